From an optimization exercise on the open Yosys and OpenROAD flow, aimed at small area and a short achievable clock period; shortcuts taken in it are not production practice.
In this exercise RTL edits were held to simulation tests only and were not proved equivalent to the original.
Order is by start time. A run may have started before the one above it ended, and the first run may already hold edits.
The series may have gaps, and a smaller design here may also do less where the tests do not look.
No activity file was given, so power comes from the tool's default toggle rates.

`flow/design.v`:
```
`timescale 1ns / 1ps
module MUX(input [31:0] a,
           input [31:0] b, 
           input sel, 
           output [31:0] y);
	assign y = sel ? a : b;
endmodule
`timescale 1ns / 1ps
module INCR(input [31:0] pcin, 
            output [31:0] pcout);
	assign pcout = pcin + 1;
endmodule
`timescale 1ns / 1ps
module PC(input clk,
          input rst, 
          input enable,
          input halt,
          input stall,
          input PCSrc,
          input [31:0] target,
          input [31:0] npc, 
          output reg [31:0] PC);
	reg        br_pend;
	reg [31:0] br_tgt;
	wire       take  = PCSrc | br_pend;
	wire [31:0] dest = PCSrc ? target : br_tgt;
	always @ (posedge clk)
	if(rst)
	begin
	   PC <= {32{1'b0}};
	   br_pend <= 1'b0;
	   br_tgt <= {32{1'b0}};
    end
    else
	begin
	if (enable)
	   begin
	       if (stall)
	       begin
	           if (PCSrc)
	           begin
	               br_pend <= 1'b1;
	               br_tgt <= target;
	           end
	       end
	       else
	       begin
	           br_pend <= 1'b0;
	           if (take)
	               PC <= dest;
	           else if (!halt)
	               PC <= npc;
	       end
	   end
	end
endmodule
`timescale 1ns / 1ps
module IF_ID(input clk,
             input rst,
             input enable,
             input stall,
             input [31:0] npc,
             input [31:0] instr,
             output reg [31:0] rs,
             output reg [31:0] rt,
             output reg [31:0] instrout,
             output reg [31:0] npcout);
	always @ (posedge clk)
        if(rst)
            begin
                npcout <= 0;
                instrout <= 0;
                rs <= 0;
                rt <= 0;
			end
        else if (enable && !stall)
        begin
            npcout <= npc;
			instrout <= instr;
			rs <= instr[25:21];
			rt <= instr[20:16];
		end
endmodule
`timescale 1ns / 1ps
module I_FETCH(
    input clk,
    input enable,
    input PCSrc,
    input rst,
    input stall,
    input wire [31:0] EX_MEM_NPC, 
    input wire [31:0] imem_data,
    output wire [31:0] imem_addr,
    output wire [31:0] IF_ID_IR, 
    output wire [31:0] IF_ID_NPC,
    output wire [31:0] IF_ID_rs,
    output wire [31:0] IF_ID_rt
    );
	wire [31:0] npc_wire;
    wire [31:0] pc_wire;
	wire halt_wire;
	assign halt_wire = (imem_data[31:26] == 6'b111111);
	PC pc(
	   .clk(clk),
	   .halt(halt_wire),
	   .rst(rst),
	   .enable(enable),
	   .stall(stall),
	   .PCSrc(PCSrc),
	   .target(EX_MEM_NPC),
	   .npc(npc_wire),
	   .PC(pc_wire));
	assign imem_addr = pc_wire;
	INCR incr(
	   .pcin(pc_wire), 
	   .pcout(npc_wire));
	IF_ID if_id(
	   .clk(clk),
	   .rst(rst),
	   .stall(stall),
	   .enable(enable),
	   .npc(npc_wire),
	   .instr(imem_data),
	   .instrout(IF_ID_IR),
	   .npcout(IF_ID_NPC),
	   .rs(IF_ID_rs),
	   .rt(IF_ID_rt));
endmodule
`timescale 1ns / 1ps
    module CONTROL(input [5:0] opcode,
                   output reg [1:0] WB,
                   output reg [2:0] M,
                   output reg [3:0] EX);
	always @ *
	begin
		case (opcode)
			6'b000000:   
				begin
					WB = 2'b10;
					M  = 3'b000;
					EX = 4'b1100;
				end					
			6'b100011:   
				begin
					WB = 2'b11;
					M  = 3'b010;
					EX = 4'b0001;
				end					
			6'b101011:  
				begin
					WB = 2'b00;
					M  = 3'b001;
					EX = 4'b0001;
				end					
			6'b000100:   
				begin
					WB = 2'b00;
					M  = 3'b100;
					EX = 4'b0010;
				end			
            6'b100000:	 
				begin
					WB = 2'b00;
					M  = 3'b000;
					EX = 4'b0000;
				end
            6'b111111:	 
				begin
					WB = 2'b00;
					M  = 3'b000;
					EX = 4'b0000;
				end
			default:
			 begin
			    WB = 2'b00;
				M  = 3'b000;
				EX = 4'b0000;
			 end
		endcase
	end
endmodule
`timescale 1ns / 1ps
module REG(input clk,
           input regwrite,
           input enable,
           input [4:0] rs,
           input [4:0] rt,
           input [4:0] rd,
           input [31:0] writedata,
	       output reg [31:0] A, B);
	reg [31:0] GP_REG [31:1];
	always @ *
	begin
		if (rs == 5'd0)
			A = 32'h00000000;
		else if (regwrite && (rd == rs))
			A = writedata;
		else
			A = GP_REG[rs];
		if (rt == 5'd0)
			B = 32'h00000000;
		else if (regwrite && (rd == rt))
			B = writedata;
		else
			B = GP_REG[rt];
	end
	always @ (posedge clk)
	begin
	   if (enable && regwrite && (rd != 5'd0))
	   begin
		  GP_REG[rd] <= writedata;
       end
	end
endmodule
`timescale 1ns / 1ps
module S_EXTEND
#(
    parameter   IN_SIZE = 16,
    parameter   OUT_SIZE = 32
)
(   input   [(IN_SIZE - 1):0]   din,
    output  [(OUT_SIZE - 1):0]  dout);
	assign dout[(OUT_SIZE - 1):0] = { { IN_SIZE{din[(IN_SIZE - 1)]} }, din[(IN_SIZE - 1):0] };
endmodule
`timescale 1ns / 1ps
module ID_EX(input clk,
        	 input rst,
	         input enable,
	         input stall,
	         input [1:0]  ctlwb_out, 
	         input [2:0]  ctlm_out, 
	         input [3:0]  ctlex_out,
	         input [31:0] npc, 
	         input [31:0] readdat1, 
	         input [31:0] readdat2, 
	         input [31:0] signext_out, 
	         input [4:0]  instr_2016, 
	         input [4:0]  instr_1511, 
	         output reg [1:0]  wb_ctlout,
	         output reg [2:0]  m_ctlout,
	         output reg [3:0]  ex_ctlout,
	         output reg [31:0] npcout,
	         output reg [31:0] rdata1out, 
	         output reg [31:0] rdata2out,
	         output reg [31:0] s_extendout,
	         output reg [4:0]  instrout_2016, 
	         output reg [4:0]  instrout_1511,
             input      [4:0]  instr_2521,
             output reg [4:0]  instrout_2521
            );
	always @ (posedge clk)
        if(rst)
            begin
            wb_ctlout     <= 2'b00;
			m_ctlout      <= 3'b000;
			ex_ctlout     <= 4'b0000;
			npcout        <= {32{1'b0}};
			rdata1out     <= {32{1'b0}};
			rdata2out     <= {32{1'b0}};
			s_extendout   <= {32{1'b0}};
			instrout_2016 <= 5'b00000;
			instrout_1511 <= 5'b00000;
			instrout_2521 <= 5'b00000;
			end
        else if (enable)
            begin
            wb_ctlout     <= stall ? 2'b00 : ctlwb_out;
			m_ctlout      <= stall ? 3'b000 : ctlm_out;
			ex_ctlout     <= ctlex_out;
			npcout        <= npc;
			rdata1out     <= readdat1;
			rdata2out     <= readdat2;
			s_extendout   <= signext_out;
			instrout_2016 <= instr_2016;
			instrout_1511 <= instr_1511;
			instrout_2521 <= instr_2521;
			end
endmodule
`timescale 1ns / 1ps
module I_DECODE(
	input  clk, 
	input  rst, 
	input  enable, 
	input  stall,
	input  RegWrite,
	input  [31:0] IF_ID_Instr, 
	input  [31:0] IF_ID_NPC, 
	input  [4:0]  MEM_WB_Writereg,
    input  [31:0] MEM_WB_Writedata,
	output [1:0]  WB,
	output [2:0]  M,
	output [3:0]  EX,
	output [31:0] NPC,
	output [31:0] rdata1out,
	output [31:0] rdata2out,
	output [31:0] IR,
	output [4:0]  instrout_2016,
	output [4:0]  instrout_1511,
	output [4:0]  instrout_2521
	);
	wire [1:0]  CTL_WB_wire;
	wire [2:0]  CTL_M_wire;
	wire [3:0]  CTL_EX_wire;
	wire [31:0] REG_A_wire;
	wire [31:0] REG_B_wire; 
	wire [31:0] EXT_OUT_wire;
	CONTROL ctl(.opcode(IF_ID_Instr[31:26]),
	            .WB(CTL_WB_wire), 
	            .M(CTL_M_wire),
	            .EX(CTL_EX_wire));
	REG gp_reg(.clk(clk), 
	           .enable(enable),
	           .regwrite(RegWrite), 
	           .rs(IF_ID_Instr[25:21]), 
		       .rt(IF_ID_Instr[20:16]), 
		       .rd(MEM_WB_Writereg),
		       .writedata(MEM_WB_Writedata), 
		       .A(REG_A_wire),
		       .B(REG_B_wire));
	S_EXTEND #(.OUT_SIZE(32), 
	           .IN_SIZE(16)) s_ex(.din(IF_ID_Instr[15:0]), 
		       .dout(EXT_OUT_wire));
	ID_EX id_ex(.clk(clk), 
	            .rst(rst), 
	            .enable(enable),
	            .stall(stall),
	            .ctlwb_out(CTL_WB_wire), 
	            .ctlm_out(CTL_M_wire), 
		        .ctlex_out(CTL_EX_wire), 
		        .npc(IF_ID_NPC), 
		        .readdat1(REG_A_wire), 
		        .readdat2(REG_B_wire), 
		        .signext_out(EXT_OUT_wire), 
		        .instr_2016(IF_ID_Instr[20:16]), 
		        .instr_1511(IF_ID_Instr[15:11]), 
		        .instr_2521(IF_ID_Instr[25:21]),
		        .wb_ctlout(WB), 
		        .m_ctlout(M),
		        .ex_ctlout(EX), 
		        .npcout(NPC), 
		        .rdata1out(rdata1out), 
		        .rdata2out(rdata2out), 
		        .s_extendout(IR), 
		        .instrout_2016(instrout_2016),
		        .instrout_1511(instrout_1511), 
		        .instrout_2521(instrout_2521));
endmodule
`timescale 1ns / 1ps
module ADDER(
    input [31:0] add_in1, 
    input [31:0] add_in2, 
    output [31:0] add_out);
	assign add_out = add_in1 + add_in2;
endmodule
`timescale 1ns / 1ps
module ALU_MUX(
    input [31:0] a,
    input [31:0] b,
    input sel,
    output [31:0] y);
	assign y = sel ? a : b;
endmodule
`timescale 1ns / 1ps
module ALU(
    input [31:0] A, 
    input [31:0] B, 
    input [2:0] control, 
    output reg zero, 
	output reg [31:0] result);
	always @ *
	begin
		case (control)
			3'b000:
				result = A & B;
			3'b001:
				result = A | B;
			3'b010:
				result = A + B;
			3'b110:
				result = A - B;
			3'b111:
				result = (A < B) ? 1 : 0;
			default:
				result = 32'h00000000;
		endcase
		zero = (result == 32'h00000000);
	end
endmodule
`timescale 1ns / 1ps
module ALU_CONTROL(
    input [5:0] funct, 
    input [1:0] alu_op, 
    output reg [2:0] select);
    always @ * 
    begin
        case (alu_op) 
			2'b00: 
				begin
					select = 3'b010;             
				end
			2'b01: 
				begin
					select = 3'b110;             
				end
			2'b10: 
				begin
					case (funct) 
						6'b100000: 
							begin
								select = 3'b010;    
							end
                        6'b100001:
							begin
								select = 3'b010;    
							end
						6'b100010: 
							begin
								select = 3'b110;    
							end
                        6'b100011: 
							begin
								select = 3'b110;    
							end
						6'b100100: 
							begin
								select = 3'b000;    
							end
						6'b100101: 
							begin
								select = 3'b001;    
							end
						6'b101010: 
							begin
								select = 3'b111;    
							end
						default:
						    begin
                                select = 3'b011;    
						    end
					endcase
				end
			2'b11:
				begin
					select = 3'b011;             
				end
		endcase
	end
endmodule
`timescale 1ns / 1ps
module BOTTOM_MUX(
    input [4:0] a,
    input [4:0] b,
    input sel,
    output [4:0] y);
	assign y = sel ? a : b;
endmodule
`timescale 1ns / 1ps
module THREE_ONE_MUX(
    input [31:0] a,
    input [31:0] b,
    input [31:0] c,
    input [1:0] sel,
    output reg [31:0] y);
	always @ *
		case (sel)
			2'b00: y = c;
			2'b01: y = b;
			2'b10: y = a;
			default: y = 0;
		endcase
endmodule
`timescale 1ns / 1ps
module EX_MEM(
    input clk, 
    input rst, 
    input enable,
    input [1:0]  ctlwb_out,
    input [2:0]  ctlm_out,
    input [31:0] adder_out,
    input        aluzero,
    input [31:0] aluout,
    input [31:0] readdat2,
    input [4:0]  muxout,
    output reg [1:0]  wb_ctlout,
    output reg [2:0]  m_ctlout,
    output reg [31:0] add_result,
    output reg        zero,
    output reg [31:0] alu_result,
    output reg [31:0] rdata2out,
    output reg [4:0]  five_bit_muxout);
	always @ (posedge clk)
        if(rst)
        begin
            wb_ctlout <= 0;
            m_ctlout <= 0;
            add_result <= 0;
            zero <= 0;
            alu_result <= 0;
            rdata2out <= 0;
            five_bit_muxout  <= 0;	
        end
        else if (enable)
		begin
			wb_ctlout <= ctlwb_out;
			m_ctlout <= ctlm_out;
			add_result <= adder_out;
			zero <= aluzero;
			alu_result <= aluout;
			rdata2out <= readdat2;
			five_bit_muxout  <= muxout;
		end
endmodule
`timescale 1ns / 1ps
module I_EXECUTE(
	input  clk, 
	input  rst, 
	input  enable,
    input  [1:0]  WB,
	input  [2:0]  M,
	input  [3:0]  EX,
	input  [31:0] NPC,
	input  [31:0] rdata1in,
	input  [31:0] rdata2in,
	input  [31:0] IR,
	input  [4:0]  instrout_2016,
	input  [4:0]  instrout_1511,	
	input  [1:0]  forward_a_sel,
	input  [1:0]  forward_b_sel,
	input  [31:0] wb_data,
	input  [31:0] mem_alu_result,
	output [1:0]  wb_ctlout,
	output [2:0]  m_ctlout,
	output [31:0] add_result,
	output        zero,
	output [31:0] alu_result,
	output [31:0] rdata2out,
	output [4:0]  five_bit_muxout
	);
	wire [31:0] add_out_wire;
	wire [31:0] alu_mux_out_wire;
	wire [2:0]  alu_control_out_wire;
	wire        alu_zero_wire;
	wire [31:0] alu_result_wire;
	wire [4:0]  bottom_mux_out_wire;
	wire [31:0] forward_mux_b_out_wire;
	wire [31:0] forward_mux_a_out_wire;
	ADDER adder(
		.add_in1(NPC), 
		.add_in2(IR), 
		.add_out(add_out_wire));	
	ALU_MUX alu_mux(
		.a(IR), 
		.b(forward_mux_b_out_wire), 
		.sel(EX[0]), 
		.y(alu_mux_out_wire));
	ALU alu(
		.A(forward_mux_a_out_wire), 
		.B(alu_mux_out_wire), 
		.control(alu_control_out_wire), 
		.zero(alu_zero_wire), 
		.result(alu_result_wire));	
	ALU_CONTROL alu_control(
		.funct(IR[5:0]), 
		.alu_op(EX[2:1]), 
		.select(alu_control_out_wire));	
	BOTTOM_MUX bottom_mux(
		.a(instrout_1511), 
		.b(instrout_2016), 
		.sel(EX[3]), 
		.y(bottom_mux_out_wire));			
	EX_MEM ex_mem(
		.clk(clk), 
		.rst(rst),
		.enable(enable),
		.ctlwb_out(WB), 
		.ctlm_out(M), 
		.adder_out(add_out_wire), 
		.aluzero(alu_zero_wire), 
		.aluout(alu_result_wire), 
		.readdat2(forward_mux_b_out_wire), 
		.muxout(bottom_mux_out_wire), 
		.wb_ctlout(wb_ctlout), 
		.m_ctlout(m_ctlout), 
		.add_result(add_result), 
		.zero(zero), 
		.alu_result(alu_result), 
		.rdata2out(rdata2out), 
		.five_bit_muxout(five_bit_muxout));
	THREE_ONE_MUX FORWARD_MUX_A(
		.a(mem_alu_result), 
		.b(wb_data), 
		.c(rdata1in), 
		.sel(forward_a_sel), 
		.y(forward_mux_a_out_wire));
	THREE_ONE_MUX FORWARD_MUX_B(
		.a(mem_alu_result), 
		.b(wb_data), 
		.c(rdata2in), 
		.sel(forward_b_sel), 
		.y(forward_mux_b_out_wire));
endmodule
`timescale 1ns / 1ps
module MEM_WB(
	input  clk, 
	input  rst,
	input  enable,
	input  [1:0]  control_wb_in,
	input  [31:0] Read_data_in,
	input  [31:0] ALU_result_in,
	input  [4:0]  Write_reg_in,
	output reg [1:0]  mem_control_wb,
	output reg [31:0] Read_data,
	output reg [31:0] mem_ALU_result,
	output reg [4:0]  mem_Write_reg);
	always @ (posedge clk)
        if(rst)
        begin
            mem_control_wb <= 0;
            Read_data      <= 0;
            mem_ALU_result <= 0;
            mem_Write_reg  <= 0;
        end
        else if (enable)
		begin
			mem_control_wb <= control_wb_in;
			Read_data      <= Read_data_in;
			mem_ALU_result <= ALU_result_in;
			mem_Write_reg  <= Write_reg_in;
		end
endmodule
`timescale 1ns / 1ps
module AND_Gate(
    input m_ctlout,
    input zero,
    output PCSrc);
	assign PCSrc = zero && m_ctlout;
endmodule
`timescale 1ns / 1ps
module MEM(
	input         clk, 
	input         rst, 
	input         enable,
	input         m_ctlout,
	input         zero,
	input  [31:0] dmem_rdata,
	input  [1:0]  control_wb_in,
	input  [31:0] ALU_result_in,
	input  [4:0]  Write_reg_in,
	output        PCSrc,
	output [1:0]  mem_control_wb,
	output [31:0] Read_data,
	output [31:0] mem_ALU_result,
	output [4:0]  mem_Write_reg);
	MEM_WB mem_wb(.clk(clk),
	              .rst(rst),
	              .enable(enable),
	              .control_wb_in(control_wb_in), 
	              .Read_data_in(dmem_rdata), 
		          .ALU_result_in(ALU_result_in), 
		          .Write_reg_in(Write_reg_in),
		          .mem_control_wb(mem_control_wb), 
		          .Read_data(Read_data),
		          .mem_ALU_result(mem_ALU_result), 
		          .mem_Write_reg(mem_Write_reg));
	AND_Gate and_gate(.m_ctlout(m_ctlout), 
	                  .zero(zero), 
	                  .PCSrc(PCSrc));
endmodule
`timescale 1ns / 1ps
module WB(
    input  MemtoReg, 
    input  [31:0] ReadData, 
    input  [31:0] ALUResult, 
	output [31:0] WriteData);
	MUX mux(.a(ReadData),
	        .b(ALUResult),
	        .sel(MemtoReg),
	        .y(WriteData));
endmodule
`timescale 1ns / 1ps
module FORWARDING_UNIT(
	input  [4:0] IdExRegisterRs,
	input  [4:0] IdExRegisterRt, 
	input  [4:0] ExMemRegisterRd, 
	input  [1:0] ExMemRegWrite, 
	input  [4:0] MemWbRegRd,
	input  [1:0] MemWbRegWrite, 
	output reg [1:0] forward_a_sel,
	output reg [1:0] forward_b_sel);
	always @ *
	begin
		forward_a_sel = 2'b00;
		forward_b_sel = 2'b00;
		if (ExMemRegWrite[1] && 
		    (ExMemRegisterRd != 0) && (ExMemRegisterRd == IdExRegisterRs)) 
			begin
				forward_a_sel = 2'b10;
			end
		if (ExMemRegWrite[1] && 
		    (ExMemRegisterRd != 0) && (ExMemRegisterRd == IdExRegisterRt)) 
			begin
				forward_b_sel = 2'b10;
			end
		if (MemWbRegWrite[1] && (MemWbRegRd != 0) && 
		    !(ExMemRegWrite[1] && (ExMemRegisterRd != 0) && (ExMemRegisterRd == IdExRegisterRs)) && 
			 (MemWbRegRd == IdExRegisterRs)) 
			begin
				forward_a_sel = 2'b01;
			end
		if (MemWbRegWrite[1] && (MemWbRegRd != 0) && 
		    !(ExMemRegWrite[1] && (ExMemRegisterRd != 0) && 
		    (ExMemRegisterRd == IdExRegisterRt)) && 
			 (MemWbRegRd == IdExRegisterRt)) 
			begin
				forward_b_sel = 2'b01;
			end
	end						  
endmodule
`timescale 1ns / 1ps
module HAZARD_DETECTION_UNIT(
    input IdExMemRead,
    input [4:0] IdExRegisterRt,
    input [4:0] IfIdRegisterRs,
    input [4:0] IfIdRegisterRt,
    output reg stall);
    always @ *
	begin
        if(IdExMemRead &&
        ((IdExRegisterRt == IfIdRegisterRs) ||
        (IdExRegisterRt == IfIdRegisterRt)))
        begin
            stall = 1'b1;
        end
        else
        begin
            stall = 1'b0;
        end
	end					
endmodule
`timescale 1ns / 1ps
module DEBUG_UNIT(
    input clk,
    input rst,
    input on,
    input btn,
    output enable);
assign enable = !rst && (!on || btn);
endmodule
`timescale 1ns / 1ps
module PIPELINE(input clk,
                input rst,
                input btn,
                input on,
                output [31:0] imem_addr,
                input  [31:0] imem_data,
                output [31:0] dmem_addr,
                output [31:0] dmem_wdata,
                output        dmem_we,
                output        dmem_re,
                input  [31:0] dmem_rdata,
                output        wb_we,
                output [4:0]  wb_reg,
                output [31:0] wb_data);
	wire [31:0] IF_ID_IR_wire;
	wire [31:0] IF_ID_NPC_wire;
	wire [31:0] IF_ID_rs_wire;
	wire [31:0] IF_ID_rt_wire;
	wire [1:0]  ID_EX_WB_wire;
	wire [2:0]  ID_EX_M_wire;
	wire [3:0]  ID_EX_EX_wire;
	wire [31:0] ID_EX_NPC_wire;
	wire [31:0] ID_EX_rdata1out_wire;
	wire [31:0] ID_EX_rdata2out_wire;
	wire [31:0] ID_EX_IR_wire;
	wire [4:0]  ID_EX_instrout_2016_wire;
	wire [4:0]  ID_EX_instrout_1511_wire;
	wire [4:0]  ID_EX_instrout_2521_wire;
	wire [1:0]  EX_MEM_wb_ctlout_wire;
	wire [2:0]  EX_MEM_m_ctlout_wire;
	wire [31:0] EX_MEM_add_result_wire;
	wire        EX_MEM_zero_wire;
	wire [31:0] EX_MEM_alu_result_wire;
	wire [31:0] EX_MEM_rdata2out_wire;
	wire [4:0]  EX_MEM_five_bit_muxout_wire;
	wire        PCSrc_wire;
	wire [4:0]  mem_Write_reg_wire;
	wire [1:0]  mem_control_wb_wire;
	wire [31:0] Read_data_wire;
	wire [31:0] mem_ALU_result_wire;
	wire [31:0] wb_data_wire;
	wire [1:0]  forward_a_sel_wire;
	wire [1:0]  forward_b_sel_wire;
	wire enable_wire;
	wire stall_wire;
	I_FETCH FETCH(
	   .clk(clk),
	   .rst(rst),
	   .stall(stall_wire),
	   .enable(enable_wire),
	   .PCSrc(PCSrc_wire), 
	   .EX_MEM_NPC(EX_MEM_add_result_wire),
	   .imem_data(imem_data),
	   .imem_addr(imem_addr),
	   .IF_ID_IR(IF_ID_IR_wire),
	   .IF_ID_NPC(IF_ID_NPC_wire),
	   .IF_ID_rs(IF_ID_rs_wire),
	   .IF_ID_rt(IF_ID_rt_wire));
	I_DECODE DECODE(
		.clk(clk),
        .rst(rst), 
        .enable(enable_wire),
        .stall(stall_wire),
		.RegWrite(mem_control_wb_wire[1]), 
		.IF_ID_Instr(IF_ID_IR_wire), 
		.IF_ID_NPC(IF_ID_NPC_wire), 
		.MEM_WB_Writereg(mem_Write_reg_wire), 
		.MEM_WB_Writedata(wb_data_wire), 
		.WB(ID_EX_WB_wire), 
		.M(ID_EX_M_wire), 
		.EX(ID_EX_EX_wire), 
		.NPC(ID_EX_NPC_wire), 
		.rdata1out(ID_EX_rdata1out_wire), 
		.rdata2out(ID_EX_rdata2out_wire), 
		.IR(ID_EX_IR_wire), 
		.instrout_2016(ID_EX_instrout_2016_wire), 
		.instrout_1511(ID_EX_instrout_1511_wire),
		.instrout_2521(ID_EX_instrout_2521_wire));
	I_EXECUTE EXECUTE(
		.clk(clk), 
		.rst(rst),
		.enable(enable_wire),
		.WB(ID_EX_WB_wire), 
		.M(ID_EX_M_wire), 
		.EX(ID_EX_EX_wire), 
		.NPC(ID_EX_NPC_wire), 
		.rdata1in(ID_EX_rdata1out_wire), 
		.rdata2in(ID_EX_rdata2out_wire), 
		.IR(ID_EX_IR_wire), 
		.instrout_2016(ID_EX_instrout_2016_wire), 
		.instrout_1511(ID_EX_instrout_1511_wire), 
		.wb_ctlout(EX_MEM_wb_ctlout_wire), 
		.m_ctlout(EX_MEM_m_ctlout_wire), 
		.add_result(EX_MEM_add_result_wire), 
		.zero(EX_MEM_zero_wire), 
		.alu_result(EX_MEM_alu_result_wire), 
		.rdata2out(EX_MEM_rdata2out_wire),
		.five_bit_muxout(EX_MEM_five_bit_muxout_wire),
		.forward_a_sel(forward_a_sel_wire), 
		.forward_b_sel(forward_b_sel_wire), 
		.wb_data(wb_data_wire), 
		.mem_alu_result(EX_MEM_alu_result_wire)
		);
	MEM MEMORY(
		.clk(clk),
		.rst(rst),
		.enable(enable_wire),
		.m_ctlout(EX_MEM_m_ctlout_wire[2]), 
		.zero(EX_MEM_zero_wire), 
		.dmem_rdata(dmem_rdata),
		.control_wb_in(EX_MEM_wb_ctlout_wire), 
		.ALU_result_in(EX_MEM_alu_result_wire), 
		.Write_reg_in(EX_MEM_five_bit_muxout_wire),
		.PCSrc(PCSrc_wire),
		.mem_control_wb(mem_control_wb_wire), 
		.Read_data(Read_data_wire),
		.mem_ALU_result(mem_ALU_result_wire), 
		.mem_Write_reg(mem_Write_reg_wire));
	assign dmem_addr  = EX_MEM_alu_result_wire;
	assign dmem_wdata = EX_MEM_rdata2out_wire;
	assign dmem_we    = EX_MEM_m_ctlout_wire[0] & enable_wire;
	assign dmem_re    = EX_MEM_m_ctlout_wire[1] & enable_wire;
	WB WRITEBACK(
		.MemtoReg(mem_control_wb_wire[0]), 
		.ReadData(Read_data_wire), 
		.ALUResult(mem_ALU_result_wire), 
		.WriteData(wb_data_wire));
	FORWARDING_UNIT FU(
		.IdExRegisterRs(ID_EX_instrout_2521_wire), 
		.IdExRegisterRt(ID_EX_instrout_2016_wire), 
		.ExMemRegisterRd(EX_MEM_five_bit_muxout_wire), 
		.ExMemRegWrite(EX_MEM_wb_ctlout_wire), 
		.MemWbRegRd(mem_Write_reg_wire), 
		.MemWbRegWrite(mem_control_wb_wire), 
		.forward_a_sel(forward_a_sel_wire), 
		.forward_b_sel(forward_b_sel_wire));
	HAZARD_DETECTION_UNIT HDU(
        .IdExMemRead(ID_EX_M_wire[1]),
        .IdExRegisterRt(ID_EX_instrout_2016_wire),
        .IfIdRegisterRs(IF_ID_rs_wire[4:0]),
        .IfIdRegisterRt(IF_ID_rt_wire[4:0]),
        .stall(stall_wire));
	DEBUG_UNIT DU(
	   .clk(clk),
	   .rst(rst),
	   .btn(btn),
	   .on(on),
	   .enable(enable_wire));
	assign wb_we   = mem_control_wb_wire[1] & enable_wire;
	assign wb_reg  = mem_Write_reg_wire;
	assign wb_data = wb_data_wire;
endmodule
```
`flow/constraint.sdc`:
```
create_clock -name core_clock -period 6.5 [get_ports {clk}]
set_input_delay 1.3000 -clock core_clock [delete_from_list [all_inputs] [get_ports {clk}]]
set_output_delay 1.3000 -clock core_clock [all_outputs]
set_load 0.01 [all_outputs]
```
`flow/config.mk`:
```
export PLATFORM = sky130hd
export DESIGN_NAME = PIPELINE
export DESIGN_NICKNAME = PIPELINE
export VERILOG_FILES = /design/flow/design.v
export SDC_FILE = /design/flow/constraint.sdc
export NUM_CORES = 4
export LEC_CHECK = 0
export CAP_MARGIN = 20
export CORE_MARGIN = 2
export CORE_UTILIZATION = 40
export SLEW_MARGIN = 20
```
`flow/run.sh`:
```
#!/bin/bash
# synth_recipe.tcl (not shown) runs the flow's synth.tcl, then flattens the netlist and writes it again
# the make line also repeats each setting of config.mk as NAME=value (left out here)
make -C /OpenROAD-flow-scripts/flow DESIGN_CONFIG=/design/flow/config.mk WORK_HOME=/design/flow/orfs CLKGATE_MAP_FILE= SYNTH_SCRIPT=/design/flow/synth_recipe.tcl finish
```
==> results.txt, run 1 <==
* Status: timing/DRC/antenna clean
* Layer with the highest usage: met2
* Reg2reg path depth at 23
* Compound-cell area share of the yosys netlist at 11.1%
* TritonCTS Buffers at 158
* PwrDens at 277 nW/µm²
* Distinct cells, synth at 85
* Hold Path End: DECODE.id_ex.npcout[11]$_SDFFE_PP0P_
* Total Wirelength at 228,000 µm
* RR Endpoint: EXECUTE.ex_mem.zero$_SDFFE_PP0P_
* # rows at 154
* First-pass GRT wire length at 331,000 µm
* Yosys top cell area share at 41.9%
* Yosys reg bits at 1,439
* Placeable Area at 176,000 µm²
* Critical path class: reg2reg
* Mapped Avg Cell Area at 12.8 µm²
* Area contributors post-synth: edfxtp_1 42%, mux4_2 16%, dfxtp_1 13%
* Initial DRC Count at 5,838
* Slew Limit Fails at 0
* Final hold violation count at 0
* Worst hold-check path type: reg2reg
* Setup ws final at 0.378 ns
* Most frequent cell on the critical path: o21ai_0
* Placed cell area at 76,600 µm²
* Tot GR Track Use at 24.7%
* DRT Pass-1 Iters at 6
* Overflow after GRT at 0
* Min cycle time layout at 6.12 ns
* Met2 usage at 38.4%
* Final setup fails at 0
* HP Start: FETCH.if_id.npcout[11]$_SDFFE_PP0P_
* Post-Syn Area at 71,100 µm²
* Most flop-heavy register: DECODE.gp_reg.GP_REG
* Detail Route Antenna Nets at 0
* Die H at 426 µm
* Setup repair after global routing missed its margin: no
* Via count at 49,400
* Post-Syn Nets at 5,766
* Max Fanout on Critical Path at 21
* Initial antenna violation count at 4
* CTS tree: yes
* Drt wl/cell at 27.9 µm
* Vias in the first global route at 47,900
* Full die area at 181,000 µm²
* R2R setup slack at 0.38 ns
* Worst stage delay on the critical path at 0.51 ns
* Slowest cell on crit path: or4_1
* Primary FF master, synth: edfxtp_1
* Max Cap Viol at 0
* Number of remaining DRC errors at 0
* Initial core utilization at 40.3%
* Setup TNS at 0 ns
* Chip width at 426 µm
* Crit-path cells: or3_1 > o31ai_1 > nor4_2 > buf_12 > nand2_1 > o21ai_0 > o21ai_0 > buf_4 > nor2_1 > a21o_1 > ha_1 > and2b_1 > o21ai_0 > a31oi_2 > a31oi_2 > o31ai_4 > a2111o_1 > o211ai_1 > o31ai_1 > xnor2_1 > a2111o_1 > or4_1 > o31ai_2
* Area grow syn2layout at 14.9%
* Met3 Use GR at 4.61%
* Register area share after synthesis at 54.5%
* Post-synth top area cell: edfxtp_1
* Relative slew margins at 27.3%
* EDFF count, synth at 992
* Adder-cell share of the synthesized area at 2.34%
* Area of all placed cells without fillers at 81,700 µm²
* Vias per cell at 6.05
* CTS max path bufs at 3
* Critical path startpoint category: register
* Final weighted congestion in routability-driven placement at 0.923
* Ports at 204
* Max reg flops at 992
* Clock Skew at 0.0726 ns
* H-tree depth at 4
* Hold depth at 2
* Final period utilization at 94.2%
* Port bufs at 203
* WP data required at 7.18 ns
* Post-detail-place hpwl at 142,000 µm
* Simple-Gate Fraction of Synth Area at 8.32%
* VDD IR max at 0.243 mV
* Leak pwr at 27.3 nW
* Worst setup EP type: register
* Slew @ Worst Pin at 1.09 ns
* Nets at 5,891
* Largest family of logic cells by synthesized area: multiplexers
* Critical path arrival at 6.80 ns
* Share of layout cells above drive strength 1 at 17.7%
* Clk slew on worst S/H paths at 0.06 ns
* Ys async rst share at 0%
* Synth warnings at 12
* Achievable Freq at 0.163 GHz
* Layout fillers at 15,700
* Clock Latency Late Sink at 0.82 ns
* XOR/XNOR share of the synthesized area at 1.33%
* FF-to-FF Start: MEMORY.mem_wb.mem_Write_reg[4]$_SDFFE_PP0P_
* Dpl ws at 0.333 ns
* Clock sinks at 1,439
* Gate Count Post-Synth at 5,567
* Post-synthesis mux area share at 19.4%
* GR Util met1 at 34.6%
* Largest net degree at the start of global routing at 138
* CTS Root Cell: clkbuf_16
-- cell usage in the layout (no fill, tap or decap), drive strengths merged, types with 192 or more instances in the layout --
cell             n
buf            192
edfxtp         992
a21oi          271
clkdlybuf4s50  202
dfxtp          447
clkbuf         213
a211oi         265
mux4           512
nand2          747
o21ai          270
mux2i          204
nor2           350
-- cell families (layout without fill, tap and decap cells) --
logic type,Yosys count,after routing
adders and majority gates,131,131
DFF,1439,1439
AOI/OAI and AO/OA,1179,1179
other,0,1
muxes,732,732
buffers and inverters,586,836
and+or+nand+nor,1392,1392
xor gates and xnor gates,108,108
-- critical path: cells and delay by family, from the launching register on --
kind | cells | cell delay (ns)
compound gates | 13 | 3.33
simple gates | 6 | 1.32
fa+ha+maj | 1 | 0.44
flops | 1 | 0.36
buf+inv | 2 | 0.34
xor+xnor | 1 | 0.19
-- layer usage --
metal | up-vias | routed length, µm
li1 | 21600 | -
met1 | 25100 | 94700
met2 | 2211 | 105000
met3 | 399 | 19900
met4 | 4 | 8270
met5 | - | 34
-- what timing repair did --
action / in CTS / in global routing
hold buffers: 0 / 0
setup buffers: 0 / 0
setup endpoints to repair: 0 / 1
resized for setup: 0 / 6
-- where the power goes --
group	total (mW)	internal, mW	switching [mW]
sequential	10.3	10.0	0.289
clock	8.84	5.02	3.82
combinational	3.50	1.43	2.07
-- worst max path at each step --
stage	slack (ns)	from	to	depth (start not counted)
2_1_floorplan	0.50	MEMORY.mem_wb.mem_Write_reg[2]$_SDFFE_PP0P_	EXECUTE.ex_mem.zero$_SDFFE_PP0P_	23
3_3_place_gp	0.32	EXECUTE.ex_mem.five_bit_muxout[4]$_SDFFE_PP0P_	EXECUTE.ex_mem.zero$_SDFFE_PP0P_	21
3_5_place_dp	0.33	MEMORY.mem_wb.mem_Write_reg[4]$_SDFFE_PP0P_	EXECUTE.ex_mem.zero$_SDFFE_PP0P_	21
4_1_cts	0.23	MEMORY.mem_wb.mem_Write_reg[4]$_SDFFE_PP0P_	EXECUTE.ex_mem.zero$_SDFFE_PP0P_	21
5_1_grt	0.01	DECODE.id_ex.instrout_2016[3]$_SDFFE_PP0P_	EXECUTE.ex_mem.zero$_SDFFE_PP0P_	22
6_report	0.38	MEMORY.mem_wb.mem_Write_reg[4]$_SDFFE_PP0P_	EXECUTE.ex_mem.zero$_SDFFE_PP0P_	23
-- synth_stat cells, types with 17 or more instances --
master and number:
buf_1 81, nor3_1 74, nand3_1 56, mux4_2 512, a21o_1 27, clkbuf_1 345
and3_1 27, xor2_1 50, edfxtp_1 992, a32o_1 64, nor2_1 350, a31oi_1 24
nor4_1 17, nand2b_1 29, o21ai_0 266, xnor2_1 58, dfxtp_1 447, a211o_1 67
a22oi_1 18, mux2i_1 204, nand2_1 747, ha_1 128, inv_1 156, a21oi_1 271
o21a_1 54, a211oi_1 265
-- area by class of cell --
class	count	area [µm²]	area share (%)
clock inverters	72	763	0.934
inverters	157	589	0.721
diodes	1	2.50	0.00306
multi-input cells	3542	30500	37.4
flip-flops and latches	1439	38800	47.5
repair buffers	394	3800	4.65
clock buffers	213	4290	5.26
well taps	2340	2930	3.58
-- stage by stage --
step,power [mW],std cells,hold slack [ns],utilization (%)
finish,22.7,8158,0.442,46.3
global route,23.4,8157,0.466,46.3
CTS,22.7,8155,0.445,46.3
detailed placement,13.9,7870,0.444,43.4
global placement,13.9,7870,0.438,43.4
floorplan,12.6,5567,0.426,-
==> inputs of run 2 (changes only) <==
==> flow/design.v (replaced) <==
`timescale 1ns / 1ps
module PIPELINE(input clk,
                input rst,
                input btn,
                input on,
                output [31:0] imem_addr,
                input  [31:0] imem_data,
                output [31:0] dmem_addr,
                output [31:0] dmem_wdata,
                output        dmem_we,
                output        dmem_re,
                input  [31:0] dmem_rdata,
                output        wb_we,
                output [4:0]  wb_reg,
                output [31:0] wb_data);
	wire enable = !rst && (!on || btn);
	reg [31:0] pc;
	reg        br_pend;
	reg [31:0] d_ir;
	reg [31:0] d_npc;
	reg        e_rw, e_ld, e_st, e_br;    
	reg        e_fa, e_fb;                
	reg [31:0] e_a, e_b;                  
	reg [31:0] e_x;                       
	reg [4:0]  e_rt;
	reg        m_rw, m_ld, m_st, m_tk;
	reg [31:0] m_res;                     
	reg [31:0] m_wd;
	reg [4:0]  m_rd;
	reg        w_rw;
	reg [31:0] w_data;
	reg [4:0]  w_rd;
	reg [31:0] rf [1:31];
	wire [5:0] d_op = d_ir[31:26];
	wire [4:0] d_rs = d_ir[25:21];
	wire [4:0] d_rt = d_ir[20:16];
	wire d_isR  = (d_op == 6'b000000);
	wire d_isLW = (d_op == 6'b100011);
	wire d_isSW = (d_op == 6'b101011);
	wire d_isBR = (d_op == 6'b000100);
	wire stall = e_ld && ((e_rt == d_rs) || (e_rt == d_rt));
	wire [4:0] e_rd = e_ld ? e_rt : e_x[15:11];
	reg [31:0] rf_a, rf_b;
	integer i;
	always @* begin
		rf_a = 32'h00000000;
		rf_b = 32'h00000000;
		for (i = 1; i < 32; i = i + 1) begin
			rf_a = rf_a | (rf[i] & {32{d_rs == i}});
			rf_b = rf_b | (rf[i] & {32{d_rt == i}});
		end
	end
	wire wbyp_a = w_rw && (w_rd == d_rs) && (d_rs != 5'd0);
	wire wbyp_b = w_rw && (w_rd == d_rt) && (d_rt != 5'd0);
	wire [31:0] m_val = m_ld ? dmem_rdata : m_res;
	wire mhit_a = m_rw && (m_rd != 5'd0) && (m_rd == d_rs);
	wire mhit_b = m_rw && (m_rd != 5'd0) && (m_rd == d_rt);
	wire [31:0] d_a = mhit_a ? m_val : wbyp_a ? w_data : rf_a;
	wire [31:0] d_b = mhit_b ? m_val : wbyp_b ? w_data : rf_b;
	wire ehit_a = e_rw && (e_rd != 5'd0) && (e_rd == d_rs);
	wire ehit_b = e_rw && (e_rd != 5'd0) && (e_rd == d_rt);
	wire [31:0] d_sext = {{16{d_ir[15]}}, d_ir[15:0]};
	wire [31:0] d_tgt  = d_npc + d_sext;
	wire [31:0] x_a  = e_fa ? m_res : e_a;
	wire [31:0] x_bf = e_fb ? m_res : e_b;
	wire        e_isR  = e_rw && !e_ld;
	wire        e_mem  = e_ld || e_st;
	wire [5:0]  e_fn   = e_x[5:0];
	wire        f_add  = e_isR && (e_fn[5:1] == 5'b10000);
	wire        f_sub  = e_isR && (e_fn[5:1] == 5'b10001);
	wire        f_and  = e_isR && (e_fn == 6'b100100);
	wire        f_or   = e_isR && (e_fn == 6'b100101);
	wire        f_slt  = e_isR && (e_fn == 6'b101010);
	wire        sub    = !e_mem && e_fn[1];
	wire [31:0] x_b    = e_mem ? e_x : x_bf;
	wire [32:0] sum    = {1'b0, x_a} + {1'b0, x_b ^ {32{sub}}} + {32'd0, sub};
	wire        ltu    = !sum[32];
	wire [31:0] x_res  = ({32{f_add | f_sub | e_mem}} & sum[31:0])
	                   | ({32{f_and}} & (x_a & x_b))
	                   | ({32{f_or}}  & (x_a | x_b))
	                   | {31'd0, f_slt & ltu}
	                   | ({32{e_br}}  & e_x);
	wire        x_eq   = (x_a == x_bf);
	wire PCSrc = m_tk;
	assign dmem_addr  = m_res;
	assign dmem_wdata = m_wd;
	assign dmem_we    = m_st & enable;
	assign dmem_re    = m_ld & enable;
	assign wb_we   = w_rw & enable;
	assign wb_reg  = w_rd;
	assign wb_data = w_data;
	wire halt = (imem_data[31:26] == 6'b111111);
	wire [31:0] pc_inc = pc + 32'd1;
	assign imem_addr = pc;
	always @(posedge clk)
		if (rst) begin
			pc      <= 32'd0;
			br_pend <= 1'b0;
		end else if (enable) begin
			if (stall)
				br_pend <= PCSrc;
			else begin
				br_pend <= 1'b0;
				if (PCSrc)
					pc <= m_res;
				else if (br_pend)
					pc <= e_x;
				else if (!halt)
					pc <= pc_inc;
			end
		end
	always @(posedge clk)
		if (rst) begin
			d_ir[31:26] <= 6'd0;
			d_ir[15:11] <= 5'd0;
			d_ir[5:0]   <= 6'd0;
		end else if (enable && !stall) begin
			d_ir[31:26] <= imem_data[31:26];
			d_ir[15:11] <= imem_data[15:11];
			d_ir[5:0]   <= imem_data[5:0];
		end
	always @(posedge clk)
		if (enable && !stall) begin
			d_ir[25:16] <= imem_data[25:16];
			d_ir[10:6]  <= imem_data[10:6];
			d_npc       <= pc_inc;
		end
	always @(posedge clk)
		if (rst) begin
			e_rw <= 1'b0;
			e_ld <= 1'b0;
			e_st <= 1'b0;
			e_br <= 1'b0;
		end else if (enable) begin
			e_rw <= !stall && (d_isR || d_isLW);
			e_ld <= !stall && d_isLW;
			e_st <= !stall && d_isSW;
			e_br <= !stall && d_isBR;
		end
	always @(posedge clk)
		if (enable) begin
			e_fa <= ehit_a;
			e_fb <= ehit_b;
			e_a  <= d_a;
			e_b  <= d_b;
			e_x  <= stall ? m_res : (d_isBR ? d_tgt : d_sext);
			e_rt <= d_rt;
		end
	always @(posedge clk)
		if (rst) begin
			m_rw <= 1'b0;
			m_ld <= 1'b0;
			m_st <= 1'b0;
			m_tk <= 1'b0;
		end else if (enable) begin
			m_rw <= e_rw;
			m_ld <= e_ld;
			m_st <= e_st;
			m_tk <= e_br && x_eq;
		end
	always @(posedge clk)
		if (enable) begin
			m_res <= x_res;
			m_wd  <= x_bf;
			m_rd  <= e_rd;
		end
	always @(posedge clk)
		if (rst)
			w_rw <= 1'b0;
		else if (enable)
			w_rw <= m_rw;
	always @(posedge clk)
		if (enable) begin
			w_data <= m_val;
			w_rd   <= m_rd;
		end
	always @(posedge clk)
		if (enable && w_rw && (w_rd != 5'd0))
			rf[w_rd] <= w_data;
endmodule
==> run 2 against run 1 <==
  * Maximum frequency grew 22%
  * Global-route usage grew 10 points
  * Synthesized area shrank 15%
  * Die area shrank 15%
  * Register-to-register slack gained 1.1 ns
  * Critical path depth shrank 10
  * Flip-flop and latch count shrank 132
  * Clock power shrank 9.2%
  * Synthesized cell count shrank 18%
  * Highest routed layer unchanged
==> results.txt, run 2 <==
* Final cell count without fillers at 6,920 (was 8,158)
* Initial core utilization at 40.3% (about the same)
* Sw Share at 26.2% (was 27.3%)
* Detail Route Antenna Nets at 0 (unchanged)
* Most common library cells after synthesis: 1,248 x edfxtp_1, 417 x a22oi_1, 256 x a221oi_1 (was 992 x edfxtp_1, 747 x nand2_1, 512 x mux4_2)
* Clock sinks at 1,307 (was 1,439)
* Chip width at 393 µm (was 426 µm)
* Full die area at 154,000 µm² (was 181,000 µm²)
* Setup repair after global routing missed its margin: no (unchanged)
* Vias in the first global route at 46,900 (was 47,900)
* Max Cap Viol at 0 (unchanged)
* First-pass GRT wire length at 375,000 µm (was 331,000 µm)
* Count leader, synth: edfxtp_1 (unchanged)
* Port bufs at 203 (unchanged)
* Initial antenna violation count at 8 (was 4)
* Clock Latency Late Sink at 0.82 ns (about the same)
* DRT Pass-1 Iters at 13 (was 6)
* Commonest non-fill, non-tap cells in the layout: 1,248 x edfxtp_1, 417 x a22oi_1, 256 x a221oi_1 (was 992 x edfxtp_1, 746 x nand2_1, 512 x mux4_2)
* Synth warnings at 1 (was 12)
* Die H at 393 µm (was 426 µm)
* Largest net degree at the start of global routing at 90 (was 138)
* RR Endpoint: m_res[30]$_DFFE_PP_ (was EXECUTE.ex_mem.zero$_SDFFE_PP0P_)
* Switch Pwr at 5.17 mW (was 6.18 mW)
* CTS Root Cell: clkbuf_16 (unchanged)
* FF-to-FF Start: e_ld$_SDFFE_PP0P_ (was MEMORY.mem_wb.mem_Write_reg[4]$_SDFFE_PP0P_)
* Slew Limit Fails at 0 (unchanged)
* Area of all placed cells without fillers at 70,900 µm² (was 81,700 µm²)
* Achievable Freq at 0.200 GHz (was 0.163 GHz)
* Slew @ Worst Pin at 1.33 ns (was 1.09 ns)
* Clock Skew at 0.0592 ns (was 0.0726 ns)
* Max reg flops at 992 (unchanged)
* Register area share after synthesis at 64.0% (was 54.5%)
* Final setup fails at 0 (unchanged)
* Resized Gates After CTS at 0 (unchanged)
* Tot GR Track Use at 34.9% (was 24.7%)
* H-tree depth at 4 (unchanged)
* # rows at 142 (was 154)
* Most flop-heavy register: rf (was DECODE.gp_reg.GP_REG)
* Via count at 49,700 (was 49,400)
* Critical path class: reg2reg (unchanged)
* Final period utilization at 77.1% (was 94.2%)
* Relative slew margins at 11.1% (was 27.3%)
* Number of remaining DRC errors at 0 (unchanged)
* Initial DRC Count at 11,100 (was 5,838)
* EDFF count, synth at 1,248 (was 992)
* Critical path startpoint category: register (unchanged)
* Post-detail-place hpwl at 170,000 µm (was 142,000 µm)
* Clock share of power at 40.6% (was 39.0%)
* Hold Buf Count CTS at 0 (unchanged)
* Worst setup EP type: register (unchanged)
* Nets at 4,920 (was 5,891)
* Drt wl/cell at 39.9 µm (was 27.9 µm)
* Mapped Avg Cell Area at 13.2 µm² (was 12.8 µm²)
* Area contributors post-synth: edfxtp_1 62%, a22oi_1 5.2%, a221oi_1 3.7% (was edfxtp_1 42%, mux4_2 16%, dfxtp_1 13%)
* Hold depth at 2 (unchanged)
* Placeable Area at 150,000 µm² (was 176,000 µm²)
* Placed insts at 6,660 (was 7,870)
* Ports at 204 (unchanged)
* Sequential Power Share at 48.5% (was 45.5%)
* Final weighted congestion in routability-driven placement at 0.989 (was 0.923)
* TritonCTS Buffers at 138 (was 158)
* Internal power at 14.6 mW (was 16.5 mW)
* Clk slew on worst S/H paths at 0.06 ns (about the same)
* R2R setup slack at 1.49 ns (was 0.38 ns)
* Leak pwr at 23.0 nW (was 27.3 nW)
* Post-synth top area cell: edfxtp_1 (unchanged)
* Yosys top cell area share at 62.0% (was 41.9%)
* Max Fanout on Critical Path at 62 (was 21)
* Gate Count Post-Synth at 4,575 (was 5,567)
* Overflow after GRT at 0 (unchanged)
* HP Start: m_st$_SDFFE_PP0P_ (was FETCH.if_id.npcout[11]$_SDFFE_PP0P_)
* Total Wirelength at 276,000 µm (was 228,000 µm)
* CTS tree: yes (unchanged)
* Yosys reg bits at 1,307 (was 1,439)
* Reg2reg path depth at 13 (was 23)
* Post-Syn Area at 60,400 µm² (was 71,100 µm²)
* WP data required at 7.01 ns (was 7.18 ns)
* Critical path arrival at 5.52 ns (was 6.80 ns)
* Status: timing/DRC/antenna clean (unchanged)
* Final hold violation count at 0 (unchanged)
* Layout fillers at 13,200 (was 15,700)
* Placed cell area at 66,200 µm² (was 76,600 µm²)
* Ys async rst share at 0% (unchanged)
* Min cycle time layout at 5.01 ns (was 6.12 ns)
* Setup TNS at 0 ns (unchanged)
* Hold Path End: m_st$_SDFFE_PP0P_ (was DECODE.id_ex.npcout[11]$_SDFFE_PP0P_)
* PwrDens at 279 nW/µm² (was 277 nW/µm²)
* Share of layout cells above drive strength 1 at 11.9% (was 17.7%)
* Commonest non-fill, non-tap cell in the layout: edfxtp_1 (unchanged)
* Post-CTS Repair Setup Buffers at 0 (unchanged)
* Worst hold-check path type: reg2reg (unchanged)
* Distinct cells, synth at 86 (was 85)
* Post-Syn Nets at 4,708 (was 5,766)
* Area grow syn2layout at 17.3% (was 14.9%)
* Primary FF master, synth: edfxtp_1 (unchanged)
* VDD IR max at 0.236 mV (was 0.243 mV)
* Vias per cell at 7.18 (was 6.05)
* CTS max path bufs at 3 (unchanged)
* Power share of the combinational group at 10.8% (was 15.5%)
==> run 2: cell families after synthesis <==
family | share of synthesized area (%)
AO/OA/AOI/OAI | 19.2
XOR/XNOR | 2.48
adder cells (fa/ha/maj) | 1.87
buffers and inverters | 2.77
flip-flops | 64.0
multiplexers | 2.45
AND/OR/NAND/NOR | 7.23
==> run 2: power groups by stage <==
stage | logic, mW | registers, mW | clock network, mW
floorplan | 1.18 | 9.75 | 0
global placement | 2.02 | 9.78 | 0
detailed placement | 2.03 | 9.78 | 0
CTS | 2.04 | 9.60 | 8.03
global route | 2.27 | 9.61 | 8.37
finish | 2.14 | 9.60 | 8.03
==> run 2: per-layer routing <==
metal | part of all wire (%) | wire length, µm | track usage [%] | up-vias
li1 | - | - | - | 19200
met1 | 35 | 95700 | 42.9 | 24000
met2 | 42 | 116000 | 51.2 | 5108
met3 | 16 | 44600 | 14.7 | 1416
met4 | 7.2 | 19900 | 20.2 | 14
met5 | 0.048 | 133 | 0.766 | -
==> run 2: worst max-delay path by stage <==
stage,start,to,slack [ns],depth (start not counted)
3_5_place_dp,btn,rf[9][21]$_DFFE_PP_,1.63,7
3_3_place_gp,btn,rf[9][21]$_DFFE_PP_,1.60,7
6_report,e_ld$_SDFFE_PP0P_,m_res[30]$_DFFE_PP_,1.49,13
4_1_cts,e_ld$_SDFFE_PP0P_,m_res[30]$_DFFE_PP_,1.57,13
2_1_floorplan,on,d_ir[10]$_DFFE_PP_,0.006,6
5_1_grt,e_ld$_SDFFE_PP0P_,m_res[30]$_DFFE_PP_,1.13,13
==> run 2: critical path, cell delays in order (launching register included) <==
cell	delay, ns
dfxtp_1	0.72
or2_2	0.59
buf_4	0.57
o21ai_0	0.21
ha_1	0.48
a21o_1	0.23
a21oi_1	0.13
o21ai_0	0.11
o41ai_1	0.47
nor3b_1	0.30
a21oi_1	0.20
a31oi_1	0.36
mux2i_1	0.24
nand3_1	0.09
==> run 2: layout make-up <==
cell class / count / area [µm²] / share of cell area (%)
Sequential cell: 1307 / 38700 / 54.6
Multi-Input combinational cell: 2859 / 21000 / 29.6
Timing Repair Buffer: 393 / 3870 / 5.46
Clock buffer: 161 / 3560 / 5.02
Tap cell: 2016 / 2520 / 3.56
Clock inverter: 87 / 937 / 1.32
Inverter: 88 / 330 / 0.466
Antenna cell: 9 / 22.5 / 0.0318
==> run 2: per-stage QoR <==
stage / hold slack, ns / power [mW] / utilization [%] / setup WS (ns)
floorplan: 0.421 / 10.9 / - / 0.00644
finish: 0.487 / 19.8 / 47.3 / 1.49
CTS: 0.483 / 19.7 / 47.1 / 1.57
detailed placement: 0.479 / 11.8 / 44.1 / 1.63
global placement: 0.477 / 11.8 / 44.1 / 1.60
global route: 0.523 / 20.2 / 47.2 / 1.13
==> inputs of run 3 (changes only) <==
--- a/flow/design.v
+++ b/flow/design.v
@@ -1,3 +1,20 @@
+`timescale 1ns / 1ps
+module ADDER(input [31:0] a, input [31:0] b, input cin, output [32:0] s);
+	wire [32:0] g0 = {a & b, cin};
+	wire [32:0] p0 = {a ^ b, 1'b0};
+	wire [32:0] g1 = g0 | (p0 & {g0[31:0], 1'b0});
+	wire [32:0] p1 = p0 & {p0[31:0], 1'b0};
+	wire [32:0] g2 = g1 | (p1 & {g1[30:0], 2'b0});
+	wire [32:0] p2 = p1 & {p1[30:0], 2'b0};
+	wire [32:0] g3 = g2 | (p2 & {g2[28:0], 4'b0});
+	wire [32:0] p3 = p2 & {p2[28:0], 4'b0};
+	wire [32:0] g4 = g3 | (p3 & {g3[24:0], 8'b0});
+	wire [32:0] p4 = p3 & {p3[24:0], 8'b0};
+	wire [32:0] g5 = g4 | (p4 & {g4[16:0], 16'b0});
+	wire [32:0] p5 = p4 & {p4[16:0], 16'b0};
+	wire [32:0] g6 = g5 | (p5 & {g5[0:0], 32'b0});
+	assign s = {g6[32], p0[32:1] ^ g6[31:0]};
+endmodule
 `timescale 1ns / 1ps
 module PIPELINE(input clk,
                 input rst,
@@ -23,6 +40,9 @@
 	reg [31:0] e_a, e_b;                  
 	reg [31:0] e_x;                       
 	reg [4:0]  e_rt;
+	reg        e_bm, e_bmn, e_bb, e_bbn, e_bx;  
+	reg        e_sub;                     
+	reg        e_rsum, e_rand, e_ror, e_rslt;  
 	reg        m_rw, m_ld, m_st, m_tk;
 	reg [31:0] m_res;                     
 	reg [31:0] m_wd;
@@ -50,37 +70,37 @@
 			rf_b = rf_b | (rf[i] & {32{d_rt == i}});
 		end
 	end
-	wire wbyp_a = w_rw && (w_rd == d_rs) && (d_rs != 5'd0);
-	wire wbyp_b = w_rw && (w_rd == d_rt) && (d_rt != 5'd0);
 	wire [31:0] m_val = m_ld ? dmem_rdata : m_res;
 	wire mhit_a = m_rw && (m_rd != 5'd0) && (m_rd == d_rs);
 	wire mhit_b = m_rw && (m_rd != 5'd0) && (m_rd == d_rt);
+	wire wbyp_a = w_rw && (w_rd == d_rs) && (d_rs != 5'd0);
+	wire wbyp_b = w_rw && (w_rd == d_rt) && (d_rt != 5'd0);
 	wire [31:0] d_a = mhit_a ? m_val : wbyp_a ? w_data : rf_a;
 	wire [31:0] d_b = mhit_b ? m_val : wbyp_b ? w_data : rf_b;
 	wire ehit_a = e_rw && (e_rd != 5'd0) && (e_rd == d_rs);
 	wire ehit_b = e_rw && (e_rd != 5'd0) && (e_rd == d_rt);
+	wire [5:0] d_fn  = d_ir[5:0];
+	wire d_mem  = d_isLW || d_isSW;
+	wire d_add  = d_isR && (d_fn[5:1] == 5'b10000);
+	wire d_sub  = d_isR && (d_fn[5:1] == 5'b10001);
+	wire d_and  = d_isR && (d_fn == 6'b100100);
+	wire d_or   = d_isR && (d_fn == 6'b100101);
+	wire d_slt  = d_isR && (d_fn == 6'b101010);
 	wire [31:0] d_sext = {{16{d_ir[15]}}, d_ir[15:0]};
 	wire [31:0] d_tgt  = d_npc + d_sext;
 	wire [31:0] x_a  = e_fa ? m_res : e_a;
 	wire [31:0] x_bf = e_fb ? m_res : e_b;
-	wire        e_isR  = e_rw && !e_ld;
-	wire        e_mem  = e_ld || e_st;
-	wire [5:0]  e_fn   = e_x[5:0];
-	wire        f_add  = e_isR && (e_fn[5:1] == 5'b10000);
-	wire        f_sub  = e_isR && (e_fn[5:1] == 5'b10001);
-	wire        f_and  = e_isR && (e_fn == 6'b100100);
-	wire        f_or   = e_isR && (e_fn == 6'b100101);
-	wire        f_slt  = e_isR && (e_fn == 6'b101010);
-	wire        sub    = !e_mem && e_fn[1];
-	wire [31:0] x_b    = e_mem ? e_x : x_bf;
-	wire [32:0] sum    = {1'b0, x_a} + {1'b0, x_b ^ {32{sub}}} + {32'd0, sub};
+	wire [31:0] x_b    = ({32{e_bm}} & m_res) | ({32{e_bmn}} & ~m_res) | ({32{e_bb}} & e_b) | ({32{e_bbn}} & ~e_b)
+	                   | ({32{e_bx}} & e_x);
+	wire [32:0] sum;
+	ADDER alu_add(.a(x_a), .b(x_b), .cin(e_sub), .s(sum));
 	wire        ltu    = !sum[32];
-	wire [31:0] x_res  = ({32{f_add | f_sub | e_mem}} & sum[31:0])
-	                   | ({32{f_and}} & (x_a & x_b))
-	                   | ({32{f_or}}  & (x_a | x_b))
-	                   | {31'd0, f_slt & ltu}
-	                   | ({32{e_br}}  & e_x);
-	wire        x_eq   = (x_a == x_bf);
+	wire [31:0] x_res  = ({32{e_rsum}} & sum[31:0])
+	                   | ({32{e_rand}} & (x_a & x_b))
+	                   | ({32{e_ror}}  & (x_a | x_b))
+	                   | {31'd0, e_rslt & ltu}
+	                   | ({32{e_br}}   & e_x);
+	wire        x_eq   = ~|(x_a ^ x_b);
 	wire PCSrc = m_tk;
 	assign dmem_addr  = m_res;
 	assign dmem_wdata = m_wd;
@@ -145,6 +165,16 @@
 			e_b  <= d_b;
 			e_x  <= stall ? m_res : (d_isBR ? d_tgt : d_sext);
 			e_rt <= d_rt;
+			e_bx   <= d_mem;
+			e_bm   <= !d_mem && ehit_b && !(d_sub || d_slt);
+			e_bmn  <= !d_mem && ehit_b && (d_sub || d_slt);
+			e_bb   <= !d_mem && !ehit_b && !(d_sub || d_slt);
+			e_bbn  <= !d_mem && !ehit_b && (d_sub || d_slt);
+			e_sub  <= d_sub || d_slt;
+			e_rsum <= d_add || d_sub || d_mem;
+			e_rand <= d_and;
+			e_ror  <= d_or;
+			e_rslt <= d_slt;
 		end
 	always @(posedge clk)
 		if (rst) begin
==> flow/flow/run.sh (new file) <==
#!/bin/bash
# The standard layout (standard.sh, unchanged synthesis and steps), with
# the port buffers that buffer_ports inserts made of buf_2 cells instead of
# the delay buffers it picks by default. make's full output goes to
# flow_make.log here; ORFS keeps each step's log under orfs/logs/.
set -euo pipefail
export BUFFER_PORTS_ARGS="-buffer_cell sky130_fd_sc_hd__buf_2"
bash standard.sh finish > flow_make.log 2>&1
==> flow/standard.sh (new file) <==
#!/bin/bash
# synth_recipe.tcl (not shown) runs the flow's synth.tcl, then flattens the netlist and writes it again
# the make line also repeats each setting of config.mk as NAME=value (left out here)
make -C /OpenROAD-flow-scripts/flow DESIGN_CONFIG=/design/flow/config.mk WORK_HOME=/design/flow/orfs CLKGATE_MAP_FILE= SYNTH_SCRIPT=/design/flow/synth_recipe.tcl "${@:-finish}"
--- a/flow/config.mk
+++ b/flow/config.mk
@@ -6,6 +6,15 @@
 export NUM_CORES = 4
 export LEC_CHECK = 0
 export CAP_MARGIN = 20
+export CELL_PAD_IN_SITES_DETAIL_PLACEMENT = 1
+export CELL_PAD_IN_SITES_GLOBAL_PLACEMENT = 1
 export CORE_MARGIN = 2
 export CORE_UTILIZATION = 40
+export CTS_BUF_LIST = sky130_fd_sc_hd__clkbuf_8
+export CTS_CLUSTER_DIAMETER = 70
+export CTS_CLUSTER_SIZE = 14
+export PLACE_DENSITY = 0.55
+export SETUP_SLACK_MARGIN = 2.8
 export SLEW_MARGIN = 20
+export SYNTH_HIERARCHICAL = 1
+export TNS_END_PERCENT = 5
removed: flow/run.sh
==> run 3 against run 2 <==
  * Critical path type unchanged
  * Non-clock buffer count grew 120
  * Register-to-register slack gained 1.2 ns
  * Design area shrank 0.55%
  * Largest power group unchanged
  * Maximum frequency grew 32%
  * Highest routed layer unchanged
==> results.txt, run 3 <==
* Status: timing/DRC/antenna clean (unchanged)
* Setup repair after global routing missed its margin: yes (was no)
* Area contributors post-synth: edfxtp_1 61%, a22oi_1 4.7%, a221oi_1 3.6% (was edfxtp_1 62%, a22oi_1 5.2%, a221oi_1 3.7%)
* Relative slew margins at 21.2% (was 11.1%)
* Clk slew on worst S/H paths at 0.10 ns (was 0.06 ns)
* CTS max path bufs at 3 (unchanged)
* Total power at 18.1 mW (was 19.8 mW)
* Gate Count Post-Synth at 4,727 (was 4,575)
* Via count at 51,000 (was 49,700)
* Final period utilization at 58.6% (was 77.1%)
* Synth warnings at 7 (was 1)
* Total Wirelength at 312,000 µm (was 276,000 µm)
* Largest net degree at the start of global routing at 73 (was 90)
* Yosys top cell area share at 61.2% (was 62.0%)
* Critical path class: reg2reg (unchanged)
* Switch Pwr at 5.49 mW (was 5.17 mW)
* Clock share of power at 28.4% (was 40.6%)
* RR Endpoint: e_a[18]$_DFFE_PP_ (was m_res[30]$_DFFE_PP_)
* TritonCTS Buffers at 120 (was 138)
* Critical path startpoint category: register (unchanged)
* Critical path arrival at 4.46 ns (was 5.52 ns)
* Full die area at 158,000 µm² (was 154,000 µm²)
* Post-synth top area cell: edfxtp_1 (unchanged)
* Slowest cell on crit path: nor2_4 (was dfxtp_1)
* Placed insts at 6,879 (was 6,660)
* Slew Limit Fails at 0 (unchanged)
* Initial core utilization at 40.2% (was 40.3%)
* Port bufs at 203 (unchanged)
* Min cycle time layout at 3.81 ns (was 5.01 ns)
* Max Fanout on Critical Path at 21 (was 62)
* Leak pwr at 23.6 nW (was 23.0 nW)
* Final hold violation count at 0 (unchanged)
* Max reg flops at 992 (unchanged)
* Crit. path cell count at 10 (was 13)
* Commonest non-fill, non-tap cells in the layout: 1,258 x edfxtp_1, 387 x a22oi_1, 285 x nand2_1 (was 1,248 x edfxtp_1, 417 x a22oi_1, 256 x a221oi_1)
* Clock Latency Late Sink at 0.92 ns (was 0.82 ns)
* Final weighted congestion in routability-driven placement at 0.941 (was 0.989)
* CTS Root Cell: clkbuf_8 (was clkbuf_16)
* HP Start: e_st$_SDFFE_PP0P_ (was m_st$_SDFFE_PP0P_)
* Worst setup EP type: register (unchanged)
* Reg2reg path depth at 10 (was 13)
* Layout fillers at 15,600 (was 13,200)
* Mapped Avg Cell Area at 13.1 µm² (was 13.2 µm²)
* CTS tree: yes (unchanged)
* Detail Route Antenna Nets at 0 (unchanged)
* Initial DRC Count at 8,539 (was 11,100)
* EDFF count, synth at 1,258 (was 1,248)
* Max Cap Viol at 0 (unchanged)
* Share of layout cells above drive strength 1 at 18.5% (was 11.9%)
* Fin util at 45.9% (was 47.3%)
* FF+latch area at 39,000 µm² (was 38,700 µm²)
* CP top delay family: simple AND/OR/NAND/NOR gates (was compound AO/OA/AOI/OAI gates)
* VDD IR max at 0.191 mV (was 0.236 mV)
* Commonest non-fill, non-tap cell in the layout: edfxtp_1 (unchanged)
* Yosys reg bits at 1,317 (was 1,307)
* PwrDens at 257 nW/µm² (was 279 nW/µm²)
* Tot GR Track Use at 38.6% (was 34.9%)
* Hold depth at 2 (unchanged)
* Area of the multi-input gates at 22,400 µm² (was 21,000 µm²)
* Worst stage delay on the critical path at 0.67 ns (was 0.72 ns)
* Primary FF master, synth: edfxtp_1 (unchanged)
* Most common library cells after synthesis: 1,258 x edfxtp_1, 387 x a22oi_1, 290 x nand2_1 (was 1,248 x edfxtp_1, 417 x a22oi_1, 256 x a221oi_1)
* Ys async rst share at 0% (unchanged)
* Chip width at 397 µm (was 393 µm)
* # rows at 144 (was 142)
* H-tree depth at 3 (was 4)
* Clock sinks at 1,317 (was 1,307)
* Placeable Area at 154,000 µm² (was 150,000 µm²)
* Clock Skew at 0.0688 ns (was 0.0592 ns)
* R2R setup slack at 2.69 ns (was 1.49 ns)
* Die H at 397 µm (was 393 µm)
* Internal power at 12.6 mW (was 14.6 mW)
* Nets at 5,234 (was 4,920)
* Post-Syn Nets at 4,925 (was 4,708)
* Vias in the first global route at 49,600 (was 46,900)
* DRT Pass-1 Iters at 11 (was 13)
* Initial antenna violation count at 8 (unchanged)
* Most flop-heavy register: rf (unchanged)
* Final cell count without fillers at 7,147 (was 6,920)
* Crit-path cells: or3b_2 > nor2_4 > buf_4 > a22o_1 > a221oi_1 > nand4_1 > nor3_1 > nand2_1 > o211ai_1 > o21ai_0 (was or2_2 > buf_4 > o21ai_0 > ha_1 > a21o_1 > a21oi_1 > o21ai_0 > o41ai_1 > nor3b_1 > a21oi_1 > a31oi_1 > mux2i_1 > nand3_1)
* FF-to-FF Start: d_ir[24]$_DFFE_PP_ (was e_ld$_SDFFE_PP0P_)
* Slew @ Worst Pin at 1.18 ns (was 1.33 ns)
* Drt wl/cell at 43.7 µm (was 39.9 µm)
* Count leader, synth: edfxtp_1 (unchanged)
* Crit path buf inv count at 1 (unchanged)
* Distinct cells, synth at 92 (was 86)
* Overflow after GRT at 0 (unchanged)
* First-pass GRT wire length at 420,000 µm (was 375,000 µm)
* Post-detail-place hpwl at 200,000 µm (was 170,000 µm)
* Post-Syn Area at 61,800 µm² (was 60,400 µm²)
* Ports at 204 (unchanged)
* Area grow syn2layout at 14.1% (was 17.3%)
* Number of remaining DRC errors at 0 (unchanged)
* Vias per cell at 7.13 (was 7.18)
* Worst hold-check path type: reg2reg (unchanged)
* Register area share after synthesis at 63.1% (was 64.0%)
* Power share of the combinational group at 17.2% (was 10.8%)
* Sw Share at 30.3% (was 26.2%)
* Hold Path End: m_st$_SDFFE_PP0P_ (unchanged)
* Final setup fails at 0 (unchanged)
* Achievable Freq at 0.263 GHz (was 0.200 GHz)
* WP data required at 7.16 ns (was 7.01 ns)
* Sequential Power Share at 54.4% (was 48.5%)
==> run 3: cell count changes in the layout (fill, tap and decap cells not counted), moves of 52 or more <==
cell	previous run	this run
clkbuf_16	138	1
clkbuf_8	2	125
inv_1	86	139
buf_2	0	203
nand2_1	226	285
clkdlybuf4s50_1	203	0
buf_4	156	273
ha_1	63	115
==> run 3: through the flow <==
step                      instance area, µm²  setup TNS (ns)  hold slack (ns)  setup slack, ns
after floorplan                        61900         -323.90            0.421           -0.582
after global placement                 66700               0            0.441             1.75
after detailed placement               66800               0            0.446             1.85
after CTS                              69400               0            0.457             2.54
after global routing                   70500               0            0.490             2.63
final                                  70500               0            0.449             2.69
==> run 3: worst max-delay path by stage <==
| stage | startpoint | to | slack [ns] |
|---|---|---|---|
| 3_3_place_gp | on | rf[21][11]$_DFFE_PP_ | 1.75 |
| 3_5_place_dp | on | pc[28]$_SDFFE_PP0P_ | 1.85 |
| 2_1_floorplan | on | rf[5][0]$_DFFE_PP_ | -0.58 |
| 5_1_grt | e_bb$_DFFE_PP_ | m_res[0]$_DFFE_PP_ | 2.63 |
| 6_report | d_ir[24]$_DFFE_PP_ | e_a[18]$_DFFE_PP_ | 2.69 |
| 4_1_cts | on | wb_we | 2.54 |
==> run 3: tightest hold or removal path, delay by kind of cell, from the launching register on <==
kind             cells  cell delay, ns
AND/OR/NAND/NOR      1            0.05
AO/OA/AOI/OAI        1            0.05
flip-flops           1            0.32
==> run 3: Yosys stat by module, one instance, submodules excluded <==
| module | times used | cells inside | flops+latches | area [µm²] |
|---|---|---|---|---|
| PIPELINE | 1 | 4470 | 1317 | 59900 |
| ADDER | 1 | 257 | 0 | 1890 |
==> run 3: final cells by class <==
type | instances | area share [%]
diodes | 7 | 0.0249
clock buffers | 125 | 2.44
clock inverters | 57 | 0.708
inverters | 130 | 0.692
multi-input cells | 2954 | 31.8
flip-flops and latches | 1317 | 55.3
well taps | 2044 | 3.63
repair buffers | 513 | 5.41
==> run 3: cells by family (layout without fill, tap and decap cells) <==
family	count (synthesis)	after routing	share of synthesized area (%)
buffers and inverters	456	825	2.90
AOI/OAI and AO/OA	1514	1514	18.9
muxes	157	157	2.61
xor gates and xnor gates	117	117	1.66
other	0	7	0
and+or+nand+nor	1036	1036	8.23
DFF	1317	1317	63.1
adders and majority gates	130	130	2.66
==> run 3: repair_timing <==
action                     4_1_cts  5_1_grt
setup buffers                   17       51
setup endpoints to repair       89      221
cloned                           1        2
hold buffers                     0        0
pin swaps                        5       21
gates resized for setup         37       79
==> run 3: metal layers <==
layer	vias up	part of all wire, %	wire length, µm	global-route usage [%]
met1	25800	36	113000	48.2
met2	4130	45	140000	60.2
met4	8	7.1	22000	22.0
li1	19800	-	-	-
met3	1172	12	36800	10.7
met5	-	0.015	47	0
==> run 3: power groups by stage <==
stage               clock (mW)  combinational [mW]  sequential [mW]
global route              5.45                3.29             9.89
CTS                       5.19                2.83             9.90
floorplan                    0                1.55             10.0
detailed placement           0                2.76             10.1
finish                    5.15                3.11             9.87
global placement             0                2.75             10.1
==> inputs of run 4 (changes only) <==
==> flow/run.sh (new file) <==
#!/bin/bash
# synth_recipe.tcl (not shown) runs the flow's synth.tcl, then flattens the netlist and writes it again
# the make line also repeats each setting of config.mk as NAME=value (left out here)
make -C /OpenROAD-flow-scripts/flow DESIGN_CONFIG=/design/flow/config.mk WORK_HOME=/design/flow/orfs CLKGATE_MAP_FILE= SYNTH_SCRIPT=/design/flow/synth_recipe.tcl finish
removed: flow/flow/run.sh
removed: flow/standard.sh
==> run 4 against run 3 <==
  * Clock skew down 0.0070 ns
  * Via count fell by 1.0%
  * Routed wire length is essentially flat
  * Critical path depth is 1 higher
  * Clock power fell by 2%
  * Synthesized area unchanged
  * Die area unchanged
  * Maximum frequency is 4.1% lower
  * Synthesized cell count did not move
  * Global-route usage grew 0.10 points
  * Hold slack improved by 0.0092 ns
  * Power decreased by 0.27%
  * Highest routed layer unchanged
==> results.txt, run 4 <==
* Max Cap Viol at 0 (unchanged)
* Placeable Area at 154,000 µm² (unchanged)
* Post-Syn Nets at 4,925 (unchanged)
* Post-Syn Area at 61,800 µm² (unchanged)
* Sequential Power Share at 54.5% (was 54.4%)
* Worst setup EP type: register (unchanged)
* Slew Limit Fails at 0 (unchanged)
* Power share of the combinational group at 17.5% (was 17.2%)
* Min cycle time layout at 3.97 ns (was 3.81 ns)
* Yosys top cell area share at 61.2% (unchanged)
* Die H at 397 µm (unchanged)
* Critical path startpoint category: register (unchanged)
* Worst stage delay on the critical path at 0.72 ns (was 0.67 ns)
* Internal power at 12.7 mW (was 12.6 mW)
* Commonest non-fill, non-tap cell in the layout: edfxtp_1 (unchanged)
* Switch Pwr at 5.43 mW (was 5.49 mW)
* Layout fillers at 15,500 (was 15,600)
* CP Launch Point: d_ir[23]$_DFFE_PP_ (was d_ir[24]$_DFFE_PP_)
* Clk slew on worst S/H paths at 0.09 ns (was 0.10 ns)
* Mapped Avg Cell Area at 13.1 µm² (unchanged)
* Vias in the first global route at 49,900 (was 49,600)
* Area of all placed cells without fillers at 70,900 µm² (was 70,500 µm²)
* Relative slew margins at 22.6% (was 21.2%)
* Crit-path cells: nand3b_1 > nor2_4 > buf_4 > buf_4 > a22o_1 > a221oi_1 > nand4_1 > nor3_1 > nand2_1 > o211ai_1 > o21ai_0 (was or3b_2 > nor2_4 > buf_4 > a22o_1 > a221oi_1 > nand4_1 > nor3_1 > nand2_1 > o211ai_1 > o21ai_0)
* RR Endpoint: e_a[29]$_DFFE_PP_ (was e_a[18]$_DFFE_PP_)
* Post-synth top area cell: edfxtp_1 (unchanged)
* Critical path class: reg2reg (unchanged)
* Hold Buf Count CTS at 0 (unchanged)
* Max Fanout on Critical Path at 19 (was 21)
* Register area share after synthesis at 63.1% (unchanged)
* Commonest non-fill, non-tap cells in the layout: 1,258 x edfxtp_1, 387 x a22oi_1, 286 x nand2_1 (was 1,258 x edfxtp_1, 387 x a22oi_1, 285 x nand2_1)
* Setup repair after global routing missed its margin: yes (unchanged)
* Vias per cell at 7.10 (was 7.13)
* Slowest cell on crit path: edfxtp_1 (was nor2_4)
* Status: timing/DRC/antenna clean (unchanged)
* Clock share of power at 28.0% (was 28.4%)
* Clock sinks at 1,317 (unchanged)
* Reg2reg path depth at 11 (was 10)
* Nets at 5,201 (was 5,234)
* Number of remaining DRC errors at 0 (unchanged)
* CTS max path bufs at 3 (unchanged)
* Largest net degree at the start of global routing at 65 (was 73)
* Primary FF master, synth: edfxtp_1 (unchanged)
* CP top delay family: simple AND/OR/NAND/NOR gates (unchanged)
* Ys async rst share at 0% (unchanged)
* Worst hold-check path type: reg2reg (unchanged)
* CP Capture Point: e_a[29]$_DFFE_PP_ (was e_a[18]$_DFFE_PP_)
* Clock Latency Late Sink at 0.90 ns (was 0.92 ns)
* Leak pwr at 23.3 nW (was 23.6 nW)
* FF-to-FF Start: d_ir[23]$_DFFE_PP_ (was d_ir[24]$_DFFE_PP_)
* Critical path arrival at 4.56 ns (was 4.46 ns)
* VDD IR max at 0.184 mV (was 0.191 mV)
* Total Wirelength at 312,000 µm (about the same)
* Final period utilization at 61.1% (was 58.6%)
* Synth warnings at 7 (unchanged)
* Share of layout cells above drive strength 1 at 13.7% (was 18.5%)
* Area contributors post-synth: edfxtp_1 61%, a22oi_1 4.7%, a221oi_1 3.6% (unchanged)
* Achievable Freq at 0.252 GHz (was 0.263 GHz)
* Ports at 204 (unchanged)
* FF+latch area at 39,000 µm² (unchanged)
* Chip width at 397 µm (unchanged)
* EDFF count, synth at 1,258 (unchanged)
* Most common library cells after synthesis: 1,258 x edfxtp_1, 387 x a22oi_1, 290 x nand2_1 (unchanged)
* Slew @ Worst Pin at 1.16 ns (was 1.18 ns)
* Initial antenna violation count at 16 (was 8)
* Sw Share at 30.0% (was 30.3%)
* Drt wl/cell at 43.9 µm (was 43.7 µm)
* Initial DRC Count at 8,399 (was 8,539)
* Overflow after GRT at 0 (unchanged)
* Post-detail-place hpwl at 201,000 µm (was 200,000 µm)
* Yosys reg bits at 1,317 (unchanged)
* WP data required at 7.10 ns (was 7.16 ns)
* Most flop-heavy register: rf (unchanged)
* Area of the multi-input gates at 22,300 µm² (was 22,400 µm²)
* Clock Skew at 0.0618 ns (was 0.0688 ns)
* CTS tree: yes (unchanged)
* Final setup fails at 0 (unchanged)
* R2R setup slack at 2.53 ns (was 2.69 ns)
* Tot GR Track Use at 38.7% (was 38.6%)
* Via count at 50,400 (was 51,000)
* First-pass GRT wire length at 422,000 µm (was 420,000 µm)
* Most frequent cell on the critical path: buf_4
* Count leader, synth: edfxtp_1 (unchanged)
* Distinct cells, synth at 92 (unchanged)
* Port bufs at 203 (unchanged)
* Final weighted congestion in routability-driven placement at 0.952 (was 0.941)
* Final hold violation count at 0 (unchanged)
* Full die area at 158,000 µm² (unchanged)
* Initial core utilization at 40.2% (unchanged)
* PwrDens at 255 nW/µm² (was 257 nW/µm²)
* Setup TNS at 0 ns (unchanged)
* Area grow syn2layout at 14.7% (was 14.1%)
* H-tree depth at 3 (unchanged)
* Placed cell area at 67,800 µm² (was 66,800 µm²)
* DRT Pass-1 Iters at 9 (was 11)
* Max reg flops at 992 (unchanged)
* Fin util at 46.1% (was 45.9%)
* Gate Count Post-Synth at 4,727 (unchanged)
* Crit. path cell count at 11 (was 10)
* TritonCTS Buffers at 118 (was 120)
* Detail Route Antenna Nets at 0 (unchanged)
* CTS Root Cell: clkbuf_8 (unchanged)
* Crit path buf inv count at 2 (was 1)
* # rows at 144 (unchanged)
-- run 4: changes by cell type in the layout (fill, tap and decap cells not counted), moves of 4 or more --
cell | previous run | this run
buf_16 | 7 | 0
ha_4 | 11 | 6
buf_4 | 273 | 255
nor3_2 | 24 | 29
clkbuf_8 | 125 | 121
buf_2 | 203 | 3
inv_1 | 139 | 148
clkdlybuf4s50_1 | 0 | 197
clkinvlp_4 | 10 | 4
nor3_4 | 17 | 11
-- run 4: worst reg2reg max path: stages (launching register included) --
cell and delay (ns):
edfxtp_1 0.72, nand3b_1 0.44, nor2_4 0.07, buf_4 0.26
buf_4 0.46, a22o_1 0.27, a221oi_1 0.34, nand4_1 0.16
nor3_1 0.60, nand2_1 0.12, o211ai_1 0.16, o21ai_0 0.13
-- run 4: through the flow --
step,hold slack [ns],setup WS (ns),cells,power [mW]
2_1_floorplan,0.421,-0.582,4727,11.6
3_3_place_gp,0.444,1.57,6872,13.0
3_5_place_dp,0.448,1.53,6873,13.0
4_1_cts,0.466,2.56,7087,18.0
5_1_grt,0.505,2.47,7107,18.6
6_report,0.458,2.53,7110,18.1
-- run 4: final cells by class --
cell class                      count  area share [%]
Clock inverter                     58           0.705
Timing Repair Buffer              482            6.20
Antenna cell                        4          0.0141
Multi-Input combinational cell   2954            31.4
Tap cell                         2044            3.61
Sequential cell                  1317            55.0
Clock buffer                      121            2.35
Inverter                          130           0.692
-- run 4: what timing repair did --
item,4_1_cts,5_1_grt
pin swaps,11,2
gates resized for setup,91,22
hold endpoints to repair,0,0
cloned,1,0
setup buffers,34,19
endpoints found under the setup margin,374,163
-- run 4: logic make-up (layout without fill, tap and decap cells) --
logic type,after synthesis,in the layout,synth area share [%]
other,0,4,0
muxes,157,157,2.61
DFF,1317,1317,63.1
and+or+nand+nor,1036,1036,8.23
xor gates and xnor gates,117,117,1.66
buffers and inverters,456,791,2.90
adders and majority gates,130,130,2.66
AOI/OAI and AO/OA,1514,1514,18.9
-- run 4: worst min path at each step --
stage               depth (start not counted)                 to  slack (ns)                from
floorplan                                   0  e_rt[0]$_DFFE_PP_        0.42  d_ir[16]$_DFFE_PP_
global route                                2  m_st$_SDFFE_PP0P_        0.50   m_st$_SDFFE_PP0P_
global placement                            2  e_st$_SDFFE_PP0P_        0.44   e_st$_SDFFE_PP0P_
CTS                                         2  m_st$_SDFFE_PP0P_        0.47   m_st$_SDFFE_PP0P_
detailed placement                          2  m_st$_SDFFE_PP0P_        0.45   m_st$_SDFFE_PP0P_
finish                                      2  m_st$_SDFFE_PP0P_        0.46   m_st$_SDFFE_PP0P_
-- run 4: power groups by stage --
stage,combinational (mW),sequential [mW],clock (mW)
2_1_floorplan,1.55,10.0,0
4_1_cts,3.02,9.87,5.11
5_1_grt,3.33,9.88,5.38
3_5_place_dp,2.89,10.1,0
3_3_place_gp,2.87,10.1,0
6_report,3.16,9.86,5.07
-- run 4: per-module statistics from Yosys, one instance, submodules excluded --
module,cell area [µm²],flops+latches,cells,copies in the design
ADDER,1890,0,257,1
PIPELINE,59900,1317,4470,1
-- run 4: layer usage --
| layer | share of wire [%] | vias to the layer above | global-route usage, % |
|---|---|---|---|
| met2 | 45 | 3850 | 61.0 |
| met1 | 36 | 25700 | 47.7 |
| li1 | - | 19800 | - |
| met5 | 0.048 | - | 0 |
| met4 | 6.9 | 22 | 22.5 |
| met3 | 12 | 1145 | 10.7 |
==> inputs of run 5 (changes only) <==
--- a/flow/design.v
+++ b/flow/design.v
@@ -1,3 +1,7 @@
+`timescale 1ns / 1ps
+module AO222N(input a0, input s0, input a1, input s1, input a2, input s2, output y);
+	assign y = ~((a0 & s0) | (a1 & s1) | (a2 & s2));
+endmodule
 `timescale 1ns / 1ps
 module ADDER(input [31:0] a, input [31:0] b, input cin, output [32:0] s);
 	wire [32:0] g0 = {a & b, cin};
@@ -60,23 +64,43 @@
 	wire d_isBR = (d_op == 6'b000100);
 	wire stall = e_ld && ((e_rt == d_rs) || (e_rt == d_rt));
 	wire [4:0] e_rd = e_ld ? e_rt : e_x[15:11];
-	reg [31:0] rf_a, rf_b;
-	integer i;
-	always @* begin
-		rf_a = 32'h00000000;
-		rf_b = 32'h00000000;
-		for (i = 1; i < 32; i = i + 1) begin
-			rf_a = rf_a | (rf[i] & {32{d_rs == i}});
-			rf_b = rf_b | (rf[i] & {32{d_rt == i}});
-		end
-	end
 	wire [31:0] m_val = m_ld ? dmem_rdata : m_res;
 	wire mhit_a = m_rw && (m_rd != 5'd0) && (m_rd == d_rs);
 	wire mhit_b = m_rw && (m_rd != 5'd0) && (m_rd == d_rt);
-	wire wbyp_a = w_rw && (w_rd == d_rs) && (d_rs != 5'd0);
-	wire wbyp_b = w_rw && (w_rd == d_rt) && (d_rt != 5'd0);
-	wire [31:0] d_a = mhit_a ? m_val : wbyp_a ? w_data : rf_a;
-	wire [31:0] d_b = mhit_b ? m_val : wbyp_b ? w_data : rf_b;
+	wire wbyp_a = !mhit_a && w_rw && (w_rd == d_rs) && (d_rs != 5'd0);
+	wire wbyp_b = !mhit_b && w_rw && (w_rd == d_rt) && (d_rt != 5'd0);
+	wire [32:0] sel_a, sel_b;                  
+	genvar gi, gb;
+	generate
+		for (gi = 0; gi < 31; gi = gi + 1) begin : g_sel
+			assign sel_a[gi] = (d_rs == gi + 1) && !mhit_a && !wbyp_a;
+			assign sel_b[gi] = (d_rt == gi + 1) && !mhit_b && !wbyp_b;
+		end
+	endgenerate
+	assign sel_a[31] = wbyp_a;
+	assign sel_a[32] = mhit_a;
+	assign sel_b[31] = wbyp_b;
+	assign sel_b[32] = mhit_b;
+	wire [31:0] d_a, d_b;
+	generate
+		for (gb = 0; gb < 32; gb = gb + 1) begin : g_rd
+			wire [32:0] in;
+			wire [10:0] ta, tb;
+			for (gi = 0; gi < 31; gi = gi + 1) begin : g_in
+				assign in[gi] = rf[gi + 1][gb];
+			end
+			assign in[31] = w_data[gb];
+			assign in[32] = m_val[gb];
+			for (gi = 0; gi < 11; gi = gi + 1) begin : g_grp
+				AO222N ga(.a0(in[3*gi]), .s0(sel_a[3*gi]), .a1(in[3*gi+1]), .s1(sel_a[3*gi+1]),
+				          .a2(in[3*gi+2]), .s2(sel_a[3*gi+2]), .y(ta[gi]));
+				AO222N gb2(.a0(in[3*gi]), .s0(sel_b[3*gi]), .a1(in[3*gi+1]), .s1(sel_b[3*gi+1]),
+				           .a2(in[3*gi+2]), .s2(sel_b[3*gi+2]), .y(tb[gi]));
+			end
+			assign d_a[gb] = ~&ta;
+			assign d_b[gb] = ~&tb;
+		end
+	endgenerate
 	wire ehit_a = e_rw && (e_rd != 5'd0) && (e_rd == d_rs);
 	wire ehit_b = e_rw && (e_rd != 5'd0) && (e_rd == d_rt);
 	wire [5:0] d_fn  = d_ir[5:0];
==> flow/flow/run.sh (new file) <==
#!/bin/bash
# The standard layout (standard.sh, unchanged synthesis and steps), with
# the port buffers that buffer_ports inserts made of buf_2 cells instead of
# the delay buffers it picks by default. make's full output goes to
# flow_make.log here; ORFS keeps each step's log under orfs/logs/.
set -euo pipefail
export BUFFER_PORTS_ARGS="-buffer_cell sky130_fd_sc_hd__buf_2"
bash standard.sh finish > flow_make.log 2>&1
==> flow/standard.sh (new file) <==
#!/bin/bash
# synth_recipe.tcl (not shown) runs the flow's synth.tcl, then flattens the netlist and writes it again
# the make line also repeats each setting of config.mk as NAME=value (left out here)
make -C /OpenROAD-flow-scripts/flow DESIGN_CONFIG=/design/flow/config.mk WORK_HOME=/design/flow/orfs CLKGATE_MAP_FILE= SYNTH_SCRIPT=/design/flow/synth_recipe.tcl "${@:-finish}"
removed: flow/run.sh
==> run 5 against run 4 <==
  * Die area fell by 4.0%
  * Worst setup slack got worse by 0.060 ns
  * Synthesized area fell by 4.0%
  * Clock skew rose by 0.0054 ns
  * Largest cell class unchanged
  * Non-clock buffer count rose by 93
  * Highest routed layer unchanged
  * Still clean on timing, DRC and antenna
  * Synthesized cell count fell by 13%
  * Routed wire length fell by 8.1%
  * Design area fell by 3.2%
  * Via count fell by 5.7%
==> results.txt, run 5 <==
* Leak pwr at 22.9 nW (was 23.3 nW)
* Slew @ Worst Pin at 1.19 ns (was 1.16 ns)
* Register area share after synthesis at 65.7% (was 63.1%)
* Max reg flops at 992 (unchanged)
* CTS Root Cell: clkbuf_8 (unchanged)
* Most common library cells after synthesis: 1,258 x edfxtp_1, 705 x a222oi_1, 266 x nor2_1 (was 1,258 x edfxtp_1, 387 x a22oi_1, 290 x nand2_1)
* Final hold violation count at 0 (unchanged)
* Share of layout cells above drive strength 1 at 21.3% (was 13.7%)
* Placed cell area at 64,300 µm² (was 67,800 µm²)
* Setup repair after global routing missed its margin: yes (unchanged)
* Hold Buf Count CTS at 0 (unchanged)
* Commonest non-fill, non-tap cells in the layout: 1,258 x edfxtp_1, 705 x a222oi_1, 298 x buf_4 (was 1,258 x edfxtp_1, 387 x a22oi_1, 286 x nand2_1)
* Initial core utilization at 40.2% (about the same)
* Final setup fails at 0 (unchanged)
* Switch Pwr at 5.26 mW (was 5.43 mW)
* Mapped Avg Cell Area at 14.5 µm² (was 13.1 µm²)
* Status: timing/DRC/antenna clean (unchanged)
* Vias in the first global route at 45,800 (was 49,900)
* Primary FF master, synth: edfxtp_1 (unchanged)
* Clock Skew at 0.0672 ns (was 0.0618 ns)
* # rows at 141 (was 144)
* Layout fillers at 14,700 (was 15,500)
* Ys async rst share at 0% (unchanged)
* TritonCTS Buffers at 114 (was 118)
* CTS tree: yes (unchanged)
* Drt wl/cell at 43.3 µm (was 43.9 µm)
* Min cycle time layout at 4.03 ns (was 3.97 ns)
* Initial antenna violation count at 14 (was 16)
* Nets at 4,836 (was 5,201)
* Post-synth top area cell: edfxtp_1 (unchanged)
* Final cell count without fillers at 6,624 (was 7,110)
* VDD IR max at 0.169 mV (was 0.184 mV)
* Placed insts at 6,292 (was 6,873)
* Post-Syn Nets at 4,294 (was 4,925)
* Yosys top cell area share at 63.7% (was 61.2%)
* Critical path class: reg2reg (unchanged)
* Post-detail-place hpwl at 181,000 µm (was 201,000 µm)
* Largest net degree at the start of global routing at 109 (was 65)
* Final weighted congestion in routability-driven placement at 0.926 (was 0.952)
* Clock Latency Late Sink at 0.91 ns (was 0.90 ns)
* Critical path arrival at 4.62 ns (was 4.56 ns)
* FF+latch area at 39,000 µm² (about the same)
* Post-Syn Area at 59,300 µm² (was 61,800 µm²)
* Most flop-heavy register: rf (unchanged)
* Via count at 47,600 (was 50,400)
* Overflow after GRT at 0 (unchanged)
* Distinct cells, synth at 83 (was 92)
* Count leader, synth: edfxtp_1 (unchanged)
* Yosys reg bits at 1,317 (unchanged)
* Area grow syn2layout at 15.7% (was 14.7%)
* Number of remaining DRC errors at 0 (unchanged)
* Max Cap Viol at 0 (unchanged)
* Worst hold-check path type: reg2reg (unchanged)
* Detail Route Antenna Nets at 0 (unchanged)
* CTS max path bufs at 3 (unchanged)
* Achievable Freq at 0.248 GHz (was 0.252 GHz)
* Vias per cell at 7.18 (was 7.10)
* Die H at 389 µm (was 397 µm)
* DRT Pass-1 Iters at 15 (was 9)
* Synth warnings at 7 (unchanged)
* Clk slew on worst S/H paths at 0.09 ns (about the same)
* Ports at 204 (unchanged)
* Power share of the combinational group at 16.4% (was 17.5%)
* Full die area at 151,000 µm² (was 158,000 µm²)
* Clock sinks at 1,317 (unchanged)
* Setup TNS at 0 ns (unchanged)
* Area contributors post-synth: edfxtp_1 64%, a222oi_1 12%, ha_1 2.7% (was edfxtp_1 61%, a22oi_1 4.7%, a221oi_1 3.6%)
* Total Wirelength at 287,000 µm (was 312,000 µm)
* PwrDens at 258 nW/µm² (was 255 nW/µm²)
* Area of all placed cells without fillers at 68,600 µm² (was 70,900 µm²)
* Placeable Area at 147,000 µm² (was 154,000 µm²)
* Max Fanout on Critical Path at 33 (was 19)
* Tot GR Track Use at 36.2% (was 38.7%)
* WP data required at 7.09 ns (was 7.10 ns)
* EDFF count, synth at 1,258 (unchanged)
* Sw Share at 29.7% (was 30.0%)
* H-tree depth at 3 (unchanged)
* Worst setup EP type: register (unchanged)
* Relative slew margins at 20.6% (was 22.6%)
* Internal power at 12.5 mW (was 12.7 mW)
* Critical path startpoint category: register (unchanged)
* Clock share of power at 27.4% (was 28.0%)
* Initial DRC Count at 9,849 (was 8,399)
* Chip width at 389 µm (was 397 µm)
* Final period utilization at 62.0% (was 61.1%)
* Gate Count Post-Synth at 4,096 (was 4,727)
* Area of the multi-input gates at 20,300 µm² (was 22,300 µm²)
* Commonest non-fill, non-tap cell in the layout: edfxtp_1 (unchanged)
* Port bufs at 203 (unchanged)
* Slew Limit Fails at 0 (unchanged)
* First-pass GRT wire length at 381,000 µm (was 422,000 µm)
* Sequential Power Share at 56.2% (was 54.5%)
[run 5: cell count changes after synthesis, moves of 63 or more]
cell,before,now
a22o_1,255,0
a22oi_1,387,6
nor3_1,104,41
nand4_1,173,245
nor2_1,195,266
o21ai_0,174,108
clkbuf_1,255,81
a222oi_1,65,705
nand3_1,110,36
a221oi_1,257,0
[run 5: logic make-up (layout without fill, tap and decap cells)]
family | count (synthesis) | after routing | synth area share [%]
AND/OR/NAND/NOR | 1003 | 1005 | 8.40
multiplexers | 159 | 159 | 2.82
flip-flops | 1317 | 1317 | 65.7
XOR/XNOR | 119 | 119 | 1.76
AO/OA/AOI/OAI | 1127 | 1127 | 16.7
other | 0 | 12 | 0
buffers and inverters | 241 | 825 | 1.85
adder cells (fa/ha/maj) | 130 | 130 | 2.77
[run 5: per-layer routing]
metal / vias up / global-route usage [%] / wire length (µm)
met4: 2 / 18.2 / 18100
li1: 18900 / - / -
met3: 672 / 7.54 / 31100
met2: 3355 / 57.5 / 130000
met5: - / 0 / 12
met1: 24600 / 47.1 / 108000
[run 5: final timing paths]
| check | startpoint | to | slack (ns) | cells after the start |
|---|---|---|---|---|
| worst max-delay path | m_rd[1]$_DFFE_PP_ | e_a[30]$_DFFE_PP_ | 2.47 | 14 |
| worst min-delay path | m_st$_SDFFE_PP0P_ | m_st$_SDFFE_PP0P_ | 0.45 | 2 |
| worst max register to register | m_rd[1]$_DFFE_PP_ | e_a[30]$_DFFE_PP_ | 2.47 | 14 |
| worst min register to register | m_st$_SDFFE_PP0P_ | m_st$_SDFFE_PP0P_ | 0.45 | 2 |
[run 5: repair_timing]
item,in CTS,in global routing
pin swaps,41,35
cloned,4,6
endpoints found under the setup margin,89,99
buffers inserted,87,61
resized for setup,101,62
[run 5: critical path, stage by stage, from the launching register on]
cell      delay (ns)
edfxtp_1        0.41
or4_4           0.55
o21ai_4         0.20
buf_4           0.14
nor3_2          0.04
buf_8           0.20
nand2b_4        0.22
nand3b_1        0.17
buf_4           0.20
nor2_2          0.05
buf_6           0.27
a222oi_1        0.60
nand4_1         0.19
nor2_1          0.31
nand4_1         0.14
[run 5: stage by stage]
stage               util [%]  power [mW]  setup slack [ns]  hold slack (ns)
CTS                     45.8        17.6              2.69            0.454
global route            46.5        18.2              2.50            0.475
detailed placement      43.6        12.7              1.78            0.441
floorplan                  -        11.4           0.00187            0.421
finish                  46.5        17.7              2.47            0.452
global placement        43.6        12.7              1.84            0.441
[run 5: per-module statistics from Yosys, one instance, submodules excluded]
module,cells inside,flip-flops and latches,area [µm²]
AO222N,1,0,10.0
ADDER,257,0,1890
PIPELINE,3135,1317,50300
[run 5: area by class of cell]
type | instances | area share [%]
diodes | 12 | 0.0438
clock buffers | 117 | 2.35
clock inverters | 43 | 0.573
inverters | 90 | 0.493
multi-input cells | 2540 | 29.6
flip-flops and latches | 1317 | 56.8
well taps | 1930 | 3.52
repair buffers | 575 | 6.64
[run 5: power by group through the flow]
| stage | clock [mW] | sequential (mW) | combinational, mW |
|---|---|---|---|
| 6_report | 4.86 | 9.96 | 2.90 |
| 5_1_grt | 5.16 | 9.96 | 3.06 |
| 4_1_cts | 4.91 | 9.95 | 2.74 |
| 3_5_place_dp | 0 | 10.2 | 2.52 |
| 3_3_place_gp | 0 | 10.2 | 2.50 |
| 2_1_floorplan | 0 | 10.0 | 1.44 |
==> inputs of run 6 (changes only) <==
--- a/flow/config.mk
+++ b/flow/config.mk
@@ -14,7 +14,7 @@
 export CTS_CLUSTER_DIAMETER = 70
 export CTS_CLUSTER_SIZE = 14
 export PLACE_DENSITY = 0.55
-export SETUP_SLACK_MARGIN = 2.8
+export SETUP_SLACK_MARGIN = 3.2
 export SLEW_MARGIN = 20
 export SYNTH_HIERARCHICAL = 1
 export TNS_END_PERCENT = 5
==> run 6 against run 5 <==
  * Critical path depth is the same
  * Worst setup slack gained 0.32 ns
  * Routed wire length grew 2.0%
  * Hold slack about the same
  * Critical endpoint is now e_b[21]$_DFFE_PP_
  * Highest routed layer unchanged
==> results.txt, run 6 <==
* TritonCTS Buffers at 114 (unchanged)
* Register area share after synthesis at 65.7% (unchanged)
* Final setup fails at 0 (unchanged)
* Drt wl/cell at 43.3 µm (about the same)
* Hold depth at 2 (unchanged)
* Gate Count Post-Synth at 4,096 (unchanged)
* CTS max path bufs at 3 (unchanged)
* Clk slew on worst S/H paths at 0.10 ns (was 0.09 ns)
* Detail Route Antenna Nets at 0 (unchanged)
* Leak pwr at 23.8 nW (was 22.9 nW)
* Chip width at 389 µm (unchanged)
* Largest net degree at the start of global routing at 109 (unchanged)
* CTS tree: yes (unchanged)
* FF-to-FF Start: m_rd[0]$_DFFE_PP_ (was m_rd[1]$_DFFE_PP_)
* Overflow after GRT at 0 (unchanged)
* Area of the multi-input gates at 20,700 µm² (was 20,300 µm²)
* Final cell count without fillers at 6,756 (was 6,624)
* Area of all placed cells without fillers at 70,600 µm² (was 68,600 µm²)
* Synth warnings at 7 (unchanged)
* Via count at 48,300 (was 47,600)
* Die H at 389 µm (unchanged)
* H-tree depth at 3 (unchanged)
* Critical path arrival at 4.34 ns (was 4.62 ns)
* Full die area at 151,000 µm² (unchanged)
* Relative slew margins at 23.1% (was 20.6%)
* PwrDens at 256 nW/µm² (was 258 nW/µm²)
* Min cycle time layout at 3.71 ns (was 4.03 ns)
* Ys async rst share at 0% (unchanged)
* Number of remaining DRC errors at 0 (unchanged)
* Achievable Freq at 0.269 GHz (was 0.248 GHz)
* Ports at 204 (unchanged)
* Clock Latency Late Sink at 0.91 ns (about the same)
* Initial DRC Count at 9,729 (was 9,849)
* Layout fillers at 14,600 (was 14,700)
* Most flop-heavy register: rf (unchanged)
* Max Fanout on Critical Path at 13 (was 33)
* Worst setup EP type: register (unchanged)
* Critical path startpoint category: register (unchanged)
* Power share of the combinational group at 18.0% (was 16.4%)
* Clock sinks at 1,317 (unchanged)
* Placeable Area at 147,000 µm² (unchanged)
* DRT Pass-1 Iters at 13 (was 15)
* Post-Syn Nets at 4,294 (unchanged)
* HP Start: m_st$_SDFFE_PP0P_ (unchanged)
* Initial antenna violation count at 16 (was 14)
* Mapped Avg Cell Area at 14.5 µm² (unchanged)
* Setup TNS at 0 ns (unchanged)
* Vias per cell at 7.15 (was 7.18)
* Count leader, synth: edfxtp_1 (unchanged)
* CTS Root Cell: clkbuf_8 (unchanged)
* Status: timing/DRC/antenna clean (unchanged)
* Final period utilization at 57.1% (was 62.0%)
* Clock share of power at 27.0% (was 27.4%)
* Hold Path End: m_st$_SDFFE_PP0P_ (unchanged)
* Total Wirelength at 293,000 µm (was 287,000 µm)
* Nets at 4,966 (was 4,836)
* Commonest non-fill, non-tap cells in the layout: 1,258 x edfxtp_1, 705 x a222oi_1, 384 x buf_4 (was 1,258 x edfxtp_1, 705 x a222oi_1, 298 x buf_4)
* Vias in the first global route at 46,900 (was 45,800)
* Max Cap Viol at 0 (unchanged)
* Distinct cells, synth at 83 (unchanged)
* Tot GR Track Use at 37.6% (was 36.2%)
* Area contributors post-synth: edfxtp_1 64%, a222oi_1 12%, ha_1 2.7% (unchanged)
* Switch Pwr at 5.39 mW (was 5.26 mW)
* VDD IR max at 0.175 mV (was 0.169 mV)
* Internal power at 12.6 mW (was 12.5 mW)
* Reg2reg path depth at 14 (unchanged)
* R2R setup slack at 2.79 ns (was 2.47 ns)
* Yosys reg bits at 1,317 (unchanged)
* Post-detail-place hpwl at 181,000 µm (unchanged)
* Final weighted congestion in routability-driven placement at 0.926 (unchanged)
* Slew @ Worst Pin at 1.15 ns (was 1.19 ns)
* Worst hold-check path type: reg2reg (unchanged)
* Port bufs at 203 (unchanged)
* Primary FF master, synth: edfxtp_1 (unchanged)
* Commonest non-fill, non-tap cell in the layout: edfxtp_1 (unchanged)
* EDFF count, synth at 1,258 (unchanged)
* Critical path class: reg2reg (unchanged)
* Hold Buf Count CTS at 0 (unchanged)
* Post-synth top area cell: edfxtp_1 (unchanged)
* WP data required at 7.13 ns (was 7.09 ns)
* Initial core utilization at 40.2% (unchanged)
* Setup repair after global routing missed its margin: yes (unchanged)
* Placed cell area at 64,300 µm² (unchanged)
* Sequential Power Share at 55.0% (was 56.2%)
* RR Endpoint: e_b[21]$_DFFE_PP_ (was e_a[30]$_DFFE_PP_)
* Sw Share at 29.9% (was 29.7%)
* Most common library cells after synthesis: 1,258 x edfxtp_1, 705 x a222oi_1, 266 x nor2_1 (unchanged)
* First-pass GRT wire length at 394,000 µm (was 381,000 µm)
* Final hold violation count at 0 (unchanged)
* # rows at 141 (unchanged)
* Placed insts at 6,292 (unchanged)
* Area grow syn2layout at 19.1% (was 15.7%)
* FF+latch area at 39,000 µm² (unchanged)
* Slew Limit Fails at 0 (unchanged)
* Share of layout cells above drive strength 1 at 24.6% (was 21.3%)
* Clock Skew at 0.0623 ns (was 0.0672 ns)
* Max reg flops at 992 (unchanged)
* Post-Syn Area at 59,300 µm² (unchanged)
* Yosys top cell area share at 63.7% (unchanged)
run 6: logic make-up after synthesis:
family | Yosys count | share of synthesized area, %
buffers and inverters | 241 | 1.85
flip-flops | 1317 | 65.7
adder cells (fa/ha/maj) | 130 | 2.77
XOR/XNOR | 119 | 1.76
AND/OR/NAND/NOR | 1003 | 8.40
multiplexers | 159 | 2.82
AO/OA/AOI/OAI | 1127 | 16.7
run 6: per-stage QoR:
| step | total power [mW] | utilization (%) | worst slack (ns) | hold slack [ns] |
|---|---|---|---|---|
| 2_1_floorplan | 11.4 | - | 0.00187 | 0.421 |
| 3_3_place_gp | 12.7 | 43.6 | 1.84 | 0.441 |
| 3_5_place_dp | 12.7 | 43.6 | 1.78 | 0.441 |
| 4_1_cts | 17.9 | 47.2 | 2.93 | 0.454 |
| 5_1_grt | 18.5 | 47.8 | 2.72 | 0.475 |
| 6_report | 18.0 | 47.8 | 2.79 | 0.452 |
run 6: Yosys stat by module, one instance, submodules excluded:
| module | cells inside | flip-flops and latches | times used | area, µm² |
|---|---|---|---|---|
| AO222N | 1 | 0 | 704 | 10.0 |
| ADDER | 257 | 0 | 1 | 1890 |
| PIPELINE | 3135 | 1317 | 1 | 50300 |
run 6: worst max-delay path by stage:
stage	startpoint	to	depth (start not counted)
after floorplan	on	rf[24][0]$_DFFE_PP_	6
after global placement	m_rd[0]$_DFFE_PP_	e_b[8]$_DFFE_PP_	12
after detailed placement	m_rd[0]$_DFFE_PP_	e_b[8]$_DFFE_PP_	12
after CTS	m_rd[1]$_DFFE_PP_	e_b[27]$_DFFE_PP_	14
after global routing	w_rd[4]$_DFFE_PP_	e_a[22]$_DFFE_PP_	14
final	m_rd[0]$_DFFE_PP_	e_b[21]$_DFFE_PP_	14
run 6: worst max-delay path, cell delays in order (launching register included):
cell and delay [ns]:
edfxtp_1 0.41, or4_4 0.55, o21ai_4 0.23, nor3_4 0.07
buf_12 0.13, nand2b_4 0.17, nand3b_1 0.14, buf_6 0.15
buf_4 0.12, nor2_4 0.08, buf_6 0.20, a222oi_1 0.47
nand4_1 0.32, nor2_2 0.28, nand4_1 0.12
run 6: routing by layer:
| metal | vias up | GRT usage [%] | share of wire, % |
|---|---|---|---|
| met5 | - | 0 | 0.014 |
| li1 | 19200 | - | - |
| met4 | 6 | 21.3 | 6.8 |
| met3 | 769 | 8.94 | 11 |
| met1 | 24900 | 47.6 | 37 |
| met2 | 3469 | 59.2 | 45 |
run 6: power by group through the flow:
stage	Sequential, mW	Combinational, mW	Clock, mW
after floorplan	10.0	1.44	0
after global placement	10.2	2.50	0
after detailed placement	10.2	2.52	0
after CTS	9.92	3.05	4.91
after global routing	9.93	3.39	5.17
final	9.92	3.24	4.87
run 6: layout make-up:
| type | count | share of cell area (%) |
|---|---|---|
| multi-input cells | 2540 | 29.3 |
| inverters | 90 | 0.479 |
| repair buffers | 705 | 8.68 |
| clock buffers | 117 | 2.28 |
| diodes | 14 | 0.0496 |
| well taps | 1930 | 3.42 |
| flip-flops and latches | 1317 | 55.2 |
| clock inverters | 43 | 0.557 |
run 6: what timing repair did:
item,in CTS,in global routing
gates resized for setup,215,60
buffers inserted,210,59
cloned,18,1
endpoints found under the setup margin,174,356
pin swaps,118,83
==> inputs of run 7 (changes only) <==
--- a/flow/design.v
+++ b/flow/design.v
@@ -2,8 +2,12 @@
 module AO222N(input a0, input s0, input a1, input s1, input a2, input s2, output y);
 	assign y = ~((a0 & s0) | (a1 & s1) | (a2 & s2));
 endmodule
+module NAND11(input [10:0] t, output y);
+	assign y = ~&t;
+endmodule
 `timescale 1ns / 1ps
-module ADDER(input [31:0] a, input [31:0] b, input cin, output [32:0] s);
+module ADDER(input [31:0] a, input [31:0] b, input cin, output [32:0] s,
+             output [31:0] and_ab, output [31:0] xor_ab);
 	wire [32:0] g0 = {a & b, cin};
 	wire [32:0] p0 = {a ^ b, 1'b0};
 	wire [32:0] g1 = g0 | (p0 & {g0[31:0], 1'b0});
@@ -18,6 +22,8 @@
 	wire [32:0] p5 = p4 & {p4[16:0], 16'b0};
 	wire [32:0] g6 = g5 | (p5 & {g5[0:0], 32'b0});
 	assign s = {g6[32], p0[32:1] ^ g6[31:0]};
+	assign and_ab = g0[32:1];
+	assign xor_ab = p0[32:1];
 endmodule
 `timescale 1ns / 1ps
 module PIPELINE(input clk,
@@ -69,36 +75,40 @@
 	wire mhit_b = m_rw && (m_rd != 5'd0) && (m_rd == d_rt);
 	wire wbyp_a = !mhit_a && w_rw && (w_rd == d_rs) && (d_rs != 5'd0);
 	wire wbyp_b = !mhit_b && w_rw && (w_rd == d_rt) && (d_rt != 5'd0);
+	wire rfsel_a = !mhit_a && !wbyp_a;
+	wire rfsel_b = !mhit_b && !wbyp_b;
 	wire [32:0] sel_a, sel_b;                  
 	genvar gi, gb;
 	generate
 		for (gi = 0; gi < 31; gi = gi + 1) begin : g_sel
-			assign sel_a[gi] = (d_rs == gi + 1) && !mhit_a && !wbyp_a;
-			assign sel_b[gi] = (d_rt == gi + 1) && !mhit_b && !wbyp_b;
+			assign sel_a[gi] = (d_rs == gi + 1);
+			assign sel_b[gi] = (d_rt == gi + 1);
 		end
 	endgenerate
-	assign sel_a[31] = wbyp_a;
-	assign sel_a[32] = mhit_a;
-	assign sel_b[31] = wbyp_b;
-	assign sel_b[32] = mhit_b;
+	assign sel_a[32:31] = 2'b00;
+	assign sel_b[32:31] = 2'b00;
 	wire [31:0] d_a, d_b;
 	generate
 		for (gb = 0; gb < 32; gb = gb + 1) begin : g_rd
 			wire [32:0] in;
 			wire [10:0] ta, tb;
+			wire ra, rb;
 			for (gi = 0; gi < 31; gi = gi + 1) begin : g_in
 				assign in[gi] = rf[gi + 1][gb];
 			end
-			assign in[31] = w_data[gb];
-			assign in[32] = m_val[gb];
-			for (gi = 0; gi < 11; gi = gi + 1) begin : g_grp
+			assign in[32:31] = 2'b00;
+			for (gi = 0; gi < 10; gi = gi + 1) begin : g_grp
 				AO222N ga(.a0(in[3*gi]), .s0(sel_a[3*gi]), .a1(in[3*gi+1]), .s1(sel_a[3*gi+1]),
 				          .a2(in[3*gi+2]), .s2(sel_a[3*gi+2]), .y(ta[gi]));
 				AO222N gb2(.a0(in[3*gi]), .s0(sel_b[3*gi]), .a1(in[3*gi+1]), .s1(sel_b[3*gi+1]),
 				           .a2(in[3*gi+2]), .s2(sel_b[3*gi+2]), .y(tb[gi]));
 			end
-			assign d_a[gb] = ~&ta;
-			assign d_b[gb] = ~&tb;
+			assign ta[10] = ~(in[30] & sel_a[30]);
+			assign tb[10] = ~(in[30] & sel_b[30]);
+			NAND11 na(.t(ta), .y(ra));
+			NAND11 nb(.t(tb), .y(rb));
+			assign d_a[gb] = (mhit_a & m_val[gb]) | (wbyp_a & w_data[gb]) | (rfsel_a & ra);
+			assign d_b[gb] = (mhit_b & m_val[gb]) | (wbyp_b & w_data[gb]) | (rfsel_b & rb);
 		end
 	endgenerate
 	wire ehit_a = e_rw && (e_rd != 5'd0) && (e_rd == d_rs);
@@ -117,14 +127,15 @@
 	wire [31:0] x_b    = ({32{e_bm}} & m_res) | ({32{e_bmn}} & ~m_res) | ({32{e_bb}} & e_b) | ({32{e_bbn}} & ~e_b)
 	                   | ({32{e_bx}} & e_x);
 	wire [32:0] sum;
-	ADDER alu_add(.a(x_a), .b(x_b), .cin(e_sub), .s(sum));
+	wire [31:0] x_and, x_xor;
+	ADDER alu_add(.a(x_a), .b(x_b), .cin(e_sub), .s(sum), .and_ab(x_and), .xor_ab(x_xor));
 	wire        ltu    = !sum[32];
 	wire [31:0] x_res  = ({32{e_rsum}} & sum[31:0])
-	                   | ({32{e_rand}} & (x_a & x_b))
-	                   | ({32{e_ror}}  & (x_a | x_b))
+	                   | ({32{e_rand}} & x_and)
+	                   | ({32{e_ror}}  & (x_and | x_xor))
 	                   | {31'd0, e_rslt & ltu}
 	                   | ({32{e_br}}   & e_x);
-	wire        x_eq   = ~|(x_a ^ x_b);
+	wire        x_eq   = ~|x_xor;
 	wire PCSrc = m_tk;
 	assign dmem_addr  = m_res;
 	assign dmem_wdata = m_wd;
--- a/flow/config.mk
+++ b/flow/config.mk
@@ -9,7 +9,7 @@
 export CELL_PAD_IN_SITES_DETAIL_PLACEMENT = 1
 export CELL_PAD_IN_SITES_GLOBAL_PLACEMENT = 1
 export CORE_MARGIN = 2
-export CORE_UTILIZATION = 40
+export CORE_UTILIZATION = 50
 export CTS_BUF_LIST = sky130_fd_sc_hd__clkbuf_8
 export CTS_CLUSTER_DIAMETER = 70
 export CTS_CLUSTER_SIZE = 14
==> run 7 against run 6 <==
  * Clock-buffer cell count fell by 4
  * Worst setup slack improved by 0.16 ns
  * Clock power decreased by 6.2%
  * Die area is 20% lower
  * Routed wire length is 21% lower
  * Synthesized area shrank 0.57%
  * Combinational power grew 2%
  * Non-clock buffer count shrank 214
  * Sequential share of layout area is 2.3 points higher
  * Synthesized cell count is 0.85% higher
  * Sequential power down 0.4%
  * Via count fell by 6.0%
  * Critical endpoint is now e_b[1]$_DFFE_PP_
  * Largest cell class unchanged
  * Largest power group unchanged
==> results.txt, run 7 <==
* Simple-Gate Fraction of Synth Area at 8.64% (was 8.40%)
* Compound-cell area share of the yosys netlist at 17.1% (was 16.7%)
* Worst hold-check path type: reg2reg (unchanged)
* Yosys top cell area share at 64.1% (was 63.7%)
* Largest family of logic cells by synthesized area: compound AO/OA/AOI/OAI gates (unchanged)
* Achievable Freq at 0.282 GHz (was 0.269 GHz)
* Setup repair after global routing missed its margin: yes (unchanged)
* Final hold violation count at 0 (unchanged)
* Power share of the combinational group at 18.7% (was 18.0%)
* Number of remaining DRC errors at 0 (unchanged)
* DRT Pass-1 Iters at 14 (was 13)
* Most common library cells after synthesis: 1,258 x edfxtp_1, 672 x a222oi_1, 258 x nand2_1 (was 1,258 x edfxtp_1, 705 x a222oi_1, 266 x nor2_1)
* Slew @ Worst Pin at 1.16 ns (was 1.15 ns)
* CTS max path bufs at 3 (unchanged)
* VDD IR max at 0.199 mV (was 0.175 mV)
* Relative slew margins at 21.6% (was 23.1%)
* Max Fanout on Critical Path at 16 (was 13)
* Critical path class: reg2reg (unchanged)
* Final setup fails at 0 (unchanged)
* Internal power at 12.6 mW (about the same)
* CP top delay family: simple AND/OR/NAND/NOR gates (unchanged)
* Critical path startpoint category: register (unchanged)
* Status: timing/DRC/antenna clean (unchanged)
* Port bufs at 203 (unchanged)
* XOR/XNOR share of the synthesized area at 1.88% (was 1.76%)
* Most flop-heavy register: rf (unchanged)
* Commonest non-fill, non-tap cell in the layout: edfxtp_1 (unchanged)
* Leak pwr at 22.4 nW (was 23.8 nW)
* Clock Skew at 0.0758 ns (was 0.0623 ns)
* Clock share of power at 25.7% (was 27.0%)
* Vias in the first global route at 44,500 (was 46,900)
* Register area share after synthesis at 66.1% (was 65.7%)
* Hold Buf Count CTS at 0 (unchanged)
* Area contributors post-synth: edfxtp_1 64%, a222oi_1 11%, mux2i_1 2.0% (was edfxtp_1 64%, a222oi_1 12%, ha_1 2.7%)
* Full die area at 121,000 µm² (was 151,000 µm²)
* Post-synth top area cell: edfxtp_1 (unchanged)
* First-pass GRT wire length at 322,000 µm (was 394,000 µm)
* Placeable Area at 117,000 µm² (was 147,000 µm²)
* Initial core utilization at 50.6% (was 40.2%)
* Sw Share at 29.1% (was 29.9%)
* Dpl ws at 1.98 ns (was 1.78 ns)
* Die H at 347 µm (was 389 µm)
* Crit-path cells: nand2_2 > buf_12 > buf_4 > nor2_4 > a222oi_1 > nand4_1 > or3_4 > nor2b_1 > a211oi_1 > a21oi_1 (was or4_4 > o21ai_4 > nor3_4 > buf_12 > nand2b_4 > nand3b_1 > buf_6 > buf_4 > nor2_4 > buf_6 > a222oi_1 > nand4_1 > nor2_2 > nand4_1)
* Commonest non-fill, non-tap cells in the layout: 1,258 x edfxtp_1, 672 x a222oi_1, 251 x nand2_1 (was 1,258 x edfxtp_1, 705 x a222oi_1, 384 x buf_4)
* Setup TNS at 0 ns (unchanged)
* H-tree depth at 3 (unchanged)
* Overflow after GRT at 0 (unchanged)
* Gate Count Post-Synth at 4,131 (was 4,096)
* Initial antenna violation count at 18 (was 16)
* Worst stage delay on the critical path at 0.70 ns (was 0.55 ns)
* Min cycle time layout at 3.55 ns (was 3.71 ns)
* Final weighted congestion in routability-driven placement at 0.901 (was 0.926)
* CTS tree: yes (unchanged)
* Sequential Power Share at 55.6% (was 55.0%)
* Primary FF master, synth: edfxtp_1 (unchanged)
* Critical path arrival at 4.11 ns (was 4.34 ns)
* TritonCTS Buffers at 110 (was 114)
* Chip width at 347 µm (was 389 µm)
* Distinct cells, synth at 84 (was 83)
* Final period utilization at 54.6% (was 57.1%)
* Max Cap Viol at 0 (unchanged)
* Clock Latency Late Sink at 0.87 ns (was 0.91 ns)
* Clock sinks at 1,317 (unchanged)
* CTS Root Cell: clkbuf_8 (unchanged)
* Detail Route Antenna Nets at 0 (unchanged)
* Adder-cell share of the synthesized area at 1.43% (was 2.77%)
* Synth warnings at 7 (unchanged)
* Ports at 204 (unchanged)
* Share of layout cells above drive strength 1 at 21.0% (was 24.6%)
* Slowest cell on crit path: a222oi_1 (was or4_4)
* Post-synthesis mux area share at 3.28% (was 2.82%)
* Vias per cell at 7.39 (was 7.15)
* Nets at 4,723 (was 4,966)
* Setup ws final at 2.95 ns (was 2.79 ns)
* # rows at 125 (was 141)
* Yosys reg bits at 1,317 (unchanged)
* Largest net degree at the start of global routing at 68 (was 109)
* WP data required at 7.06 ns (was 7.13 ns)
* Clk slew on worst S/H paths at 0.10 ns (about the same)
* Switch Pwr at 5.17 mW (was 5.39 mW)
* Post-Syn Area at 58,900 µm² (was 59,300 µm²)
* Slew Limit Fails at 0 (unchanged)
* Via count at 45,400 (was 48,300)
* PwrDens at 262 nW/µm² (was 256 nW/µm²)
* Total Wirelength at 230,000 µm (was 293,000 µm)
* Mapped Avg Cell Area at 14.3 µm² (was 14.5 µm²)
* EDFF count, synth at 1,258 (unchanged)
* Worst setup EP type: register (unchanged)
* Ys async rst share at 0% (unchanged)
* Count leader, synth: edfxtp_1 (unchanged)
* Max reg flops at 992 (unchanged)
* Post-Syn Nets at 4,265 (was 4,294)
* Crit path buf inv count at 2 (was 4)
* Area grow syn2layout at 15.1% (was 19.1%)
* Post-detail-place hpwl at 146,000 µm (was 181,000 µm)
* Tot GR Track Use at 36.6% (was 37.6%)
* Drt wl/cell at 37.5 µm (was 43.3 µm)
* Initial DRC Count at 9,094 (was 9,729)
## run 7: path summary, 6_finish.rpt
check                           slack [ns]  depth (start not counted)                   from                    end
worst min-delay path                  0.48                          2  d_ir[26]$_SDFFE_PP0P_  d_ir[26]$_SDFFE_PP0P_
worst max-delay path                  2.95                         10     d_ir[17]$_DFFE_PP_       e_b[1]$_DFFE_PP_
worst max register to register        2.95                         10     d_ir[17]$_DFFE_PP_       e_b[1]$_DFFE_PP_
worst min register to register        0.48                          2  d_ir[26]$_SDFFE_PP0P_  d_ir[26]$_SDFFE_PP0P_
## run 7: power groups by stage
stage / sequential, mW / clock (mW) / combinational [mW]
after floorplan: 10.1 / 0 / 1.52
after global placement: 10.1 / 0 / 2.65
after detailed placement: 10.1 / 0 / 2.68
after CTS: 9.88 / 4.61 / 3.04
after global routing: 9.89 / 4.87 / 3.49
final: 9.88 / 4.57 / 3.32
## run 7: area by class of cell
type	count	area [µm²]
clock inverter	33	294
multi-input combinational	2610	20800
tap	1524	1910
timing repair buffer	491	4040
sequential	1317	39000
inverter	59	221
antenna	3	7.51
fill	11100	48700
clock buffer	113	1560
## run 7: layer usage
layer / part of all wire [%] / global-route usage [%] / vias up / routed length (µm)
met5: 0.017 / 0 / - / 39
met4: 4.3 / 12.4 / 6 / 9900
met3: 11 / 7.41 / 476 / 24800
met2: 48 / 60.1 / 2889 / 110000
met1: 37 / 48.9 / 23300 / 85500
li1: - / - / 18800 / -
## run 7: worst min-delay path: stages (launching register included)
cell	delay, ns
dfxtp_1	0.33
nand2_1	0.05
o21ai_0	0.06
## run 7: kinds of logic (layout without fill, tap and decap cells)
family / count (synthesis) / after routing
compound gates: 1202 / 1202
xor+xnor: 125 / 125
fa+ha+maj: 66 / 66
buf+inv: 215 / 696
flops: 1317 / 1317
mux: 185 / 185
other cells: 0 / 3
simple gates: 1021 / 1032
## run 7: modules after synthesis (local to each module, per instance)
module    flip-flops and latches  cells inside  copies in the design
PIPELINE                    1317          2994                     1
ADDER                          0           241                     1
NAND11                         0             4                    64
AO222N                         0             1                   640
## run 7: per-stage QoR
step                total power [mW]  utilization (%)  instance area (µm²)  cells  hold slack (ns)
finish                          17.8             58.2                67800   6150            0.481
global route                    18.3             58.2                67800   6149            0.509
CTS                             17.5             57.3                66800   6089            0.485
detailed placement              12.8             54.0                63000   5833            0.464
global placement                12.7             53.9                62800   5827            0.450
floorplan                       11.6                -                59000   4131            0.428
## run 7: what timing repair did
action	4_1_cts	5_1_grt
gates resized for setup	207	109
buffers inserted	100	48
cloned	10	8
setup endpoints to repair	491	309
pin swaps	130	83
==> inputs of run 8 (changes only) <==
--- a/flow/config.mk
+++ b/flow/config.mk
@@ -9,12 +9,12 @@
 export CELL_PAD_IN_SITES_DETAIL_PLACEMENT = 1
 export CELL_PAD_IN_SITES_GLOBAL_PLACEMENT = 1
 export CORE_MARGIN = 2
-export CORE_UTILIZATION = 50
+export CORE_UTILIZATION = 40
 export CTS_BUF_LIST = sky130_fd_sc_hd__clkbuf_8
-export CTS_CLUSTER_DIAMETER = 70
-export CTS_CLUSTER_SIZE = 14
+export CTS_CLUSTER_DIAMETER = 80
+export CTS_CLUSTER_SIZE = 16
 export PLACE_DENSITY = 0.55
-export SETUP_SLACK_MARGIN = 3.2
+export SETUP_SLACK_MARGIN = 3.0
 export SLEW_MARGIN = 20
 export SYNTH_HIERARCHICAL = 1
 export TNS_END_PERCENT = 5
==> run 8 against run 7 <==
  * Flip-flop and latch count did not move
  * Highest routed layer unchanged
  * Maximum frequency shrank 1.9%
  * Largest power group unchanged
  * Synthesized cell count unchanged
  * Power down 0.89%
  * Non-clock buffer count decreased by 56
  * Sequential share of layout area grew 0.50 points
  * Clock-buffer cell count shrank 14
  * Via count decreased by 2.3%
==> results.txt, run 8 <==
* Status: timing/DRC/antenna clean (unchanged)
* Adder-cell share of the synthesized area at 1.43% (unchanged)
* Chip width at 388 µm (was 347 µm)
* Vias in the first global route at 43,900 (was 44,500)
* Number of remaining DRC errors at 0 (unchanged)
* Most common library cells after synthesis: 1,258 x edfxtp_1, 672 x a222oi_1, 258 x nand2_1 (unchanged)
* Distinct cells, synth at 84 (unchanged)
* Full die area at 150,000 µm² (was 121,000 µm²)
* Ys async rst share at 0% (unchanged)
* Critical path class: reg2reg (unchanged)
* Leak pwr at 22.0 nW (was 22.4 nW)
* Max Cap Viol at 0 (unchanged)
* Total Wirelength at 239,000 µm (was 230,000 µm)
* Mapped Avg Cell Area at 14.3 µm² (unchanged)
* Compound-cell area share of the yosys netlist at 17.1% (unchanged)
* Clk slew on worst S/H paths at 0.12 ns (was 0.10 ns)
* Port bufs at 203 (unchanged)
* Largest family of logic cells by synthesized area: compound AO/OA/AOI/OAI gates (unchanged)
* Slew @ Worst Pin at 1.22 ns (was 1.16 ns)
* Final period utilization at 55.7% (was 54.6%)
* Setup TNS at 0 ns (unchanged)
* Synth warnings at 7 (unchanged)
* Drt wl/cell at 36.7 µm (was 37.5 µm)
* Clock share of power at 25.9% (was 25.7%)
* Simple-Gate Fraction of Synth Area at 8.64% (unchanged)
* Vias per cell at 6.83 (was 7.39)
* Largest net degree at the start of global routing at 106 (was 68)
* EDFF count, synth at 1,258 (unchanged)
* Clock Skew at 0.0551 ns (was 0.0758 ns)
* Initial DRC Count at 7,432 (was 9,094)
* XOR/XNOR share of the synthesized area at 1.88% (unchanged)
* Internal power at 12.4 mW (was 12.6 mW)
* Final setup fails at 0 (unchanged)
* Sw Share at 29.8% (was 29.1%)
* Share of layout cells above drive strength 1 at 18.9% (was 21.0%)
* Max reg flops at 992 (unchanged)
* Nets at 4,657 (was 4,723)
* Final weighted congestion in routability-driven placement at 0.884 (was 0.901)
* Placed insts at 6,233 (was 5,833)
* DRT Pass-1 Iters at 13 (was 14)
* Relative slew margins at 18.4% (was 21.6%)
* Worst hold-check path type: reg2reg (unchanged)
* Tot GR Track Use at 30.4% (was 36.6%)
* # rows at 140 (was 125)
* Placeable Area at 146,000 µm² (was 117,000 µm²)
* Worst setup EP type: register (unchanged)
* First-pass GRT wire length at 332,000 µm (was 322,000 µm)
* Max Fanout on Critical Path at 32 (was 16)
* Power share of the combinational group at 18.0% (was 18.7%)
* Slew Limit Fails at 0 (unchanged)
* VDD IR max at 0.158 mV (was 0.199 mV)
* Overflow after GRT at 0 (unchanged)
* Sequential Power Share at 56.1% (was 55.6%)
* Detail Route Antenna Nets at 0 (unchanged)
* Achievable Freq at 0.276 GHz (was 0.282 GHz)
* TritonCTS Buffers at 99 (was 110)
* Hold Buf Count CTS at 0 (unchanged)
* Clock sinks at 1,317 (unchanged)
* WP data required at 7.09 ns (was 7.06 ns)
* Initial antenna violation count at 26 (was 18)
* Via count at 44,400 (was 45,400)
* CTS Root Cell: clkbuf_8 (unchanged)
* Min cycle time layout at 3.62 ns (was 3.55 ns)
* Clock Latency Late Sink at 0.88 ns (was 0.87 ns)
* Switch Pwr at 5.24 mW (was 5.17 mW)
* Count leader, synth: edfxtp_1 (unchanged)
* Most flop-heavy register: rf (unchanged)
* Commonest non-fill, non-tap cells in the layout: 1,258 x edfxtp_1, 672 x a222oi_1, 253 x nand2_1 (was 1,258 x edfxtp_1, 672 x a222oi_1, 251 x nand2_1)
* CTS tree: yes (unchanged)
* Initial core utilization at 40.4% (was 50.6%)
* Post-synthesis mux area share at 3.28% (unchanged)
* Register area share after synthesis at 66.1% (unchanged)
* Area contributors post-synth: edfxtp_1 64%, a222oi_1 11%, mux2i_1 2.0% (unchanged)
* Yosys top cell area share at 64.1% (unchanged)
* H-tree depth at 3 (unchanged)
* Yosys reg bits at 1,317 (unchanged)
* CTS max path bufs at 3 (unchanged)
* Post-Syn Nets at 4,265 (unchanged)
* Post-synth top area cell: edfxtp_1 (unchanged)
* Final cell count without fillers at 6,498 (was 6,150)
* PwrDens at 262 nW/µm² (about the same)
* Area grow syn2layout at 14.1% (was 15.1%)
* Critical path startpoint category: register (unchanged)
* Primary FF master, synth: edfxtp_1 (unchanged)
* Post-Syn Area at 58,900 µm² (unchanged)
* Setup repair after global routing missed its margin: yes (unchanged)
* Die H at 388 µm (was 347 µm)
* Final hold violation count at 0 (unchanged)
* Post-detail-place hpwl at 154,000 µm (was 146,000 µm)
* Gate Count Post-Synth at 4,131 (unchanged)
* Critical path arrival at 4.21 ns (was 4.11 ns)
* Ports at 204 (unchanged)
* Commonest non-fill, non-tap cell in the layout: edfxtp_1 (unchanged)
-- run 8: cell types whose count changed in the layout (fill, tap and decap cells not counted), sizes merged, moves of 2 or more --
cell / delta
bufbuf: -2
clkbuf: -14
inv: +20
buf: -54
diode: +2
-- run 8: routing by layer --
metal / share of wire [%] / GRT usage [%]
met2: 47 / 49.2
met3: 9.0 / 5.31
met5: 0.017 / 0
met1: 41 / 41.5
met4: 3.1 / 9.96
-- run 8: per-module statistics from Yosys, one instance, submodules excluded --
module / flip-flops and latches / cells inside / cell area, µm²
PIPELINE: 1317 / 2994 / 49200
ADDER: 0 / 241 / 1780
NAND11: 0 / 4 / 23.8
AO222N: 0 / 1 / 10.0
-- run 8: through the flow --
stage / power [mW] / hold WS (ns) / util, % / cell area, µm² / setup slack (ns)
after detailed placement: 12.9 / 0.459 / 43.6 / 63500 / 1.93
after floorplan: 11.6 / 0.428 / - / 59000 / 1.34
final: 17.6 / 0.493 / 46.1 / 67200 / 2.88
after global routing: 18.2 / 0.522 / 46.1 / 67200 / 2.87
after CTS: 17.5 / 0.489 / 45.4 / 66300 / 2.88
after global placement: 12.8 / 0.449 / 43.4 / 63300 / 1.95
-- run 8: power by group through the flow --
stage / combinational (mW) / clock, mW / sequential, mW
2_1_floorplan: 1.52 / 0 / 10.1
3_3_place_gp: 2.73 / 0 / 10.1
3_5_place_dp: 2.76 / 0 / 10.1
4_1_cts: 2.97 / 4.66 / 9.88
5_1_grt: 3.35 / 4.91 / 9.90
6_report: 3.16 / 4.57 / 9.88
-- run 8: worst paths after layout --
check	start	to	slack, ns	cells past startpoint
worst max-delay path	d_ir[17]$_DFFE_PP_	e_b[10]$_DFFE_PP_	2.88	11
worst min-delay path	e_st$_SDFFE_PP0P_	e_st$_SDFFE_PP0P_	0.49	1
worst max register to register	d_ir[17]$_DFFE_PP_	e_b[10]$_DFFE_PP_	2.88	11
worst min register to register	e_st$_SDFFE_PP0P_	e_st$_SDFFE_PP0P_	0.49	1
-- run 8: cell families after synthesis --
| family | Yosys count |
|---|---|
| xor+xnor | 125 |
| fa+ha+maj | 66 |
| buf+inv | 215 |
| flops | 1317 |
| mux | 185 |
| simple gates | 1021 |
| compound gates | 1202 |
-- run 8: cell type report --
class / instances / area, µm²
diodes: 5 / 12.5
clock buffers: 99 / 1360
clock inverters: 55 / 415
fillers: 14600 / 78700
inverters: 59 / 221
multi-input cells: 2611 / 20600
flip-flops and latches: 1317 / 39000
well taps: 1917 / 2400
repair buffers: 435 / 3280
-- run 8: what timing repair did --
item                       4_1_cts  5_1_grt
gates cloned                     7        7
resized for setup              100       72
setup buffers                   42       46
setup endpoints to repair      167      140
pin swaps                       30       41
-- run 8: worst max-delay path, cell delays in order (launching register included) --
cell	delay, ns
edfxtp_1	0.53
buf_4	0.20
nand2b_4	0.20
buf_4	0.17
nor2_4	0.03
buf_4	0.29
a222oi_1	0.48
nand4_1	0.39
or3_4	0.55
nor2b_1	0.15
a211oi_1	0.23
a21oi_1	0.07
==> inputs of run 9 (changes only) <==
--- a/flow/design.v
+++ b/flow/design.v
@@ -4,6 +4,12 @@
 endmodule
 module NAND11(input [10:0] t, output y);
 	assign y = ~&t;
+endmodule
+module RDTAIL(input [10:0] t, input rfsel, input m, input mh, input w, input wb, output y);
+	assign y = (mh & m) | (wb & w) | (rfsel & ~&t);
+endmodule
+module AO21(input a, input b, input c, output y);
+	assign y = (a & b) | c;
 endmodule
 `timescale 1ns / 1ps
 module ADDER(input [31:0] a, input [31:0] b, input cin, output [32:0] s,
@@ -92,7 +98,6 @@
 		for (gb = 0; gb < 32; gb = gb + 1) begin : g_rd
 			wire [32:0] in;
 			wire [10:0] ta, tb;
-			wire ra, rb;
 			for (gi = 0; gi < 31; gi = gi + 1) begin : g_in
 				assign in[gi] = rf[gi + 1][gb];
 			end
@@ -105,10 +110,8 @@
 			end
 			assign ta[10] = ~(in[30] & sel_a[30]);
 			assign tb[10] = ~(in[30] & sel_b[30]);
-			NAND11 na(.t(ta), .y(ra));
-			NAND11 nb(.t(tb), .y(rb));
-			assign d_a[gb] = (mhit_a & m_val[gb]) | (wbyp_a & w_data[gb]) | (rfsel_a & ra);
-			assign d_b[gb] = (mhit_b & m_val[gb]) | (wbyp_b & w_data[gb]) | (rfsel_b & rb);
+			RDTAIL na(.t(ta), .rfsel(rfsel_a), .m(m_val[gb]), .mh(mhit_a), .w(w_data[gb]), .wb(wbyp_a), .y(d_a[gb]));
+			RDTAIL nb(.t(tb), .rfsel(rfsel_b), .m(m_val[gb]), .mh(mhit_b), .w(w_data[gb]), .wb(wbyp_b), .y(d_b[gb]));
 		end
 	endgenerate
 	wire ehit_a = e_rw && (e_rd != 5'd0) && (e_rd == d_rs);
@@ -130,11 +133,17 @@
 	wire [31:0] x_and, x_xor;
 	ADDER alu_add(.a(x_a), .b(x_b), .cin(e_sub), .s(sum), .and_ab(x_and), .xor_ab(x_xor));
 	wire        ltu    = !sum[32];
-	wire [31:0] x_res  = ({32{e_rsum}} & sum[31:0])
-	                   | ({32{e_rand}} & x_and)
+	wire [31:0] x_oth  = ({32{e_rand}} & x_and)
 	                   | ({32{e_ror}}  & (x_and | x_xor))
 	                   | {31'd0, e_rslt & ltu}
 	                   | ({32{e_br}}   & e_x);
+	wire [31:0] x_res;
+	genvar gr;
+	generate
+		for (gr = 0; gr < 32; gr = gr + 1) begin : g_res
+			AO21 ro(.a(e_rsum), .b(sum[gr]), .c(x_oth[gr]), .y(x_res[gr]));
+		end
+	endgenerate
 	wire        x_eq   = ~|x_xor;
 	wire PCSrc = m_tk;
 	assign dmem_addr  = m_res;
--- a/flow/config.mk
+++ b/flow/config.mk
@@ -9,12 +9,12 @@
 export CELL_PAD_IN_SITES_DETAIL_PLACEMENT = 1
 export CELL_PAD_IN_SITES_GLOBAL_PLACEMENT = 1
 export CORE_MARGIN = 2
-export CORE_UTILIZATION = 40
+export CORE_UTILIZATION = 50
 export CTS_BUF_LIST = sky130_fd_sc_hd__clkbuf_8
-export CTS_CLUSTER_DIAMETER = 80
-export CTS_CLUSTER_SIZE = 16
+export CTS_CLUSTER_DIAMETER = 70
+export CTS_CLUSTER_SIZE = 14
 export PLACE_DENSITY = 0.55
-export SETUP_SLACK_MARGIN = 3.0
+export SETUP_SLACK_MARGIN = 3.2
 export SLEW_MARGIN = 20
 export SYNTH_HIERARCHICAL = 1
 export TNS_END_PERCENT = 5
==> run 9 against run 8 <==
  * Clock-buffer cell count grew 13
  * Still clean
  * Highest routed layer unchanged
  * Combinational power decreased by 19%
  * Sequential share of layout area is 1.2 points higher
  * Flip-flop and latch count did not move
  * Largest cell class unchanged
==> results.txt, run 9 <==
* Initial DRC Count at 8,262 (was 7,432)
* Die H at 346 µm (was 388 µm)
* Distinct cells, synth at 80 (was 84)
* Worst stage delay on the critical path at 0.70 ns (was 0.55 ns)
* Critical path startpoint category: register (unchanged)
* Largest net degree at the start of global routing at 169 (was 106)
* Crit path buf inv count at 1 (was 3)
* Post-synthesis mux area share at 3.51% (was 3.28%)
* Post-detail-place hpwl at 157,000 µm (was 154,000 µm)
* Share of layout cells above drive strength 1 at 19.4% (was 18.9%)
* PwrDens at 258 nW/µm² (was 262 nW/µm²)
* Vias in the first global route at 44,200 (was 43,900)
* Clock Latency Late Sink at 0.91 ns (was 0.88 ns)
* R2R setup slack at 2.90 ns (was 2.88 ns)
* Max Cap Viol at 0 (unchanged)
* Relative slew margins at 29.7% (was 18.4%)
* Max Fanout on Critical Path at 32 (unchanged)
* Compound-cell area share of the yosys netlist at 17.5% (was 17.1%)
* Mapped Avg Cell Area at 14.4 µm² (was 14.3 µm²)
* Critical path arrival at 4.17 ns (was 4.21 ns)
* Slowest cell on crit path: edfxtp_1 (was or3_4)
* TritonCTS Buffers at 109 (was 99)
* Most flop-heavy register: rf (unchanged)
* Yosys reg bits at 1,317 (unchanged)
* Register area share after synthesis at 66.6% (was 66.1%)
* Port bufs at 203 (unchanged)
* Nets at 4,634 (was 4,657)
* Number of remaining DRC errors at 0 (unchanged)
* Ys async rst share at 0% (unchanged)
* Setup repair after global routing missed its margin: yes (unchanged)
* Worst hold-check path type: reg2reg (unchanged)
* XOR/XNOR share of the synthesized area at 1.86% (was 1.88%)
* Primary FF master, synth: edfxtp_1 (unchanged)
* Gate Count Post-Synth at 4,060 (was 4,131)
* Min cycle time layout at 3.60 ns (was 3.62 ns)
* CTS tree: yes (unchanged)
* Commonest non-fill, non-tap cell in the layout: edfxtp_1 (unchanged)
* Max reg flops at 992 (unchanged)
* Final weighted congestion in routability-driven placement at 0.923 (was 0.884)
* Adder-cell share of the synthesized area at 1.44% (was 1.43%)
* CTS Root Cell: clkbuf_8 (unchanged)
* Crit-path cells: or2_4 > nor2_2 > buf_4 > a222oi_1 > nand4_1 > o31ai_1 > nand2_1 (was buf_4 > nand2b_4 > buf_4 > nor2_4 > buf_4 > a222oi_1 > nand4_1 > or3_4 > nor2b_1 > a211oi_1 > a21oi_1)
* WP data required at 7.07 ns (was 7.09 ns)
* Count leader, synth: edfxtp_1 (unchanged)
* Detail Route Antenna Nets at 0 (unchanged)
* Via count at 44,900 (was 44,400)
* Post-synth top area cell: edfxtp_1 (unchanged)
* DRT Pass-1 Iters at 15 (was 13)
* Initial antenna violation count at 14 (was 26)
* Post-Syn Area at 58,500 µm² (was 58,900 µm²)
* Ports at 204 (unchanged)
* Total Wirelength at 237,000 µm (was 239,000 µm)
* Clock sinks at 1,317 (unchanged)
* Full die area at 120,000 µm² (was 150,000 µm²)
* Initial core utilization at 50.4% (was 40.4%)
* Placeable Area at 116,000 µm² (was 146,000 µm²)
* Worst setup EP type: register (unchanged)
* Final setup fails at 0 (unchanged)
* Yosys top cell area share at 64.6% (was 64.1%)
* Overflow after GRT at 0 (unchanged)
* Simple-Gate Fraction of Synth Area at 8.10% (was 8.64%)
* Critical path class: reg2reg (unchanged)
* Clk slew on worst S/H paths at 0.09 ns (was 0.12 ns)
* Slew Limit Fails at 0 (unchanged)
* Tot GR Track Use at 38.6% (was 30.4%)
* Final period utilization at 55.3% (was 55.7%)
* Achievable Freq at 0.278 GHz (was 0.276 GHz)
* Synth warnings at 7 (unchanged)
* Commonest non-fill, non-tap cells in the layout: 1,258 x edfxtp_1, 640 x a222oi_1, 348 x nand2_1 (was 1,258 x edfxtp_1, 672 x a222oi_1, 253 x nand2_1)
* Clock Skew at 0.0699 ns (was 0.0551 ns)
* # rows at 125 (was 140)
* Post-Syn Nets at 4,194 (was 4,265)
* EDFF count, synth at 1,258 (unchanged)
* Most common library cells after synthesis: 1,258 x edfxtp_1, 640 x a222oi_1, 350 x nand2_1 (was 1,258 x edfxtp_1, 672 x a222oi_1, 258 x nand2_1)
* First-pass GRT wire length at 332,000 µm (about the same)
* Setup TNS at 0 ns (unchanged)
* Chip width at 346 µm (was 388 µm)
* Area grow syn2layout at 12.6% (was 14.1%)
* Worst Hold Slack at 0.457 ns (was 0.493 ns)
* Vias per cell at 7.40 (was 6.83)
* H-tree depth at 3 (unchanged)
* VDD IR max at 0.218 mV (was 0.158 mV)
* Total power at 17.0 mW (was 17.6 mW)
* Status: timing/DRC/antenna clean (unchanged)
* CTS max path bufs at 3 (unchanged)
* Largest family of logic cells by synthesized area: compound AO/OA/AOI/OAI gates (unchanged)
* Drt wl/cell at 39.1 µm (was 36.7 µm)
* Hold Buf Count CTS at 0 (unchanged)
* Area contributors post-synth: edfxtp_1 65%, a222oi_1 11%, nand2_1 2.2% (was edfxtp_1 64%, a222oi_1 11%, mux2i_1 2.0%)
* CP top delay family: compound AO/OA/AOI/OAI gates (was simple AND/OR/NAND/NOR gates)
* Final hold violation count at 0 (unchanged)
* Slew @ Worst Pin at 1.05 ns (was 1.22 ns)
* Leak pwr at 21.8 nW (was 22.0 nW)
-- run 9: cell type report --
type	instances	area [µm²]
antenna	6	15.0
clock buffer	112	1540
clock inverter	38	320
fill	11200	50300
inverter	25	97.6
multi-input combinational	2592	19900
sequential	1317	39000
tap	1524	1910
timing repair buffer	455	3170
-- run 9: worst paths after layout --
check                           from           endpoint  cells after the start
setup / recovery  d_ir[21]$_DFFE_PP_  e_a[25]$_DFFE_PP_                      7
setup reg to reg  d_ir[21]$_DFFE_PP_  e_a[25]$_DFFE_PP_                      7
hold reg to reg    m_st$_SDFFE_PP0P_  m_st$_SDFFE_PP0P_                      2
hold / removal     m_st$_SDFFE_PP0P_  m_st$_SDFFE_PP0P_                      2
-- run 9: per-module statistics from Yosys (local to each module, per instance) --
module    area, µm²  flip-flops and latches  copies in the design
AO222N         10.0                       0                   640
ADDER          1810                       0                     1
PIPELINE      47700                    1317                     1
AO21           7.51                       0                    32
RDTAIL         36.3                       0                    64
-- run 9: cells by family after synthesis --
group | count (synthesis)
AO/OA/AOI/OAI | 1222
XOR/XNOR | 124
flip-flops | 1317
adder cells (fa/ha/maj) | 66
AND/OR/NAND/NOR | 985
multiplexers | 193
buffers and inverters | 153
-- run 9: per-layer routing --
layer  vias to the layer above  routed length, µm  global-route usage [%]
met4                        14              12600                    16.1
li1                      18500                  -                       -
met3                       501              24800                    7.80
met5                         -                 91                       0
met2                      2819             114000                    64.2
met1                     23000              86200                    49.4
-- run 9: stage by stage --
step	cells	instance area, µm²	util [%]	setup WS (ns)
global placement	5816	62600	53.9	2.04
finish	6069	65900	56.7	2.90
global route	6065	65900	56.7	2.94
detailed placement	5825	62800	54.0	1.98
floorplan	4060	58600	-	0.522
CTS	6013	65100	56.0	2.93
-- run 9: power by group --
| group | internal [mW] | leakage, nW | total [mW] | switching [mW] |
|---|---|---|---|---|
| Combinational | 0.862 | 8.81 | 2.56 | 1.70 |
| Sequential | 9.59 | 12.0 | 9.84 | 0.250 |
| Clock | 1.69 | 1.02 | 4.57 | 2.88 |
-- run 9: worst min-delay path, cell delays in order (launching register included) --
cell and delay [ns]:
dfxtp_1 0.32, nand2_1 0.05, a21oi_1 0.05
-- run 9: what timing repair did --
item                       4_1_cts  5_1_grt
setup endpoints to repair      157      133
hold endpoints to repair         0        0
cloned                           1        2
buffers inserted                37       46
resized for setup               34       65
pin swaps                        7       21
==> inputs of run 10 (changes only) <==
--- a/flow/design.v
+++ b/flow/design.v
@@ -10,6 +10,9 @@
 endmodule
 module AO21(input a, input b, input c, output y);
 	assign y = (a & b) | c;
+endmodule
+module AND2(input a, input b, output y);
+	assign y = a & b;
 endmodule
 `timescale 1ns / 1ps
 module ADDER(input [31:0] a, input [31:0] b, input cin, output [32:0] s,
@@ -66,7 +69,7 @@
 	reg        w_rw;
 	reg [31:0] w_data;
 	reg [4:0]  w_rd;
-	reg [31:0] rf [1:31];
+	reg [32*31-1:0] rf;                    
 	wire [5:0] d_op = d_ir[31:26];
 	wire [4:0] d_rs = d_ir[25:21];
 	wire [4:0] d_rt = d_ir[20:16];
@@ -99,7 +102,7 @@
 			wire [32:0] in;
 			wire [10:0] ta, tb;
 			for (gi = 0; gi < 31; gi = gi + 1) begin : g_in
-				assign in[gi] = rf[gi + 1][gb];
+				assign in[gi] = rf[32*gi + gb];
 			end
 			assign in[32:31] = 2'b00;
 			for (gi = 0; gi < 10; gi = gi + 1) begin : g_grp
@@ -248,7 +251,16 @@
 			w_data <= m_val;
 			w_rd   <= m_rd;
 		end
-	always @(posedge clk)
-		if (enable && w_rw && (w_rd != 5'd0))
-			rf[w_rd] <= w_data;
-endmodule
+	wire [31:1] rf_we;
+	genvar gw;
+	generate
+		for (gw = 1; gw < 32; gw = gw + 1) begin : g_we
+			AND2 wa(.a(w_rw && (w_rd == gw)), .b(enable), .y(rf_we[gw]));
+		end
+	endgenerate
+	integer j;
+	always @(posedge clk)
+		for (j = 1; j < 32; j = j + 1)
+			if (rf_we[j])
+				rf[32*j-1 -: 32] <= w_data;
+endmodule
==> run 10 against run 9 <==
  * Highest routed layer unchanged
  * Sequential power about the same
  * Global-route usage is 2.0 points lower
  * Maximum frequency grew 1.0%
  * Still clean
  * Sequential share of layout area increased by 0.72 points
  * Synthesized cell count is 0.86% higher
  * Largest power group unchanged
  * Combinational power shrank 11%
  * Via count fell by 1.8%
  * Utilization down 0.76 points
  * Register-to-register slack better by 0.04 ns
  * Worst setup slack better by 0.037 ns
  * Die area is 0.34% higher
  * Critical path depth stayed put
==> results.txt, run 10 <==
* Yosys top cell area share at 64.3% (was 64.6%)
* Critical path startpoint category: register (unchanged)
* Internal power at 12.1 mW (about the same)
* FF-to-FF Start: d_ir[22]$_DFFE_PP_ (was d_ir[21]$_DFFE_PP_)
* Clk slew on worst S/H paths at 0.10 ns (was 0.09 ns)
* Post-Syn Area at 58,700 µm² (was 58,500 µm²)
* Ports at 204 (unchanged)
* Dpl ws at 2.14 ns (was 1.98 ns)
* Max Fanout on Critical Path at 32 (unchanged)
* Area grow syn2layout at 10.8% (was 12.6%)
* Commonest non-fill, non-tap cell in the layout: edfxtp_1 (unchanged)
* Register area share after synthesis at 66.4% (was 66.6%)
* Nets at 4,593 (was 4,634)
* Final setup fails at 0 (unchanged)
* Clock Skew at 0.0321 ns (was 0.0699 ns)
* Detail Route Antenna Nets at 0 (unchanged)
* Slowest cell on crit path: edfxtp_1 (unchanged)
* Chip width at 347 µm (was 346 µm)
* VDD IR max at 0.214 mV (was 0.218 mV)
* Hold Buf Count CTS at 0 (unchanged)
* CP top delay family: compound AO/OA/AOI/OAI gates (unchanged)
* Worst stage delay on the critical path at 0.64 ns (was 0.70 ns)
* Max reg flops at 992 (unchanged)
* FF+latch area at 39,000 µm² (unchanged)
* Setup repair after global routing missed its margin: yes (unchanged)
* Switch Pwr at 4.56 mW (was 4.83 mW)
* Overflow after GRT at 0 (unchanged)
* Crit-path cells: or2_2 > nor2_2 > buf_4 > a222oi_1 > nand4_1 > o31ai_1 > nand2_1 (was or2_4 > nor2_2 > buf_4 > a222oi_1 > nand4_1 > o31ai_1 > nand2_1)
* Gate Count Post-Synth at 4,095 (was 4,060)
* Crit path buf inv count at 1 (unchanged)
* Sequential Power Share at 58.7% (was 58.0%)
* Clock sinks at 1,317 (unchanged)
* Initial DRC Count at 8,159 (was 8,262)
* # rows at 125 (unchanged)
* Worst hold-check path type: reg2reg (unchanged)
* Area contributors post-synth: edfxtp_1 64%, a222oi_1 11%, nand2_1 2.0% (was edfxtp_1 65%, a222oi_1 11%, nand2_1 2.2%)
* Slew @ Worst Pin at 1.16 ns (was 1.05 ns)
* Synth warnings at 7 (unchanged)
* Post-synth top area cell: edfxtp_1 (unchanged)
* Vias per cell at 7.30 (was 7.40)
* DRT Pass-1 Iters at 12 (was 15)
* Number of remaining DRC errors at 0 (unchanged)
* Post-detail-place hpwl at 147,000 µm (was 157,000 µm)
* CP Launch Point: d_ir[22]$_DFFE_PP_ (was d_ir[21]$_DFFE_PP_)
* Via count at 44,100 (was 44,900)
* Initial core utilization at 50.5% (was 50.4%)
* Distinct cells, synth at 83 (was 80)
* Total Wirelength at 225,000 µm (was 237,000 µm)
* TritonCTS Buffers at 108 (was 109)
* Area of the multi-input gates at 19,600 µm² (was 19,900 µm²)
* Leak pwr at 21.8 nW (about the same)
* Largest net degree at the start of global routing at 160 (was 169)
* CTS tree: yes (unchanged)
* WP data required at 7.02 ns (was 7.07 ns)
* Setup TNS at 0 ns (unchanged)
* Achievable Freq at 0.281 GHz (was 0.278 GHz)
* CTS max path bufs at 3 (unchanged)
* Layout fillers at 11,200 (about the same)
* H-tree depth at 3 (unchanged)
* Sw Share at 27.3% (was 28.5%)
* Setup ws final at 2.94 ns (was 2.90 ns)
* Most common library cells after synthesis: 1,258 x edfxtp_1, 640 x a222oi_1, 320 x nand2_1 (was 1,258 x edfxtp_1, 640 x a222oi_1, 350 x nand2_1)
* Yosys reg bits at 1,317 (unchanged)
* Final period utilization at 54.8% (was 55.3%)
* CTS Root Cell: clkbuf_8 (unchanged)
* Critical path arrival at 4.08 ns (was 4.17 ns)
* Mapped Avg Cell Area at 14.3 µm² (was 14.4 µm²)
* Vias in the first global route at 44,500 (was 44,200)
* Worst setup EP type: register (unchanged)
* Final weighted congestion in routability-driven placement at 0.942 (was 0.923)
* Clock share of power at 27.7% (was 27.0%)
* Post-Syn Nets at 4,229 (was 4,194)
* Ys async rst share at 0% (unchanged)
* Power share of the combinational group at 13.6% (was 15.1%)
* Primary FF master, synth: edfxtp_1 (unchanged)
* Port bufs at 203 (unchanged)
* HP Start: m_st$_SDFFE_PP0P_ (unchanged)
* Full die area at 120,000 µm² (about the same)
* Relative slew margins at 22.9% (was 29.7%)
* Final hold violation count at 0 (unchanged)
* EDFF count, synth at 1,258 (unchanged)
* Most flop-heavy register: rf (unchanged)
* Commonest non-fill, non-tap cells in the layout: 1,258 x edfxtp_1, 640 x a222oi_1, 308 x nand2_1 (was 1,258 x edfxtp_1, 640 x a222oi_1, 348 x nand2_1)
* Initial antenna violation count at 5 (was 14)
* Min cycle time layout at 3.56 ns (was 3.60 ns)
* Max Cap Viol at 0 (unchanged)
* Slew Limit Fails at 0 (unchanged)
* Share of layout cells above drive strength 1 at 18.3% (was 19.4%)
* Die H at 347 µm (was 346 µm)
* First-pass GRT wire length at 321,000 µm (was 332,000 µm)
* Clock Latency Late Sink at 0.82 ns (was 0.91 ns)
* Drt wl/cell at 37.2 µm (was 39.1 µm)
* Critical path class: reg2reg (unchanged)
* Tot GR Track Use at 36.6% (was 38.6%)
* Placeable Area at 116,000 µm² (about the same)
* Count leader, synth: edfxtp_1 (unchanged)
* PwrDens at 257 nW/µm² (was 258 nW/µm²)
* Status: timing/DRC/antenna clean (unchanged)
[run 10: per-module statistics from Yosys, one instance, submodules excluded]
module	cell area, µm²	cells inside	flops+latches	times used
PIPELINE	47700	2766	1317	1
RDTAIL	36.3	6	0	64
AND2	6.26	1	0	31
AO222N	10.0	1	0	640
ADDER	1810	242	0	1
AO21	7.51	1	0	32
[run 10: area by class of cell]
type	count	share of cell area, %
Sequential cell	1317	59.9
Tap cell	1524	2.93
Timing Repair Buffer	387	3.92
Multi-Input combinational cell	2621	30.1
Inverter	24	0.161
Clock inverter	52	0.569
Clock buffer	114	2.41
Antenna cell	2	0.00769
[run 10: logic make-up after synthesis]
logic type	share of synthesized area, %
XOR/XNOR	1.89
AO/OA/AOI/OAI	17.5
flip-flops	66.4
AND/OR/NAND/NOR	8.26
buffers and inverters	1.06
adder cells (fa/ha/maj)	1.43
multiplexers	3.54
[run 10: repair_timing]
item | in CTS | in global routing
pin swaps | 5 | 5
setup endpoints to repair | 167 | 113
cloned | 2 | 0
buffers inserted | 13 | 33
resized for setup | 35 | 37
[run 10: metrics by stage]
step,power [mW],std cells,hold slack [ns],area (µm²),util [%]
6_report,16.7,6041,0.486,65100,55.9
3_3_place_gp,12.1,5823,0.455,62400,53.6
2_1_floorplan,11.2,4095,0.421,58800,-
4_1_cts,16.7,6004,0.493,64600,55.5
5_1_grt,17.2,6040,0.516,65100,55.9
3_5_place_dp,12.1,5823,0.463,62400,53.6
[run 10: worst paths after layout]
path	to	slack (ns)	depth (start not counted)
worst max-delay path	e_a[18]$_DFFE_PP_	2.94	7
worst min-delay path	m_st$_SDFFE_PP0P_	0.49	1
worst max register to register	e_a[18]$_DFFE_PP_	2.94	7
worst min register to register	m_st$_SDFFE_PP0P_	0.49	1
[run 10: power by group through the flow]
stage,registers [mW],logic [mW],clock network (mW)
floorplan,10.0,1.18,0
global placement,10.0,2.09,0
detailed placement,10.0,2.12,0
CTS,9.82,2.16,4.69
global route,9.82,2.40,4.96
finish,9.81,2.27,4.63
[run 10: routing by layer]
| layer | wire length [µm] | global-route usage, % |
|---|---|---|
| met5 | 13 | 0 |
| met4 | 9770 | 14.9 |
| met3 | 22000 | 6.04 |
| met2 | 110000 | 61.4 |
| met1 | 83500 | 47.5 |
==> inputs of run 11 (changes only) <==
--- a/flow/config.mk
+++ b/flow/config.mk
@@ -11,9 +11,9 @@
 export CORE_MARGIN = 2
 export CORE_UTILIZATION = 50
 export CTS_BUF_LIST = sky130_fd_sc_hd__clkbuf_8
-export CTS_CLUSTER_DIAMETER = 70
-export CTS_CLUSTER_SIZE = 14
-export PLACE_DENSITY = 0.55
+export CTS_CLUSTER_DIAMETER = 60
+export CTS_CLUSTER_SIZE = 12
+export PLACE_DENSITY = 0.65
 export SETUP_SLACK_MARGIN = 3.2
 export SLEW_MARGIN = 20
 export SYNTH_HIERARCHICAL = 1
==> run 11 against run 10 <==
  * Still clean
  * Sequential power about the same
  * Clock skew up 0.025 ns
  * Largest power group unchanged
  * Flip-flop and latch count is the same
==> results.txt, run 11 <==
* Yosys reg bits at 1,317 (unchanged)
* Most common library cells after synthesis: 1,258 x edfxtp_1, 640 x a222oi_1, 320 x nand2_1 (unchanged)
* RR Endpoint: e_a[20]$_DFFE_PP_ (was e_a[18]$_DFFE_PP_)
* R2R setup slack at 3.01 ns (was 2.94 ns)
* PwrDens at 266 nW/µm² (was 257 nW/µm²)
* Placeable Area at 116,000 µm² (unchanged)
* Placed cell area at 62,400 µm² (unchanged)
* First-pass GRT wire length at 322,000 µm (was 321,000 µm)
* Primary FF master, synth: edfxtp_1 (unchanged)
* Clock share of power at 30.8% (was 27.7%)
* GR Util met1 at 47.3% (was 47.5%)
* Post-synth top area cell: edfxtp_1 (unchanged)
* Crit-path cells: nand2b_4 > nor2_2 > buf_4 > a222oi_1 > nand4_1 > o31ai_1 > nand2_1 (was or2_2 > nor2_2 > buf_4 > a222oi_1 > nand4_1 > o31ai_1 > nand2_1)
* Drt wl/cell at 37.3 µm (was 37.2 µm)
* Hold Buf Count CTS at 0 (unchanged)
* Clock sinks at 1,317 (unchanged)
* EDFF count, synth at 1,258 (unchanged)
* Fin util at 56.3% (was 55.9%)
* Leak pwr at 22.0 nW (was 21.8 nW)
* Layer with the highest usage: met2 (unchanged)
* Max Cap Viol at 0 (unchanged)
* Clk slew on worst S/H paths at 0.08 ns (was 0.10 ns)
* Reg2reg path depth at 7 (unchanged)
* Area of the multi-input gates at 19,600 µm² (about the same)
* Power share of the combinational group at 13.0% (was 13.6%)
* Hold depth at 1 (unchanged)
* Most flop-heavy register: rf (unchanged)
* Initial antenna violation count at 12 (was 5)
* Post-Syn Area at 58,700 µm² (unchanged)
* H-tree depth at 4 (was 3)
* Final period utilization at 53.7% (was 54.8%)
* Synth warnings at 7 (unchanged)
* Slowest cell on crit path: edfxtp_1 (unchanged)
* Worst hold-check path type: reg2reg (unchanged)
* Slew Limit Fails at 0 (unchanged)
* FF+latch area at 39,000 µm² (about the same)
* Mapped Avg Cell Area at 14.3 µm² (unchanged)
* Overflow after GRT at 0 (unchanged)
* Clock Skew at 0.0568 ns (was 0.0321 ns)
* Setup repair after global routing missed its margin: yes (unchanged)
* Port bufs at 203 (unchanged)
* Setup ws final at 3.01 ns (was 2.94 ns)
* Commonest non-fill, non-tap cell in the layout: edfxtp_1 (unchanged)
* Max reg flops at 992 (unchanged)
* Met2 usage at 62.5% (was 61.4%)
* Post-Syn Nets at 4,229 (unchanged)
* Critical path startpoint category: register (unchanged)
* Vias in the first global route at 44,800 (was 44,500)
* DRT Pass-1 Iters at 13 (was 12)
* Detail Route Antenna Nets at 0 (unchanged)
* WP data required at 7.05 ns (was 7.02 ns)
* Sequential Power Share at 56.2% (was 58.7%)
* Status: timing/DRC/antenna clean (unchanged)
* Area grow syn2layout at 11.6% (was 10.8%)
* Layout fillers at 11,200 (about the same)
* Met3 Use GR at 6.77% (was 6.04%)
* Crit path buf inv count at 1 (unchanged)
* Number of remaining DRC errors at 0 (unchanged)
* Largest net degree at the start of global routing at 160 (unchanged)
* Slew @ Worst Pin at 1.18 ns (was 1.16 ns)
* Relative slew margins at 21.2% (was 22.9%)
* TritonCTS Buffers at 137 (was 108)
* Vias per cell at 7.31 (was 7.30)
* CP top delay family: simple AND/OR/NAND/NOR gates (was compound AO/OA/AOI/OAI gates)
* Sw Share at 27.2% (was 27.3%)
* Via count at 44,300 (was 44,100)
* Initial core utilization at 50.5% (unchanged)
* Ports at 204 (unchanged)
* Initial DRC Count at 8,076 (was 8,159)
* Die H at 347 µm (unchanged)
* # rows at 125 (unchanged)
* Gate Count Post-Synth at 4,095 (unchanged)
* Distinct cells, synth at 83 (unchanged)
* Ys async rst share at 0% (unchanged)
* Setup TNS at 0 ns (unchanged)
* Post-detail-place hpwl at 147,000 µm (unchanged)
* Crit. path cell count at 7 (unchanged)
* Total power at 17.5 mW (was 16.7 mW)
* Final weighted congestion in routability-driven placement at 0.942 (unchanged)
* Internal power at 12.7 mW (was 12.1 mW)
* Achievable Freq at 0.287 GHz (was 0.281 GHz)
* Total Wirelength at 226,000 µm (was 225,000 µm)
* Share of layout cells above drive strength 1 at 18.8% (was 18.3%)
* CP Capture Point: e_a[20]$_DFFE_PP_ (was e_a[18]$_DFFE_PP_)
* Commonest non-fill, non-tap cells in the layout: 1,258 x edfxtp_1, 640 x a222oi_1, 308 x nand2_1 (unchanged)
* Critical path arrival at 4.04 ns (was 4.08 ns)
* CP Launch Point: d_ir[22]$_DFFE_PP_ (unchanged)
* Worst setup EP type: register (unchanged)
* Max Fanout on Critical Path at 32 (unchanged)
* CTS tree: yes (unchanged)
* FF-to-FF Start: d_ir[22]$_DFFE_PP_ (unchanged)
* Area of all placed cells without fillers at 65,500 µm² (was 65,100 µm²)
* Tot GR Track Use at 36.9% (was 36.6%)
* Critical path class: reg2reg (unchanged)
* Final setup fails at 0 (unchanged)
* Full die area at 120,000 µm² (unchanged)
* Yosys top cell area share at 64.3% (unchanged)
* Switch Pwr at 4.75 mW (was 4.56 mW)
* Dpl ws at 2.14 ns (unchanged)
* Area contributors post-synth: edfxtp_1 64%, a222oi_1 11%, nand2_1 2.0% (unchanged)
* VDD IR max at 0.204 mV (was 0.214 mV)
* Worst stage delay on the critical path at 0.63 ns (was 0.64 ns)
* Register area share after synthesis at 66.4% (unchanged)
* Final hold violation count at 0 (unchanged)
* Clock Latency Late Sink at 0.88 ns (was 0.82 ns)
* CTS max path bufs at 3 (unchanged)
* Chip width at 347 µm (unchanged)
* Min cycle time layout at 3.49 ns (was 3.56 ns)
* CTS Root Cell: clkbuf_8 (unchanged)
* Nets at 4,615 (was 4,593)
* Count leader, synth: edfxtp_1 (unchanged)
==> run 11: cell count changes in the layout (fill, tap and decap cells not counted), sizes merged, moves of 2 or more <==
| cell | previous run | this run |
|---|---|---|
| clkbuf | 114 | 143 |
| inv | 63 | 57 |
| clkinvlp | 4 | 2 |
| clkinv | 4 | 8 |
| bufinv | 5 | 8 |
| buf | 386 | 379 |
==> run 11: power by group through the flow <==
stage	combinational [mW]	clock [mW]	sequential (mW)
floorplan	1.18	0	10.0
global placement	2.09	0	10.0
detailed placement	2.12	0	10.0
CTS	2.17	5.44	9.82
global route	2.40	5.72	9.82
finish	2.26	5.38	9.81
==> run 11: area by class of cell <==
type	instances	share of cell area (%)
clock inverters	51	0.788
inverters	24	0.160
clock buffers	143	3.00
repair buffers	380	3.79
flip-flops and latches	1317	59.4
well taps	1524	2.91
multi-input cells	2621	29.9
diodes	3	0.0115
==> run 11: worst min path at each step <==
stage                                     start                    end  slack, ns
after global routing      d_ir[31]$_SDFFE_PP0P_  d_ir[31]$_SDFFE_PP0P_       0.51
after CTS                     m_st$_SDFFE_PP0P_      m_st$_SDFFE_PP0P_       0.49
final                         m_st$_SDFFE_PP0P_      m_st$_SDFFE_PP0P_       0.48
after floorplan              d_ir[16]$_DFFE_PP_      e_rt[0]$_DFFE_PP_       0.42
after global placement    d_ir[31]$_SDFFE_PP0P_  d_ir[31]$_SDFFE_PP0P_       0.45
after detailed placement      m_st$_SDFFE_PP0P_      m_st$_SDFFE_PP0P_       0.46
==> run 11: metrics by stage <==
step                      hold slack (ns)  instances
after floorplan                     0.421       4095
after global placement              0.455       5823
after detailed placement            0.463       5823
after CTS                           0.490       6035
after global routing                0.515       6062
final                               0.483       6063
==> run 11: per-layer routing <==
layer  part of all wire [%]  vias up
met2                     49     2708
met3                     10      424
met4                    4.0       10
met1                     37    22700
li1                       -    18500
met5                  0.025        -
==> run 11: logic make-up (layout without fill, tap and decap cells) <==
logic type,count (synthesis),after routing,share of synthesized area (%)
flip-flops,1317,1317,66.4
AO/OA/AOI/OAI,1222,1222,17.5
AND/OR/NAND/NOR,1010,1011,8.26
multiplexers,195,195,3.54
buffers and inverters,158,598,1.06
XOR/XNOR,127,127,1.89
adder cells (fa/ha/maj),66,66,1.43
other,0,3,0
==> run 11: Yosys stat by module, one instance, submodules excluded <==
module | cells inside | copies in the design | flops+latches
AO222N | 1 | 640 | 0
RDTAIL | 6 | 64 | 0
AO21 | 1 | 32 | 0
PIPELINE | 2766 | 1 | 1317
AND2 | 1 | 31 | 0
ADDER | 242 | 1 | 0
==> run 11: repair_timing <==
| item | in CTS | in global routing |
|---|---|---|
| setup buffers | 16 | 25 |
| pin swaps | 5 | 8 |
| resized for setup | 32 | 33 |
| endpoints found under the setup margin | 165 | 113 |
| cloned | 2 | 0 |
==> inputs of run 12 (changes only) <==
--- a/flow/config.mk
+++ b/flow/config.mk
@@ -11,10 +11,10 @@
 export CORE_MARGIN = 2
 export CORE_UTILIZATION = 50
 export CTS_BUF_LIST = sky130_fd_sc_hd__clkbuf_8
-export CTS_CLUSTER_DIAMETER = 60
-export CTS_CLUSTER_SIZE = 12
-export PLACE_DENSITY = 0.65
+export CTS_CLUSTER_DIAMETER = 70
+export CTS_CLUSTER_SIZE = 14
+export PLACE_DENSITY = 0.55
 export SETUP_SLACK_MARGIN = 3.2
 export SLEW_MARGIN = 20
 export SYNTH_HIERARCHICAL = 1
-export TNS_END_PERCENT = 5
+export TNS_END_PERCENT = 25
==> run 12 against run 11 <==
  * Still clean
  * First-iteration DRC count increased by 2.6%
  * Cell count decreased by 0.26%
  * Worst setup slack improved by 0.084 ns
  * Routed wire length decreased by 0.40%
  * Register-to-register slack improved by 0.08 ns
  * Synthesized cell count unchanged
  * Largest power group unchanged
  * Highest routed layer unchanged
==> results.txt, run 12 <==
* Worst setup EP type: register (unchanged)
* Chip width at 347 µm (unchanged)
* Final period utilization at 52.4% (was 53.7%)
* Post-detail-place hpwl at 147,000 µm (unchanged)
* Initial core utilization at 50.5% (unchanged)
* Commonest non-fill, non-tap cell in the layout: edfxtp_1 (unchanged)
* Die H at 347 µm (unchanged)
* Synth warnings at 7 (unchanged)
* Full die area at 120,000 µm² (unchanged)
* Via count at 44,200 (was 44,300)
* Ys async rst share at 0% (unchanged)
* Vias in the first global route at 44,600 (was 44,800)
* CTS tree: yes (unchanged)
* Number of remaining DRC errors at 0 (unchanged)
* RR Endpoint: e_a[23]$_DFFE_PP_ (was e_a[20]$_DFFE_PP_)
* Setup repair after global routing missed its margin: yes (unchanged)
* Register area share after synthesis at 66.4% (unchanged)
* Worst hold-check path type: reg2reg (unchanged)
* Area of all placed cells without fillers at 65,400 µm² (was 65,500 µm²)
* Clock Latency Late Sink at 0.83 ns (was 0.88 ns)
* Largest net degree at the start of global routing at 160 (unchanged)
* Initial DRC Count at 8,285 (was 8,076)
* Distinct cells, synth at 83 (unchanged)
* Detail Route Antenna Nets at 0 (unchanged)
* CTS max path bufs at 3 (unchanged)
* Hold Buf Count CTS at 0 (unchanged)
* Critical path startpoint category: register (unchanged)
* Max Fanout on Critical Path at 32 (unchanged)
* Clock sinks at 1,317 (unchanged)
* Relative slew margins at 23.1% (was 21.2%)
* TritonCTS Buffers at 108 (was 137)
* Leak pwr at 21.8 nW (was 22.0 nW)
* DRT Pass-1 Iters at 14 (was 13)
* Port bufs at 203 (unchanged)
* Max Cap Viol at 0 (unchanged)
* Drt wl/cell at 37.3 µm (about the same)
* Nets at 4,599 (was 4,615)
* Post-Syn Area at 58,700 µm² (unchanged)
* Yosys reg bits at 1,317 (unchanged)
* Initial antenna violation count at 7 (was 12)
* Most flop-heavy register: rf (unchanged)
* Clk slew on worst S/H paths at 0.10 ns (was 0.08 ns)
* Most common library cells after synthesis: 1,258 x edfxtp_1, 640 x a222oi_1, 320 x nand2_1 (unchanged)
* Post-Syn Nets at 4,229 (unchanged)
* Mapped Avg Cell Area at 14.3 µm² (unchanged)
* Gate Count Post-Synth at 4,095 (unchanged)
* VDD IR max at 0.214 mV (was 0.204 mV)
* Slew @ Worst Pin at 1.15 ns (was 1.18 ns)
* HP Start: m_st$_SDFFE_PP0P_ (unchanged)
* Total Wirelength at 225,000 µm (was 226,000 µm)
* Hold depth at 1 (unchanged)
* Post-synth top area cell: edfxtp_1 (unchanged)
* Final setup fails at 0 (unchanged)
* Ports at 204 (unchanged)
* PwrDens at 257 nW/µm² (was 266 nW/µm²)
* WP data required at 7.03 ns (was 7.05 ns)
* Overflow after GRT at 0 (unchanged)
* Area grow syn2layout at 11.3% (was 11.6%)
* Setup ws final at 3.10 ns (was 3.01 ns)
* FF-to-FF Start: d_ir[24]$_DFFE_PP_ (was d_ir[22]$_DFFE_PP_)
* Share of layout cells above drive strength 1 at 19.0% (was 18.8%)
* Placed cell area at 62,400 µm² (unchanged)
* Clock Skew at 0.0349 ns (was 0.0568 ns)
* CTS Root Cell: clkbuf_8 (unchanged)
* Placeable Area at 116,000 µm² (unchanged)
* Final weighted congestion in routability-driven placement at 0.942 (unchanged)
* # rows at 125 (unchanged)
* Fin util at 56.2% (was 56.3%)
* Yosys top cell area share at 64.3% (unchanged)
* Primary FF master, synth: edfxtp_1 (unchanged)
* Tot GR Track Use at 36.6% (was 36.9%)
* Setup TNS at 0 ns (unchanged)
* Dpl ws at 2.14 ns (unchanged)
* Min cycle time layout at 3.40 ns (was 3.49 ns)
* Hold Path End: m_st$_SDFFE_PP0P_ (unchanged)
* Critical path class: reg2reg (unchanged)
* Count leader, synth: edfxtp_1 (unchanged)
* Final hold violation count at 0 (unchanged)
* Vias per cell at 7.31 (about the same)
* First-pass GRT wire length at 322,000 µm (about the same)
* Achievable Freq at 0.294 GHz (was 0.287 GHz)
* EDFF count, synth at 1,258 (unchanged)
* Layout fillers at 11,200 (about the same)
* Slew Limit Fails at 0 (unchanged)
* R2R setup slack at 3.10 ns (was 3.01 ns)
* Total power at 16.8 mW (was 17.5 mW)
* Area contributors post-synth: edfxtp_1 64%, a222oi_1 11%, nand2_1 2.0% (unchanged)
* Status: timing/DRC/antenna clean (unchanged)
* Max reg flops at 992 (unchanged)
* H-tree depth at 3 (was 4)
* Commonest non-fill, non-tap cells in the layout: 1,258 x edfxtp_1, 640 x a222oi_1, 307 x nand2_1 (was 1,258 x edfxtp_1, 640 x a222oi_1, 308 x nand2_1)
* Reg2reg path depth at 8 (was 7)
* Critical path arrival at 3.94 ns (was 4.04 ns)
[run 12: cell counts after synthesis]
No cell type changed its count.
[run 12: worst max path at each step]
stage	startpoint	endpoint	slack, ns
global route	e_bmn$_DFFE_PP_	m_res[29]$_DFFE_PP_	3.05
floorplan	on	rf[0]$_DFFE_PP_	0.34
detailed placement	rst	dmem_we	2.14
finish	d_ir[24]$_DFFE_PP_	e_a[23]$_DFFE_PP_	3.10
global placement	rst	dmem_we	2.19
CTS	d_ir[24]$_DFFE_PP_	e_a[18]$_DFFE_PP_	3.01
[run 12: where the power goes]
part | internal (mW) | total, mW | switching, mW | leakage [nW]
combinational | 0.814 | 2.34 | 1.53 | 8.71
sequential | 9.57 | 9.80 | 0.231 | 12.0
clock | 1.81 | 4.64 | 2.83 | 1.11
total | 12.2 | 16.8 | 4.59 | 21.8
[run 12: cell type report]
class                      count  area, µm²  share of cell area (%)
clock inverter                52        370                   0.567
sequential                  1317      39000                    59.6
inverter                      24        105                   0.161
multi-input combinational   2621      19900                    30.4
antenna                        2       5.00                 0.00766
timing repair buffer         393       2570                    3.94
clock buffer                 114       1570                    2.40
tap                         1524       1910                    2.92
[run 12: critical path: stages (launching register included)]
cell,delay [ns]
edfxtp_1,0.60
nor2_1,0.07
nand2_1,0.35
nor2_2,0.05
buf_4,0.32
a222oi_1,0.52
nand4_1,0.33
o31ai_1,0.64
nand2_1,0.19
[run 12: cell families after synthesis]
logic type,after synthesis,share of synthesized area (%)
DFF,1317,66.4
AOI/OAI and AO/OA,1222,17.5
and+or+nand+nor,1010,8.26
muxes,195,3.54
buffers and inverters,158,1.06
xor gates and xnor gates,127,1.89
adders and majority gates,66,1.43
[run 12: Yosys stat by module (local to each module, per instance)]
module    cells inside  flip-flops and latches
AO21                 1                       0
AND2                 1                       0
ADDER              242                       0
AO222N               1                       0
PIPELINE          2766                    1317
RDTAIL               6                       0
[run 12: metrics by stage]
step / hold WS (ns) / cells
floorplan: 0.421 / 4095
detailed placement: 0.463 / 5823
global placement: 0.455 / 5823
global route: 0.516 / 6046
CTS: 0.493 / 6020
finish: 0.483 / 6047
[run 12: layer usage]
| metal | part of all wire, % | global-route usage, % | wire [µm] | vias to the layer above |
|---|---|---|---|---|
| met3 | 10 | 6.20 | 22600 | 440 |
| met5 | 0.013 | 0 | 29 | - |
| met1 | 37 | 47.4 | 83000 | 22600 |
| met4 | 4.5 | 14.7 | 10100 | 6 |
| li1 | - | - | - | 18500 |
| met2 | 49 | 61.6 | 110000 | 2701 |
[run 12: repair_timing]
action                                  4_1_cts  5_1_grt
endpoints found under the setup margin      167      105
gates cloned                                  2        0
setup buffers                                29       25
gates resized for setup                      56       65
pin swaps                                    10       12
==> inputs of run 13 (changes only) <==
--- a/flow/config.mk
+++ b/flow/config.mk
@@ -11,9 +11,9 @@
 export CORE_MARGIN = 2
 export CORE_UTILIZATION = 50
 export CTS_BUF_LIST = sky130_fd_sc_hd__clkbuf_8
-export CTS_CLUSTER_DIAMETER = 70
-export CTS_CLUSTER_SIZE = 14
-export PLACE_DENSITY = 0.55
+export CTS_CLUSTER_DIAMETER = 60
+export CTS_CLUSTER_SIZE = 12
+export PLACE_DENSITY = 0.65
 export SETUP_SLACK_MARGIN = 3.2
 export SLEW_MARGIN = 20
 export SYNTH_HIERARCHICAL = 1
==> run 13 against run 12 <==
  * Cell count increased by 0.50%
  * Flip-flop and latch count unchanged
  * Design area increased by 0.85%
  * Maximum frequency decreased by 1.2%
  * Non-clock buffer count increased by 1
  * Synthesized cell count unchanged
  * Combinational power about the same
  * Critical endpoint is now e_a[4]$_DFFE_PP_
  * Largest cell class unchanged
==> results.txt, run 13 <==
* Status: timing/DRC/antenna clean (unchanged)
* Port bufs at 203 (unchanged)
* Most frequent cell on the critical path: buf_4 (was nand2_1)
* Layout fillers at 11,200 (about the same)
* GR Util met1 at 47.0% (was 47.4%)
* First-pass GRT wire length at 323,000 µm (was 322,000 µm)
* Commonest non-fill, non-tap cells in the layout: 1,258 x edfxtp_1, 640 x a222oi_1, 307 x nand2_1 (unchanged)
* Reg2reg path depth at 8 (unchanged)
* Register area share after synthesis at 66.4% (unchanged)
* Initial DRC Count at 7,779 (was 8,285)
* Total Wirelength at 226,000 µm (was 225,000 µm)
* Critical path startpoint category: register (unchanged)
* Area of all placed cells without fillers at 65,900 µm² (was 65,400 µm²)
* Largest net degree at the start of global routing at 160 (unchanged)
* Compound-cell area share of the yosys netlist at 17.5% (unchanged)
* Setup TNS at 0 ns (unchanged)
* WP data required at 7.09 ns (was 7.03 ns)
* PwrDens at 266 nW/µm² (was 257 nW/µm²)
* Most flop-heavy register: rf (unchanged)
* CTS max path bufs at 3 (unchanged)
* Layer with the highest usage: met2 (unchanged)
* Mapped Avg Cell Area at 14.3 µm² (unchanged)
* Worst stage delay on the critical path at 0.66 ns (was 0.64 ns)
* DRT Pass-1 Iters at 13 (was 14)
* Ports at 204 (unchanged)
* Clock Latency Late Sink at 0.88 ns (was 0.83 ns)
* Max Cap Viol at 0 (unchanged)
* Max Fanout on Critical Path at 32 (unchanged)
* Die H at 347 µm (unchanged)
* Gate Count Post-Synth at 4,095 (unchanged)
* Critical path class: reg2reg (unchanged)
* Post-synth top area cell: edfxtp_1 (unchanged)
* Final hold violation count at 0 (unchanged)
* Yosys reg bits at 1,317 (unchanged)
* Met2 usage at 62.3% (was 61.6%)
* Drt wl/cell at 37.3 µm (about the same)
* Primary FF master, synth: edfxtp_1 (unchanged)
* Final period utilization at 53.0% (was 52.4%)
* Tot GR Track Use at 36.9% (was 36.6%)
* CTS tree: yes (unchanged)
* Share of layout cells above drive strength 1 at 19.8% (was 19.0%)
* Relative slew margins at 23.5% (was 23.1%)
* Clock Skew at 0.0544 ns (was 0.0349 ns)
* Clk slew on worst S/H paths at 0.09 ns (was 0.10 ns)
* Simple-Gate Fraction of Synth Area at 8.26% (unchanged)
* Critical path arrival at 4.04 ns (was 3.94 ns)
* Worst hold-check path type: reg2reg (unchanged)
* CTS Root Cell: clkbuf_8 (unchanged)
* Area grow syn2layout at 12.3% (was 11.3%)
* Area contributors post-synth: edfxtp_1 64%, a222oi_1 11%, nand2_1 2.0% (unchanged)
* Met3 Use GR at 6.94% (was 6.20%)
* Slowest cell on crit path: o31ai_1 (unchanged)
* Hold depth at 1 (unchanged)
* Overflow after GRT at 0 (unchanged)
* Max reg flops at 992 (unchanged)
* Slew Limit Fails at 0 (unchanged)
* Via count at 44,500 (was 44,200)
* Final setup fails at 0 (unchanged)
* Worst setup EP type: register (unchanged)
* Placeable Area at 116,000 µm² (unchanged)
* Clock sinks at 1,317 (unchanged)
* Ys async rst share at 0% (unchanged)
* Placed cell area at 62,400 µm² (unchanged)
* Distinct cells, synth at 83 (unchanged)
* Nets at 4,629 (was 4,599)
* Crit-path cells: buf_4 > or3b_2 > nor2_2 > buf_4 > a222oi_1 > nand4_1 > o31ai_1 > nand2_1 (was nor2_1 > nand2_1 > nor2_2 > buf_4 > a222oi_1 > nand4_1 > o31ai_1 > nand2_1)
* Achievable Freq at 0.290 GHz (was 0.294 GHz)
* Commonest non-fill, non-tap cell in the layout: edfxtp_1 (unchanged)
* EDFF count, synth at 1,258 (unchanged)
* Hold Buf Count CTS at 0 (unchanged)
* Post-synthesis mux area share at 3.54% (unchanged)
* Vias in the first global route at 45,000 (was 44,600)
* Vias per cell at 7.32 (was 7.31)
* Detail Route Antenna Nets at 0 (unchanged)
* Full die area at 120,000 µm² (unchanged)
* XOR/XNOR share of the synthesized area at 1.89% (unchanged)
* Count leader, synth: edfxtp_1 (unchanged)
* Most common library cells after synthesis: 1,258 x edfxtp_1, 640 x a222oi_1, 320 x nand2_1 (unchanged)
* TritonCTS Buffers at 137 (was 108)
* Initial antenna violation count at 12 (was 7)
* Final weighted congestion in routability-driven placement at 0.942 (unchanged)
* Post-detail-place hpwl at 147,000 µm (unchanged)
* Number of remaining DRC errors at 0 (unchanged)
* H-tree depth at 4 (was 3)
* Yosys top cell area share at 64.3% (unchanged)
* Leak pwr at 22.1 nW (was 21.8 nW)
* Adder-cell share of the synthesized area at 1.43% (unchanged)
* Post-Syn Nets at 4,229 (unchanged)
* # rows at 125 (unchanged)
* Setup repair after global routing missed its margin: yes (unchanged)
* Synth warnings at 7 (unchanged)
* Largest family of logic cells by synthesized area: compound AO/OA/AOI/OAI gates (unchanged)
* Chip width at 347 µm (unchanged)
* Initial core utilization at 50.5% (unchanged)
* Post-Syn Area at 58,700 µm² (unchanged)
* Min cycle time layout at 3.44 ns (was 3.40 ns)
* Slew @ Worst Pin at 1.15 ns (about the same)
* VDD IR max at 0.205 mV (was 0.214 mV)
==> run 13: cell counts after synthesis <==
No cell type changed its count.
==> run 13: where the power goes <==
part | leakage (nW) | switching, mW | internal (mW)
Clock | 1.34 | 3.01 | 2.37
Sequential | 12.0 | 0.227 | 9.57
Combinational | 8.73 | 1.54 | 0.815
Total | 22.1 | 4.78 | 12.8
==> run 13: layout make-up <==
class	instances	area (µm²)	share of cell area, %
Antenna cell	3	7.51	0.0114
Clock inverter	51	517	0.784
Inverter	24	105	0.159
Sequential cell	1317	39000	59.1
Timing Repair Buffer	394	2620	3.97
Multi-Input combinational cell	2621	19800	30.1
Tap cell	1524	1910	2.89
Clock buffer	143	1970	2.99
==> run 13: repair_timing <==
item | 4_1_cts | 5_1_grt
gates resized for setup | 49 | 70
setup buffers | 28 | 27
cloned | 2 | 0
setup endpoints to repair | 165 | 101
pin swaps | 11 | 23
==> run 13: per-layer routing <==
metal  wire length [µm]  share of wire [%]
met3              22600                 10
met2             111000                 49
met5                 54              0.024
met4               9620                4.2
met1              82700                 37
==> run 13: path summary, 6_finish.rpt <==
check,start,slack [ns],endpoint
max,d_ir[24]$_DFFE_PP_,3.06,e_a[4]$_DFFE_PP_
max reg2reg,d_ir[24]$_DFFE_PP_,3.06,e_a[4]$_DFFE_PP_
min reg2reg,m_st$_SDFFE_PP0P_,0.48,m_st$_SDFFE_PP0P_
min,m_st$_SDFFE_PP0P_,0.48,m_st$_SDFFE_PP0P_
==> run 13: worst max-delay path: cells and delay by family (launching register included) <==
| family | cells | cell delay (ns) |
|---|---|---|
| AO/OA/AOI/OAI | 2 | 1.14 |
| flip-flops | 1 | 0.54 |
| buffers and inverters | 2 | 0.52 |
| AND/OR/NAND/NOR | 4 | 0.95 |
==> run 13: logic make-up after synthesis <==
kind of cell | after synthesis
AOI/OAI and AO/OA | 1222
buffers and inverters | 158
adders and majority gates | 66
DFF | 1317
and+or+nand+nor | 1010
muxes | 195
xor gates and xnor gates | 127
==> run 13: stage by stage <==
step | hold slack [ns] | setup slack (ns) | total power [mW] | utilization [%] | instances
after CTS | 0.490 | 3.12 | 17.4 | 56.1 | 6047
after detailed placement | 0.463 | 2.14 | 12.1 | 53.6 | 5823
after floorplan | 0.421 | 0.342 | 11.2 | - | 4095
final | 0.481 | 3.06 | 17.5 | 56.7 | 6077
after global routing | 0.515 | 3.06 | 18.0 | 56.6 | 6076
after global placement | 0.455 | 2.19 | 12.1 | 53.6 | 5823
==> run 13: Yosys stat by module (local to each module, per instance) <==
module,times used,cells
ADDER,1,242
PIPELINE,1,2766
AO222N,640,1
AO21,32,1
RDTAIL,64,6
AND2,31,1
==> inputs of run 14 (changes only) <==
--- a/flow/config.mk
+++ b/flow/config.mk
@@ -11,10 +11,10 @@
 export CORE_MARGIN = 2
 export CORE_UTILIZATION = 50
 export CTS_BUF_LIST = sky130_fd_sc_hd__clkbuf_8
-export CTS_CLUSTER_DIAMETER = 60
-export CTS_CLUSTER_SIZE = 12
-export PLACE_DENSITY = 0.65
+export CTS_CLUSTER_DIAMETER = 70
+export CTS_CLUSTER_SIZE = 14
+export PLACE_DENSITY = 0.55
 export SETUP_SLACK_MARGIN = 3.2
 export SLEW_MARGIN = 20
 export SYNTH_HIERARCHICAL = 1
-export TNS_END_PERCENT = 25
+export TNS_END_PERCENT = 50
==> run 14 against run 13 <==
  * First-iteration DRC count grew 2.6%
  * Power shrank 4.1%
  * Clock-buffer cell count shrank 29
  * Cell count shrank 0.46%
  * Sequential share of layout area grew 0.30 points
  * Worst setup slack gained 0.069 ns
  * Largest power group unchanged
  * Flip-flop and latch count is the same
  * Combinational power is essentially flat
  * Sequential power is essentially flat
  * Routed wire length shrank 0.36%
==> results.txt, run 14 <==
* Status: timing/DRC/antenna clean (unchanged)
* VDD IR max at 0.214 mV (was 0.205 mV)
* Initial DRC Count at 7,978 (was 7,779)
* Critical path startpoint category: register (unchanged)
* Mapped Avg Cell Area at 14.3 µm² (unchanged)
* H-tree depth at 3 (was 4)
* Post-detail-place hpwl at 147,000 µm (unchanged)
* XOR/XNOR share of the synthesized area at 1.89% (unchanged)
* CTS max path bufs at 3 (unchanged)
* Clock Latency Late Sink at 0.82 ns (was 0.88 ns)
* CP top delay family: compound AO/OA/AOI/OAI gates (unchanged)
* Met3 Use GR at 6.31% (was 6.94%)
* Commonest non-fill, non-tap cell in the layout: edfxtp_1 (unchanged)
* Initial antenna violation count at 5 (was 12)
* Port bufs at 203 (unchanged)
* Count leader, synth: edfxtp_1 (unchanged)
* Most flop-heavy register: rf (unchanged)
* WP data required at 7.05 ns (was 7.09 ns)
* Slew @ Worst Pin at 1.15 ns (about the same)
* Post-synth top area cell: edfxtp_1 (unchanged)
* Worst hold-check path type: reg2reg (unchanged)
* Critical path class: reg2reg (unchanged)
* Nets at 4,602 (was 4,629)
* Worst stage delay on the critical path at 0.71 ns (was 0.66 ns)
* Clock Skew at 0.0346 ns (was 0.0544 ns)
* Synth warnings at 7 (unchanged)
* Critical path arrival at 3.93 ns (was 4.04 ns)
* Final hold violation count at 0 (unchanged)
* Worst setup EP type: register (unchanged)
* Most common library cells after synthesis: 1,258 x edfxtp_1, 640 x a222oi_1, 320 x nand2_1 (unchanged)
* Max Cap Viol at 0 (unchanged)
* PwrDens at 256 nW/µm² (was 266 nW/µm²)
* Via count at 44,400 (was 44,500)
* Total Wirelength at 226,000 µm (about the same)
* Full die area at 120,000 µm² (unchanged)
* Distinct cells, synth at 83 (unchanged)
* EDFF count, synth at 1,258 (unchanged)
* Final period utilization at 51.9% (was 53.0%)
* Hold Buf Count CTS at 0 (unchanged)
* Number of remaining DRC errors at 0 (unchanged)
* Layout fillers at 11,200 (about the same)
* Primary FF master, synth: edfxtp_1 (unchanged)
* DRT Pass-1 Iters at 14 (was 13)
* Area grow syn2layout at 11.7% (was 12.3%)
* CTS Root Cell: clkbuf_8 (unchanged)
* Gate Count Post-Synth at 4,095 (unchanged)
* Final weighted congestion in routability-driven placement at 0.942 (unchanged)
* Dpl ws at 2.14 ns (unchanged)
* Max reg flops at 992 (unchanged)
* Simple-Gate Fraction of Synth Area at 8.26% (unchanged)
* Drt wl/cell at 37.3 µm (about the same)
* Layer with the highest usage: met2 (unchanged)
* Commonest non-fill, non-tap cells in the layout: 1,258 x edfxtp_1, 640 x a222oi_1, 307 x nand2_1 (unchanged)
* Post-Syn Nets at 4,229 (unchanged)
* Compound-cell area share of the yosys netlist at 17.5% (unchanged)
* Ys async rst share at 0% (unchanged)
* Crit-path cells: buf_12 > or3b_2 > nor2_2 > buf_4 > a222oi_1 > nand4_1 > o31ai_1 > nand2_1 (was buf_4 > or3b_2 > nor2_2 > buf_4 > a222oi_1 > nand4_1 > o31ai_1 > nand2_1)
* Post-Syn Area at 58,700 µm² (unchanged)
* Slew Limit Fails at 0 (unchanged)
* Setup repair after global routing missed its margin: yes (unchanged)
* Relative slew margins at 23.6% (was 23.5%)
* Setup TNS at 0 ns (unchanged)
* Register area share after synthesis at 66.4% (unchanged)
* Yosys top cell area share at 64.3% (unchanged)
* Worst Hold Slack at 0.484 ns (was 0.481 ns)
* Vias per cell at 7.34 (was 7.32)
* Slowest cell on crit path: o31ai_1 (unchanged)
* Max Fanout on Critical Path at 32 (unchanged)
* Final setup fails at 0 (unchanged)
* Largest family of logic cells by synthesized area: compound AO/OA/AOI/OAI gates (unchanged)
* Crit path buf inv count at 2 (unchanged)
* Vias in the first global route at 44,800 (was 45,000)
* # rows at 125 (unchanged)
* Tot GR Track Use at 36.7% (was 36.9%)
* Initial core utilization at 50.5% (unchanged)
* Yosys reg bits at 1,317 (unchanged)
* Overflow after GRT at 0 (unchanged)
* Met2 usage at 61.6% (was 62.3%)
* Achievable Freq at 0.296 GHz (was 0.290 GHz)
* Adder-cell share of the synthesized area at 1.43% (unchanged)
* Post-synthesis mux area share at 3.54% (unchanged)
* Share of layout cells above drive strength 1 at 19.5% (was 19.8%)
* Area of all placed cells without fillers at 65,600 µm² (was 65,900 µm²)
* Detail Route Antenna Nets at 0 (unchanged)
* First-pass GRT wire length at 322,000 µm (was 323,000 µm)
* Largest net degree at the start of global routing at 160 (unchanged)
* GR Util met1 at 47.4% (was 47.0%)
* Placed cell area at 62,400 µm² (unchanged)
* Clk slew on worst S/H paths at 0.10 ns (was 0.09 ns)
* Die H at 347 µm (unchanged)
* Leak pwr at 21.9 nW (was 22.1 nW)
* Area contributors post-synth: edfxtp_1 64%, a222oi_1 11%, nand2_1 2.0% (unchanged)
* Min cycle time layout at 3.38 ns (was 3.44 ns)
* Ports at 204 (unchanged)
* Setup ws final at 3.12 ns (was 3.06 ns)
* Clock sinks at 1,317 (unchanged)
* Chip width at 347 µm (unchanged)
* CTS tree: yes (unchanged)
* Fin util at 56.4% (was 56.7%)
* TritonCTS Buffers at 108 (was 137)
* Placeable Area at 116,000 µm² (unchanged)
run 14: cell counts after synthesis:
Identical to the previous run, type by type.
run 14: final timing paths:
path                                         start                 to  slack, ns  cells after the start
worst max-delay path            d_ir[23]$_DFFE_PP_   e_a[2]$_DFFE_PP_       3.12                      8
worst min-delay path             m_st$_SDFFE_PP0P_  m_st$_SDFFE_PP0P_       0.48                      1
worst max register to register  d_ir[23]$_DFFE_PP_   e_a[2]$_DFFE_PP_       3.12                      8
worst min register to register   m_st$_SDFFE_PP0P_  m_st$_SDFFE_PP0P_       0.48                      1
run 14: logic make-up (layout without fill, tap and decap cells):
group                    after synthesis  count (layout)
other                                  0               1
flip-flops                          1317            1317
AND/OR/NAND/NOR                     1010            1011
multiplexers                         195             195
AO/OA/AOI/OAI                       1222            1222
adder cells (fa/ha/maj)               66              66
XOR/XNOR                             127             127
buffers and inverters                158             586
run 14: per-stage QoR:
stage,cells,total power [mW]
after CTS,6025,16.7
after floorplan,4095,11.2
after detailed placement,5823,12.1
after global routing,6049,17.3
after global placement,5823,12.1
final,6049,16.8
run 14: timing repair:
item | CTS | global route
gates resized for setup | 68 | 91
gates cloned | 2 | 0
pin swaps | 10 | 26
endpoints found under the setup margin | 167 | 101
buffers inserted | 34 | 22
run 14: layout make-up:
| type | count | area (µm²) | area share (%) |
|---|---|---|---|
| Timing Repair Buffer | 396 | 2640 | 4.03 |
| Tap cell | 1524 | 1910 | 2.91 |
| Clock buffer | 114 | 1570 | 2.39 |
| Clock inverter | 52 | 370 | 0.565 |
| Sequential cell | 1317 | 39000 | 59.4 |
| Inverter | 24 | 105 | 0.160 |
| Multi-Input combinational cell | 2621 | 20000 | 30.5 |
| Antenna cell | 1 | 2.50 | 0.00382 |
run 14: per-module statistics from Yosys, one instance, submodules excluded:
module	area (µm²)	copies in the design	cells inside	flops+latches
AO222N	10.0	640	1	0
AND2	6.26	31	1	0
AO21	7.51	32	1	0
RDTAIL	36.3	64	6	0
PIPELINE	47700	1	2766	1317
ADDER	1810	1	242	0
run 14: power by group:
part | internal [mW] | total, mW | switching, mW
logic | 0.837 | 2.38 | 1.55
clock network | 1.81 | 4.63 | 2.82
registers | 9.57 | 9.80 | 0.232
total | 12.2 | 16.8 | 4.60
run 14: metal layers:
layer	vias up	share of wire, %	routed length, µm
met5	-	0.0058	13
met4	2	4.4	9920
met3	429	9.8	22200
met2	2736	49	110000
met1	22700	37	83900
li1	18500	-	-
==> inputs of run 15 (changes only) <==
--- a/flow/config.mk
+++ b/flow/config.mk
@@ -14,7 +14,7 @@
 export CTS_CLUSTER_DIAMETER = 70
 export CTS_CLUSTER_SIZE = 14
 export PLACE_DENSITY = 0.55
-export SETUP_SLACK_MARGIN = 3.2
+export SETUP_SLACK_MARGIN = 3.4
 export SLEW_MARGIN = 20
 export SYNTH_HIERARCHICAL = 1
-export TNS_END_PERCENT = 50
+export TNS_END_PERCENT = 25
==> run 15 against run 14 <==
  * Utilization up 1.2 points
  * Synthesized cell count unchanged
  * Via count up 0.96%
  * Critical path depth up 4
  * Clock skew down 0.0056 ns
  * Die area unchanged
  * Critical endpoint is now e_x[28]$_DFFE_PP_
  * Hold slack better by 0.0050 ns
  * Synthesized area unchanged
  * Sequential power about the same
==> results.txt, run 15 <==
* XOR/XNOR share of the synthesized area at 1.89% (unchanged)
* Most flop-heavy register: rf (unchanged)
* Count leader, synth: edfxtp_1 (unchanged)
* WP data required at 7.17 ns (was 7.05 ns)
* Layout fillers at 11,100 (was 11,200)
* Max Cap Viol at 0 (unchanged)
* Adder-cell share of the synthesized area at 1.43% (unchanged)
* Gate Count Post-Synth at 4,095 (unchanged)
* VDD IR max at 0.214 mV (about the same)
* Area contributors post-synth: edfxtp_1 64%, a222oi_1 11%, nand2_1 2.0% (unchanged)
* Status: timing/DRC/antenna clean (unchanged)
* Critical path class: reg2reg (unchanged)
* Relative slew margins at 24.8% (was 23.6%)
* Initial DRC Count at 7,919 (was 7,978)
* EDFF count, synth at 1,258 (unchanged)
* Nets at 4,652 (was 4,602)
* Placed cell area at 62,400 µm² (unchanged)
* Detail Route Antenna Nets at 0 (unchanged)
* HP Start: d_ir[26]$_SDFFE_PP0P_ (was m_st$_SDFFE_PP0P_)
* Clock Skew at 0.0290 ns (was 0.0346 ns)
* Full die area at 120,000 µm² (unchanged)
* Hold depth at 2 (was 1)
* CTS max path bufs at 3 (unchanged)
* Worst setup EP type: register (unchanged)
* PwrDens at 254 nW/µm² (was 256 nW/µm²)
* Chip width at 347 µm (unchanged)
* First-pass GRT wire length at 324,000 µm (was 322,000 µm)
* Final weighted congestion in routability-driven placement at 0.942 (unchanged)
* Yosys top cell area share at 64.3% (unchanged)
* Final hold violation count at 0 (unchanged)
* Worst Hold Slack at 0.489 ns (was 0.484 ns)
* Worst stage delay on the critical path at 0.44 ns (was 0.71 ns)
* Vias in the first global route at 44,900 (was 44,800)
* # rows at 125 (unchanged)
* Final setup fails at 0 (unchanged)
* Commonest non-fill, non-tap cells in the layout: 1,258 x edfxtp_1, 640 x a222oi_1, 302 x nand2_1 (was 1,258 x edfxtp_1, 640 x a222oi_1, 307 x nand2_1)
* Tot GR Track Use at 36.9% (was 36.7%)
* Post-synth top area cell: edfxtp_1 (unchanged)
* Post-Syn Nets at 4,229 (unchanged)
* Placeable Area at 116,000 µm² (unchanged)
* Leak pwr at 22.4 nW (was 21.9 nW)
* Slowest cell on crit path: or4_1 (was o31ai_1)
* Setup repair after global routing missed its margin: yes (unchanged)
* Yosys reg bits at 1,317 (unchanged)
* Slew Limit Fails at 0 (unchanged)
* Initial core utilization at 50.5% (unchanged)
* FF-to-FF Start: d_npc[0]$_DFFE_PP_ (was d_ir[23]$_DFFE_PP_)
* Crit-path cells: ha_2 > fa_2 > a21oi_4 > o211ai_1 > buf_4 > a2111oi_4 > nor2_2 > nor4b_4 > or4_1 > a31oi_2 > mux2_1 > nand2_1 (was buf_12 > or3b_2 > nor2_2 > buf_4 > a222oi_1 > nand4_1 > o31ai_1 > nand2_1)
* CTS tree: yes (unchanged)
* Post-Syn Area at 58,700 µm² (unchanged)
* Simple-Gate Fraction of Synth Area at 8.26% (unchanged)
* Ys async rst share at 0% (unchanged)
* Largest family of logic cells by synthesized area: compound AO/OA/AOI/OAI gates (unchanged)
* Max Fanout on Critical Path at 3 (was 32)
* Register area share after synthesis at 66.4% (unchanged)
* Commonest non-fill, non-tap cell in the layout: edfxtp_1 (unchanged)
* Number of remaining DRC errors at 0 (unchanged)
* Min cycle time layout at 3.25 ns (was 3.38 ns)
* Compound-cell area share of the yosys netlist at 17.5% (unchanged)
* Share of layout cells above drive strength 1 at 22.1% (was 19.5%)
* Distinct cells, synth at 83 (unchanged)
* Max reg flops at 992 (unchanged)
* H-tree depth at 3 (unchanged)
* Clk slew on worst S/H paths at 0.10 ns (about the same)
* Primary FF master, synth: edfxtp_1 (unchanged)
* Die H at 347 µm (unchanged)
* Reg2reg path depth at 12 (was 8)
* Most common library cells after synthesis: 1,258 x edfxtp_1, 640 x a222oi_1, 320 x nand2_1 (unchanged)
* Setup TNS at 0 ns (unchanged)
* R2R setup slack at 3.25 ns (was 3.12 ns)
* Critical path arrival at 3.92 ns (was 3.93 ns)
* RR Endpoint: e_x[28]$_DFFE_PP_ (was e_a[2]$_DFFE_PP_)
* Initial antenna violation count at 5 (unchanged)
* Post-synthesis mux area share at 3.54% (unchanged)
* Worst hold-check path type: reg2reg (unchanged)
* Clock sinks at 1,317 (unchanged)
* Clock Latency Late Sink at 0.82 ns (about the same)
* Mapped Avg Cell Area at 14.3 µm² (unchanged)
* Synth warnings at 7 (unchanged)
* Port bufs at 203 (unchanged)
* Overflow after GRT at 0 (unchanged)
* Via count at 44,800 (was 44,400)
* Final period utilization at 50.1% (was 51.9%)
* Area grow syn2layout at 14.2% (was 11.7%)
* DRT Pass-1 Iters at 13 (was 14)
* Area of all placed cells without fillers at 67,000 µm² (was 65,600 µm²)
* Post-detail-place hpwl at 147,000 µm (unchanged)
* Largest net degree at the start of global routing at 160 (unchanged)
* Total Wirelength at 229,000 µm (was 226,000 µm)
* CTS Root Cell: clkbuf_8 (unchanged)
* TritonCTS Buffers at 108 (unchanged)
* Vias per cell at 7.34 (about the same)
* Drt wl/cell at 37.5 µm (was 37.3 µm)
* Slew @ Worst Pin at 1.13 ns (was 1.15 ns)
* Achievable Freq at 0.307 GHz (was 0.296 GHz)
* Hold Path End: d_ir[26]$_SDFFE_PP0P_ (was m_st$_SDFFE_PP0P_)
* Ports at 204 (unchanged)
* Critical path startpoint category: register (unchanged)
[run 15: area by class of cell]
cell class	instances	area, µm²	area share [%]
inverter	24	119	0.177
antenna	2	5.00	0.00747
multi-input combinational	2621	20800	31.1
tap	1524	1910	2.84
clock buffer	114	1570	2.34
timing repair buffer	446	3270	4.87
sequential	1317	39000	58.1
clock inverter	52	370	0.552
[run 15: cells by family after synthesis]
logic type                 after synthesis
muxes                                  195
DFF                                   1317
AOI/OAI and AO/OA                     1222
adders and majority gates               66
buffers and inverters                  158
and+or+nand+nor                       1010
xor gates and xnor gates               127
[run 15: timing repair]
| action | CTS | global route |
|---|---|---|
| cloned | 3 | 1 |
| endpoints found under the setup margin | 440 | 906 |
| setup buffers | 64 | 40 |
| resized for setup | 177 | 167 |
| hold endpoints to repair | 0 | 0 |
| hold buffers | 0 | 0 |
| pin swaps | 43 | 71 |
[run 15: worst max path at each step]
stage,from,end,cells past startpoint
finish,d_npc[0]$_DFFE_PP_,e_x[28]$_DFFE_PP_,12
global route,d_npc[0]$_DFFE_PP_,e_x[28]$_DFFE_PP_,12
CTS,d_npc[0]$_DFFE_PP_,e_x[28]$_DFFE_PP_,12
detailed placement,rst,dmem_we,5
global placement,rst,dmem_we,5
floorplan,on,rf[0]$_DFFE_PP_,3
[run 15: modules after synthesis, one instance, submodules excluded]
| module | cells inside | area [µm²] | times used | flops+latches |
|---|---|---|---|---|
| RDTAIL | 6 | 36.3 | 64 | 0 |
| AND2 | 1 | 6.26 | 31 | 0 |
| PIPELINE | 2766 | 47700 | 1 | 1317 |
| ADDER | 242 | 1810 | 1 | 0 |
| AO21 | 1 | 7.51 | 32 | 0 |
| AO222N | 1 | 10.0 | 640 | 0 |
[run 15: per-layer routing]
layer / GRT usage [%] / part of all wire [%]
met5: 0 / 0
met4: 14.7 / 4.4
met3: 6.29 / 10
met2: 61.9 / 49
met1: 47.8 / 37
[run 15: worst max-delay path, delay by kind of cell, from the launching register on]
family | cells | cell delay [ns]
compound gates | 4 | 0.85
simple gates | 4 | 0.78
fa+ha+maj | 2 | 0.58
flops | 1 | 0.38
mux | 1 | 0.35
buf+inv | 1 | 0.18
[run 15: metrics by stage]
| stage | cells | total power, mW | worst slack (ns) | util [%] |
|---|---|---|---|---|
| detailed placement | 5823 | 12.1 | 2.14 | 53.6 |
| global route | 6099 | 17.5 | 3.19 | 57.6 |
| finish | 6100 | 17.0 | 3.25 | 57.6 |
| floorplan | 4095 | 11.2 | 0.342 | - |
| CTS | 6056 | 16.8 | 3.16 | 56.5 |
| global placement | 5823 | 12.1 | 2.19 | 53.6 |
[run 15: power breakdown]
group / internal (mW) / total, mW / switching [mW]
logic: 0.958 / 2.60 / 1.65
registers: 9.57 / 9.80 / 0.227
clock network: 1.81 / 4.64 / 2.83
==> inputs of run 16 (changes only) <==
--- a/flow/config.mk
+++ b/flow/config.mk
@@ -14,7 +14,7 @@
 export CTS_CLUSTER_DIAMETER = 70
 export CTS_CLUSTER_SIZE = 14
 export PLACE_DENSITY = 0.55
-export SETUP_SLACK_MARGIN = 3.4
+export SETUP_SLACK_MARGIN = 3.6
 export SLEW_MARGIN = 20
 export SYNTH_HIERARCHICAL = 1
 export TNS_END_PERCENT = 25
==> run 16 against run 15 <==
  * Sequential share of layout area is 2.1 points lower
  * Hold slack improved by 0.0011 ns
  * Maximum frequency fell by 4.7%
  * Critical endpoint is now m_res[30]$_DFFE_PP_
  * Highest routed layer is now met5
==> results.txt, run 16 <==
* Vias in the first global route at 46,600 (was 44,900)
* Final period utilization at 52.5% (was 50.1%)
* Clock Latency Late Sink at 0.82 ns (about the same)
* Slew @ Worst Pin at 1.10 ns (was 1.13 ns)
* Port bufs at 203 (unchanged)
* Total power at 17.4 mW (was 17.0 mW)
* Synth warnings at 7 (unchanged)
* Distinct cells, synth at 83 (unchanged)
* Detail Route Antenna Nets at 0 (unchanged)
* Max reg flops at 992 (unchanged)
* Met2 usage at 65.5% (was 61.9%)
* CTS Root Cell: clkbuf_8 (unchanged)
* Post-Syn Area at 58,700 µm² (unchanged)
* Final hold violation count at 0 (unchanged)
* Final cell count without fillers at 6,226 (was 6,100)
* Vias per cell at 7.40 (was 7.34)
* Setup repair after global routing missed its margin: yes (unchanged)
* WP data required at 7.07 ns (was 7.17 ns)
* Placeable Area at 116,000 µm² (unchanged)
* Chip width at 347 µm (unchanged)
* Ys async rst share at 0% (unchanged)
* Gate Count Post-Synth at 4,095 (unchanged)
* Yosys reg bits at 1,317 (unchanged)
* Full die area at 120,000 µm² (unchanged)
* Area of the multi-input gates at 21,300 µm² (was 20,800 µm²)
* Clock sinks at 1,317 (unchanged)
* Max Fanout on Critical Path at 6 (was 3)
* Final setup fails at 0 (unchanged)
* Critical path startpoint category: register (unchanged)
* Initial antenna violation count at 7 (was 5)
* Via count at 46,100 (was 44,800)
* Tot GR Track Use at 39.4% (was 36.9%)
* Ports at 204 (unchanged)
* Commonest non-fill, non-tap cells in the layout: 1,258 x edfxtp_1, 640 x a222oi_1, 299 x nand2_1 (was 1,258 x edfxtp_1, 640 x a222oi_1, 302 x nand2_1)
* Critical path arrival at 3.98 ns (was 3.92 ns)
* Relative slew margins at 27.0% (was 24.8%)
* Post-Syn Nets at 4,229 (unchanged)
* Nets at 4,779 (was 4,652)
* Clock Skew at 0.0348 ns (was 0.0290 ns)
* Critical path class: reg2reg (unchanged)
* Min cycle time layout at 3.42 ns (was 3.25 ns)
* FF+latch area at 39,000 µm² (about the same)
* # rows at 125 (unchanged)
* Hold Buf Count CTS at 0 (unchanged)
* Layer with the highest usage: met2 (unchanged)
* Setup TNS at 0 ns (unchanged)
* Area contributors post-synth: edfxtp_1 64%, a222oi_1 11%, nand2_1 2.0% (unchanged)
* Placed insts at 5,823 (unchanged)
* Total Wirelength at 243,000 µm (was 229,000 µm)
* Most flop-heavy register: rf (unchanged)
* Post-detail-place hpwl at 147,000 µm (unchanged)
* Share of layout cells above drive strength 1 at 25.0% (was 22.1%)
* Achievable Freq at 0.293 GHz (was 0.307 GHz)
* Primary FF master, synth: edfxtp_1 (unchanged)
* Clk slew on worst S/H paths at 0.10 ns (about the same)
* EDFF count, synth at 1,258 (unchanged)
* Commonest non-fill, non-tap cell in the layout: edfxtp_1 (unchanged)
* CTS max path bufs at 3 (unchanged)
* Register area share after synthesis at 66.4% (unchanged)
* DRT Pass-1 Iters at 14 (was 13)
* Initial core utilization at 50.5% (unchanged)
* Most common library cells after synthesis: 1,258 x edfxtp_1, 640 x a222oi_1, 320 x nand2_1 (unchanged)
* Layout fillers at 10,900 (was 11,100)
* Leak pwr at 23.6 nW (was 22.4 nW)
* Slew Limit Fails at 0 (unchanged)
* Drt wl/cell at 39.1 µm (was 37.5 µm)
* Final weighted congestion in routability-driven placement at 0.942 (unchanged)
* Mapped Avg Cell Area at 14.3 µm² (unchanged)
* GR Util met1 at 50.2% (was 47.8%)
* Worst hold-check path type: reg2reg (unchanged)
* Max Cap Viol at 0 (unchanged)
* Worst setup EP type: register (unchanged)
* Overflow after GRT at 0 (unchanged)
* Initial DRC Count at 8,755 (was 7,919)
* TritonCTS Buffers at 108 (unchanged)
* Largest net degree at the start of global routing at 160 (unchanged)
* Status: timing/DRC/antenna clean (unchanged)
* PwrDens at 251 nW/µm² (was 254 nW/µm²)
* Number of remaining DRC errors at 0 (unchanged)
* Die H at 347 µm (unchanged)
* Met3 Use GR at 7.51% (was 6.29%)
* H-tree depth at 3 (unchanged)
* Yosys top cell area share at 64.3% (unchanged)
* Count leader, synth: edfxtp_1 (unchanged)
* VDD IR max at 0.214 mV (about the same)
* Area grow syn2layout at 18.4% (was 14.2%)
* Post-synth top area cell: edfxtp_1 (unchanged)
* First-pass GRT wire length at 343,000 µm (was 324,000 µm)
* CTS tree: yes (unchanged)
## run 16: cell counts after synthesis
No cell type changed its count.
## run 16: logic make-up after synthesis
group	after synthesis	synth area share, %
simple gates	1010	8.26
mux	195	3.54
buf+inv	158	1.06
compound gates	1222	17.5
flops	1317	66.4
fa+ha+maj	66	1.43
xor+xnor	127	1.89
## run 16: area by class of cell
| cell class | count | share of cell area [%] |
|---|---|---|
| Sequential cell | 1317 | 56.1 |
| Multi-Input combinational cell | 2621 | 30.6 |
| Timing Repair Buffer | 573 | 7.61 |
| Tap cell | 1524 | 2.74 |
| Clock buffer | 114 | 2.26 |
| Clock inverter | 52 | 0.533 |
| Inverter | 24 | 0.171 |
| Antenna cell | 1 | 0.00360 |
## run 16: power breakdown
part	internal (mW)	total (mW)	switching, mW
Combinational	1.18	2.99	1.81
Clock	1.81	4.65	2.84
Sequential	9.57	9.80	0.233
## run 16: per-module statistics from Yosys, one instance, submodules excluded
module / times used / flip-flops and latches / cells / cell area (µm²)
PIPELINE: 1 / 1317 / 2766 / 47700
AND2: 31 / 0 / 1 / 6.26
RDTAIL: 64 / 0 / 6 / 36.3
AO21: 32 / 0 / 1 / 7.51
AO222N: 640 / 0 / 1 / 10.0
ADDER: 1 / 0 / 242 / 1810
## run 16: path summary, 6_finish.rpt
path,from,end,slack [ns],cells past startpoint
max,e_bbn$_DFFE_PP_,m_res[30]$_DFFE_PP_,3.08,14
min,m_st$_SDFFE_PP0P_,m_st$_SDFFE_PP0P_,0.49,1
max reg2reg,e_bbn$_DFFE_PP_,m_res[30]$_DFFE_PP_,3.08,14
min reg2reg,m_st$_SDFFE_PP0P_,m_st$_SDFFE_PP0P_,0.49,1
## run 16: critical path, stage by stage (launching register included)
cell      delay [ns]
edfxtp_1        0.43
buf_6           0.15
buf_12          0.12
buf_16          0.14
mux2i_1         0.13
nand3_1         0.18
ha_4            0.34
o211ai_2        0.12
o211ai_4        0.28
nand4b_4        0.21
a311oi_4        0.45
o21bai_1        0.16
a21oi_2         0.19
xor2_1          0.09
a21o_1          0.17
## run 16: timing repair
item	CTS	global route
setup endpoints to repair	1208	1021
buffers inserted	174	33
pin swaps	184	56
gates cloned	26	3
resized for setup	477	65
## run 16: per-stage QoR
step	area, µm²	hold WS, ns	util [%]	worst slack (ns)
global route	69500	0.519	59.7	3.00
detailed placement	62400	0.463	53.6	2.14
global placement	62400	0.455	53.6	2.19
floorplan	58800	0.421	-	0.342
CTS	68900	0.493	59.2	3.16
finish	69500	0.490	59.7	3.08
## run 16: per-layer routing
| layer | wire, µm | part of all wire [%] |
|---|---|---|
| met3 | 27100 | 11 |
| met2 | 117000 | 48 |
| met4 | 13500 | 5.5 |
| met5 | 15 | 0.0062 |
| met1 | 85800 | 35 |
==> inputs of run 17 (changes only) <==
--- a/flow/config.mk
+++ b/flow/config.mk
@@ -14,7 +14,7 @@
 export CTS_CLUSTER_DIAMETER = 70
 export CTS_CLUSTER_SIZE = 14
 export PLACE_DENSITY = 0.55
-export SETUP_SLACK_MARGIN = 3.6
+export SETUP_SLACK_MARGIN = 3.5
 export SLEW_MARGIN = 20
 export SYNTH_HIERARCHICAL = 1
-export TNS_END_PERCENT = 25
+export TNS_END_PERCENT = 35
==> run 17 against run 16 <==
  * Register-to-register slack improved by 0.15 ns
  * Sequential share of layout area increased by 0.70 points
  * Cell count decreased by 0.69%
  * Critical path depth decreased by 2
  * Critical path type unchanged
  * Critical endpoint is now e_x[28]$_DFFE_PP_
  * Largest power group unchanged
==> results.txt, run 17 <==
* Clk slew on worst S/H paths at 0.10 ns (about the same)
* Vias in the first global route at 45,300 (was 46,600)
* Via count at 45,400 (was 46,100)
* Detail Route Antenna Nets at 0 (unchanged)
* Register area share after synthesis at 66.4% (unchanged)
* Critical path arrival at 3.94 ns (was 3.98 ns)
* Max Cap Viol at 0 (unchanged)
* Status: timing/DRC/antenna clean (unchanged)
* Area of all placed cells without fillers at 68,600 µm² (was 69,500 µm²)
* Count leader, synth: edfxtp_1 (unchanged)
* Final period utilization at 50.3% (was 52.5%)
* Worst setup EP type: register (unchanged)
* Full die area at 120,000 µm² (unchanged)
* Post-synth top area cell: edfxtp_1 (unchanged)
* Initial core utilization at 50.5% (unchanged)
* Most common library cells after synthesis: 1,258 x edfxtp_1, 640 x a222oi_1, 320 x nand2_1 (unchanged)
* WP data required at 7.17 ns (was 7.07 ns)
* Post-synthesis mux area share at 3.54% (unchanged)
* Min cycle time layout at 3.27 ns (was 3.42 ns)
* Max Fanout on Critical Path at 3 (was 6)
* Mapped Avg Cell Area at 14.3 µm² (unchanged)
* Final weighted congestion in routability-driven placement at 0.942 (unchanged)
* Commonest non-fill, non-tap cell in the layout: edfxtp_1 (unchanged)
* Total Wirelength at 236,000 µm (was 243,000 µm)
* Adder-cell share of the synthesized area at 1.43% (unchanged)
* CTS tree: yes (unchanged)
* Clock sinks at 1,317 (unchanged)
* Synth warnings at 7 (unchanged)
* Area grow syn2layout at 16.9% (was 18.4%)
* Placed insts at 5,823 (unchanged)
* Slew Limit Fails at 0 (unchanged)
* Worst Hold Slack at 0.489 ns (was 0.490 ns)
* PwrDens at 251 nW/µm² (about the same)
* CTS Root Cell: clkbuf_8 (unchanged)
* Initial antenna violation count at 4 (was 7)
* Ys async rst share at 0% (unchanged)
* Leak pwr at 23.1 nW (was 23.6 nW)
* Clock Skew at 0.0391 ns (was 0.0348 ns)
* Max reg flops at 992 (unchanged)
* Setup TNS at 0 ns (unchanged)
* Initial DRC Count at 8,290 (was 8,755)
* Nets at 4,736 (was 4,779)
* Post-Syn Area at 58,700 µm² (unchanged)
* CTS max path bufs at 3 (unchanged)
* Setup repair after global routing missed its margin: yes (unchanged)
* Commonest non-fill, non-tap cells in the layout: 1,258 x edfxtp_1, 640 x a222oi_1, 300 x nand2_1 (was 1,258 x edfxtp_1, 640 x a222oi_1, 299 x nand2_1)
* Simple-Gate Fraction of Synth Area at 8.26% (unchanged)
* VDD IR max at 0.214 mV (about the same)
* Largest family of logic cells by synthesized area: compound AO/OA/AOI/OAI gates (unchanged)
* Share of layout cells above drive strength 1 at 24.0% (was 25.0%)
* Gate Count Post-Synth at 4,095 (unchanged)
* Critical path class: reg2reg (unchanged)
* First-pass GRT wire length at 329,000 µm (was 343,000 µm)
* Achievable Freq at 0.306 GHz (was 0.293 GHz)
* Largest net degree at the start of global routing at 160 (unchanged)
* Final setup fails at 0 (unchanged)
* Placeable Area at 116,000 µm² (unchanged)
* Relative slew margins at 27.6% (was 27.0%)
* Worst hold-check path type: reg2reg (unchanged)
* Clock Latency Late Sink at 0.82 ns (about the same)
* Compound-cell area share of the yosys netlist at 17.5% (unchanged)
* Final cell count without fillers at 6,183 (was 6,226)
* Ports at 204 (unchanged)
* Slew @ Worst Pin at 1.09 ns (was 1.10 ns)
* H-tree depth at 3 (unchanged)
* Area contributors post-synth: edfxtp_1 64%, a222oi_1 11%, nand2_1 2.0% (unchanged)
* Number of remaining DRC errors at 0 (unchanged)
* Total power at 17.2 mW (was 17.4 mW)
* Overflow after GRT at 0 (unchanged)
* Critical path startpoint category: register (unchanged)
* Yosys top cell area share at 64.3% (unchanged)
* R2R setup slack at 3.23 ns (was 3.08 ns)
* Die H at 347 µm (unchanged)
* Vias per cell at 7.35 (was 7.40)
* Dpl ws at 2.14 ns (unchanged)
* Fin util at 59.0% (was 59.7%)
* Placed cell area at 62,400 µm² (unchanged)
* Port bufs at 203 (unchanged)
* Yosys reg bits at 1,317 (unchanged)
* Post-detail-place hpwl at 147,000 µm (unchanged)
* EDFF count, synth at 1,258 (unchanged)
* Setup ws final at 3.23 ns (was 3.08 ns)
* Primary FF master, synth: edfxtp_1 (unchanged)
* Chip width at 347 µm (unchanged)
* Hold Buf Count CTS at 0 (unchanged)
* Distinct cells, synth at 83 (unchanged)
* XOR/XNOR share of the synthesized area at 1.89% (unchanged)
* Drt wl/cell at 38.2 µm (was 39.1 µm)
* # rows at 125 (unchanged)
* Most flop-heavy register: rf (unchanged)
* Post-Syn Nets at 4,229 (unchanged)
* DRT Pass-1 Iters at 12 (was 14)
* Final hold violation count at 0 (unchanged)
* Tot GR Track Use at 37.5% (was 39.4%)
* TritonCTS Buffers at 108 (unchanged)
## run 17: cell count changes in the layout (fill, tap and decap cells not counted), moves of 6 or more
cell / previous run / this run
buf_6: 64 / 37
buf_16: 12 / 5
bufbuf_16: 17 / 6
buf_2: 187 / 193
buf_4: 247 / 236
clkbuf_16: 3 / 12
## run 17: report_power, final
| part | internal, mW | total [mW] | switching [mW] |
|---|---|---|---|
| clock | 1.81 | 4.65 | 2.84 |
| sequential | 9.57 | 9.80 | 0.229 |
| combinational | 1.08 | 2.79 | 1.71 |
## run 17: kinds of logic after synthesis
family	count (synthesis)
AO/OA/AOI/OAI	1222
AND/OR/NAND/NOR	1010
buffers and inverters	158
flip-flops	1317
adder cells (fa/ha/maj)	66
XOR/XNOR	127
multiplexers	195
## run 17: per-layer routing
metal | global-route usage, % | vias to the layer above | part of all wire (%)
li1 | - | 18800 | -
met1 | 48.3 | 23200 | 36
met2 | 63.3 | 2945 | 49
met3 | 6.68 | 498 | 10
met4 | 14.7 | 4 | 4.9
met5 | 0 | - | 0.0085
## run 17: layout make-up
type	instances	area [µm²]
multi-input cells	2621	21100
repair buffers	530	4570
diodes	1	2.50
clock buffers	114	1570
clock inverters	52	370
inverters	24	119
flip-flops and latches	1317	39000
fillers	11000	47700
well taps	1524	1910
## run 17: path summary, 6_finish.rpt
check | endpoint | cells past startpoint | startpoint
min reg2reg | m_st$_SDFFE_PP0P_ | 1 | m_st$_SDFFE_PP0P_
min | m_st$_SDFFE_PP0P_ | 1 | m_st$_SDFFE_PP0P_
max | e_x[28]$_DFFE_PP_ | 12 | d_npc[0]$_DFFE_PP_
max reg2reg | e_x[28]$_DFFE_PP_ | 12 | d_npc[0]$_DFFE_PP_
## run 17: Yosys stat by module (local to each module, per instance)
module	times used	cells inside	area [µm²]	flops+latches
AO222N	640	1	10.0	0
AND2	31	1	6.26	0
RDTAIL	64	6	36.3	0
ADDER	1	242	1810	0
PIPELINE	1	2766	47700	1317
AO21	32	1	7.51	0
## run 17: timing repair
action                     4_1_cts  5_1_grt
setup endpoints to repair     1144      800
gates cloned                     9       12
buffers inserted                94       78
resized for setup              343      160
pin swaps                      104       86
## run 17: critical path, stage by stage, from the launching register on
cell       delay [ns]
edfxtp_1         0.38
ha_2             0.21
fa_2             0.37
a21oi_4          0.16
o211ai_1         0.10
buf_4            0.18
a2111oi_4        0.39
nor2_2           0.11
nor4b_4          0.17
or4_1            0.44
a31oi_2          0.21
mux2_1           0.35
nand2_1          0.06

## port drivers added, routing unchanged
How much do the figures lean on ideal ports? The routed layouts below were timed once more, with nothing changed but the port constraints.
Step 1 assumes that a clkbuf_16 drives the clock port and a buf_2 every other input.
Step 2 moves the port delays by t, midway between the first and last clock arrival at a register: inputs arrive t later, outputs are due t later. That takes back most of the time a late clock gives input paths.
a / b / c = ideal ports / drivers / drivers and shift; a / b = the first two.
run	t, ns	setup WS [ns]	latest minus earliest clock arrival (ns)	slew at the worst register clock pin (ns)	pins driven straight from the clock port
run 1	0.867	0.378 / 0.378 / 0.378	0.075 / 0.075	0.07 / 0.07	1
run 2	0.866	1.492 / 1.492 / 1.492	0.064 / 0.064	0.07 / 0.07	1
run 3	0.964	2.694 / 2.694 / 2.087	0.072 / 0.073	0.11 / 0.11	1
run 4	0.945	2.531 / 2.531 / 1.870	0.068 / 0.068	0.11 / 0.11	1
run 5	0.966	2.471 / 2.471 / 2.187	0.069 / 0.069	0.11 / 0.11	1
run 6	0.969	2.786 / 2.786 / 2.101	0.063 / 0.063	0.11 / 0.11	1
run 7	0.907	2.949 / 2.949 / 2.292	0.082 / 0.081	0.11 / 0.11	1
run 8	0.929	2.880 / 2.880 / 2.093	0.055 / 0.055	0.12 / 0.12	1
run 9	0.935	2.903 / 2.903 / 2.023	0.093 / 0.093	0.11 / 0.11	1
run 10	0.879	2.940 / 2.940 / 2.395	0.041 / 0.041	0.11 / 0.11	1
run 11	0.930	3.011 / 3.011 / 2.309	0.057 / 0.057	0.09 / 0.09	1
run 12	0.885	3.095 / 3.085 / 2.407	0.040 / 0.040	0.11 / 0.11	1
run 13	0.935	3.055 / 3.055 / 2.345	0.055 / 0.055	0.09 / 0.09	1
run 14	0.880	3.124 / 3.083 / 2.420	0.042 / 0.042	0.11 / 0.11	1
run 15	0.883	3.247 / 3.150 / 2.383	0.037 / 0.037	0.10 / 0.10	1
run 16	0.875	3.085 / 3.085 / 2.580	0.035 / 0.035	0.11 / 0.11	1
run 17	0.879	3.233 / 3.148 / 2.401	0.044 / 0.043	0.10 / 0.10	1
After both steps setup and hold are still met in every run listed. For run 9, which loses most, drivers alone change the setup slack by 0.000 ns; drivers and shift together by -0.880 ns.
